This is an optimization exercise on Yosys and OpenROAD, whose aim is small area and a short achievable clock period, not a production implementation.
Where RTL was checked, it was by simulation tests only, not by an equivalence proof against the original.
The runs stand in the order in which they began. Some may have run side by side, so a run need not build on the results above it, and the first need not be the original design.
The series may have gaps, and a smaller design here may also do less where the tests do not look.
The RTL of runs 3 to 10 was laid out without a check of its function.

### flow/design.v
module uart_fifo #(
    parameter WIDTH = 32,            
    parameter DEPTH = 4,             
    parameter AWIDTH = $clog2(DEPTH)
) (
    input                       rst,
    input                       clk,
    input                       push,
    input                       pop,
    input [WIDTH-1:0]           din,
    output logic [WIDTH-1:0]    dout,
    output                      full,
    output                      empty,
    output [AWIDTH:0]           entry
);
    reg [WIDTH-1:0]     mem[2**AWIDTH-1:0];      
    reg [AWIDTH:0]      rdptr;
    reg [AWIDTH:0]      wtptr;
    logic               ren;
    logic               wen;
    logic [AWIDTH:0]    wrptr_minus_rdptr;
    always @(posedge clk) begin
        if (rst) begin
            rdptr <= 'b0;
            wtptr <= 'b0;
        end
        else begin
            if (ren) begin
                rdptr <= rdptr + 1'b1;
            end
            if (wen) begin
                wtptr <= wtptr + 1'b1;
            end
        end
    end
    assign wen = ~full & push;
    assign ren = ~empty & pop;
    assign wrptr_minus_rdptr = wtptr - rdptr;
    assign full  = wrptr_minus_rdptr == DEPTH;
    assign empty = wrptr_minus_rdptr == 0;
    assign entry = wrptr_minus_rdptr;
    always @(posedge clk) begin
        if (wen)
        begin
            mem[wtptr[AWIDTH-1:0]] <= din;
        end
    end
    always @* begin
        dout = mem[rdptr[AWIDTH-1:0]];
    end
endmodule
module uart_baud #(
    parameter SAMPLE = 1
) (
    input           clk,
    input           rst,
    input [15:0]    cfg_div,
    input           baud_clear,
    output reg      baud_tick,
    output reg      baud_sample
);
    reg [15:0]      baud_cnt;
    logic           baud_cnt_fire;
    logic [15:0]    div;
    assign baud_cnt_fire = baud_cnt == 0;
    assign div = cfg_div + 1'b1;
    always @(posedge clk) begin
        if (rst) baud_cnt <= 0;
        else begin
            if (baud_cnt_fire || baud_clear) baud_cnt <= div;
            else baud_cnt <= baud_cnt - 1'b1;
        end
    end
    always @(posedge clk) begin
        if (rst) baud_tick <= 0;
        else baud_tick <= baud_cnt_fire;
    end
    generate
        if (SAMPLE) begin: sample_logic
            reg [11:0]  sample_cnt;
            logic       sample_cnt_fire;
            assign sample_cnt_fire = sample_cnt == 0;
            always @(posedge clk) begin
                if (rst) sample_cnt <= 0;
                else begin
                    if (sample_cnt_fire || baud_clear) sample_cnt <= div[15:4];
                    else sample_cnt <= sample_cnt - 1'b1;
                end
            end
            always @(posedge clk) begin
                if (rst) baud_sample <= 0;
                else baud_sample <= sample_cnt_fire;
            end
        end
        else begin: no_sample_logic
            always baud_sample = 0;
        end
    endgenerate
endmodule
module uart_rx (
    input           clk,
    input           rst,
    input [15:0]    cfg_div,
    input           cfg_rxen,
    input           cfg_nstop,
    output reg       rx_valid,
    output reg [7:0] rx_data,
    input           uart_rxd
);
    logic           baud_tick;
    logic           baud_sample;
    logic           cycle_cnt_fire;
    logic           cycle_cnt_cmpl;
    logic           sample_cnt_fire;
    logic           uart_rxd_synced;
    reg [1:0]       uart_rxd_sync;
    reg             baud_clear;
    reg [2:0]       cycle_cnt;
    reg [3:0]       sample_cnt;
    localparam IDLE  = 0;
    localparam START = 1;
    localparam DATA  = 2;
    localparam STOP  = 3;
    reg [1:0]       state;
    logic [1:0]     state_next;
    assign cycle_cnt_fire = (cycle_cnt == 0);
    assign cycle_cnt_cmpl = cycle_cnt_fire & baud_tick;
    assign sample_cnt_fire = (sample_cnt == 0);
    always @(posedge clk) begin
        if (rst) uart_rxd_sync <= 2'b11;
        else begin
            uart_rxd_sync[0] <= uart_rxd;
            uart_rxd_sync[1] <= uart_rxd_sync[0];
        end
    end
    assign uart_rxd_synced = uart_rxd_sync[1];
    always @(*) begin
        state_next = state;
        case(state)
            IDLE:  if (!uart_rxd_synced & cfg_rxen) state_next = START;
            START: if (sample_cnt_fire) state_next = DATA;  
            DATA:  if (cycle_cnt_cmpl) state_next = STOP;
            STOP:  if (cycle_cnt_cmpl) state_next = IDLE;
        endcase
    end
    always @(posedge clk) begin
        if (rst) state <= IDLE;
        else state <= state_next;
    end
    always @(posedge clk) begin
        baud_clear <= 1'b0;
        rx_valid <= 1'b0;
        if (baud_sample) sample_cnt <= sample_cnt - 1'b1;
        if (baud_tick) cycle_cnt <= cycle_cnt - 1'b1;
        case(state)
            IDLE: begin
                baud_clear <= 1'b1;
                sample_cnt <= 7;
            end
            START: begin
                if (sample_cnt_fire) baud_clear <= 1'b1;
                cycle_cnt <= 7;
            end
            DATA: begin
                if (baud_tick) rx_data <= {uart_rxd_synced, rx_data[7:1]};
                if (cycle_cnt_cmpl) cycle_cnt <= {2'b0, cfg_nstop};
            end
            STOP: begin
                rx_valid <= cycle_cnt_cmpl;
            end
        endcase
    end
    uart_baud u_uart_baud(
        .clk            (clk),
        .rst            (rst),
        .cfg_div        (cfg_div),
        .baud_clear     (baud_clear),
        .baud_tick      (baud_tick),
        .baud_sample    (baud_sample)
    );
endmodule
module uart_tx (
    input           clk,
    input           rst,
    input [15:0]    cfg_div,
    input           cfg_txen,
    input           cfg_nstop,
    input           tx_valid,
    input [7:0]     tx_data,
    output reg      tx_ready,
    output reg      uart_txd
);
    logic           req;
    logic           baud_tick;
    logic           cycle_cnt_cmpl;
    logic           cycle_cnt_fire;
    reg             baud_clear;
    reg [7:0]       buffer;
    reg [2:0]       cycle_cnt;
    localparam IDLE  = 0;
    localparam START = 1;
    localparam DATA  = 2;
    localparam STOP  = 3;
    reg [1:0]       state;
    logic [1:0]     state_next;
    assign          req = tx_valid & tx_ready & cfg_txen;
    assign          cycle_cnt_fire = (cycle_cnt == 0);
    assign          cycle_cnt_cmpl = cycle_cnt_fire & baud_tick;
    always @(*) begin
        state_next = state;
        case(state)
            IDLE:  if (req) state_next = START;
            START: if (baud_tick) state_next = DATA;
            DATA:  if (cycle_cnt_cmpl) state_next = STOP;
            STOP:  if (cycle_cnt_cmpl) state_next = IDLE;
        endcase
    end
    always @(posedge clk) begin
        if (rst) state <= IDLE;
        else state <= state_next;
    end
    always @(posedge clk) begin
        baud_clear <= 1'b0;
        tx_ready <= 1'b0;
        if (baud_tick) cycle_cnt <= cycle_cnt - 1'b1;
        case(state)
            IDLE: begin
                buffer <= tx_data;
                tx_ready <= ~req;
                uart_txd <= 1'b1;
                baud_clear <= 1'b1;
            end
            START: begin
                uart_txd <= 1'b0;
                cycle_cnt <= 7;
            end
            DATA: begin
                uart_txd <= buffer[0];
                if (baud_tick) buffer <= (buffer >> 1);
                if (cycle_cnt_cmpl) cycle_cnt <= {2'b0, cfg_nstop};
            end
            STOP: begin
                uart_txd <= 1'b1;
            end
        endcase
    end
    uart_baud u_uart_baud(
        .clk            (clk),
        .rst            (rst),
        .cfg_div        (cfg_div),
        .baud_clear     (baud_clear),
        .baud_tick      (baud_tick),
        .baud_sample    ()
    );
endmodule
module avalon_uart (
    input               clk,
    input               rst,
    input               avn_read,
    input               avn_write,
    input [4:0]         avn_address,
    input [31:0]        avn_writedata,
    output reg [31:0]   avn_readdata,
    output              avn_waitrequest,
    output              int_txwm,
    output              int_rxwm,
    output              uart_txd,
    input               uart_rxd
);
    logic [15:0]    cfg_div;
    logic           cfg_txen;
    logic           cfg_rxen;
    logic           cfg_nstop;
    logic           tx_valid;
    logic [7:0]     tx_data;
    logic           tx_ready;
    logic           rx_valid;
    logic [7:0]     rx_data;
    logic           txfifo_push;
    logic           txfifo_pop;
    logic [7:0]     txfifo_din;
    logic [7:0]     txfifo_dout;
    logic           txfifo_full;
    logic           txfifo_empty;
    logic [3:0]     txfifo_entry;
    logic           rxfifo_push;
    logic           rxfifo_pop;
    logic [7:0]     rxfifo_din;
    logic [7:0]     rxfifo_dout;
    logic           rxfifo_full;
    logic           rxfifo_empty;
    logic [3:0]     rxfifo_entry;
    logic           txwm;
    logic           rxwm;
    reg             txdata_valid;
    logic [31:0]    txdata;
    reg             txdata_full;
    reg [7:0]       txdata_data;
    logic           txdata_write;
    assign txdata = {txdata_full, 23'b0, txdata_data};
    logic [31:0]    rxdata;
    logic           rxdata_empty;
    logic [7:0]     rxdata_data;
    logic           rxdata_read;
    assign rxdata = {rxdata_empty, 23'b0, rxdata_data};
    logic [31:0]    txctrl;
    reg [2:0]       txctrl_txcnt;
    reg             txctrl_nstop;    
    reg             txctrl_txen;
    logic           txctrl_write;
    assign txctrl = {13'b0, txctrl_txcnt, 14'b0, txctrl_nstop, txctrl_txen};
    logic [31:0]    rxctrl;
    reg [2:0]       rxctrl_rxcnt;
    reg             rxctrl_rxen;
    logic           rxctrl_write;
    assign rxctrl = {13'b0, rxctrl_rxcnt, 15'b0, rxctrl_rxen};
    logic [31:0]    ie;
    reg             ie_rxwm;
    reg             ie_txwm;
    logic           ie_write;
    assign ie = {30'b0, ie_rxwm, ie_txwm};
    logic [31:0]    ip;
    reg             ip_rxwm;
    reg             ip_txwm;
    assign ip = {30'b0, ip_rxwm, ip_txwm};
    logic [31:0]    div;
    reg [15:0]      div_div;     
    logic           div_write;
    assign div = {16'b0, div_div};
    always @(posedge clk) begin
        case(avn_address)
        5'h00: avn_readdata <= txdata;
        5'h04: avn_readdata <= rxdata;
        5'h08: avn_readdata <= txctrl;
        5'h0C: avn_readdata <= rxctrl;
        5'h10: avn_readdata <= ie;
        5'h14: avn_readdata <= ip;
        5'h18: avn_readdata <= div;
        default: avn_readdata <= txdata;
        endcase
    end
    always @* begin
        txdata_write = 1'b0;
        txctrl_write = 1'b0;
        rxctrl_write = 1'b0;
        ie_write = 1'b0;
        div_write = 1'b0;
        /*verilator lint_off CASEINCOMPLETE*/
        case(avn_address)
        /*verilator lint_on CASEINCOMPLETE*/
        5'h00: txdata_write = avn_write;
        5'h08: txctrl_write = avn_write;
        5'h0C: rxctrl_write = avn_write;
        5'h10: ie_write = avn_write;
        5'h18: div_write = avn_write;
        endcase
    end
    always @(posedge clk) begin
        if (rst) begin
            txdata_data <= 8'b0;
            txctrl_txcnt <= 3'b0;
            txctrl_nstop <= 1'b0;
            txctrl_txen <= 1'b0;
            rxctrl_rxcnt <= 3'b0;
            rxctrl_rxen <= 1'b0;
            ie_rxwm <= 1'b0;
            ie_txwm <= 1'b0;
            div_div <= 16'b0;
        end
        else begin
        if (txdata_write) begin
            txdata_data <= avn_writedata[7:0];
        end
        if (txctrl_write) begin
            txctrl_txcnt <= avn_writedata[18:16];
            txctrl_nstop <= avn_writedata[1];
            txctrl_txen <= avn_writedata[0];
        end
        if (rxctrl_write) begin
            rxctrl_rxcnt <= avn_writedata[18:16];
            rxctrl_rxen <= avn_writedata[0];
        end
        if (ie_write) begin
            ie_rxwm <= avn_writedata[1];
            ie_txwm <= avn_writedata[0];
        end
        if (div_write) begin
            div_div <= avn_writedata[15:0];
        end
        end
    end
    always @(posedge clk) begin
        txdata_full <= txfifo_full;
        ip_rxwm <= rxwm;
        ip_txwm <= txwm;
    end
    assign avn_waitrequest = 1'b0;
    assign rxdata_empty = rxfifo_empty;
    assign rxdata_data = rxfifo_dout;
    assign int_txwm = ip_txwm;
    assign int_rxwm = ip_rxwm;
    assign rxdata_read = (avn_address == 5'h04) & avn_read;
    assign cfg_div   = div_div;
    assign cfg_txen  = txctrl_txen;
    assign cfg_rxen  = rxctrl_rxen;
    assign cfg_nstop = txctrl_nstop;
    always @(posedge clk) begin
        if (rst) txdata_valid <= 1'b0;
        else txdata_valid <= txdata_write;
    end
    assign txfifo_push  = txdata_valid & ~txfifo_full;
    assign txfifo_pop   = ~txfifo_empty & tx_ready;
    assign txfifo_din   = txdata_data;
    assign tx_valid     = txfifo_pop;
    assign tx_data      = txfifo_dout;
    assign txwm         = (txfifo_entry < {1'b0, txctrl_txcnt}) & ie_txwm;
    assign rxfifo_push  = rx_valid & ~rxfifo_full;
    assign rxfifo_pop   = rxdata_read;
    assign rxfifo_din   = rx_data;
    assign rxwm         = (rxfifo_entry > {1'b0, rxctrl_rxcnt}) & ie_rxwm;
    uart_tx u_uart_tx(.*);
    uart_rx u_uart_rx(.*);
    uart_fifo #( .WIDTH (8), .DEPTH (8))
    u_tx_fifo (
        .rst    (rst),
        .clk    (clk),
        .push   (txfifo_push),
        .pop    (txfifo_pop),
        .din    (txfifo_din),
        .dout   (txfifo_dout),
        .full   (txfifo_full),
        .empty  (txfifo_empty),
        .entry  (txfifo_entry)
    );
    uart_fifo #( .WIDTH (8), .DEPTH (8))
    u_rx_fifo (
        .rst    (rst),
        .clk    (clk),
        .push   (rxfifo_push),
        .pop    (rxfifo_pop),
        .din    (rxfifo_din),
        .dout   (rxfifo_dout),
        .full   (rxfifo_full),
        .empty  (rxfifo_empty),
        .entry  (rxfifo_entry)
    );
endmodule
### flow/run.sh
#!/bin/bash
# synth_recipe.tcl (not shown) runs the flow's synth.tcl, then flattens the netlist and writes it again
# the make line also repeats each setting of config.mk as NAME=value (left out here)
make -C /OpenROAD-flow-scripts/flow DESIGN_CONFIG=/design/flow/config.mk WORK_HOME=/design/flow/orfs CLKGATE_MAP_FILE= SYNTH_SCRIPT=/design/flow/synth_recipe.tcl finish
### flow/config.mk
export PLATFORM = sky130hd
export DESIGN_NAME = avalon_uart
export DESIGN_NICKNAME = avalon_uart
export VERILOG_FILES = /design/flow/design.v
export SDC_FILE = /design/flow/constraint.sdc
export NUM_CORES = 4
export LEC_CHECK = 0
export CAP_MARGIN = 20
export CORE_MARGIN = 2
export CORE_UTILIZATION = 40
export SLEW_MARGIN = 20
### flow/constraint.sdc
create_clock -name core_clock -period 3.5 [get_ports {clk}]
set_input_delay 0.7000 -clock core_clock [delete_from_list [all_inputs] [get_ports {clk}]]
set_output_delay 0.7000 -clock core_clock [all_outputs]
set_load 0.01 [all_outputs]
==> results by group, run 1 <==
Placement
  – Area after DPL: 13700 sq um
  – PortBufs: 51
  – Dpl ws: 0.479 ns
  – Placed cell count: 1487
  – Gp weighted congestion: 0.776
  – Detail Placement HPWL: 18.2 mm

Global route
  – GRT overflow: 0
  – First-pass GRT wire length: 42.6 mm
  – Total GRT Usage: 16.0%
  – Pin count of the biggest net entering global routing: 83
  – Vias in the first global route: 7865
  – Antenna violations before repair: 0

Final layout
  – Antenna diodes: 0
  – Fin area: 14700 sq um
  – Area grow syn2layout: 15.6%
  – Non-Filler Instances: 1545
  – Layout cell share with drive strength beyond 1: 12.1%
  – Total Nets Final: 1197

Logic synthesis
  – Sequential area share after synthesis: 57.4%
  – Ys Warns: 5
  – Number of flops mapped to enable cells by yosys: 144
  – Synth cell types: 70
  – Synth Register Bits: 293
  – Syn_area_per_cell: 12.1 sq um
  – Asr flop ratio synth: 0%
  – Mapped cell area: 12700 sq um
  – Post-Syn Instances: 1056
  – Main synth FF type: dfxtp_1

Timing
  – Fin. max-slew vios: 0
  – Peak Freq: 335 MHz
  – Fin. Hold Viols: 0
  – Worst slew pin tran: 1.04 ns
  – Slew headroom: 30.8%
  – Final setup violation count: 0
  – Period utilization: 85.2%
  – Min cycle time layout: 2.98 ns
  – Total Neg Setup Slack: 0 ns
  – Worst setup margin: 0.516 ns
  – Clock skew: 0.0174 ns
  – RSZ-0062 raised after global routing: no

Critical path
  – CP Data Arrival Time: 3.24 ns
  – Slowest stage delay, CP: 0.53 ns
  – CP cell instances: inv_1 > ha_1 > inv_1 > fa_1 > xor2_1 > or3b_1 > o311a_1 > and3_1
  – Crit path max-delay family: simple AND/OR/NAND/NOR gates
  – Worst Path Buf+Inv: 2
  – Critical Path RT: 3.75 ns
  – Slowest cell on the critical path: or3b_1
  – Cell mode on critical path: inv_1
  – Worst-path fanout max: 8
  – Crit. End Element: flip-flop
  – Critical path type: reg -> reg
  – Startpoint type of the worst setup path: flip-flop
  – Critical Path Stages: 8
  – Worst reg2reg path depth: 8

Floorplanning
  – Row cnt: 65
  – Die Area: 33300 sq um
  – Die width: 182 um
  – Die height: 182 um
  – Core ar.: 31500 sq um
  – IO Count: 78
  – Starting Density: 40.5%

Clocking
  – CTS tree: done
  – Root Buffer: clkbuf_16
  – Reg clk slew, reported paths: 0.06 ns
  – Post-CTS Setup Inserts: 0
  – Worst-Skew Late Latency: 0.55 ns
  – Hold Buf Count CTS: 0
  – Clock Path Buffers: 3
  – Num CTS Buffers: 31
  – Num Clock Sinks: 293
  – Cts repair resizes: 0
  – H-tree levels: 1

Route
  – First-pass DRT Iterations: 5
  – Vias per cell: 5.21
  – Via count: 8053
  – WL per Instance: 17.1 um
  – Routed Antenna Nets: 0
  – WL final: 26.5 mm
  – DRC: 0
  – Iteration-0 DRC Markers: 447

Run
  – Max cap viols: 0

Min path
  – Min-Delay Path Depth: 1
  – Min-delay worst type: reg -> reg

Run status
  – Status: timing/DRC/antenna clean
[cell usage in the layout (no fill, tap or decap), drive strengths merged, types with 7 or more instances in the layout]
cell type and instances:
a211oi 40, a21oi 39, a311oi 7, and2 13, buf 28, clkbuf 38
clkdlybuf4s50 50, clkinv 11, conb 13, dfxtp 149, edfxtp 144, ha 35
inv 42, mux2i 40, mux4 32, nand2 69, nand2b 7, nand3 36
nor2 101, nor2b 8, nor3 24, nor3b 7, nor4 17, o21ai 34
o31ai 8, or2 7, xnor2 37, xor2 26
[worst paths after layout]
| path | startpoint | end | slack [ns] |
|---|---|---|---|
| min reg2reg | u_uart_rx.uart_rxd_sync[0]$_SDFF_PP1_ | u_uart_rx.uart_rxd_sync[1]$_SDFF_PP1_ | 0.42 |
| max reg2reg | u_tx_fifo.wtptr[0]$_SDFFE_PP0P_ | u_tx_fifo.mem[6][5]$_DFFE_PP_ | 0.52 |
| max | u_tx_fifo.wtptr[0]$_SDFFE_PP0P_ | u_tx_fifo.mem[6][5]$_DFFE_PP_ | 0.52 |
| min | u_uart_rx.uart_rxd_sync[0]$_SDFF_PP1_ | u_uart_rx.uart_rxd_sync[1]$_SDFF_PP1_ | 0.42 |
[cells by family (layout without fill, tap and decap cells)]
kind of cell | after synthesis | count (layout) | synth area share [%]
buf+inv | 101 | 176 | 3.64
flops | 293 | 293 | 57.4
xor+xnor | 63 | 63 | 4.33
other cells | 1 | 13 | 0.0294
fa+ha+maj | 37 | 37 | 3.75
simple gates | 325 | 325 | 12.6
compound gates | 161 | 161 | 9.21
mux | 75 | 75 | 9.07
[metal layers]
| layer | vias up | wire length, um | GRT usage (%) |
|---|---|---|---|
| li1 | 3948 | - | - |
| met1 | 3920 | 12500 | 22.0 |
| met2 | 154 | 12400 | 26.6 |
| met3 | 31 | 1120 | 2.69 |
| met4 | 0 | 490 | 3.94 |
| met5 | - | 0 | 0 |
[Yosys cell counts (16+ instances only)]
cell	n	area, sq um
dfxtp_1	149	2980
edfxtp_1	144	4320
nor2_1	101	379
nand2_1	69	259
inv_1	40	150
mux2i_1	40	400
a21oi_1	39	195
xnor2_1	37	324
nand3_1	36	180
ha_1	35	438
o21ai_0	34	170
mux4_2	32	721
clkbuf_1	31	116
a211oi_1	30	225
xor2_1	26	228
nor3_1	22	110
nor4_1	16	100
[cell type report]
type / count / area, sq um
Sequential cell: 293 / 7310
Fill cell: 2791 / 16800
Clock inverter: 20 / 208
Multi-Input combinational cell: 674 / 5020
Clock buffer: 38 / 802
Timing Repair Buffer: 78 / 723
Tap cell: 402 / 503
Inverter: 40 / 150
[registers in the layout, summed over array words and instances, names as in the netlist, 8 cells and up, named ones only]
name / cells
avn_readdata: 20
div_div: 16
txdata_data: 8
u_rx_fifo.mem: 64
u_tx_fifo.mem: 64
u_uart_rx.rx_data: 8
u_uart_rx.u_uart_baud.baud_cnt: 16
u_uart_rx.u_uart_baud.sample_logic.sample_cnt: 12
u_uart_tx.buffer: 8
u_uart_tx.u_uart_baud.baud_cnt: 16
[metrics by stage]
stage,util [%],hold WS (ns)
after floorplan,-,0.389
after global placement,43.5,0.409
after detailed placement,43.5,0.402
after CTS,46.8,0.420
after global routing,46.8,0.430
final,46.8,0.417
Power of run 1 is not shown: the default activity estimate is doubtful for this run.
==> inputs of run 2 (changes only) <==
==> flow/design.v (replaced) <==
module avalon_uart (
    input               clk,
    input               rst,
    input               avn_read,
    input               avn_write,
    input [4:0]         avn_address,
    input [31:0]        avn_writedata,
    output reg [31:0]   avn_readdata,
    output              avn_waitrequest,
    output              int_txwm,
    output              int_rxwm,
    output              uart_txd,
    input               uart_rxd
);
    localparam IDLE  = 2'd0;
    localparam START = 2'd1;
    localparam DATA  = 2'd2;
    localparam STOP  = 2'd3;
    reg [7:0]   txdata_data;
    reg [2:0]   txctrl_txcnt;
    reg         txctrl_nstop;
    reg         txctrl_txen;
    reg [2:0]   rxctrl_rxcnt;
    reg         rxctrl_rxen;
    reg         ie_rxwm;
    reg         ie_txwm;
    reg [15:0]  div_div;
    reg         txdata_full;
    reg         ip_rxwm;
    reg         ip_txwm;
    reg         txdata_valid;
    wire a_txdata = avn_address == 5'h00;
    wire a_rxdata = avn_address == 5'h04;
    wire a_txctrl = avn_address == 5'h08;
    wire a_rxctrl = avn_address == 5'h0C;
    wire a_ie     = avn_address == 5'h10;
    wire a_ip     = avn_address == 5'h14;
    wire a_div    = avn_address == 5'h18;
    wire txdata_write = avn_write & a_txdata;
    wire rxdata_read  = avn_read  & a_rxdata;
    always @(posedge clk) begin
        if (rst) begin
            txdata_data  <= 8'b0;
            txctrl_txcnt <= 3'b0;
            txctrl_nstop <= 1'b0;
            txctrl_txen  <= 1'b0;
            rxctrl_rxcnt <= 3'b0;
            rxctrl_rxen  <= 1'b0;
            ie_rxwm      <= 1'b0;
            ie_txwm      <= 1'b0;
            div_div      <= 16'b0;
        end
        else begin
            if (txdata_write) txdata_data <= avn_writedata[7:0];
            if (avn_write & a_txctrl) begin
                txctrl_txcnt <= avn_writedata[18:16];
                txctrl_nstop <= avn_writedata[1];
                txctrl_txen  <= avn_writedata[0];
            end
            if (avn_write & a_rxctrl) begin
                rxctrl_rxcnt <= avn_writedata[18:16];
                rxctrl_rxen  <= avn_writedata[0];
            end
            if (avn_write & a_ie) begin
                ie_rxwm <= avn_writedata[1];
                ie_txwm <= avn_writedata[0];
            end
            if (avn_write & a_div) div_div <= avn_writedata[15:0];
        end
    end
    always @(posedge clk) begin
        if (rst) txdata_valid <= 1'b0;
        else txdata_valid <= txdata_write;
    end
    reg [7:0]   txmem [0:7];
    reg [3:0]   tx_wp;
    reg [3:0]   tx_rp;
    reg [7:0]   rxmem [0:7];
    reg [3:0]   rx_wp;
    reg [3:0]   rx_rp;
    wire [3:0]  tx_entry = tx_wp - tx_rp;
    wire        tx_full  = (tx_wp ^ tx_rp) == 4'b1000;
    wire        tx_empty = tx_wp == tx_rp;
    wire [7:0]  tx_head  = txmem[tx_rp[2:0]];
    wire [3:0]  rx_entry = rx_wp - rx_rp;
    wire        rx_full  = (rx_wp ^ rx_rp) == 4'b1000;
    wire        rx_empty = rx_wp == rx_rp;
    wire [7:0]  rx_head  = rxmem[rx_rp[2:0]];
    wire        tx_ready;
    wire        rx_valid;
    reg [7:0]   rx_data;
    wire        tx_push = txdata_valid & ~tx_full;
    wire        tx_pop  = ~tx_empty & tx_ready;
    wire        rx_push = rx_valid & ~rx_full;
    wire        rx_pop  = rxdata_read & ~rx_empty;
    always @(posedge clk) begin
        if (rst) begin
            tx_wp <= 4'b0;
            tx_rp <= 4'b0;
            rx_wp <= 4'b0;
            rx_rp <= 4'b0;
        end
        else begin
            if (tx_push) tx_wp <= tx_wp + 1'b1;
            if (tx_pop)  tx_rp <= tx_rp + 1'b1;
            if (rx_push) rx_wp <= rx_wp + 1'b1;
            if (rx_pop)  rx_rp <= rx_rp + 1'b1;
        end
    end
    always @(posedge clk) begin
        if (tx_push) txmem[tx_wp[2:0]] <= txdata_data;
        if (rx_push) rxmem[rx_wp[2:0]] <= rx_data;
    end
    always @(posedge clk) begin
        txdata_full <= tx_full;
        ip_txwm <= (tx_entry < {1'b0, txctrl_txcnt}) & ie_txwm;
        ip_rxwm <= (rx_entry > {1'b0, rxctrl_rxcnt}) & ie_rxwm;
    end
    always @(posedge clk) begin
        avn_readdata <= 32'b0;
        if (a_rxdata) begin
            avn_readdata[31]  <= rx_empty;
            avn_readdata[7:0] <= rx_head;
        end
        else if (a_txctrl) begin
            avn_readdata[18:16] <= txctrl_txcnt;
            avn_readdata[1:0]   <= {txctrl_nstop, txctrl_txen};
        end
        else if (a_rxctrl) begin
            avn_readdata[18:16] <= rxctrl_rxcnt;
            avn_readdata[0]     <= rxctrl_rxen;
        end
        else if (a_ie) begin
            avn_readdata[1:0] <= {ie_rxwm, ie_txwm};
        end
        else if (a_ip) begin
            avn_readdata[1:0] <= {ip_rxwm, ip_txwm};
        end
        else if (a_div) begin
            avn_readdata[15:0] <= div_div;
        end
        else begin
            avn_readdata[31]  <= txdata_full;
            avn_readdata[7:0] <= txdata_data;
        end
    end
    assign avn_waitrequest = 1'b0;
    assign int_txwm = ip_txwm;
    assign int_rxwm = ip_rxwm;
    reg [1:0]   tx_state;
    reg         tx_prev_idle;      
    reg [15:0]  tx_bcnt;
    reg         tx_tick;
    reg [2:0]   tx_ccnt;
    reg [7:0]   tx_buf;
    reg         txd;
    wire tx_idle   = tx_state == IDLE;
    assign tx_ready = tx_prev_idle & tx_idle;
    wire tx_req    = tx_ready & ~tx_empty & txctrl_txen;
    wire tx_cfire  = tx_ccnt == 3'd0;
    wire tx_cmpl   = tx_cfire & tx_tick;
    wire tx_bfire  = &tx_bcnt;
    always @(posedge clk) begin
        if (rst) tx_state <= IDLE;
        else begin
            case (tx_state)
            IDLE:  if (tx_req)  tx_state <= START;
            START: if (tx_tick) tx_state <= DATA;
            DATA:  if (tx_cmpl) tx_state <= STOP;
            STOP:  if (tx_cmpl) tx_state <= IDLE;
            endcase
        end
    end
    always @(posedge clk) begin
        if (rst) begin
            tx_bcnt <= 16'hFFFF;
            tx_tick <= 1'b0;
        end
        else begin
            if (tx_bfire || tx_prev_idle) tx_bcnt <= div_div;
            else tx_bcnt <= tx_bcnt - 1'b1;
            tx_tick <= tx_bfire;
        end
    end
    always @(posedge clk) begin
        tx_prev_idle <= tx_idle;
        if (tx_idle) tx_buf <= tx_head;
        case (tx_state)
        START: tx_ccnt <= 3'd7;
        DATA:  if (tx_cmpl) tx_ccnt <= {2'b0, txctrl_nstop};
               else if (tx_tick) tx_ccnt <= tx_ccnt - 1'b1;
        default: if (tx_tick) tx_ccnt <= tx_ccnt - 1'b1;
        endcase
        case (tx_state)
        START:   txd <= 1'b0;
        DATA:    txd <= tx_buf[~tx_ccnt];
        default: txd <= 1'b1;
        endcase
    end
    assign uart_txd = txd;
    reg [1:0]   rxd_sync;
    reg [1:0]   rx_state;
    reg         rx_bclear;
    reg [15:0]  rx_bcnt;
    reg         rx_tick;
    reg [11:0]  rx_scnt;
    reg         rx_sample;
    reg [2:0]   rx_ccnt;
    reg [2:0]   rx_smp;
    wire rxd_s     = rxd_sync[1];
    wire rx_idle   = rx_state == IDLE;
    wire rx_cfire  = rx_ccnt == 3'd0;
    wire rx_cmpl   = rx_cfire & rx_tick;
    wire rx_sfire  = rx_smp == 3'd0;
    wire rx_bfire  = &rx_bcnt;
    wire rx_scfire = rx_scnt == 12'd0;
    wire [11:0] div_hi_p1 = div_div[15:4] + (&div_div[3:0]);
    assign rx_valid = rx_idle & ~rx_bclear;
    always @(posedge clk) begin
        if (rst) rxd_sync <= 2'b11;
        else rxd_sync <= {rxd_sync[0], uart_rxd};
    end
    always @(posedge clk) begin
        if (rst) rx_state <= IDLE;
        else begin
            case (rx_state)
            IDLE:  if (!rxd_s & rxctrl_rxen) rx_state <= START;
            START: if (rx_sfire) rx_state <= DATA;
            DATA:  if (rx_cmpl) rx_state <= STOP;
            STOP:  if (rx_cmpl) rx_state <= IDLE;
            endcase
        end
    end
    always @(posedge clk) begin
        if (rst) begin
            rx_bcnt   <= 16'hFFFF;
            rx_tick   <= 1'b0;
            rx_scnt   <= 12'd0;
            rx_sample <= 1'b0;
        end
        else begin
            if (rx_bfire || rx_bclear) rx_bcnt <= div_div;
            else rx_bcnt <= rx_bcnt - 1'b1;
            rx_tick <= rx_bfire;
            if (rx_scfire || rx_bclear) rx_scnt <= div_hi_p1;
            else rx_scnt <= rx_scnt - 1'b1;
            rx_sample <= rx_scfire;
        end
    end
    always @(posedge clk) begin
        rx_bclear <= rx_idle | ((rx_state == START) & rx_sfire);
        case (rx_state)
        IDLE:  rx_smp <= 3'd7;
        START: if (rx_sample) rx_smp <= rx_smp - 1'b1;
        default: ;
        endcase
        case (rx_state)
        START: rx_ccnt <= 3'd7;
        DATA:  if (rx_cmpl) rx_ccnt <= {2'b0, txctrl_nstop};
               else if (rx_tick) rx_ccnt <= rx_ccnt - 1'b1;
        default: if (rx_tick) rx_ccnt <= rx_ccnt - 1'b1;
        endcase
        if ((rx_state == DATA) & rx_tick) rx_data <= {rxd_s, rx_data[7:1]};
    end
endmodule
==> results by group, run 2 <==
Global route
  – First-pass GRT wire length: 43.1 mm
  – Pin count of the biggest net entering global routing: 63
  – Vias in the first global route: 7724
  – Total GRT Usage: 16.7%
  – Antenna violations before repair: 1
  – GRT overflow: 0

Clocking
  – Cts repair resizes: 0
  – CTS tree: done
  – Root Buffer: clkbuf_16
  – Num CTS Buffers: 34
  – Post-CTS Setup Inserts: 0
  – H-tree levels: 2
  – Reg clk slew, reported paths: 0.06 ns
  – Num Clock Sinks: 287
  – Clock Path Buffers: 3
  – Worst-Skew Late Latency: 0.50 ns
  – Hold Buf Count CTS: 0

Timing
  – Fin. max-slew vios: 0
  – Total Neg Setup Slack: 0 ns
  – Worst slew pin tran: 0.739 ns
  – Fin. Hold Viols: 0
  – Min cycle time layout: 2.38 ns
  – Slew headroom: 50.7%
  – Peak Freq: 419 MHz
  – Final setup violation count: 0
  – RSZ-0062 raised after global routing: no
  – Clock skew: 0.0177 ns
  – Period utilization: 68.1%

Min path
  – Worst Hold Endpoint: rxd_sync[1]$_SDFF_PP1_
  – Min-Delay Path Depth: 1
  – Hold path start: rxd_sync[0]$_SDFF_PP1_
  – Min-delay worst type: reg -> reg

Route
  – First-pass DRT Iterations: 4
  – Vias per cell: 5.20
  – Via count: 7833
  – Routed Antenna Nets: 0
  – DRC: 0
  – WL final: 27.2 mm
  – WL per Instance: 18.0 um
  – Iteration-0 DRC Markers: 534

Floorplanning
  – Row cnt: 64
  – Core ar.: 30700 sq um
  – Die height: 181 um
  – Die width: 181 um
  – Die Area: 32600 sq um
  – Starting Density: 40.6%
  – IO Count: 78

Logic synthesis
  – Synth cell types: 72
  – Top post-synthesis cells by count: edfxtp_1, dfxtp_1, nor2_1
  – Largest cells by area after synthesis: edfxtp_1, dfxtp_1, mux4_2
  – Asr flop ratio synth: 0%
  – Synth top area share: 35.4%
  – Sequential area share after synthesis: 57.9%
  – Post-Syn Instances: 1016
  – Mapped cell area: 12500 sq um
  – Number of flops mapped to enable cells by yosys: 147
  – Cell taking the most area after synthesis: edfxtp_1
  – Count leader, synth: edfxtp_1
  – Ys Warns: 1
  – Synth Register Bits: 287
  – Main synth FF type: edfxtp_1
  – Syn_area_per_cell: 12.3 sq um

Final layout
  – Total Nets Final: 1166
  – Fillers: 2751
  – Commonest cells after routing, fill and taps aside: edfxtp_1, dfxtp_1, nor2_1, nand2_1, mux2i_1
  – Commonest non-fill, non-tap cell in the layout: edfxtp_1
  – Area grow syn2layout: 16.3%
  – Layout cell share with drive strength beyond 1: 12.8%
  – Non-Filler Instances: 1507

Critical path
  – Worst R2R Start: tx_rp[1]$_SDFFE_PP0N_
  – Crit path max-delay family: buffers and inverters
  – Crit. End Element: flip-flop
  – Cell mode on critical path: buf_4
  – Critical Path RT: 3.71 ns
  – CP cell instances: buf_4 > inv_1 > ha_1 > nand3_1 > o21a_1 > nand2_1 > nor2_1 > buf_4
  – Flop2flop setup slack: 1.12 ns
  – Worst-path fanout max: 19
  – Slowest stage delay, CP: 0.34 ns
  – Slowest cell on the critical path: nor2_1
  – FF-to-FF End: txmem[3][5]$_DFFE_PP_
  – CP Data Arrival Time: 2.59 ns
  – Critical path type: reg -> reg
  – Startpoint type of the worst setup path: flip-flop
  – Worst reg2reg path depth: 8
  – Worst Path Buf+Inv: 3

Run
  – Max cap viols: 0

Placement
  – Gp weighted congestion: 0.783
  – Detail Placement HPWL: 18.3 mm
  – PortBufs: 51
  – Placed cell count: 1444

Run status
  – Status: timing/DRC/antenna clean
==> run 2: cell count changes in the layout (fill, tap and decap cells not counted), sizes merged, moves of 9 or more <==
cell / before / now
a211o: 0 / 14
a211oi: 40 / 13
a21oi: 39 / 28
a22oi: 6 / 16
clkbuf: 38 / 50
dfxtp: 149 / 140
mux2i: 40 / 52
nand3: 36 / 21
nor2: 101 / 112
o21ai: 34 / 24
==> run 2: area by class of cell <==
type	count	area [sq um]	share of cell area, %
Clock inverter	12	88.8	0.613
Timing Repair Buffer	79	718	4.96
Tap cell	396	495	3.42
Clock buffer	50	995	6.87
Multi-Input combinational cell	644	4830	33.3
Antenna cell	1	2.50	0.0173
Inverter	38	143	0.985
Sequential cell	287	7220	49.8
==> run 2: worst max-delay path by stage <==
stage | from | end | slack, ns | depth (start not counted)
5_1_grt | tx_rp[1]$_SDFFE_PP0N_ | txmem[3][7]$_DFFE_PP_ | 0.94 | 8
3_5_place_dp | avn_address[3] | div_div[14]$_SDFFE_PP0P_ | 0.62 | 8
4_1_cts | tx_rp[1]$_SDFFE_PP0N_ | txmem[2][7]$_DFFE_PP_ | 1.08 | 8
6_report | tx_rp[1]$_SDFFE_PP0N_ | txmem[3][5]$_DFFE_PP_ | 1.12 | 8
2_1_floorplan | tx_rp[1]$_SDFFE_PP0N_ | txmem[1][0]$_DFFE_PP_ | 0.71 | 8
3_3_place_gp | avn_address[3] | div_div[11]$_SDFFE_PP0P_ | 0.67 | 8
==> run 2: logic make-up (layout without fill, tap and decap cells) <==
group	count (synthesis)	in the layout	share of synthesized area, %
flops	287	287	57.9
other cells	1	14	0.0301
fa+ha+maj	40	40	4.14
buf+inv	97	179	3.70
compound gates	136	136	7.84
simple gates	310	310	11.9
mux	88	88	10.5
xor+xnor	57	57	4.01
==> run 2: per-stage QoR <==
| step | area, sq um | utilization (%) | setup WS [ns] | hold slack, ns |
|---|---|---|---|---|
| after floorplan | 12500 | - | 0.713 | 0.389 |
| after global placement | 13400 | 43.7 | 0.672 | 0.417 |
| after detailed placement | 13400 | 43.7 | 0.623 | 0.412 |
| after CTS | 14500 | 47.2 | 1.08 | 0.426 |
| after global routing | 14500 | 47.2 | 0.944 | 0.439 |
| final | 14500 | 47.2 | 1.12 | 0.420 |
==> run 2: per-layer routing <==
metal | part of all wire (%) | up-vias | global-route usage [%]
met5 | 0 | - | 0
met4 | 1.5 | 0 | 3.58
met3 | 5.1 | 33 | 2.91
met2 | 46 | 185 | 27.1
met1 | 47 | 3810 | 23.6
li1 | - | 3805 | -
==> run 2: worst reg2reg max path, delay by kind of cell (launching register included) <==
family,cells,cell delay [ns]
buf+inv,3,0.66
simple gates,3,0.61
fa+ha+maj,1,0.33
flops,1,0.30
compound gates,1,0.19
Power of run 2 is not shown: the default activity estimate is doubtful for this run.
==> inputs of run 3 (changes only) <==
--- a/flow/design.v
+++ b/flow/design.v
@@ -69,22 +69,19 @@
         end
     end
-    always @(posedge clk) begin
-        if (rst) txdata_valid <= 1'b0;
-        else txdata_valid <= txdata_write;
-    end
+    always @(posedge clk) txdata_valid <= txdata_write;
     reg [7:0]   txmem [0:7];
-    reg [3:0]   tx_wp;
-    reg [3:0]   tx_rp;
+    reg [2:0]   tx_wp;
+    reg [2:0]   tx_rp;
+    reg [3:0]   tx_cnt;
     reg [7:0]   rxmem [0:7];
-    reg [3:0]   rx_wp;
-    reg [3:0]   rx_rp;
-    wire [3:0]  tx_entry = tx_wp - tx_rp;
-    wire        tx_full  = (tx_wp ^ tx_rp) == 4'b1000;
-    wire        tx_empty = tx_wp == tx_rp;
-    wire [7:0]  tx_head  = txmem[tx_rp[2:0]];
-    wire [3:0]  rx_entry = rx_wp - rx_rp;
-    wire        rx_full  = (rx_wp ^ rx_rp) == 4'b1000;
-    wire        rx_empty = rx_wp == rx_rp;
-    wire [7:0]  rx_head  = rxmem[rx_rp[2:0]];
+    reg [2:0]   rx_wp;
+    reg [2:0]   rx_rp;
+    reg [3:0]   rx_cnt;
+    wire        tx_full  = tx_cnt[3];
+    wire        tx_empty = tx_cnt == 4'd0;
+    wire [7:0]  tx_head  = txmem[tx_rp];
+    wire        rx_full  = rx_cnt[3];
+    wire        rx_empty = rx_cnt == 4'd0;
+    wire [7:0]  rx_head  = rxmem[rx_rp];
     wire        tx_ready;
     wire        rx_valid;
@@ -96,24 +93,30 @@
     always @(posedge clk) begin
         if (rst) begin
-            tx_wp <= 4'b0;
-            tx_rp <= 4'b0;
-            rx_wp <= 4'b0;
-            rx_rp <= 4'b0;
+            tx_wp  <= 3'b0;
+            tx_rp  <= 3'b0;
+            tx_cnt <= 4'b0;
+            rx_wp  <= 3'b0;
+            rx_rp  <= 3'b0;
+            rx_cnt <= 4'b0;
         end
         else begin
             if (tx_push) tx_wp <= tx_wp + 1'b1;
             if (tx_pop)  tx_rp <= tx_rp + 1'b1;
+            if (tx_push & ~tx_pop) tx_cnt <= tx_cnt + 1'b1;
+            else if (tx_pop & ~tx_push) tx_cnt <= tx_cnt - 1'b1;
             if (rx_push) rx_wp <= rx_wp + 1'b1;
             if (rx_pop)  rx_rp <= rx_rp + 1'b1;
-        end
-    end
-    always @(posedge clk) begin
-        if (tx_push) txmem[tx_wp[2:0]] <= txdata_data;
-        if (rx_push) rxmem[rx_wp[2:0]] <= rx_data;
+            if (rx_push & ~rx_pop) rx_cnt <= rx_cnt + 1'b1;
+            else if (rx_pop & ~rx_push) rx_cnt <= rx_cnt - 1'b1;
+        end
+    end
+    always @(posedge clk) begin
+        if (tx_push) txmem[tx_wp] <= txdata_data;
+        if (rx_push) rxmem[rx_wp] <= rx_data;
     end
     always @(posedge clk) begin
         txdata_full <= tx_full;
-        ip_txwm <= (tx_entry < {1'b0, txctrl_txcnt}) & ie_txwm;
-        ip_rxwm <= (rx_entry > {1'b0, rxctrl_rxcnt}) & ie_rxwm;
+        ip_txwm <= (tx_cnt < {1'b0, txctrl_txcnt}) & ie_txwm;
+        ip_rxwm <= (rx_cnt > {1'b0, rxctrl_rxcnt}) & ie_rxwm;
     end
     always @(posedge clk) begin
@@ -173,13 +176,7 @@
     end
     always @(posedge clk) begin
-        if (rst) begin
-            tx_bcnt <= 16'hFFFF;
-            tx_tick <= 1'b0;
-        end
-        else begin
-            if (tx_bfire || tx_prev_idle) tx_bcnt <= div_div;
-            else tx_bcnt <= tx_bcnt - 1'b1;
-            tx_tick <= tx_bfire;
-        end
+        if (tx_bfire || tx_prev_idle) tx_bcnt <= div_div;
+        else tx_bcnt <= tx_bcnt - 1'b1;
+        tx_tick <= tx_bfire;
     end
     always @(posedge clk) begin
@@ -233,18 +230,10 @@
     end
     always @(posedge clk) begin
-        if (rst) begin
-            rx_bcnt   <= 16'hFFFF;
-            rx_tick   <= 1'b0;
-            rx_scnt   <= 12'd0;
-            rx_sample <= 1'b0;
-        end
-        else begin
-            if (rx_bfire || rx_bclear) rx_bcnt <= div_div;
-            else rx_bcnt <= rx_bcnt - 1'b1;
-            rx_tick <= rx_bfire;
-            if (rx_scfire || rx_bclear) rx_scnt <= div_hi_p1;
-            else rx_scnt <= rx_scnt - 1'b1;
-            rx_sample <= rx_scfire;
-        end
+        if (rx_bfire || rx_bclear) rx_bcnt <= div_div;
+        else rx_bcnt <= rx_bcnt - 1'b1;
+        rx_tick <= rx_bfire;
+        if (rx_scfire || rx_bclear) rx_scnt <= div_hi_p1;
+        else rx_scnt <= rx_scnt - 1'b1;
+        rx_sample <= rx_scfire;
     end
     always @(posedge clk) begin
==> flow/flow/run.sh (new file) <==
#!/bin/bash
set -euo pipefail
bash standard.sh "BUFFER_PORTS_ARGS=-buffer_cell sky130_fd_sc_hd__buf_2" finish > flow_make.log 2>&1
==> flow/standard.sh (new file) <==
#!/bin/bash
# synth_recipe.tcl (not shown) runs the flow's synth.tcl, then flattens the netlist and writes it again
# the make line also repeats each setting of config.mk as NAME=value (left out here)
make -C /OpenROAD-flow-scripts/flow DESIGN_CONFIG=/design/flow/config.mk WORK_HOME=/design/flow/orfs CLKGATE_MAP_FILE= SYNTH_SCRIPT=/design/flow/synth_recipe.tcl "${@:-finish}"
removed: flow/run.sh
==> results by group, run 3 <==
Run status
  – Status: timing/DRC/antenna clean

Logic synthesis
  – Mapped cell area: 12500 sq um
  – Main synth FF type: edfxtp_1
  – Syn_area_per_cell: 12.4 sq um
  – Asr flop ratio synth: 0%
  – Count leader, synth: edfxtp_1
  – Ys Warns: 1
  – Sequential area share after synthesis: 58.5%
  – Largest cells by area after synthesis: edfxtp_1, dfxtp_1, mux4_2
  – Cell taking the most area after synthesis: edfxtp_1
  – Post-Syn Instances: 1008
  – Synth top area share: 35.4%
  – Synth Register Bits: 291
  – Number of flops mapped to enable cells by yosys: 147
  – Top post-synthesis cells by count: edfxtp_1, dfxtp_1, nor2_1
  – Synth cell types: 64

Critical path
  – Crit. End Element: flip-flop
  – CP Data Arrival Time: 3.26 ns
  – Worst-path fanout max: 5
  – Critical Path RT: 3.94 ns
  – Startpoint type of the worst setup path: flip-flop
  – Critical path type: reg -> reg

Clocking
  – Clock Path Buffers: 3
  – Root Buffer: clkbuf_16
  – Cts repair resizes: 0
  – Worst-Skew Late Latency: 0.55 ns
  – Post-CTS Setup Inserts: 0
  – Num CTS Buffers: 31
  – CTS tree: done
  – Hold Buf Count CTS: 0
  – H-tree levels: 1
  – Reg clk slew, reported paths: 0.06 ns
  – Num Clock Sinks: 291

Placement
  – PortBufs: 51
  – Placed cell count: 1443
  – Area after DPL: 13200 sq um
  – Gp weighted congestion: 0.821
  – Detail Placement HPWL: 17.7 mm

Floorplanning
  – Die height: 181 um
  – IO Count: 78
  – Row cnt: 64
  – Die Area: 32600 sq um
  – Die width: 181 um
  – Starting Density: 40.7%
  – Core ar.: 30700 sq um

Timing
  – Min cycle time layout: 2.82 ns
  – Clock skew: 0.0110 ns
  – Fin. max-slew vios: 0
  – Worst slew pin tran: 0.949 ns
  – RSZ-0062 raised after global routing: no
  – Fin. Hold Viols: 0
  – Slew headroom: 36.4%
  – Total Neg Setup Slack: 0 ns
  – Period utilization: 80.4%
  – Peak Freq: 355 MHz
  – Final setup violation count: 0

Global route
  – First-pass GRT wire length: 40.8 mm
  – GRT overflow: 0
  – Vias in the first global route: 7494
  – Total GRT Usage: 15.6%
  – Antenna violations before repair: 0
  – Pin count of the biggest net entering global routing: 39

Route
  – Iteration-0 DRC Markers: 463
  – Vias per cell: 5.09
  – WL final: 25.5 mm
  – WL per Instance: 17.0 um
  – First-pass DRT Iterations: 5
  – Via count: 7628
  – DRC: 0
  – Routed Antenna Nets: 0

Final layout
  – Antenna diodes: 0
  – Area grow syn2layout: 14.1%
  – Commonest non-fill, non-tap cell in the layout: edfxtp_1
  – Non-Filler Instances: 1500
  – Fin area: 14200 sq um
  – Commonest cells after routing, fill and taps aside: edfxtp_1, dfxtp_1, nor2_1, nand2_1, mux2i_1
  – Layout Utilization: 46.4%
  – Layout cell share with drive strength beyond 1: 17.0%
  – Total Nets Final: 1163

Min path
  – Min-delay worst type: in -> reg

Run
  – Max cap viols: 0
## run 3: cell types whose count changed after synthesis, moves of 10 or more
cell	delta
mux2_2	+10
a22oi_1	-15
mux2i_1	+12
a211o_1	-14
nor2_1	-15
o21ai_0	+26
## run 3: metal layers
metal | share of wire [%] | global-route usage [%]
met4 | 2.2 | 4.26
met1 | 45 | 20.1
met5 | 0 | 0
met2 | 49 | 27.7
met3 | 3.9 | 2.06
## run 3: final timing paths
path / startpoint / depth (start not counted) / slack [ns] / to
min reg2reg: rxd_sync[0]$_SDFF_PP1_ / 1 / 0.41 / rxd_sync[1]$_SDFF_PP1_
max: tx_cnt[0]$_SDFFE_PP0P_ / 10 / 0.68 / tx_cnt[3]$_SDFFE_PP0P_
max reg2reg: tx_cnt[0]$_SDFFE_PP0P_ / 10 / 0.68 / tx_cnt[3]$_SDFFE_PP0P_
min: uart_rxd / 2 / 0.33 / rxd_sync[0]$_SDFF_PP1_
## run 3: cell families after synthesis
group / Yosys count / share of synthesized area, %
AND/OR/NAND/NOR: 300 / 12.0
flip-flops: 291 / 58.5
AO/OA/AOI/OAI: 112 / 5.34
multiplexers: 110 / 12.3
buffers and inverters: 92 / 3.36
XOR/XNOR: 61 / 4.28
adder cells (fa/ha/maj): 41 / 4.23
other: 1 / 0.0300
## run 3: area by class of cell
cell class,instances,area (sq um)
Fill cell,2760,16400
Sequential cell,291,7300
Multi-Input combinational cell,637,4830
Clock buffer,35,811
Tap cell,396,495
Timing Repair Buffer,79,465
Clock inverter,22,198
Inverter,40,150
## run 3: metrics by stage
step | setup WS (ns) | hold WS, ns
final | 0.684 | 0.330
after global routing | 0.500 | 0.309
after CTS | 0.650 | 0.301
after detailed placement | 0.266 | 0.395
after global placement | 0.261 | 0.393
after floorplan | 0.233 | 0.380
## run 3: critical path, stage by stage (launching register included)
cell and delay, ns:
dfxtp_1 0.37, or4_1 0.59, and3_1 0.26, inv_1 0.07, ha_1 0.15, inv_1 0.09
ha_1 0.28, a21o_1 0.17, a21oi_1 0.16, mux2i_1 0.21, mux2_2 0.34
Power of run 3 is not shown: the default activity estimate is doubtful for this run.
==> inputs of run 4 (changes only) <==
==> flow/run.sh (new file) <==
#!/bin/bash
# synth_recipe.tcl (not shown) runs the flow's synth.tcl, then flattens the netlist and writes it again
# the make line also repeats each setting of config.mk as NAME=value (left out here)
make -C /OpenROAD-flow-scripts/flow DESIGN_CONFIG=/design/flow/config.mk WORK_HOME=/design/flow/orfs CLKGATE_MAP_FILE= SYNTH_SCRIPT=/design/flow/synth_recipe.tcl finish
removed: flow/flow/run.sh
removed: flow/standard.sh
==> results by group, run 4 <==
Run status
  – Status: timing/DRC/antenna clean

Timing
  – Worst slew pin tran: 0.928 ns
  – Peak Freq: 340 MHz
  – Fin. Hold Viols: 0
  – Clock skew: 0.00877 ns
  – RSZ-0062 raised after global routing: no
  – Total Neg Setup Slack: 0 ns
  – Slew headroom: 37.9%
  – Final setup violation count: 0
  – Fin. max-slew vios: 0
  – Period utilization: 84.1%
  – Min cycle time layout: 2.94 ns

Global route
  – Vias in the first global route: 7776
  – Total GRT Usage: 16.0%
  – Pin count of the biggest net entering global routing: 35
  – First-pass GRT wire length: 42.2 mm
  – GRT overflow: 0
  – Antenna violations before repair: 0

Placement
  – Area after DPL: 13500 sq um
  – Gp weighted congestion: 0.805
  – Placed cell count: 1447
  – Detail Placement HPWL: 17.9 mm
  – PortBufs: 51

Logic synthesis
  – Top post-synthesis cells by count: edfxtp_1, dfxtp_1, nor2_1
  – Mapped cell area: 12500 sq um
  – Largest cells by area after synthesis: edfxtp_1, dfxtp_1, mux4_2
  – Cell taking the most area after synthesis: edfxtp_1
  – Synth Register Bits: 291
  – Synth top area share: 35.4%
  – Sequential area share after synthesis: 58.5%
  – Synth cell types: 64
  – Asr flop ratio synth: 0%
  – Syn_area_per_cell: 12.4 sq um
  – Ys Warns: 1
  – Post-Syn Instances: 1008
  – Main synth FF type: edfxtp_1
  – Number of flops mapped to enable cells by yosys: 147
  – Count leader, synth: edfxtp_1

Floorplanning
  – Core ar.: 30700 sq um
  – Die width: 181 um
  – Starting Density: 40.7%
  – Row cnt: 64
  – Die height: 181 um
  – Die Area: 32600 sq um
  – IO Count: 78

Final layout
  – Layout cell share with drive strength beyond 1: 12.9%
  – Commonest non-fill, non-tap cell in the layout: edfxtp_1
  – Antenna diodes: 0
  – Total Nets Final: 1167
  – Area grow syn2layout: 16.2%
  – Commonest cells after routing, fill and taps aside: edfxtp_1, dfxtp_1, nor2_1, nand2_1, mux2i_1
  – Fillers: 2727
  – Fin area: 14500 sq um
  – Non-Filler Instances: 1505
  – Layout Utilization: 47.3%

Clocking
  – Num CTS Buffers: 31
  – Reg clk slew, reported paths: 0.06 ns
  – H-tree levels: 1
  – Hold Buf Count CTS: 0
  – CTS tree: done
  – Cts repair resizes: 0
  – Num Clock Sinks: 291
  – Clock Path Buffers: 3
  – Worst-Skew Late Latency: 0.55 ns
  – Root Buffer: clkbuf_16
  – Post-CTS Setup Inserts: 0

Route
  – Routed Antenna Nets: 0
  – Vias per cell: 5.13
  – DRC: 0
  – Via count: 7715
  – WL final: 26.0 mm
  – Iteration-0 DRC Markers: 416
  – First-pass DRT Iterations: 5
  – WL per Instance: 17.3 um

Critical path
  – Worst-path fanout max: 2
  – Startpoint type of the worst setup path: input pin
  – Worst R2R Start: tx_cnt[0]$_SDFFE_PP0P_
  – Critical Path RT: 3.94 ns
  – Critical path type: in -> reg
  – CP Data Arrival Time: 3.39 ns
  – Setup crit start: avn_address[2]
  – Crit. End Element: flip-flop

Min path
  – Min-delay worst type: reg -> reg
  – Hold path start: rxd_sync[0]$_SDFF_PP1_

Run
  – Max cap viols: 0
-- run 4: cell count changes in the layout (fill, tap and decap cells not counted), sizes merged --
| cell | previous run | this run |
|---|---|---|
| clkinv | 13 | 14 |
| bufinv | 3 | 1 |
| clkdlybuf4s50 | 0 | 50 |
| inv | 42 | 43 |
| clkbuf | 35 | 36 |
| buf | 79 | 33 |
-- run 4: per-stage QoR --
stage | hold slack, ns | setup WS [ns]
2_1_floorplan | 0.380 | 0.233
3_3_place_gp | 0.393 | -0.0111
3_5_place_dp | 0.398 | -0.00512
4_1_cts | 0.413 | 0.579
5_1_grt | 0.425 | 0.412
6_report | 0.410 | 0.556
-- run 4: layout make-up --
class / count / area (sq um) / area share (%)
Multi-Input combinational cell: 637 / 4830 / 33.3
Clock inverter: 22 / 155 / 1.07
Sequential cell: 291 / 7300 / 50.3
Tap cell: 396 / 495 / 3.41
Inverter: 40 / 150 / 1.03
Clock buffer: 36 / 826 / 5.69
Timing Repair Buffer: 83 / 758 / 5.23
-- run 4: path summary, 6_finish.rpt --
path,end,slack (ns),cells past startpoint
max,rx_cnt[3]$_SDFFE_PP0P_,0.56,11
min,rxd_sync[1]$_SDFF_PP1_,0.41,1
max reg2reg,tx_cnt[3]$_SDFFE_PP0P_,0.66,10
min reg2reg,rxd_sync[1]$_SDFF_PP1_,0.41,1
-- run 4: cells by family after synthesis --
logic type | Yosys count | share of synthesized area, %
flops | 291 | 58.5
fa+ha+maj | 41 | 4.23
buf+inv | 92 | 3.36
compound gates | 112 | 5.34
other cells | 1 | 0.0300
xor+xnor | 61 | 4.28
simple gates | 300 | 12.0
mux | 110 | 12.3
-- run 4: critical path, cell delays in order --
cell and delay (ns):
clkdlybuf4s50_1 0.47, or3b_2 0.47, nor3_1 0.27, inv_1 0.08
ha_1 0.20, inv_1 0.08, ha_1 0.22, a21o_1 0.18
a21oi_1 0.17, mux2i_1 0.21, mux2_2 0.34
-- run 4: per-layer routing --
layer / GRT usage [%] / routed length [um]
met4: 3.90 / 525
met5: 0 / 0
met2: 28.0 / 12800
met1: 21.0 / 11800
met3: 2.26 / 799
Power of run 4 is not shown: the default activity estimate is doubtful for this run.
==> inputs of run 5 (changes only) <==
--- a/flow/design.v
+++ b/flow/design.v
@@ -80,8 +80,19 @@
     wire        tx_full  = tx_cnt[3];
     wire        tx_empty = tx_cnt == 4'd0;
-    wire [7:0]  tx_head  = txmem[tx_rp];
+    reg  [7:0]  tx_head;
     wire        rx_full  = rx_cnt[3];
     wire        rx_empty = rx_cnt == 4'd0;
-    wire [7:0]  rx_head  = rxmem[rx_rp];
+    reg  [7:0]  rx_head;
+    wire [7:0]  tx_rsel = 8'd1 << tx_rp;
+    wire [7:0]  rx_rsel = 8'd1 << rx_rp;
+    integer     k;
+    always @* begin
+        tx_head = 8'd0;
+        rx_head = 8'd0;
+        for (k = 0; k < 8; k = k + 1) begin
+            tx_head = tx_head | (txmem[k] & {8{tx_rsel[k]}});
+            rx_head = rx_head | (rxmem[k] & {8{rx_rsel[k]}});
+        end
+    end
     wire        tx_ready;
     wire        rx_valid;
@@ -91,4 +102,8 @@
     wire        rx_push = rx_valid & ~rx_full;
     wire        rx_pop  = rxdata_read & ~rx_empty;
+    wire [3:0]  tx_cnt_pop   = tx_push ? tx_cnt : tx_cnt - 1'b1;
+    wire [3:0]  tx_cnt_nopop = tx_push ? tx_cnt + 1'b1 : tx_cnt;
+    wire [3:0]  rx_cnt_pop   = rx_push ? rx_cnt : rx_cnt - 1'b1;
+    wire [3:0]  rx_cnt_nopop = rx_push ? rx_cnt + 1'b1 : rx_cnt;
     always @(posedge clk) begin
         if (rst) begin
@@ -103,10 +118,8 @@
             if (tx_push) tx_wp <= tx_wp + 1'b1;
             if (tx_pop)  tx_rp <= tx_rp + 1'b1;
-            if (tx_push & ~tx_pop) tx_cnt <= tx_cnt + 1'b1;
-            else if (tx_pop & ~tx_push) tx_cnt <= tx_cnt - 1'b1;
+            tx_cnt <= tx_pop ? tx_cnt_pop : tx_cnt_nopop;
             if (rx_push) rx_wp <= rx_wp + 1'b1;
             if (rx_pop)  rx_rp <= rx_rp + 1'b1;
-            if (rx_push & ~rx_pop) rx_cnt <= rx_cnt + 1'b1;
-            else if (rx_pop & ~rx_push) rx_cnt <= rx_cnt - 1'b1;
+            rx_cnt <= rx_pop ? rx_cnt_pop : rx_cnt_nopop;
         end
     end
@@ -120,31 +133,17 @@
         ip_rxwm <= (rx_cnt > {1'b0, rxctrl_rxcnt}) & ie_rxwm;
     end
-    always @(posedge clk) begin
-        avn_readdata <= 32'b0;
-        if (a_rxdata) begin
-            avn_readdata[31]  <= rx_empty;
-            avn_readdata[7:0] <= rx_head;
-        end
-        else if (a_txctrl) begin
-            avn_readdata[18:16] <= txctrl_txcnt;
-            avn_readdata[1:0]   <= {txctrl_nstop, txctrl_txen};
-        end
-        else if (a_rxctrl) begin
-            avn_readdata[18:16] <= rxctrl_rxcnt;
-            avn_readdata[0]     <= rxctrl_rxen;
-        end
-        else if (a_ie) begin
-            avn_readdata[1:0] <= {ie_rxwm, ie_txwm};
-        end
-        else if (a_ip) begin
-            avn_readdata[1:0] <= {ip_rxwm, ip_txwm};
-        end
-        else if (a_div) begin
-            avn_readdata[15:0] <= div_div;
-        end
-        else begin
-            avn_readdata[31]  <= txdata_full;
-            avn_readdata[7:0] <= txdata_data;
-        end
+    wire a_other = ~(a_rxdata | a_txctrl | a_rxctrl | a_ie | a_ip | a_div);
+    always @(posedge clk) begin
+        avn_readdata[31]    <= (a_rxdata & rx_empty) | (a_other & txdata_full);
+        avn_readdata[30:19] <= 12'b0;
+        avn_readdata[18:16] <= ({3{a_txctrl}} & txctrl_txcnt) | ({3{a_rxctrl}} & rxctrl_rxcnt);
+        avn_readdata[15:8]  <= {8{a_div}} & div_div[15:8];
+        avn_readdata[7:2]   <= ({6{a_other}} & txdata_data[7:2]) | ({6{a_rxdata}} & rx_head[7:2])
+                             | ({6{a_div}} & div_div[7:2]);
+        avn_readdata[1]     <= (a_other & txdata_data[1]) | (a_rxdata & rx_head[1]) | (a_div & div_div[1])
+                             | (a_txctrl & txctrl_nstop) | (a_ie & ie_rxwm) | (a_ip & ip_rxwm);
+        avn_readdata[0]     <= (a_other & txdata_data[0]) | (a_rxdata & rx_head[0]) | (a_div & div_div[0])
+                             | (a_txctrl & txctrl_txen) | (a_rxctrl & rxctrl_rxen) | (a_ie & ie_txwm)
+                             | (a_ip & ip_txwm);
     end
     assign avn_waitrequest = 1'b0;
==> flow/flow/run.sh (new file) <==
#!/bin/bash
set -euo pipefail
bash standard.sh "BUFFER_PORTS_ARGS=-buffer_cell sky130_fd_sc_hd__buf_2" finish > flow_make.log 2>&1
==> flow/standard.sh (new file) <==
#!/bin/bash
# synth_recipe.tcl (not shown) runs the flow's synth.tcl, then flattens the netlist and writes it again
# the make line also repeats each setting of config.mk as NAME=value (left out here)
make -C /OpenROAD-flow-scripts/flow DESIGN_CONFIG=/design/flow/config.mk WORK_HOME=/design/flow/orfs CLKGATE_MAP_FILE= SYNTH_SCRIPT=/design/flow/synth_recipe.tcl "${@:-finish}"
--- a/flow/config.mk
+++ b/flow/config.mk
@@ -9,3 +9,4 @@
 export CORE_MARGIN = 2
 export CORE_UTILIZATION = 40
+export SETUP_SLACK_MARGIN = 1.5
 export SLEW_MARGIN = 20
removed: flow/run.sh
==> results by group, run 5 <==
Clocking
  – Worst-Skew Late Latency: 0.56 ns
  – Hold Buf Count CTS: 0
  – Clock Path Buffers: 3
  – Reg clk slew, reported paths: 0.06 ns
  – Num CTS Buffers: 31
  – Num Clock Sinks: 288
  – H-tree levels: 1
  – CTS tree: done
  – Root Buffer: clkbuf_16

Timing
  – Fin. Hold Viols: 0
  – Clock skew: 0.0239 ns
  – RSZ-0062 raised after global routing: yes
  – Final setup violation count: 0
  – Peak Freq: 458 MHz
  – Period utilization: 62.4%
  – Worst slew pin tran: 0.825 ns
  – Fin. max-slew vios: 0
  – Slew headroom: 44.6%
  – Total Neg Setup Slack: 0 ns
  – Min cycle time layout: 2.18 ns

Logic synthesis
  – Syn_area_per_cell: 11.5 sq um
  – Number of flops mapped to enable cells by yosys: 147
  – Sequential area share after synthesis: 59.3%
  – Post-Syn Instances: 1062
  – Synth top area share: 36.2%
  – Ys Warns: 1
  – Synth cell types: 64
  – Synth Register Bits: 288
  – Count leader, synth: edfxtp_1
  – Top post-synthesis cells by count: edfxtp_1, dfxtp_1, nand2_1
  – Main synth FF type: edfxtp_1
  – Largest cells by area after synthesis: edfxtp_1, dfxtp_1, ha_1
  – Asr flop ratio synth: 0%
  – Mapped cell area: 12200 sq um
  – Cell taking the most area after synthesis: edfxtp_1

Final layout
  – Layout cell share with drive strength beyond 1: 18.7%
  – Multi-input gate area: 4860 sq um
  – Fillers: 2682
  – Commonest cells after routing, fill and taps aside: edfxtp_1, dfxtp_1, nand2_1, o21ai_0, buf_2
  – Total Nets Final: 1226
  – Commonest non-fill, non-tap cell in the layout: edfxtp_1
  – Sequential cell area: 7270 sq um
  – Area grow syn2layout: 18.8%

Critical path
  – Startpoint type of the worst setup path: flip-flop
  – Worst R2R Start: tx_cnt[0]$_SDFFE_PP0P_
  – Critical path type: reg -> reg
  – Worst-path fanout max: 3
  – Critical Path RT: 3.97 ns
  – Setup crit start: tx_cnt[0]$_SDFFE_PP0P_
  – Crit. End Element: flip-flop
  – CP Data Arrival Time: 2.66 ns

Global route
  – GRT overflow: 0
  – Antenna violations before repair: 3
  – Pin count of the biggest net entering global routing: 33
  – Vias in the first global route: 8073
  – First-pass GRT wire length: 42.9 mm
  – Total GRT Usage: 17.0%

Floorplanning
  – Core ar.: 29900 sq um
  – Row cnt: 63
  – IO Count: 78
  – Die height: 179 um
  – Die Area: 31900 sq um
  – Starting Density: 40.8%
  – Die width: 179 um

Route
  – DRC: 0
  – Vias per cell: 5.34
  – Routed Antenna Nets: 0
  – Iteration-0 DRC Markers: 628
  – Via count: 8298
  – First-pass DRT Iterations: 8
  – WL per Instance: 17.4 um
  – WL final: 27.0 mm

Placement
  – Detail Placement HPWL: 18.3 mm
  – Gp weighted congestion: 0.788
  – PortBufs: 51

Min path
  – Min-delay worst type: in -> reg
  – Hold path start: uart_rxd

Run status
  – Status: timing/DRC/antenna clean

Run
  – Max cap viols: 0
-- run 5: cell types whose count changed after synthesis, moves of 8 or more --
cell	change
a21oi_1	+20
a221o_1	+10
a222oi_1	+34
clkbuf_1	+16
mux2i_1	-34
mux4_2	-32
nand2_1	+57
nand3_1	+8
nor2_1	-52
nor3b_1	+8
o21ai_0	+19
-- run 5: stage by stage --
step / area [sq um] / worst slack (ns) / hold slack [ns] / instances / util [%]
after floorplan: 12300 / 1.23 / 0.350 / 1074 / -
after global placement: 13000 / 0.806 / 0.398 / 1475 / 43.4
after detailed placement: 13000 / 0.781 / 0.399 / 1476 / 43.5
after CTS: 14300 / 1.27 / 0.354 / 1542 / 47.9
after global routing: 14500 / 1.21 / 0.360 / 1554 / 48.5
final: 14500 / 1.32 / 0.384 / 1554 / 48.5
-- run 5: layout make-up --
type	count	area share, %
clock inverter	25	2.22
sequential	288	50.1
tap	390	3.37
timing repair buffer	92	4.20
inverter	41	1.13
multi-input combinational	683	33.5
antenna	3	0.0518
clock buffer	32	5.38
-- run 5: worst max-delay path, stage by stage, from the launching register on --
cell,delay [ns]
dfxtp_4,0.34
or4_4,0.55
nand3_4,0.12
inv_6,0.04
ha_4,0.19
a21o_1,0.15
a21o_1,0.18
or4_1,0.39
a31oi_1,0.13
-- run 5: cell families after synthesis --
logic type	Yosys count	synth area share, %
and+or+nand+nor	325	13.3
AOI/OAI and AO/OA	205	11.5
DFF	288	59.3
buffers and inverters	103	3.65
other	1	0.0307
muxes	37	3.29
adders and majority gates	47	4.94
xor gates and xnor gates	56	4.02
-- run 5: worst paths after layout --
| path | cells after the start | endpoint | slack (ns) |
|---|---|---|---|
| max | 8 | tx_cnt[3]$_SDFFE_PP0P_ | 1.32 |
| min | 2 | rxd_sync[0]$_SDFF_PP1_ | 0.38 |
| max reg2reg | 8 | tx_cnt[3]$_SDFFE_PP0P_ | 1.32 |
| min reg2reg | 1 | rxd_sync[1]$_SDFF_PP1_ | 0.41 |
-- run 5: what timing repair did --
item                                    4_1_cts  5_1_grt
setup buffers                                 9        9
pin swaps                                    10       13
gates cloned                                  0        0
gates resized for setup                      35       28
endpoints found under the setup margin       69       89
-- run 5: per-layer routing --
layer / part of all wire (%) / track usage (%) / up-vias
li1: - / - / 4065
met1: 44 / 22.6 / 3994
met5: 0 / 0 / -
met4: 2.1 / 4.98 / 0
met3: 5.0 / 2.29 / 46
met2: 49 / 29.0 / 193
Power of run 5 is not shown: the default activity estimate is doubtful for this run.
==> inputs of run 6 (changes only) <==
--- a/flow/config.mk
+++ b/flow/config.mk
@@ -9,4 +9,4 @@
 export CORE_MARGIN = 2
 export CORE_UTILIZATION = 40
-export SETUP_SLACK_MARGIN = 1.5
+export SETUP_SLACK_MARGIN = 2.0
 export SLEW_MARGIN = 20
==> results by group, run 6 <==
Run status
  – Status: timing/DRC/antenna clean

Logic synthesis
  – Count leader, synth: edfxtp_1
  – Largest cells by area after synthesis: edfxtp_1, dfxtp_1, ha_1
  – Number of flops mapped to enable cells by yosys: 147
  – Mapped cell area: 12200 sq um
  – Main synth FF type: edfxtp_1
  – Top post-synthesis cells by count: edfxtp_1, dfxtp_1, nand2_1
  – Synth Register Bits: 288
  – Cell taking the most area after synthesis: edfxtp_1
  – Sequential area share after synthesis: 59.3%
  – Synth top area share: 36.2%
  – Synth cell types: 64
  – Post-Syn Instances: 1062
  – Syn_area_per_cell: 11.5 sq um
  – Ys Warns: 1
  – Asr flop ratio synth: 0%

Critical path
  – Slowest stage delay, CP: 0.49 ns
  – Slowest cell on the critical path: o41a_1
  – Cell mode on critical path: a21o_1
  – CP Data Arrival Time: 2.80 ns
  – Critical path type: reg -> reg
  – FF-to-FF End: rx_cnt[3]$_SDFFE_PP0P_
  – Worst reg2reg path depth: 8
  – Worst R2R Start: rx_cnt[3]$_SDFFE_PP0P_
  – Critical Path RT: 3.98 ns
  – Worst-path fanout max: 3
  – Startpoint type of the worst setup path: flip-flop
  – Crit. End Element: flip-flop
  – Setup crit start: rx_cnt[3]$_SDFFE_PP0P_
  – CP cell instances: o41a_1 > nand3_4 > inv_6 > ha_4 > a21o_1 > a21o_1 > or4_1 > a31oi_2
  – Flop2flop setup slack: 1.19 ns

Global route
  – First-pass GRT wire length: 47.3 mm
  – Total GRT Usage: 19.1%
  – Pin count of the biggest net entering global routing: 42
  – GRT overflow: 0
  – Vias in the first global route: 8465
  – Antenna violations before repair: 1

Final layout
  – Area grow syn2layout: 36.9%
  – Total Nets Final: 1316
  – Layout cell share with drive strength beyond 1: 39.1%
  – Layout Utilization: 55.9%
  – Fillers: 2339
  – Commonest non-fill, non-tap cell in the layout: edfxtp_1
  – Fin area: 16700 sq um
  – Commonest cells after routing, fill and taps aside: edfxtp_1, nand2_1, buf_4, dfxtp_1, buf_6

Timing
  – Period utilization: 66.1%
  – Fin. max-slew vios: 0
  – Total Neg Setup Slack: 0 ns
  – Worst slew pin tran: 0.887 ns
  – Fin. Hold Viols: 0
  – WHS: 0.323 ns
  – Clock skew: 0.0243 ns
  – Final setup violation count: 0
  – Min cycle time layout: 2.31 ns
  – RSZ-0062 raised after global routing: yes
  – Peak Freq: 432 MHz
  – Slew headroom: 40.9%

Placement
  – PortBufs: 51
  – Gp weighted congestion: 0.811
  – Area after DPL: 13200 sq um
  – Detail Placement HPWL: 18.3 mm

Min path
  – Worst Hold Endpoint: rxd_sync[0]$_SDFF_PP1_
  – Hold path start: uart_rxd
  – Min-delay worst type: in -> reg
  – Min-Delay Path Depth: 2

Route
  – First-pass DRT Iterations: 5
  – WL per Instance: 19.3 um
  – WL final: 31.6 mm
  – Vias per cell: 5.44
  – DRC: 0
  – Via count: 8916
  – Iteration-0 DRC Markers: 616
  – Routed Antenna Nets: 0

Clocking
  – Root Buffer: clkbuf_16
  – CTS tree: done
  – Hold Buf Count CTS: 0
  – Clock Path Buffers: 3
  – Worst-Skew Late Latency: 0.58 ns
  – Reg clk slew, reported paths: 0.06 ns
  – Num Clock Sinks: 288
  – Num CTS Buffers: 30
  – H-tree levels: 1

Floorplanning
  – Die width: 179 um
  – Core ar.: 29900 sq um
  – Die Area: 31900 sq um
  – Starting Density: 40.8%
  – IO Count: 78
  – Die height: 179 um
  – Row cnt: 63

Run
  – Max cap viols: 0
==> run 6: cell types whose count changed in the layout (fill, tap and decap cells not counted), sizes merged <==
cell	change
clkinv	-4
clkbuf	+14
or4	+1
diode	-2
inv	-3
bufinv	-4
buf	+89
clkinvlp	-5
==> run 6: cells by family after synthesis <==
logic type	Yosys count	share of synthesized area (%)
buf+inv	103	3.65
flops	288	59.3
xor+xnor	56	4.02
fa+ha+maj	47	4.94
simple gates	325	13.3
compound gates	205	11.5
other cells	1	0.0307
mux	37	3.29
==> run 6: repair_timing <==
item / 4_1_cts / 5_1_grt
setup buffers: 81 / 35
resized for setup: 229 / 163
pin swaps: 77 / 75
endpoints found under the setup margin: 249 / 184
hold endpoints to repair: 0 / 0
gates cloned: 5 / 1
==> run 6: through the flow <==
| stage | worst slack (ns) | std cells |
|---|---|---|
| 2_1_floorplan | 1.25 | 1074 |
| 3_3_place_gp | 0.854 | 1463 |
| 3_5_place_dp | 0.840 | 1463 |
| 4_1_cts | 1.31 | 1603 |
| 5_1_grt | 1.15 | 1640 |
| 6_report | 1.19 | 1640 |
==> run 6: worst max-delay path by stage <==
| stage | to | slack, ns |
|---|---|---|
| 6_report | rx_cnt[3]$_SDFFE_PP0P_ | 1.19 |
| 5_1_grt | rx_cnt[3]$_SDFFE_PP0P_ | 1.15 |
| 4_1_cts | tx_cnt[3]$_SDFFE_PP0P_ | 1.31 |
| 3_5_place_dp | rx_cnt[3]$_SDFFE_PP0P_ | 0.84 |
| 3_3_place_gp | rx_cnt[3]$_SDFFE_PP0P_ | 0.85 |
| 2_1_floorplan | rx_cnt[3]$_SDFFE_PP0P_ | 1.25 |
==> run 6: routing by layer <==
metal,vias up,share of wire (%),GRT usage (%)
met3,54,5.2,2.21
li1,4244,-,-
met4,0,2.8,5.32
met2,248,50,32.5
met5,-,0,0
met1,4370,42,25.7
==> run 6: final cells by class <==
class / count / area, sq um / area share [%]
clock inverter: 9 / 151 / 0.906
inverter: 41 / 176 / 1.06
multi-input combinational: 684 / 5830 / 34.9
sequential: 288 / 7410 / 44.3
timing repair buffer: 182 / 1750 / 10.5
antenna: 1 / 2.50 / 0.0150
clock buffer: 45 / 898 / 5.38
tap: 390 / 488 / 2.92
==> run 6: worst max-delay path: cells and delay by family, from the launching register on <==
| family | cells | cell delay [ns] |
|---|---|---|
| compound gates | 4 | 1.03 |
| simple gates | 2 | 0.60 |
| flops | 1 | 0.34 |
| fa+ha+maj | 1 | 0.20 |
| buf+inv | 1 | 0.05 |
Power of run 6 is not shown: the default activity estimate is doubtful for this run.
==> inputs of run 7 (changes only) <==
--- a/flow/design.v
+++ b/flow/design.v
@@ -154,4 +154,5 @@
     reg [15:0]  tx_bcnt;
     reg         tx_tick;
+    reg         tx_bfire;
     reg [2:0]   tx_ccnt;
     reg [7:0]   tx_buf;
@@ -162,5 +163,6 @@
     wire tx_cfire  = tx_ccnt == 3'd0;
     wire tx_cmpl   = tx_cfire & tx_tick;
-    wire tx_bfire  = &tx_bcnt;
+    wire div_ones  = &div_div;
+    wire tx_reload = tx_bfire | tx_prev_idle;
     always @(posedge clk) begin
         if (rst) tx_state <= IDLE;
@@ -175,6 +177,7 @@
     end
     always @(posedge clk) begin
-        if (tx_bfire || tx_prev_idle) tx_bcnt <= div_div;
+        if (tx_reload) tx_bcnt <= div_div;
         else tx_bcnt <= tx_bcnt - 1'b1;
+        tx_bfire <= tx_reload ? div_ones : (tx_bcnt == 16'd0);
         tx_tick <= tx_bfire;
     end
@@ -200,5 +203,7 @@
     reg [15:0]  rx_bcnt;
     reg         rx_tick;
+    reg         rx_bfire;      
     reg [11:0]  rx_scnt;
+    reg         rx_scfire;     
     reg         rx_sample;
     reg [2:0]   rx_ccnt;
@@ -209,7 +214,7 @@
     wire rx_cmpl   = rx_cfire & rx_tick;
     wire rx_sfire  = rx_smp == 3'd0;
-    wire rx_bfire  = &rx_bcnt;
-    wire rx_scfire = rx_scnt == 12'd0;
     wire [11:0] div_hi_p1 = div_div[15:4] + (&div_div[3:0]);
+    wire rx_breload = rx_bfire | rx_bclear;
+    wire rx_sreload = rx_scfire | rx_bclear;
     assign rx_valid = rx_idle & ~rx_bclear;
     always @(posedge clk) begin
@@ -229,9 +234,11 @@
     end
     always @(posedge clk) begin
-        if (rx_bfire || rx_bclear) rx_bcnt <= div_div;
+        if (rx_breload) rx_bcnt <= div_div;
         else rx_bcnt <= rx_bcnt - 1'b1;
+        rx_bfire <= rx_breload ? div_ones : (rx_bcnt == 16'd0);
         rx_tick <= rx_bfire;
-        if (rx_scfire || rx_bclear) rx_scnt <= div_hi_p1;
+        if (rx_sreload) rx_scnt <= div_hi_p1;
         else rx_scnt <= rx_scnt - 1'b1;
+        rx_scfire <= rx_sreload ? (div_hi_p1 == 12'd0) : (rx_scnt == 12'd1);
         rx_sample <= rx_scfire;
     end
--- a/flow/config.mk
+++ b/flow/config.mk
@@ -9,4 +9,6 @@
 export CORE_MARGIN = 2
 export CORE_UTILIZATION = 40
-export SETUP_SLACK_MARGIN = 2.0
+export CTS_BUF_LIST = sky130_fd_sc_hd__clkbuf_8
+export CTS_CLUSTER_SIZE = 20
+export SETUP_SLACK_MARGIN = 1.5
 export SLEW_MARGIN = 20
==> results by group, run 7 <==
Run status
  – Status: timing/DRC/antenna clean

Timing
  – RSZ-0062 raised after global routing: yes
  – Fin. max-slew vios: 0
  – Slew headroom: 35.0%
  – Period utilization: 58.4%
  – Fin. Hold Viols: 0
  – Worst slew pin tran: 0.975 ns
  – Peak Freq: 489 MHz
  – Final setup violation count: 0
  – Clock skew: 0.0615 ns
  – Min cycle time layout: 2.04 ns
  – Total Neg Setup Slack: 0 ns

Critical path
  – Slowest stage delay, CP: 0.51 ns
  – Startpoint type of the worst setup path: flip-flop
  – Worst R2R Start: rx_cnt[3]$_SDFFE_PP0P_
  – Worst reg2reg path depth: 8
  – Flop2flop setup slack: 1.46 ns
  – FF-to-FF End: rx_cnt[3]$_SDFFE_PP0P_
  – CP cell instances: or4_4 > and4_4 > ha_4 > a21o_1 > a21oi_2 > and3_1 > nor3_1 > a211oi_1
  – Worst Path Buf+Inv: 0
  – Crit. End Element: flip-flop
  – Worst-path fanout max: 4
  – Slowest cell on the critical path: or4_4
  – CP Data Arrival Time: 2.54 ns
  – Crit path max-delay family: simple AND/OR/NAND/NOR gates
  – Critical path type: reg -> reg
  – Critical Path RT: 4.00 ns

Floorplanning
  – Die Area: 31900 sq um
  – Starting Density: 40.9%
  – IO Count: 78
  – Die height: 179 um
  – Die width: 179 um
  – Row cnt: 63
  – Core ar.: 29900 sq um

Global route
  – Vias in the first global route: 7884
  – Total GRT Usage: 17.0%
  – First-pass GRT wire length: 42.5 mm
  – Antenna violations before repair: 0
  – Pin count of the biggest net entering global routing: 38
  – GRT overflow: 0

Min path
  – Min-Delay Path Depth: 2
  – Worst Hold Endpoint: rxd_sync[0]$_SDFF_PP1_
  – Hold path start: uart_rxd
  – Min-delay worst type: in -> reg

Logic synthesis
  – Cell taking the most area after synthesis: edfxtp_1
  – Post-Syn Instances: 1062
  – Top post-synthesis cells by count: edfxtp_1, dfxtp_1, nand2_1
  – Largest cells by area after synthesis: edfxtp_1, dfxtp_1, ha_1
  – Mapped cell area: 12200 sq um
  – Count leader, synth: edfxtp_1
  – Syn_area_per_cell: 11.5 sq um
  – Synth Register Bits: 291
  – Number of flops mapped to enable cells by yosys: 147
  – Asr flop ratio synth: 0%
  – Main synth FF type: edfxtp_1
  – Synth cell types: 65
  – Sequential area share after synthesis: 59.7%
  – Ys Warns: 1
  – Synth top area share: 36.1%

Clocking
  – Reg clk slew, reported paths: 0.06 ns
  – Hold Buf Count CTS: 0
  – Clock Path Buffers: 3
  – Num CTS Buffers: 49
  – H-tree levels: 2
  – Num Clock Sinks: 291
  – CTS tree: done
  – Worst-Skew Late Latency: 0.61 ns
  – Root Buffer: clkbuf_8

Placement
  – PortBufs: 51
  – Gp weighted congestion: 0.797
  – Area after DPL: 12900 sq um
  – Detail Placement HPWL: 17.6 mm

Final layout
  – Commonest non-fill, non-tap cell in the layout: edfxtp_1
  – Commonest cells after routing, fill and taps aside: edfxtp_1, dfxtp_1, nand2_1, nor2_1, inv_1
  – Layout cell share with drive strength beyond 1: 18.0%
  – Area grow syn2layout: 15.9%
  – Fin area: 14200 sq um
  – Antenna diodes: 0
  – Total Nets Final: 1228

Route
  – Routed Antenna Nets: 0
  – WL final: 26.9 mm
  – Via count: 8166
  – First-pass DRT Iterations: 5
  – DRC: 0
  – WL per Instance: 17.1 um
  – Vias per cell: 5.20
  – Iteration-0 DRC Markers: 653

Run
  – Max cap viols: 0
[run 7: timing repair]
action | CTS | global route
pin swaps | 11 | 17
buffers inserted | 8 | 9
endpoints found under the setup margin | 54 | 84
gates resized for setup | 33 | 25
hold endpoints to repair | 0 | 0
[run 7: how the worst max path moves through the flow]
stage / from / endpoint / slack [ns] / cells after the start
after floorplan: avn_address[4] / rx_cnt[3]$_SDFFE_PP0P_ / 1.31 / 9
after global placement: avn_address[2] / div_div[13]$_SDFFE_PP0P_ / 0.73 / 6
after detailed placement: avn_address[2] / div_div[14]$_SDFFE_PP0P_ / 0.73 / 6
after CTS: div_div[2]$_SDFFE_PP0P_ / rx_scfire$_DFF_P_ / 1.38 / 8
after global routing: tx_cnt[2]$_SDFFE_PP0P_ / tx_cnt[3]$_SDFFE_PP0P_ / 1.40 / 9
final: rx_cnt[3]$_SDFFE_PP0P_ / rx_cnt[3]$_SDFFE_PP0P_ / 1.46 / 8
[run 7: cells by family after synthesis]
| group | count (synthesis) | synth area share, % |
|---|---|---|
| XOR/XNOR | 65 | 4.82 |
| multiplexers | 41 | 3.61 |
| adder cells (fa/ha/maj) | 45 | 4.73 |
| AO/OA/AOI/OAI | 180 | 10.2 |
| AND/OR/NAND/NOR | 333 | 13.1 |
| other | 1 | 0.0307 |
| buffers and inverters | 106 | 3.76 |
| flip-flops | 291 | 59.7 |
[run 7: through the flow]
stage / std cells / utilization, % / hold WS (ns) / worst slack (ns)
detailed placement: 1463 / 43.1 / 0.338 / 0.730
finish: 1570 / 47.4 / 0.278 / 1.46
global route: 1570 / 47.4 / 0.259 / 1.40
floorplan: 1074 / - / 0.323 / 1.31
CTS: 1561 / 46.8 / 0.242 / 1.38
global placement: 1463 / 43.1 / 0.339 / 0.728
[run 7: final cells by class]
| type | count | area [sq um] |
|---|---|---|
| clock inverter | 37 | 174 |
| fill | 2700 | 15700 |
| sequential | 291 | 7330 |
| multi-input combinational | 677 | 4760 |
| timing repair buffer | 83 | 524 |
| clock buffer | 53 | 729 |
| inverter | 39 | 151 |
| tap | 390 | 488 |
[run 7: worst reg2reg max path, stage by stage, from the launching register on]
cell and delay [ns]:
dfxtp_4 0.35, or4_4 0.51, and4_4 0.22, ha_4 0.20
a21o_1 0.15, a21oi_2 0.13, and3_1 0.18, nor3_1 0.05
a211oi_1 0.15
[run 7: routing by layer]
layer	routed length (um)	share of wire, %	vias up	global-route usage (%)
met4	459	1.7	0	4.95
li1	-	-	3995	-
met5	0	0	-	0
met2	13200	49	191	28.9
met1	11900	44	3941	22.2
met3	1360	5.1	39	2.86
Power of run 7 is not shown: the default activity estimate is doubtful for this run.
==> inputs of run 8 (changes only) <==
--- a/flow/config.mk
+++ b/flow/config.mk
@@ -9,6 +9,4 @@
 export CORE_MARGIN = 2
 export CORE_UTILIZATION = 40
-export CTS_BUF_LIST = sky130_fd_sc_hd__clkbuf_8
-export CTS_CLUSTER_SIZE = 20
 export SETUP_SLACK_MARGIN = 1.5
 export SLEW_MARGIN = 20
==> results by group, run 8 <==
Final layout
  – Layout cell share with drive strength beyond 1: 17.2%
  – Antenna diodes: 0
  – Fillers: 2669
  – Commonest non-fill, non-tap cell in the layout: edfxtp_1
  – Commonest cells after routing, fill and taps aside: edfxtp_1, dfxtp_1, nand2_1, nor2_1, buf_2
  – Multi-input gate area: 4760 sq um
  – Total Nets Final: 1209
  – Layout Utilization: 47.7%
  – Sequential cell area: 7330 sq um
  – Area grow syn2layout: 16.8%
  – Fin area: 14300 sq um

Logic synthesis
  – Synth Register Bits: 291
  – Asr flop ratio synth: 0%
  – Main synth FF type: edfxtp_1
  – Top post-synthesis cells by count: edfxtp_1, dfxtp_1, nand2_1
  – Ys Warns: 1
  – Mapped cell area: 12200 sq um
  – Post-Syn Instances: 1062
  – Cell taking the most area after synthesis: edfxtp_1
  – Synth top area share: 36.1%
  – Count leader, synth: edfxtp_1
  – Syn_area_per_cell: 11.5 sq um
  – Number of flops mapped to enable cells by yosys: 147
  – Synth cell types: 65
  – Largest cells by area after synthesis: edfxtp_1, dfxtp_1, ha_1
  – Sequential area share after synthesis: 59.7%

Clocking
  – Worst-Skew Late Latency: 0.58 ns
  – CTS tree: done
  – Hold Buf Count CTS: 0
  – Num CTS Buffers: 30
  – Clock Path Buffers: 3
  – H-tree levels: 1
  – Root Buffer: clkbuf_16
  – Num Clock Sinks: 291
  – Reg clk slew, reported paths: 0.06 ns

Timing
  – Period utilization: 58.7%
  – Fin. max-slew vios: 0
  – Worst slew pin tran: 0.973 ns
  – Final setup violation count: 0
  – Slew headroom: 35.1%
  – Peak Freq: 486 MHz
  – RSZ-0062 raised after global routing: yes
  – Total Neg Setup Slack: 0 ns
  – Clock skew: 0.0336 ns
  – Min cycle time layout: 2.06 ns
  – Fin. Hold Viols: 0

Placement
  – Area after DPL: 12900 sq um
  – Gp weighted congestion: 0.797
  – PortBufs: 51
  – Detail Placement HPWL: 17.6 mm

Critical path
  – Worst-path fanout max: 5
  – CP Data Arrival Time: 2.54 ns
  – Critical path type: reg -> reg
  – Critical Path RT: 3.98 ns
  – Worst R2R Start: rx_cnt[0]$_SDFFE_PP0P_
  – Setup crit start: rx_cnt[0]$_SDFFE_PP0P_
  – Crit. End Element: flip-flop
  – Startpoint type of the worst setup path: flip-flop

Floorplanning
  – Core ar.: 29900 sq um
  – IO Count: 78
  – Starting Density: 40.9%
  – Die height: 179 um
  – Row cnt: 63
  – Die width: 179 um
  – Die Area: 31900 sq um

Route
  – WL per Instance: 17.2 um
  – DRC: 0
  – Via count: 8060
  – First-pass DRT Iterations: 6
  – Iteration-0 DRC Markers: 613
  – Vias per cell: 5.25
  – WL final: 26.4 mm
  – Routed Antenna Nets: 0

Global route
  – Pin count of the biggest net entering global routing: 38
  – Antenna violations before repair: 0
  – First-pass GRT wire length: 41.9 mm
  – Total GRT Usage: 16.7%
  – GRT overflow: 0
  – Vias in the first global route: 7730

Min path
  – Hold path start: uart_rxd
  – Min-delay worst type: in -> reg

Run
  – Max cap viols: 0

Run status
  – Status: timing/DRC/antenna clean
[run 8: logic make-up (layout without fill, tap and decap cells)]
kind of cell,Yosys count,in the layout,share of synthesized area (%)
adders and majority gates,45,45,4.73
other,1,13,0.0307
buffers and inverters,106,178,3.76
xor gates and xnor gates,65,65,4.82
AOI/OAI and AO/OA,180,180,10.2
DFF,291,291,59.7
and+or+nand+nor,333,333,13.1
muxes,41,41,3.61
[run 8: timing repair]
item                       4_1_cts  5_1_grt
setup endpoints to repair       54       84
pin swaps                       13       23
buffers inserted                 9        8
resized for setup               35       25
[run 8: path summary, 6_finish.rpt]
check,end,slack [ns],cells after the start
setup / recovery,rx_cnt[3]$_SDFFE_PP0P_,1.44,8
hold / removal,rxd_sync[0]$_SDFF_PP1_,0.31,2
setup reg to reg,rx_cnt[3]$_SDFFE_PP0P_,1.44,8
hold reg to reg,rx_sample$_DFF_P_,0.35,0
[run 8: final cells by class]
type | count | area share (%)
clock buffers | 36 | 5.42
clock inverters | 20 | 1.68
inverters | 39 | 1.06
multi-input cells | 677 | 33.4
flip-flops and latches | 291 | 51.4
well taps | 390 | 3.42
repair buffers | 83 | 3.64
[run 8: metal layers]
layer / wire, um / part of all wire [%] / GRT usage, %
met5: 0 / 0 / 0
met4: 478 / 1.8 / 4.40
met3: 1110 / 4.2 / 2.08
met2: 12900 / 49 / 28.8
met1: 11900 / 45 / 22.1
[run 8: per-stage QoR]
step / hold slack [ns] / instances / worst slack [ns]
2_1_floorplan: 0.323 / 1074 / 1.31
3_3_place_gp: 0.339 / 1463 / 0.728
3_5_place_dp: 0.338 / 1463 / 0.730
4_1_cts: 0.289 / 1528 / 1.34
5_1_grt: 0.303 / 1536 / 1.39
6_report: 0.308 / 1536 / 1.44
[run 8: critical path: stages, from the launching register on]
cell      delay (ns)
dfxtp_2         0.32
or4_4           0.53
and4_4          0.23
ha_4            0.21
a21o_1          0.15
a21oi_2         0.14
and3_1          0.18
nor3_1          0.05
a211oi_1        0.15
Power of run 8 is not shown: the default activity estimate is doubtful for this run.
==> inputs of run 9 (changes only) <==
--- a/flow/design.v
+++ b/flow/design.v
@@ -78,9 +78,9 @@
     reg [2:0]   rx_rp;
     reg [3:0]   rx_cnt;
+    reg         tx_empty;      
+    reg         rx_empty;      
     wire        tx_full  = tx_cnt[3];
-    wire        tx_empty = tx_cnt == 4'd0;
     reg  [7:0]  tx_head;
     wire        rx_full  = rx_cnt[3];
-    wire        rx_empty = rx_cnt == 4'd0;
     reg  [7:0]  rx_head;
     wire [7:0]  tx_rsel = 8'd1 << tx_rp;
@@ -96,5 +96,5 @@
     end
     wire        tx_ready;
-    wire        rx_valid;
+    reg         rx_valid;
     reg [7:0]   rx_data;
     wire        tx_push = txdata_valid & ~tx_full;
@@ -111,4 +111,6 @@
             tx_rp  <= 3'b0;
             tx_cnt <= 4'b0;
+            tx_empty <= 1'b1;
+            rx_empty <= 1'b1;
             rx_wp  <= 3'b0;
             rx_rp  <= 3'b0;
@@ -119,7 +121,9 @@
             if (tx_pop)  tx_rp <= tx_rp + 1'b1;
             tx_cnt <= tx_pop ? tx_cnt_pop : tx_cnt_nopop;
+            tx_empty <= ~tx_push & (tx_pop ? (tx_cnt == 4'd1) : tx_empty);
             if (rx_push) rx_wp <= rx_wp + 1'b1;
             if (rx_pop)  rx_rp <= rx_rp + 1'b1;
             rx_cnt <= rx_pop ? rx_cnt_pop : rx_cnt_nopop;
+            rx_empty <= ~rx_push & (rx_pop ? (rx_cnt == 4'd1) : rx_empty);
         end
     end
@@ -217,5 +221,4 @@
     wire rx_breload = rx_bfire | rx_bclear;
     wire rx_sreload = rx_scfire | rx_bclear;
-    assign rx_valid = rx_idle & ~rx_bclear;
     always @(posedge clk) begin
         if (rst) rxd_sync <= 2'b11;
@@ -240,9 +243,11 @@
         if (rx_sreload) rx_scnt <= div_hi_p1;
         else rx_scnt <= rx_scnt - 1'b1;
-        rx_scfire <= rx_sreload ? (div_hi_p1 == 12'd0) : (rx_scnt == 12'd1);
+        rx_scfire <= rx_sreload ? (((div_div[15:4] == 12'd0) & ~(&div_div[3:0])) | div_ones)
+                                : (rx_scnt == 12'd1);
         rx_sample <= rx_scfire;
     end
     always @(posedge clk) begin
         rx_bclear <= rx_idle | ((rx_state == START) & rx_sfire);
+        rx_valid  <= (rx_state == STOP) & rx_cmpl;
         case (rx_state)
         IDLE:  rx_smp <= 3'd7;
==> flow/flow/run.sh (replaced) <==
#!/bin/bash
set -euo pipefail
bash standard.sh "BUFFER_PORTS_ARGS=-buffer_cell sky130_fd_sc_hd__buf_2" \
  "CTS_ARGS=-sink_clustering_enable -repair_clock_nets -sink_clustering_size 16 -sink_clustering_max_diameter 60 -buf_list sky130_fd_sc_hd__clkbuf_8 -dont_use_dummy_load" \
  finish > flow_make.log 2>&1
--- a/flow/config.mk
+++ b/flow/config.mk
@@ -8,5 +8,6 @@
 export CAP_MARGIN = 20
 export CORE_MARGIN = 2
-export CORE_UTILIZATION = 40
+export CORE_UTILIZATION = 65
+export PLACE_DENSITY = 0.75
 export SETUP_SLACK_MARGIN = 1.5
 export SLEW_MARGIN = 20
==> results by group, run 9 <==
Run status
  – Status: timing/DRC/antenna clean

Critical path
  – Worst-path fanout max: 15
  – FF-to-FF End: rx_state[0]$_SDFFE_PP0P_
  – Critical Path RT: 3.94 ns
  – Flop2flop setup slack: 1.56 ns
  – Worst reg2reg path depth: 7
  – Startpoint type of the worst setup path: input pin
  – Worst R2R Start: rx_state[0]$_SDFFE_PP0P_
  – Critical path type: in -> reg
  – Crit. End Element: flip-flop
  – CP Data Arrival Time: 2.41 ns

Timing
  – RSZ-0062 raised after global routing: no
  – Peak Freq: 507 MHz
  – Total Neg Setup Slack: 0 ns
  – Clock skew: 0.0382 ns
  – Final setup violation count: 0
  – Worst slew pin tran: 0.819 ns
  – Period utilization: 56.3%
  – Min cycle time layout: 1.97 ns
  – Fin. Hold Viols: 0
  – Fin. max-slew vios: 0
  – Slew headroom: 45.2%

Clocking
  – Root Buffer: clkbuf_8
  – Clock Path Buffers: 3
  – Num Clock Sinks: 294
  – H-tree levels: 1
  – Num CTS Buffers: 22
  – CTS tree: done
  – Reg clk slew, reported paths: 0.10 ns
  – Worst-Skew Late Latency: 0.54 ns

Floorplanning
  – Core ar.: 18700 sq um
  – Die Area: 20200 sq um
  – IO Count: 78
  – Starting Density: 66.2%
  – Die width: 142 um
  – Row cnt: 50
  – Die height: 142 um

Logic synthesis
  – Sequential area share after synthesis: 59.4%
  – Synth top area share: 35.6%
  – Post-Syn Instances: 1088
  – Largest cells by area after synthesis: edfxtp_1, dfxtp_1, ha_1
  – Syn_area_per_cell: 11.4 sq um
  – Mapped cell area: 12400 sq um
  – Asr flop ratio synth: 0%
  – Main synth FF type: edfxtp_1
  – Synth cell types: 69
  – Synth Register Bits: 294
  – Number of flops mapped to enable cells by yosys: 147
  – Ys Warns: 1
  – Top post-synthesis cells by count: dfxtp_1, edfxtp_1, nor2_1
  – Cell taking the most area after synthesis: edfxtp_1

Global route
  – Total GRT Usage: 25.1%
  – GRT overflow: 0
  – First-pass GRT wire length: 40.0 mm
  – Pin count of the biggest net entering global routing: 48
  – Antenna violations before repair: 1
  – Vias in the first global route: 7633

Final layout
  – Commonest non-fill, non-tap cell in the layout: edfxtp_1
  – Multi-input gate area: 4710 sq um
  – Total Nets Final: 1206
  – Sequential cell area: 7370 sq um
  – Fillers: 1371
  – Area grow syn2layout: 6.70%
  – Commonest cells after routing, fill and taps aside: edfxtp_1, dfxtp_1, nor2_1, nand2_1, a21oi_1
  – Layout cell share with drive strength beyond 1: 12.1%

Route
  – DRC: 0
  – Via count: 8243
  – WL final: 25.3 mm
  – Routed Antenna Nets: 0
  – WL per Instance: 18.7 um
  – Iteration-0 DRC Markers: 822
  – Vias per cell: 6.10
  – First-pass DRT Iterations: 9

Min path
  – Worst Hold Endpoint: rxd_sync[0]$_SDFF_PP1_
  – Min-Delay Path Depth: 2
  – Min-delay worst type: in -> reg
  – Hold path start: uart_rxd

Placement
  – PortBufs: 51
  – Gp weighted congestion: 0.861
  – Detail Placement HPWL: 17.2 mm

Run
  – Max cap viols: 0
[run 9: what timing repair did]
item	CTS	global route
pin swaps	0	3
gates resized for setup	8	19
setup buffers	0	1
hold buffers	0	0
setup endpoints to repair	16	27
[run 9: critical path, cell delays in order]
cell	delay, ns
buf_2	0.19
or4_4	0.60
or2_0	0.35
o22ai_1	0.24
mux2_1	0.33
[run 9: worst max-delay path by stage]
stage                        startpoint                          end  slack (ns)  cells after the start
3_5_place_dp                  avn_write  txdata_data[0]$_SDFFE_PP0P_        0.97                      5
5_1_grt        rx_state[0]$_SDFFE_PP0P_     rx_state[1]$_SDFFE_PP0P_        1.43                      7
6_report                 avn_address[4]       rx_cnt[2]$_SDFFE_PP0P_        1.53                      5
3_3_place_gp                  avn_write  txdata_data[7]$_SDFFE_PP0P_        0.95                      5
2_1_floorplan            avn_address[3]       rx_cnt[2]$_SDFFE_PP0P_        1.28                      6
4_1_cts           rx_rp[0]$_SDFFE_PP0P_      avn_readdata[5]$_DFF_P_        1.53                      6
[run 9: routing by layer]
layer  up-vias  share of wire, %  GRT usage, %
li1       3996                 -             -
met3        35               5.9          3.43
met4         0               2.0          5.42
met5         -                 0             0
met2       247                46          41.0
met1      3965                46          36.3
[run 9: layout make-up]
type                    count  area share [%]
well taps                 234            2.22
multi-input cells         693            35.7
flip-flops and latches    294            55.7
diodes                      1          0.0189
inverters                  39            1.11
clock buffers              22            2.29
repair buffers             69            2.95
[run 9: cells by family after synthesis]
kind of cell | synth area share (%)
fa+ha+maj | 4.55
compound gates | 10.9
flops | 59.4
simple gates | 14.0
xor+xnor | 3.89
other cells | 0.0303
mux | 3.38
buf+inv | 3.84
[run 9: per-stage QoR]
step                util [%]  instances  instance area, sq um  setup WS (ns)  hold slack, ns
floorplan                  -       1100                 12400           1.28           0.332
global placement        68.3       1328                 12800          0.945           0.357
detailed placement      68.3       1328                 12800          0.969           0.360
CTS                     70.1       1350                 13100           1.53           0.319
global route            70.6       1351                 13200           1.43           0.321
finish                  70.6       1352                 13200           1.53           0.336
Power of run 9 is not shown: the default activity estimate is doubtful for this run.
==> inputs of run 10 (changes only) <==
==> flow/flow/run.sh (replaced) <==
#!/bin/bash
set -euo pipefail
bash standard.sh "BUFFER_PORTS_ARGS=-buffer_cell sky130_fd_sc_hd__buf_2" \
  "CTS_ARGS=-sink_clustering_enable -repair_clock_nets -sink_clustering_size 30 -sink_clustering_max_diameter 100 -buf_list sky130_fd_sc_hd__clkbuf_16 -dont_use_dummy_load" \
  finish > flow_make.log 2>&1
==> results by group, run 10 <==
Final layout
  – Sequential cell area: 7370 sq um
  – Commonest cells after routing, fill and taps aside: edfxtp_1, dfxtp_1, nor2_1, nand2_1, a21oi_1
  – Fillers: 1386
  – Area grow syn2layout: 7.01%
  – Commonest non-fill, non-tap cell in the layout: edfxtp_1
  – Total Nets Final: 1197
  – Multi-input gate area: 4720 sq um
  – Layout cell share with drive strength beyond 1: 11.7%

Critical path
  – Slowest stage delay, CP: 0.60 ns
  – Critical path type: in -> reg
  – Crit. End Element: flip-flop
  – Critical Path RT: 3.88 ns
  – Slowest cell on the critical path: or4_4
  – CP cell instances: buf_2 > or4_4 > or2_1 > o22ai_1 > mux2_1
  – Startpoint type of the worst setup path: input pin
  – CP Data Arrival Time: 2.37 ns
  – Flop2flop setup slack: 1.53 ns
  – Worst-path fanout max: 15

Logic synthesis
  – Main combinational cell family by area after synthesis: simple AND/OR/NAND/NOR gates
  – Ys Warns: 1
  – Post-synthesis simple-gate area fraction: 14.0%
  – Mux share of post-synthesis cell area: 3.38%
  – Cell taking the most area after synthesis: edfxtp_1
  – Synth Register Bits: 294
  – Synth cell types: 69
  – Largest cells by area after synthesis: edfxtp_1, dfxtp_1, ha_1
  – Top post-synthesis cells by count: dfxtp_1, edfxtp_1, nor2_1
  – Mapped cell area: 12400 sq um
  – Compound-cell area share of the yosys netlist: 10.9%
  – Post-Synth Adder-Cell Area: 4.55%
  – Sequential area share after synthesis: 59.4%
  – Main synth FF type: edfxtp_1
  – Post-synthesis xor/xnor area fraction: 3.89%
  – Number of flops mapped to enable cells by yosys: 147
  – Syn_area_per_cell: 11.4 sq um
  – Synth top area share: 35.6%
  – Asr flop ratio synth: 0%
  – Post-Syn Instances: 1088

Global route
  – Vias in the first global route: 7655
  – First-pass GRT wire length: 39.9 mm
  – GRT overflow: 0
  – Global route hottest layer: met2
  – Pin count of the biggest net entering global routing: 48
  – GR Util met1: 36.3%
  – Met2 GRT Util: 41.3%
  – Total GRT Usage: 25.2%
  – Antenna violations before repair: 1
  – GR Layer Usage met3: 2.96%

Timing
  – Total Neg Setup Slack: 0 ns
  – RSZ-0062 raised after global routing: yes
  – Fin. max-slew vios: 0
  – Period utilization: 56.7%
  – Slew headroom: 46.0%
  – Worst slew pin tran: 0.804 ns
  – Peak Freq: 504 MHz
  – Fin. Hold Viols: 0
  – Clock skew: 0.0181 ns
  – Min cycle time layout: 1.98 ns
  – Final setup violation count: 0

Run status
  – Status: timing/DRC/antenna clean

Floorplanning
  – IO Count: 78
  – Die width: 142 um
  – Starting Density: 66.2%
  – Die Area: 20200 sq um
  – Row cnt: 50
  – Core ar.: 18700 sq um
  – Die height: 142 um

Clocking
  – Worst-Skew Late Latency: 0.48 ns
  – Num CTS Buffers: 13
  – Num Clock Sinks: 294
  – CTS tree: done
  – H-tree levels: 1
  – Reg clk slew, reported paths: 0.11 ns
  – Root Buffer: clkbuf_16
  – Clock Path Buffers: 3
  – Hold Buf Count CTS: 0

Placement
  – Detail Placement HPWL: 17.2 mm
  – Gp weighted congestion: 0.861
  – PortBufs: 51

Route
  – Routed Antenna Nets: 0
  – Iteration-0 DRC Markers: 835
  – DRC: 0
  – WL final: 25.3 mm
  – First-pass DRT Iterations: 7
  – Vias per cell: 6.14
  – Via count: 8240
  – WL per Instance: 18.8 um

Min path
  – Min-delay worst type: reg -> reg

Run
  – Max cap viols: 0
[run 10: metrics by stage]
step                      hold slack [ns]  cell area (sq um)  util [%]  worst slack [ns]  instances
final                               0.377              13300      70.9              1.52       1343
after CTS                           0.377              13100      70.2              1.49       1341
after global placement              0.357              12800      68.3             0.945       1328
after floorplan                     0.332              12400         -              1.28       1100
after global routing                0.379              13300      70.8              1.35       1342
after detailed placement            0.360              12800      68.3             0.969       1328
[run 10: critical path, delay by kind of cell]
kind	cells	cell delay, ns
buffers and inverters	1	0.19
multiplexers	1	0.33
AO/OA/AOI/OAI	1	0.22
AND/OR/NAND/NOR	2	0.93
[run 10: cell families (layout without fill, tap and decap cells)]
group	count (synthesis)	count (layout)
buf+inv	113	121
mux	39	39
fa+ha+maj	45	45
compound gates	198	198
xor+xnor	55	55
flops	294	294
other cells	1	14
simple gates	343	343
[run 10: routing by layer]
metal	vias to the layer above	wire length, um
li1	3995	-
met2	266	11900
met4	0	512
met1	3943	11500
met3	36	1420
met5	-	0
[run 10: worst paths after layout]
| check | endpoint | cells past startpoint | startpoint |
|---|---|---|---|
| worst min register to register | rx_tick$_DFF_P_ | 0 | rx_bfire$_DFF_P_ |
| worst min-delay path | rx_tick$_DFF_P_ | 0 | rx_bfire$_DFF_P_ |
| worst max register to register | avn_readdata[3]$_DFF_P_ | 6 | rx_rp[0]$_SDFFE_PP0P_ |
| worst max-delay path | rx_cnt[2]$_SDFFE_PP0P_ | 5 | avn_address[4] |
[run 10: final cells by class]
| class | instances | share of cell area, % |
|---|---|---|
| flip-flops and latches | 294 | 55.6 |
| inverters | 39 | 1.10 |
| clock buffers | 13 | 2.45 |
| diodes | 1 | 0.0189 |
| multi-input cells | 693 | 35.6 |
| well taps | 234 | 2.21 |
| repair buffers | 69 | 2.95 |
[run 10: timing repair]
item                                   in CTS  in global routing
endpoints found under the hold margin       0                  0
gates resized for setup                     8                 26
pin swaps                                   0                  4
buffers inserted                            0                  1
setup endpoints to repair                  23                 52
Power of run 10 is not shown: the default activity estimate is doubtful for this run.
==> inputs of run 11 (changes only) <==
--- a/flow/design.v
+++ b/flow/design.v
@@ -209,4 +209,5 @@
     reg         rx_bfire;      
     reg [11:0]  rx_scnt;
+    reg         rx_sext;
     reg         rx_scfire;     
     reg         rx_sample;
@@ -218,5 +219,5 @@
     wire rx_cmpl   = rx_cfire & rx_tick;
     wire rx_sfire  = rx_smp == 3'd0;
-    wire [11:0] div_hi_p1 = div_div[15:4] + (&div_div[3:0]);
+    wire        div_lo_ones = &div_div[3:0];
     wire rx_breload = rx_bfire | rx_bclear;
     wire rx_sreload = rx_scfire | rx_bclear;
@@ -241,8 +242,14 @@
         rx_bfire <= rx_breload ? div_ones : (rx_bcnt == 16'd0);
         rx_tick <= rx_bfire;
-        if (rx_sreload) rx_scnt <= div_hi_p1;
-        else rx_scnt <= rx_scnt - 1'b1;
+        if (rx_sreload) begin
+            rx_scnt <= div_div[15:4] & {12{~div_ones}};
+            rx_sext <= div_lo_ones & ~div_ones;
+        end
+        else begin
+            rx_scnt <= rx_scnt - {11'd0, ~rx_sext};
+            rx_sext <= 1'b0;
+        end
         rx_scfire <= rx_sreload ? (((div_div[15:4] == 12'd0) & ~(&div_div[3:0])) | div_ones)
-                                : (rx_scnt == 12'd1);
+                                : (rx_sext ? (rx_scnt == 12'd0) : (rx_scnt == 12'd1));
         rx_sample <= rx_scfire;
     end
==> flow/flow/run.sh (replaced) <==
#!/bin/bash
set -euo pipefail
bash standard.sh "BUFFER_PORTS_ARGS=-buffer_cell sky130_fd_sc_hd__buf_2" \
  "CTS_ARGS=-sink_clustering_enable -repair_clock_nets -sink_clustering_size 16 -sink_clustering_max_diameter 60 -buf_list sky130_fd_sc_hd__clkbuf_8 -dont_use_dummy_load" \
  finish > flow_make.log 2>&1
==> results by group, run 11 <==
Run status
  – Status: timing/DRC/antenna clean

Route
  – Met1 Wirelength: 11.4 mm
  – First-pass DRT Iterations: 6
  – Vias per cell: 6.13
  – WL per Instance: 18.8 um
  – Top Layer Used: met4
  – Met2 WL post-DR: 12.0 mm
  – Iteration-0 DRC Markers: 796
  – DRC: 0
  – Routed wl met3: 1.30 mm
  – WL final: 25.3 mm
  – Routed Antenna Nets: 0
  – Via count: 8226

Logic synthesis
  – Count leader, synth: dfxtp_1
  – Mapped cell area: 12200 sq um
  – Sequential area share after synthesis: 60.3%
  – Synth top area share: 36.1%
  – Post-Syn Instances: 1062
  – Largest cells by area after synthesis: edfxtp_1, dfxtp_1, ha_1
  – Cell taking the most area after synthesis: edfxtp_1
  – Syn_area_per_cell: 11.5 sq um
  – Asr flop ratio synth: 0%
  – Top post-synthesis cells by count: dfxtp_1, edfxtp_1, nand2_1
  – Number of flops mapped to enable cells by yosys: 147
  – Synth Register Bits: 295
  – Main synth FF type: dfxtp_1
  – Ys Warns: 1
  – Synth cell types: 70

Min path
  – Hold path start: uart_rxd
  – Min-delay worst type: in -> reg
  – Min-Delay Path Depth: 2
  – Worst Hold Endpoint: rxd_sync[0]$_SDFF_PP1_

Timing
  – Slew headroom: 28.7%
  – Final setup violation count: 0
  – Worst slew pin tran: 1.04 ns
  – Period utilization: 56.5%
  – Peak Freq: 506 MHz
  – Worst setup margin: 1.52 ns
  – Clock skew: 0.0369 ns
  – Min cycle time layout: 1.98 ns
  – Fin. max-slew vios: 0
  – Fin. Hold Viols: 0
  – Total Neg Setup Slack: 0 ns
  – RSZ-0062 raised after global routing: yes

Final layout
  – Total Nets Final: 1194
  – Antenna diodes: 0
  – Commonest non-fill, non-tap cell in the layout: edfxtp_1
  – Layout cell share with drive strength beyond 1: 13.7%
  – Fillers: 1355
  – Area grow syn2layout: 7.64%
  – Fin area: 13200 sq um
  – Commonest cells after routing, fill and taps aside: edfxtp_1, dfxtp_1, nand2_1, nor2_1, a21oi_1

Floorplanning
  – Core ar.: 18600 sq um
  – Starting Density: 65.9%
  – Die width: 141 um
  – Die Area: 19900 sq um
  – IO Count: 78
  – Row cnt: 50
  – Die height: 141 um

Clocking
  – Num Clock Sinks: 295
  – Worst-Skew Late Latency: 0.55 ns
  – Hold Buf Count CTS: 0
  – Clock Path Buffers: 3
  – Root Buffer: clkbuf_8
  – CTS tree: done
  – H-tree levels: 1
  – Num CTS Buffers: 23
  – Reg clk slew, reported paths: 0.10 ns

Critical path
  – Startpoint type of the worst setup path: flip-flop
  – FF-to-FF End: avn_readdata[3]$_DFF_P_
  – Crit. End Element: flip-flop
  – Worst-path fanout max: 13
  – Critical Path RT: 3.93 ns
  – Setup crit start: rx_rp[1]$_SDFFE_PP0P_
  – Critical path type: reg -> reg
  – Worst reg2reg path depth: 6
  – Worst R2R Start: rx_rp[1]$_SDFFE_PP0P_
  – Flop2flop setup slack: 1.52 ns
  – CP Data Arrival Time: 2.40 ns

Placement
  – PortBufs: 51
  – Gp weighted congestion: 0.816
  – Dpl ws: 0.846 ns
  – Detail Placement HPWL: 17.1 mm
  – Area after DPL: 12700 sq um

Global route
  – Antenna violations before repair: 0
  – GRT overflow: 0
  – Pin count of the biggest net entering global routing: 34
  – Total GRT Usage: 25.5%
  – First-pass GRT wire length: 40.0 mm
  – Vias in the first global route: 7673

Run
  – Max cap viols: 0
run 11: stage by stage:
step	hold slack [ns]	utilization (%)	cells
floorplan	0.344	-	1074
global placement	0.363	68.3	1311
detailed placement	0.369	68.3	1311
CTS	0.305	70.4	1334
global route	0.303	70.9	1341
finish	0.322	70.9	1341
run 11: worst max path at each step:
stage	to
floorplan	rx_cnt[2]$_SDFFE_PP0P_
global placement	div_div[15]$_SDFFE_PP0P_
detailed placement	div_div[11]$_SDFFE_PP0P_
CTS	avn_readdata[3]$_DFF_P_
global route	avn_readdata[3]$_DFF_P_
finish	avn_readdata[3]$_DFF_P_
run 11: area by class of cell:
type / instances / area [sq um] / share of cell area [%]
Clock buffer: 23 / 317 / 2.40
Inverter: 36 / 136 / 1.04
Multi-Input combinational cell: 674 / 4570 / 34.7
Sequential cell: 295 / 7380 / 56.1
Tap cell: 234 / 293 / 2.22
Timing Repair Buffer: 79 / 465 / 3.53
run 11: kinds of logic after synthesis:
logic type      after synthesis  share of synthesized area (%)
other cells                   1                         0.0306
simple gates                337                           14.1
flops                       295                           60.3
mux                          25                           2.29
buf+inv                     105                           3.69
fa+ha+maj                    43                           4.40
compound gates              208                           11.7
xor+xnor                     48                           3.44
run 11: metal layers:
layer,track usage (%),vias up
li1,-,3965
met1,36.7,3980
met2,40.9,242
met3,3.40,39
met4,7.47,0
met5,0,-
run 11: timing repair:
item / in CTS / in global routing
setup buffers: 0 / 7
pin swaps: 2 / 10
resized for setup: 19 / 10
endpoints found under the setup margin: 49 / 54
endpoints found under the hold margin: 0 / 0
run 11: worst max-delay path, stage by stage, from the launching register on:
cell	delay, ns
dfxtp_4	0.39
inv_1	0.10
ha_4	0.24
a222oi_1	0.42
nand2_1	0.12
a222oi_1	0.45
o21ai_0	0.12
Power of run 11 is not shown: the default activity estimate is doubtful for this run.
==> inputs of run 12 (changes only) <==
--- a/flow/config.mk
+++ b/flow/config.mk
@@ -10,4 +10,4 @@
 export CORE_UTILIZATION = 65
 export PLACE_DENSITY = 0.75
-export SETUP_SLACK_MARGIN = 1.5
+export SETUP_SLACK_MARGIN = 1.7
 export SLEW_MARGIN = 20
==> results by group, run 12 <==
Run status
  – Status: timing/DRC/antenna clean

Critical path
  – CP Data Arrival Time: 2.32 ns
  – Crit. End Element: flip-flop
  – Worst-path fanout max: 7
  – Critical Path RT: 3.93 ns
  – Startpoint type of the worst setup path: flip-flop
  – Critical path type: reg -> reg

Placement
  – Placed cell count: 1305
  – Detail Placement HPWL: 16.8 mm
  – PortBufs: 51
  – Gp weighted congestion: 0.837

Floorplanning
  – Core ar.: 18600 sq um
  – Die Area: 19900 sq um
  – Die width: 141 um
  – IO Count: 78
  – Die height: 141 um
  – Starting Density: 65.9%
  – Row cnt: 50

Logic synthesis
  – Cell taking the most area after synthesis: edfxtp_1
  – Main synth FF type: dfxtp_1
  – Post-Syn Instances: 1062
  – Largest cells by area after synthesis: edfxtp_1, dfxtp_1, ha_1
  – Mux share of post-synthesis cell area: 2.29%
  – Synth top area share: 36.1%
  – Top post-synthesis cells by count: dfxtp_1, edfxtp_1, nand2_1
  – Compound-cell area share of the yosys netlist: 11.7%
  – Synth Register Bits: 295
  – Ys Warns: 1
  – Post-synthesis xor/xnor area fraction: 3.44%
  – Sequential area share after synthesis: 60.3%
  – Mapped cell area: 12200 sq um
  – Syn_area_per_cell: 11.5 sq um
  – Asr flop ratio synth: 0%
  – Count leader, synth: dfxtp_1
  – Number of flops mapped to enable cells by yosys: 147
  – Main combinational cell family by area after synthesis: simple AND/OR/NAND/NOR gates
  – Post-Synth Adder-Cell Area: 4.40%
  – Post-synthesis simple-gate area fraction: 14.1%
  – Synth cell types: 70

Final layout
  – Commonest non-fill, non-tap cell in the layout: edfxtp_1
  – Layout cell share with drive strength beyond 1: 17.9%
  – Fillers: 1266
  – Area grow syn2layout: 11.3%
  – Total Nets Final: 1207
  – Non-Filler Instances: 1355
  – Commonest cells after routing, fill and taps aside: edfxtp_1, dfxtp_1, nand2_1, nor2_1, a21oi_1

Timing
  – Clock skew: 0.0359 ns
  – RSZ-0062 raised after global routing: yes
  – Fin. max-slew vios: 0
  – Total Neg Setup Slack: 0 ns
  – Final setup violation count: 0
  – Worst slew pin tran: 0.818 ns
  – Fin. Hold Viols: 0
  – Peak Freq: 530 MHz
  – Min cycle time layout: 1.89 ns
  – Period utilization: 53.9%
  – Slew headroom: 44.1%

Global route
  – Total GRT Usage: 25.7%
  – Antenna violations before repair: 1
  – GRT overflow: 0
  – First-pass GRT wire length: 40.6 mm
  – Vias in the first global route: 7776
  – Pin count of the biggest net entering global routing: 35

Clocking
  – Num Clock Sinks: 295
  – Worst-Skew Late Latency: 0.55 ns
  – H-tree levels: 1
  – Root Buffer: clkbuf_8
  – Num CTS Buffers: 23
  – CTS tree: done
  – Clock Path Buffers: 3
  – Reg clk slew, reported paths: 0.10 ns

Route
  – Iteration-0 DRC Markers: 789
  – WL per Instance: 19.3 um
  – Routed Antenna Nets: 0
  – DRC: 0
  – Via count: 8315
  – First-pass DRT Iterations: 5
  – Vias per cell: 6.14
  – WL final: 26.1 mm

Run
  – Max cap viols: 0

Min path
  – Min-delay worst type: in -> reg
-- run 12: layout make-up --
type                       count  area [sq um]  share of cell area (%)
inverter                      36           143                    1.05
antenna                        1          2.50                  0.0184
sequential                   295          7400                    54.4
multi-input combinational    674          4820                    35.4
tap                          234           293                    2.15
timing repair buffer          92           641                    4.71
clock buffer                  23           317                    2.33
-- run 12: worst max-delay path: stages, from the launching register on --
cell      delay (ns)
dfxtp_4         0.40
inv_4           0.06
ha_4            0.20
buf_4           0.14
a222oi_1        0.33
nand2_1         0.10
a222oi_1        0.43
o21ai_1         0.11
-- run 12: cells by family (layout without fill, tap and decap cells) --
family	Yosys count	in the layout
muxes	25	25
and+or+nand+nor	337	337
AOI/OAI and AO/OA	208	208
DFF	295	295
xor gates and xnor gates	48	48
adders and majority gates	43	43
other	1	14
buffers and inverters	105	151
-- run 12: repair_timing --
item | CTS | global route
endpoints found under the setup margin | 128 | 123
resized for setup | 49 | 41
hold buffers | 0 | 0
pin swaps | 21 | 28
setup buffers | 14 | 12
-- run 12: worst paths after layout --
| check | from | to | slack (ns) | cells past startpoint |
|---|---|---|---|---|
| worst max-delay path | rx_rp[1]$_SDFFE_PP0P_ | avn_readdata[2]$_DFF_P_ | 1.61 | 7 |
| worst min-delay path | uart_rxd | rxd_sync[0]$_SDFF_PP1_ | 0.33 | 2 |
| worst max register to register | rx_rp[1]$_SDFFE_PP0P_ | avn_readdata[2]$_DFF_P_ | 1.61 | 7 |
| worst min register to register | rx_bfire$_DFF_P_ | rx_tick$_DFF_P_ | 0.37 | 0 |
-- run 12: per-layer routing --
metal | GRT usage, % | vias to the layer above | wire length [um]
li1 | - | 4001 | -
met1 | 38.2 | 4010 | 11700
met2 | 41.0 | 253 | 12300
met3 | 2.96 | 51 | 1530
met4 | 6.42 | 0 | 574
met5 | 0 | - | 0
-- run 12: per-stage QoR --
step	hold WS (ns)	setup WS [ns]	util, %	area (sq um)
floorplan	0.344	1.35	-	12400
global placement	0.358	1.03	68.3	12700
detailed placement	0.357	1.03	68.3	12700
CTS	0.311	1.60	71.7	13300
global route	0.311	1.49	73.3	13600
finish	0.331	1.61	73.3	13600
Power of run 12 is not shown: the default activity estimate is doubtful for this run.
==> inputs of run 13 (changes only) <==
--- a/flow/design.v
+++ b/flow/design.v
@@ -71,10 +71,10 @@
     always @(posedge clk) txdata_valid <= txdata_write;
     reg [7:0]   txmem [0:7];
-    reg [2:0]   tx_wp;
-    reg [2:0]   tx_rp;
+    reg [3:0]   tx_wp;
+    reg [3:0]   tx_rp;
     reg [3:0]   tx_cnt;
     reg [7:0]   rxmem [0:7];
-    reg [2:0]   rx_wp;
-    reg [2:0]   rx_rp;
+    reg [3:0]   rx_wp;
+    reg [3:0]   rx_rp;
     reg [3:0]   rx_cnt;
     reg         tx_empty;      
@@ -84,6 +84,12 @@
     wire        rx_full  = rx_cnt[3];
     reg  [7:0]  rx_head;
-    wire [7:0]  tx_rsel = 8'd1 << tx_rp;
-    wire [7:0]  rx_rsel = 8'd1 << rx_rp;
+    function automatic [7:0] jdec(input [3:0] j);
+        jdec = {j[3] & ~j[2], j[2] & ~j[1], j[1] & ~j[0], j[3] & j[0],
+                ~j[3] & j[2], ~j[2] & j[1], ~j[1] & j[0], ~j[3] & ~j[0]};
+    endfunction
+    wire [7:0]  tx_rsel = jdec(tx_rp);
+    wire [7:0]  rx_rsel = jdec(rx_rp);
+    wire [7:0]  tx_wsel = jdec(tx_wp);
+    wire [7:0]  rx_wsel = jdec(rx_wp);
     integer     k;
     always @* begin
@@ -108,20 +114,20 @@
     always @(posedge clk) begin
         if (rst) begin
-            tx_wp  <= 3'b0;
-            tx_rp  <= 3'b0;
+            tx_wp  <= 4'b0;
+            tx_rp  <= 4'b0;
             tx_cnt <= 4'b0;
             tx_empty <= 1'b1;
             rx_empty <= 1'b1;
-            rx_wp  <= 3'b0;
-            rx_rp  <= 3'b0;
+            rx_wp  <= 4'b0;
+            rx_rp  <= 4'b0;
             rx_cnt <= 4'b0;
         end
         else begin
-            if (tx_push) tx_wp <= tx_wp + 1'b1;
-            if (tx_pop)  tx_rp <= tx_rp + 1'b1;
+            if (tx_push) tx_wp <= {tx_wp[2:0], ~tx_wp[3]};
+            if (tx_pop)  tx_rp <= {tx_rp[2:0], ~tx_rp[3]};
             tx_cnt <= tx_pop ? tx_cnt_pop : tx_cnt_nopop;
             tx_empty <= ~tx_push & (tx_pop ? (tx_cnt == 4'd1) : tx_empty);
-            if (rx_push) rx_wp <= rx_wp + 1'b1;
-            if (rx_pop)  rx_rp <= rx_rp + 1'b1;
+            if (rx_push) rx_wp <= {rx_wp[2:0], ~rx_wp[3]};
+            if (rx_pop)  rx_rp <= {rx_rp[2:0], ~rx_rp[3]};
             rx_cnt <= rx_pop ? rx_cnt_pop : rx_cnt_nopop;
             rx_empty <= ~rx_push & (rx_pop ? (rx_cnt == 4'd1) : rx_empty);
@@ -129,6 +135,8 @@
     end
     always @(posedge clk) begin
-        if (tx_push) txmem[tx_wp] <= txdata_data;
-        if (rx_push) rxmem[rx_wp] <= rx_data;
+        for (k = 0; k < 8; k = k + 1) begin
+            if (tx_push & tx_wsel[k]) txmem[k] <= txdata_data;
+            if (rx_push & rx_wsel[k]) rxmem[k] <= rx_data;
+        end
     end
     always @(posedge clk) begin
@@ -159,4 +167,5 @@
     reg         tx_tick;
     reg         tx_bfire;
+    reg         tx_blz;        
     reg [2:0]   tx_ccnt;
     reg [7:0]   tx_buf;
@@ -168,4 +177,5 @@
     wire tx_cmpl   = tx_cfire & tx_tick;
     wire div_ones  = &div_div;
+    wire div_lo8_zero = div_div[7:0] == 8'd0;
     wire tx_reload = tx_bfire | tx_prev_idle;
     always @(posedge clk) begin
@@ -182,6 +192,10 @@
     always @(posedge clk) begin
         if (tx_reload) tx_bcnt <= div_div;
-        else tx_bcnt <= tx_bcnt - 1'b1;
-        tx_bfire <= tx_reload ? div_ones : (tx_bcnt == 16'd0);
+        else begin
+            tx_bcnt[7:0]  <= tx_bcnt[7:0] - 1'b1;
+            tx_bcnt[15:8] <= tx_bcnt[15:8] - tx_blz;
+        end
+        tx_blz   <= tx_reload ? div_lo8_zero : (tx_bcnt[7:0] == 8'd1);
+        tx_bfire <= tx_reload ? div_ones : ((tx_bcnt[15:8] == 8'd0) & tx_blz);
         tx_tick <= tx_bfire;
     end
@@ -208,4 +222,6 @@
     reg         rx_tick;
     reg         rx_bfire;      
+    reg         rx_blz;        
+    reg         rx_slz;        
     reg [11:0]  rx_scnt;
     reg         rx_sext;
@@ -239,17 +255,24 @@
     always @(posedge clk) begin
         if (rx_breload) rx_bcnt <= div_div;
-        else rx_bcnt <= rx_bcnt - 1'b1;
-        rx_bfire <= rx_breload ? div_ones : (rx_bcnt == 16'd0);
+        else begin
+            rx_bcnt[7:0]  <= rx_bcnt[7:0] - 1'b1;
+            rx_bcnt[15:8] <= rx_bcnt[15:8] - rx_blz;
+        end
+        rx_blz   <= rx_breload ? div_lo8_zero : (rx_bcnt[7:0] == 8'd1);
+        rx_bfire <= rx_breload ? div_ones : ((rx_bcnt[15:8] == 8'd0) & rx_blz);
         rx_tick <= rx_bfire;
         if (rx_sreload) begin
             rx_scnt <= div_div[15:4] & {12{~div_ones}};
             rx_sext <= div_lo_ones & ~div_ones;
-        end
-        else begin
-            rx_scnt <= rx_scnt - {11'd0, ~rx_sext};
+            rx_slz  <= (div_div[9:4] == 6'd0) | div_ones;
+        end
+        else begin
+            rx_scnt[5:0]  <= rx_scnt[5:0] - {5'd0, ~rx_sext};
+            rx_scnt[11:6] <= rx_scnt[11:6] - {5'd0, ~rx_sext & rx_slz};
             rx_sext <= 1'b0;
+            rx_slz  <= rx_sext ? rx_slz : (rx_scnt[5:0] == 6'd1);
         end
         rx_scfire <= rx_sreload ? (((div_div[15:4] == 12'd0) & ~(&div_div[3:0])) | div_ones)
-                                : (rx_sext ? (rx_scnt == 12'd0) : (rx_scnt == 12'd1));
+                                : ((rx_scnt[11:6] == 6'd0) & (rx_sext ? rx_slz : (rx_scnt[5:0] == 6'd1)));
         rx_sample <= rx_scfire;
     end
==> results by group, run 13 <==
Run status
  – Status: timing/DRC/antenna clean

Global route
  – Total GRT Usage: 26.5%
  – Vias in the first global route: 7918
  – First-pass GRT wire length: 42.0 mm
  – GRT overflow: 0
  – Antenna violations before repair: 1
  – Pin count of the biggest net entering global routing: 40

Critical path
  – Critical path type: in -> reg
  – Crit. End Element: flip-flop
  – CP Data Arrival Time: 2.20 ns
  – Worst-path fanout max: 9
  – Critical Path RT: 3.95 ns
  – Startpoint type of the worst setup path: input pin

Floorplanning
  – Die Area: 20100 sq um
  – Starting Density: 66.1%
  – IO Count: 78
  – Die width: 142 um
  – Core ar.: 18700 sq um
  – Row cnt: 50
  – Die height: 142 um

Route
  – Iteration-0 DRC Markers: 744
  – DRC: 0
  – First-pass DRT Iterations: 5
  – Vias per cell: 6.15
  – WL per Instance: 19.1 um
  – Via count: 8481
  – WL final: 26.3 mm
  – Routed Antenna Nets: 0

Clocking
  – Num Clock Sinks: 302
  – Clock Path Buffers: 3
  – H-tree levels: 1
  – Hold Buf Count CTS: 0
  – CTS tree: done
  – Worst-Skew Late Latency: 0.55 ns
  – Reg clk slew, reported paths: 0.10 ns
  – Num CTS Buffers: 23
  – Root Buffer: clkbuf_8

Logic synthesis
  – Count leader, synth: dfxtp_1
  – Syn_area_per_cell: 11.3 sq um
  – Synth Register Bits: 302
  – Top post-synthesis cells by count: dfxtp_1, edfxtp_1, nand2_1
  – Asr flop ratio synth: 0%
  – Synth cell types: 69
  – Cell taking the most area after synthesis: edfxtp_1
  – Mapped cell area: 12400 sq um
  – Number of flops mapped to enable cells by yosys: 147
  – Synth top area share: 35.7%
  – Sequential area share after synthesis: 60.8%
  – Ys Warns: 3
  – Post-Syn Instances: 1093
  – Main synth FF type: dfxtp_1
  – Largest cells by area after synthesis: edfxtp_1, dfxtp_1, ha_1

Timing
  – Worst slew pin tran: 0.783 ns
  – Min cycle time layout: 1.75 ns
  – Peak Freq: 573 MHz
  – Slew headroom: 47.7%
  – Total Neg Setup Slack: 0 ns
  – Final setup violation count: 0
  – RSZ-0062 raised after global routing: yes
  – Period utilization: 49.9%
  – Clock skew: 0.0586 ns
  – Fin. Hold Viols: 0
  – Fin. max-slew vios: 0

Placement
  – Detail Placement HPWL: 17.9 mm
  – PortBufs: 51
  – Gp weighted congestion: 0.878

Final layout
  – Antenna diodes: 0
  – Total Nets Final: 1226
  – Area grow syn2layout: 7.11%
  – Commonest cells after routing, fill and taps aside: dfxtp_1, edfxtp_1, nand2_1, nor2_1, a21oi_1
  – Layout cell share with drive strength beyond 1: 12.1%
  – Layout Utilization: 70.8%

Min path
  – Min-delay worst type: in -> reg

Run
  – Max cap viols: 0
[run 13: changes by cell type after synthesis, moves of 7 or more]
cell,change
nor3b_1,+7
a22o_1,+7
inv_1,+9
nand3_1,-7
dfxtp_1,+7
nor2_1,+11
a222oi_1,-34
a22oi_1,+9
a221o_1,-8
and2_1,+11
a221oi_1,+33
a21oi_1,+11
[run 13: stage by stage]
| stage | cells | hold WS [ns] | worst slack, ns | cell area (sq um) |
|---|---|---|---|---|
| final | 1379 | 0.333 | 1.75 | 13200 |
| after global routing | 1379 | 0.314 | 1.64 | 13200 |
| after CTS | 1376 | 0.314 | 1.70 | 13200 |
| after detailed placement | 1349 | 0.341 | 1.07 | 12800 |
| after global placement | 1349 | 0.341 | 1.07 | 12800 |
| after floorplan | 1105 | 0.324 | 1.28 | 12400 |
[run 13: timing repair]
item / CTS / global route
gates cloned: 0 / 0
resized for setup: 13 / 11
endpoints found under the setup margin: 66 / 46
pin swaps: 3 / 2
setup buffers: 4 / 3
[run 13: critical path, stage by stage]
cell     delay, ns
buf_2         0.16
or4_4         0.61
or2_4         0.30
o22ai_2       0.10
mux2_1        0.32
[run 13: layout make-up]
class / instances / area (sq um)
tap: 234 / 293
timing repair buffer: 77 / 450
fill: 1362 / 5460
sequential: 302 / 7530
inverter: 47 / 183
clock buffer: 23 / 317
multi-input combinational: 696 / 4480
[run 13: metal layers]
layer / GRT usage (%) / vias to the layer above / share of wire [%] / wire length [um]
met2: 43.6 / 276 / 48 / 12500
met4: 7.16 / 2 / 2.6 / 680
li1: - / 4051 / - / -
met5: 0 / - / 0.049 / 13
met1: 37.9 / 4103 / 44 / 11600
met3: 3.36 / 49 / 5.6 / 1470
[run 13: cell families after synthesis]
| kind of cell | after synthesis | share of synthesized area (%) |
|---|---|---|
| AOI/OAI and AO/OA | 240 | 13.1 |
| xor gates and xnor gates | 42 | 2.97 |
| adders and majority gates | 37 | 3.74 |
| buffers and inverters | 107 | 3.78 |
| DFF | 302 | 60.8 |
| muxes | 22 | 2.00 |
| other | 1 | 0.0303 |
| and+or+nand+nor | 342 | 13.6 |
[run 13: path summary, 6_finish.rpt]
kind / startpoint / to / slack [ns] / cells after the start
setup reg to reg: div_div[9]$_SDFFE_PP0P_ / rx_scnt[9]$_DFF_P_ / 1.78 / 4
hold / removal: uart_rxd / rxd_sync[0]$_SDFF_PP1_ / 0.33 / 2
hold reg to reg: tx_bfire$_DFF_P_ / tx_tick$_DFF_P_ / 0.36 / 0
setup / recovery: avn_address[0] / rx_cnt[2]$_SDFFE_PP0P_ / 1.75 / 5
Power of run 13 is not shown: the default activity estimate is doubtful for this run.
==> inputs of run 14 (changes only) <==
--- a/flow/design.v
+++ b/flow/design.v
@@ -229,10 +229,9 @@
     reg         rx_sample;
     reg [2:0]   rx_ccnt;
-    reg [2:0]   rx_smp;
     wire rxd_s     = rxd_sync[1];
     wire rx_idle   = rx_state == IDLE;
     wire rx_cfire  = rx_ccnt == 3'd0;
     wire rx_cmpl   = rx_cfire & rx_tick;
-    wire rx_sfire  = rx_smp == 3'd0;
+    wire rx_sfire  = rx_cfire;
     wire        div_lo_ones = &div_div[3:0];
     wire rx_breload = rx_bfire | rx_bclear;
@@ -281,10 +280,7 @@
         rx_valid  <= (rx_state == STOP) & rx_cmpl;
         case (rx_state)
-        IDLE:  rx_smp <= 3'd7;
-        START: if (rx_sample) rx_smp <= rx_smp - 1'b1;
-        default: ;
-        endcase
-        case (rx_state)
-        START: rx_ccnt <= 3'd7;
+        IDLE:  rx_ccnt <= 3'd7;
+        START: if (rx_sfire) rx_ccnt <= 3'd7;
+               else if (rx_sample) rx_ccnt <= rx_ccnt - 1'b1;
         DATA:  if (rx_cmpl) rx_ccnt <= {2'b0, txctrl_nstop};
                else if (rx_tick) rx_ccnt <= rx_ccnt - 1'b1;
==> flow/flow/run.sh (replaced) <==
#!/bin/bash
set -euo pipefail
bash standard.sh "BUFFER_PORTS_ARGS=-buffer_cell sky130_fd_sc_hd__buf_2" \
  "CTS_ARGS=-sink_clustering_enable -repair_clock_nets -sink_clustering_size 24 -sink_clustering_max_diameter 100 -buf_list sky130_fd_sc_hd__clkbuf_16 -dont_use_dummy_load" \
  finish > flow_make.log 2>&1
--- a/flow/config.mk
+++ b/flow/config.mk
@@ -10,4 +10,4 @@
 export CORE_UTILIZATION = 65
 export PLACE_DENSITY = 0.75
-export SETUP_SLACK_MARGIN = 1.7
+export SETUP_SLACK_MARGIN = 1.9
 export SLEW_MARGIN = 20
==> results by group, run 14 <==
Timing
  – Worst slew pin tran: 0.659 ns
  – Clock skew: 0.0375 ns
  – Fin. max-slew vios: 0
  – Final setup violation count: 0
  – RSZ-0062 raised after global routing: yes
  – Period utilization: 50.7%
  – Peak Freq: 564 MHz
  – Total Neg Setup Slack: 0 ns
  – Fin. Hold Viols: 0
  – Min cycle time layout: 1.77 ns
  – Slew headroom: 56.1%

Clocking
  – Num Clock Sinks: 299
  – Reg clk slew, reported paths: 0.09 ns
  – H-tree levels: 1
  – Num CTS Buffers: 16
  – Hold Buf Count CTS: 0
  – Clock Path Buffers: 3
  – Root Buffer: clkbuf_16
  – CTS tree: done
  – Worst-Skew Late Latency: 0.50 ns

Floorplanning
  – Die height: 142 um
  – IO Count: 78
  – Core ar.: 18700 sq um
  – Starting Density: 66.0%
  – Row cnt: 50
  – Die Area: 20100 sq um
  – Die width: 142 um

Final layout
  – Layout cell share with drive strength beyond 1: 23.3%
  – Commonest non-fill, non-tap cell in the layout: edfxtp_1
  – Antenna diodes: 0
  – Area grow syn2layout: 16.4%
  – Total Nets Final: 1261
  – Layout Utilization: 76.9%
  – Fillers: 1191
  – Commonest cells after routing, fill and taps aside: edfxtp_1, nand2_1, dfxtp_1, buf_4, o21ai_0

Route
  – Iteration-0 DRC Markers: 906
  – Top Layer Used: met4
  – Met2 WL post-DR: 14.5 mm
  – Met1 Wirelength: 12.3 mm
  – Routed Antenna Nets: 0
  – First-pass DRT Iterations: 5
  – WL per Instance: 20.5 um
  – Via count: 8748
  – Vias per cell: 6.18
  – Routed wl met3: 1.85 mm
  – DRC: 0
  – WL final: 29.0 mm

Logic synthesis
  – Syn_area_per_cell: 11.2 sq um
  – Sequential area share after synthesis: 60.4%
  – Synth cell types: 65
  – Largest cells by area after synthesis: edfxtp_1, dfxtp_1, nand2_1
  – Ys Warns: 3
  – Cell taking the most area after synthesis: edfxtp_1
  – Asr flop ratio synth: 0%
  – Mapped cell area: 12400 sq um
  – Post-Syn Instances: 1100
  – Synth top area share: 35.7%
  – Top post-synthesis cells by count: dfxtp_1, edfxtp_1, nand2_1
  – Main synth FF type: dfxtp_1
  – Synth Register Bits: 299
  – Number of flops mapped to enable cells by yosys: 147
  – Count leader, synth: dfxtp_1

Global route
  – Pin count of the biggest net entering global routing: 44
  – Antenna violations before repair: 1
  – Vias in the first global route: 8244
  – Total GRT Usage: 28.3%
  – GRT overflow: 0
  – First-pass GRT wire length: 44.2 mm

Critical path
  – CP Data Arrival Time: 2.17 ns
  – Startpoint type of the worst setup path: input pin
  – Slowest stage delay, CP: 0.57 ns
  – Slowest cell on the critical path: or4b_4
  – Worst-path fanout max: 4
  – CP cell instances: buf_12 > or4b_4 > or2_4 > o22ai_4 > mux2_4
  – Crit. End Element: flip-flop
  – Critical Path RT: 3.89 ns
  – Critical path type: in -> reg

Placement
  – PortBufs: 51
  – Gp weighted congestion: 0.837
  – Detail Placement HPWL: 17.9 mm

Min path
  – Min-delay worst type: reg -> reg

Run status
  – Status: timing/DRC/antenna clean

Run
  – Max cap viols: 0
==> run 14: cell count changes in the layout (fill, tap and decap cells not counted), moves of 9 or more <==
| cell | delta |
|---|---|
| a21oi_1 | -17 |
| nor2_4 | +9 |
| nand2_1 | +14 |
| clkbuf_8 | -23 |
| buf_2 | -18 |
| dfxtp_4 | +10 |
| buf_6 | +16 |
| nor2_1 | -22 |
| buf_4 | +35 |
| dfxtp_2 | +25 |
| clkbuf_16 | +16 |
| dfxtp_1 | -38 |
==> run 14: path summary, 6_finish.rpt <==
kind,endpoint,slack (ns),start,depth (start not counted)
min reg2reg,tx_tick$_DFF_P_,0.35,tx_bfire$_DFF_P_,0
max reg2reg,rx_cnt[2]$_SDFFE_PP0P_,1.75,rx_empty$_SDFF_PP1_,4
max,rx_cnt[2]$_SDFFE_PP0P_,1.73,avn_address[1],5
min,tx_tick$_DFF_P_,0.35,tx_bfire$_DFF_P_,0
==> run 14: cell type report <==
type | count | area [sq um] | area share, %
well taps | 234 | 293 | 2.04
repair buffers | 122 | 993 | 6.91
clock buffers | 16 | 400 | 2.79
flip-flops and latches | 299 | 7540 | 52.4
multi-input cells | 700 | 4970 | 34.5
inverters | 45 | 185 | 1.29
==> run 14: cell families (layout without fill, tap and decap cells) <==
family                     Yosys count  in the layout  share of synthesized area, %
DFF                                299            299                          60.4
muxes                               23             23                          2.09
buffers and inverters              113            183                          4.00
and+or+nand+nor                    346            346                          13.9
xor gates and xnor gates            41             41                          2.91
AOI/OAI and AO/OA                  242            242                          13.2
adders and majority gates           35             35                          3.55
other                                1             13                        0.0304
==> run 14: what timing repair did <==
action                                  CTS  global route
pin swaps                                14            21
setup buffers                            42            21
endpoints found under the setup margin  239           131
resized for setup                       109            76
==> run 14: per-layer routing <==
metal | GRT usage (%) | up-vias
li1 | - | 4155
met1 | 39.8 | 4273
met2 | 47.5 | 290
met3 | 3.31 | 30
met4 | 7.11 | 0
met5 | 0 | -
==> run 14: critical path, delay by kind of cell <==
family | cells | cell delay (ns)
and+or+nand+nor | 2 | 0.86
muxes | 1 | 0.31
AOI/OAI and AO/OA | 1 | 0.19
buffers and inverters | 1 | 0.10
==> run 14: through the flow <==
step           hold slack (ns)  instances  setup WS [ns]  area [sq um]
2_1_floorplan            0.323       1112           1.22         12600
3_3_place_gp             0.330       1337          0.928         12800
3_5_place_dp             0.339       1337          0.911         12800
4_1_cts                  0.357       1395           1.74         13900
5_1_grt                  0.359       1416           1.71         14400
6_report                 0.352       1416           1.73         14400
Power of run 14 is not shown: the default activity estimate is doubtful for this run.
==> inputs of run 15 (changes only) <==
==> flow/flow/run.sh (replaced) <==
#!/bin/bash
set -euo pipefail
bash standard.sh "BUFFER_PORTS_ARGS=-buffer_cell sky130_fd_sc_hd__buf_2" \
  "CTS_ARGS=-sink_clustering_enable -repair_clock_nets -sink_clustering_size 16 -sink_clustering_max_diameter 60 -buf_list sky130_fd_sc_hd__clkbuf_8 -dont_use_dummy_load" \
  finish > flow_make.log 2>&1
--- a/flow/config.mk
+++ b/flow/config.mk
@@ -10,4 +10,4 @@
 export CORE_UTILIZATION = 65
 export PLACE_DENSITY = 0.75
-export SETUP_SLACK_MARGIN = 1.9
+export SETUP_SLACK_MARGIN = 1.85
 export SLEW_MARGIN = 20
==> results by group, run 15 <==
Run status
  – Status: timing/DRC/antenna clean

Route
  – WL final: 26.8 mm
  – First-pass DRT Iterations: 6
  – Met2 WL post-DR: 12.9 mm
  – WL per Instance: 19.0 um
  – Iteration-0 DRC Markers: 778
  – Met1 Wirelength: 11.9 mm
  – Routed Antenna Nets: 0
  – DRC: 0
  – Routed wl met3: 1.41 mm
  – Via count: 8531
  – Vias per cell: 6.06
  – Top Layer Used: met4

Logic synthesis
  – Synth cell types: 65
  – Mapped cell area: 12400 sq um
  – Cell taking the most area after synthesis: edfxtp_1
  – Ys Warns: 3
  – Asr flop ratio synth: 0%
  – Synth Register Bits: 299
  – Syn_area_per_cell: 11.2 sq um
  – Top post-synthesis cells by count: dfxtp_1, edfxtp_1, nand2_1
  – Sequential area share after synthesis: 60.4%
  – Synth top area share: 35.7%
  – Count leader, synth: dfxtp_1
  – Number of flops mapped to enable cells by yosys: 147
  – Post-Syn Instances: 1100
  – Largest cells by area after synthesis: edfxtp_1, dfxtp_1, nand2_1
  – Main synth FF type: dfxtp_1

Final layout
  – Layout cell share with drive strength beyond 1: 20.9%
  – Total Nets Final: 1251
  – Commonest non-fill, non-tap cell in the layout: edfxtp_1
  – Fin area: 13900 sq um
  – Non-Filler Instances: 1407
  – Area grow syn2layout: 12.9%
  – Commonest cells after routing, fill and taps aside: edfxtp_1, nand2_1, dfxtp_1, o21ai_0

Timing
  – Worst slew pin tran: 0.869 ns
  – RSZ-0062 raised after global routing: yes
  – Fin. Hold Viols: 0
  – Worst setup margin: 1.69 ns
  – Total Neg Setup Slack: 0 ns
  – Clock skew: 0.0480 ns
  – Slew headroom: 42.1%
  – Fin. max-slew vios: 0
  – Peak Freq: 554 MHz
  – Min cycle time layout: 1.81 ns
  – Final setup violation count: 0
  – Period utilization: 51.6%

Critical path
  – Slowest stage delay, CP: 0.47 ns
  – Critical path type: reg -> reg
  – Crit. End Element: flip-flop
  – Slowest cell on the critical path: a2111oi_2
  – Worst-path fanout max: 10
  – CP Data Arrival Time: 2.22 ns
  – Startpoint type of the worst setup path: flip-flop
  – Flop2flop setup slack: 1.69 ns
  – Worst reg2reg path depth: 4
  – Critical Path RT: 3.91 ns
  – CP cell instances: and3b_1 > a2111oi_2 > a41oi_2 > a221o_1

Global route
  – Pin count of the biggest net entering global routing: 51
  – Vias in the first global route: 7835
  – Total GRT Usage: 26.4%
  – GRT overflow: 0
  – First-pass GRT wire length: 42.0 mm
  – Antenna violations before repair: 1

Min path
  – Min-delay worst type: in -> reg
  – Min-Delay Path Depth: 2

Placement
  – Dpl ws: 0.890 ns
  – Area after DPL: 12800 sq um
  – Gp weighted congestion: 0.854
  – PortBufs: 51
  – Detail Placement HPWL: 17.0 mm
  – Placed cell count: 1338

Floorplanning
  – Die height: 142 um
  – IO Count: 78
  – Core ar.: 18700 sq um
  – Die Area: 20100 sq um
  – Die width: 142 um
  – Starting Density: 66.0%
  – Row cnt: 50

Run
  – Max cap viols: 0

Clocking
  – Hold Buf Count CTS: 0
  – Root Buffer: clkbuf_8
  – Clock Path Buffers: 3
  – Reg clk slew, reported paths: 0.10 ns
  – CTS tree: done
  – Worst-Skew Late Latency: 0.57 ns
  – Num CTS Buffers: 23
  – Num Clock Sinks: 299
  – H-tree levels: 1
## run 15: cell types whose count changed in the layout (fill, tap and decap cells not counted), moves of 3 or more
cell / before / now
a22oi_1: 13 / 16
dfxtp_2: 32 / 29
dfxtp_1: 109 / 115
buf_2: 33 / 37
dfxtp_4: 11 / 8
clkbuf_4: 4 / 0
buf_12: 8 / 3
clkbuf_8: 0 / 23
a22oi_2: 3 / 0
buf_4: 61 / 48
clkbuf_16: 16 / 0
## run 15: what timing repair did
action / CTS / global route
gates resized for setup: 88 / 57
endpoints found under the hold margin: 0 / 0
cloned: 0 / 1
setup endpoints to repair: 217 / 136
buffers inserted: 19 / 25
pin swaps: 10 / 15
## run 15: final cells by class
type / instances / area (sq um)
tap: 234 / 293
fill: 1250 / 4760
sequential: 299 / 7520
antenna: 1 / 2.50
clock buffer: 23 / 317
timing repair buffer: 104 / 786
timing repair inverter: 1 / 7.51
inverter: 45 / 186
multi-input combinational: 700 / 4830
## run 15: final timing paths
kind	end	start
hold / removal	rxd_sync[0]$_SDFF_PP1_	uart_rxd
hold reg to reg	tx_tick$_DFF_P_	tx_bfire$_DFF_P_
setup / recovery	avn_readdata[6]$_DFF_P_	rx_rp[3]$_SDFFE_PP0P_
setup reg to reg	avn_readdata[6]$_DFF_P_	rx_rp[3]$_SDFFE_PP0P_
## run 15: cell families (layout without fill, tap and decap cells)
family                     count (synthesis)  after routing  share of synthesized area (%)
xor gates and xnor gates                  41             41                           2.91
muxes                                     23             23                           2.09
DFF                                      299            299                           60.4
buffers and inverters                    113            173                           4.00
other                                      1             14                         0.0304
adders and majority gates                 35             35                           3.55
AOI/OAI and AO/OA                        242            242                           13.2
and+or+nand+nor                          346            346                           13.9
## run 15: stage by stage
step | hold slack (ns) | utilization (%)
finish | 0.316 | 74.5
CTS | 0.304 | 72.3
floorplan | 0.323 | -
global placement | 0.340 | 68.2
detailed placement | 0.338 | 68.2
global route | 0.303 | 74.5
## run 15: critical path: cells and delay by family, from the launching register on
| family | cells | cell delay (ns) |
|---|---|---|
| compound gates | 3 | 1.01 |
| flops | 1 | 0.43 |
| simple gates | 1 | 0.20 |
## run 15: routing by layer
layer,vias up,global-route usage (%)
met1,4109,39.0
met4,0,6.84
li1,4121,-
met2,267,41.7
met5,-,0
met3,34,3.51
Power of run 15 is not shown: the default activity estimate is doubtful for this run.
==> inputs of run 16 (changes only) <==
--- a/flow/config.mk
+++ b/flow/config.mk
@@ -8,6 +8,6 @@
 export CAP_MARGIN = 20
 export CORE_MARGIN = 2
-export CORE_UTILIZATION = 65
-export PLACE_DENSITY = 0.75
-export SETUP_SLACK_MARGIN = 1.85
+export CORE_UTILIZATION = 75
+export PLACE_DENSITY = 0.85
+export SETUP_SLACK_MARGIN = 1.7
 export SLEW_MARGIN = 20
==> results by group, run 16 <==
Global route
  – Antenna violations before repair: 2
  – GRT overflow: 0
  – Total GRT Usage: 29.0%
  – First-pass GRT wire length: 40.7 mm
  – Vias in the first global route: 8029
  – Pin count of the biggest net entering global routing: 41

Route
  – Vias per cell: 6.36
  – WL per Instance: 19.5 um
  – Via count: 8635
  – Iteration-0 DRC Markers: 758
  – WL final: 26.4 mm
  – DRC: 0
  – First-pass DRT Iterations: 5
  – Routed Antenna Nets: 0

Critical path
  – Crit. End Element: flip-flop
  – Startpoint type of the worst setup path: flip-flop
  – Critical Path RT: 3.94 ns
  – Worst-path fanout max: 6
  – Worst reg2reg path depth: 4
  – Critical path type: reg -> reg
  – CP Data Arrival Time: 2.21 ns

Timing
  – Min cycle time layout: 1.78 ns
  – Peak Freq: 563 MHz
  – Final setup violation count: 0
  – Period utilization: 50.8%
  – Fin. max-slew vios: 0
  – RSZ-0062 raised after global routing: yes
  – Worst slew pin tran: 0.728 ns
  – Total Neg Setup Slack: 0 ns
  – Clock skew: 0.0207 ns
  – Fin. Hold Viols: 0
  – Slew headroom: 51.3%

Floorplanning
  – Die Area: 17500 sq um
  – Die width: 132 um
  – Core ar.: 16000 sq um
  – IO Count: 78
  – Row cnt: 46
  – Starting Density: 77.2%
  – Die height: 132 um

Logic synthesis
  – Synth Register Bits: 299
  – Count leader, synth: dfxtp_1
  – Asr flop ratio synth: 0%
  – Cell taking the most area after synthesis: edfxtp_1
  – Main synth FF type: dfxtp_1
  – Synth cell types: 65
  – Synth top area share: 35.7%
  – Largest cells by area after synthesis: edfxtp_1, dfxtp_1, nand2_1
  – Sequential area share after synthesis: 60.4%
  – Post-Syn Instances: 1100
  – Mapped cell area: 12400 sq um
  – Top post-synthesis cells by count: dfxtp_1, edfxtp_1, nand2_1
  – Number of flops mapped to enable cells by yosys: 147
  – Syn_area_per_cell: 11.2 sq um
  – Ys Warns: 3

Clocking
  – Worst-Skew Late Latency: 0.54 ns
  – Root Buffer: clkbuf_8
  – Num Clock Sinks: 299
  – Num CTS Buffers: 22
  – Reg clk slew, reported paths: 0.11 ns
  – Clock Path Buffers: 3
  – Hold Buf Count CTS: 0
  – H-tree levels: 1
  – CTS tree: done

Final layout
  – Layout cell share with drive strength beyond 1: 13.3%
  – Area grow syn2layout: 7.43%
  – Total Nets Final: 1219
  – Commonest cells after routing, fill and taps aside: edfxtp_1, dfxtp_1, nand2_1, o21ai_0, nor2_1
  – Commonest non-fill, non-tap cell in the layout: edfxtp_1
  – Fin area: 13300 sq um

Placement
  – PortBufs: 51
  – Gp weighted congestion: 0.824
  – Detail Placement HPWL: 17.3 mm
  – Area after DPL: 12700 sq um

Run
  – Max cap viols: 0

Min path
  – Min-Delay Path Depth: 2
  – Min-delay worst type: in -> reg

Run status
  – Status: timing/DRC/antenna clean
run 16: cell counts after synthesis:
No cell type changed its count.
run 16: path summary, 6_finish.rpt:
kind,from,endpoint,slack (ns)
worst min-delay path,uart_rxd,rxd_sync[0]$_SDFF_PP1_,0.34
worst max-delay path,rx_empty$_SDFF_PP1_,rx_cnt[2]$_SDFFE_PP0P_,1.72
worst max register to register,rx_empty$_SDFF_PP1_,rx_cnt[2]$_SDFFE_PP0P_,1.72
worst min register to register,tx_bfire$_DFF_P_,tx_tick$_DFF_P_,0.35
run 16: cell type report:
cell class / count / area [sq um]
flip-flops and latches: 299 / 7480
multi-input cells: 700 / 4600
fillers: 927 / 2730
repair buffers: 74 / 437
clock buffers: 22 / 303
well taps: 216 / 270
inverters: 45 / 174
diodes: 2 / 5.00
run 16: cell families after synthesis:
group / after synthesis / share of synthesized area (%)
xor+xnor: 41 / 2.91
other cells: 1 / 0.0304
flops: 299 / 60.4
fa+ha+maj: 35 / 3.55
simple gates: 346 / 13.9
buf+inv: 113 / 4.00
compound gates: 242 / 13.2
mux: 23 / 2.09
run 16: metrics by stage:
| step | worst slack (ns) | hold slack [ns] | utilization (%) | instances |
|---|---|---|---|---|
| 2_1_floorplan | 1.22 | 0.323 | - | 1112 |
| 3_3_place_gp | 0.913 | 0.335 | 79.6 | 1324 |
| 3_5_place_dp | 0.881 | 0.338 | 79.6 | 1324 |
| 4_1_cts | 1.71 | 0.337 | 81.9 | 1348 |
| 5_1_grt | 1.65 | 0.337 | 82.9 | 1358 |
| 6_report | 1.72 | 0.340 | 82.9 | 1358 |
run 16: what timing repair did:
item | in CTS | in global routing
pin swaps | 1 | 3
setup buffers | 2 | 8
gates resized for setup | 28 | 23
endpoints found under the hold margin | 0 | 0
endpoints found under the setup margin | 104 | 105
run 16: worst max-delay path, stage by stage, from the launching register on:
cell and delay, ns:
dfxtp_2 0.34, or4b_4 0.56, or2_4 0.31, o22ai_4 0.16
mux2_4 0.31
run 16: per-layer routing:
layer / GRT usage, % / vias to the layer above / part of all wire (%)
li1: - / 4067 / -
met1: 40.5 / 4158 / 42
met2: 47.8 / 359 / 48
met3: 3.38 / 51 / 7.0
met4: 10.2 / 0 / 2.8
met5: 0 / - / 0
Power of run 16 is not shown: the default activity estimate is doubtful for this run.
==> inputs of run 17 (changes only) <==
--- a/flow/config.mk
+++ b/flow/config.mk
@@ -8,6 +8,6 @@
 export CAP_MARGIN = 20
 export CORE_MARGIN = 2
-export CORE_UTILIZATION = 75
-export PLACE_DENSITY = 0.85
+export CORE_UTILIZATION = 65
+export PLACE_DENSITY = 0.75
 export SETUP_SLACK_MARGIN = 1.7
 export SLEW_MARGIN = 20
==> results by group, run 17 <==
Global route
  – Antenna violations before repair: 1
  – Total GRT Usage: 26.0%
  – Pin count of the biggest net entering global routing: 45
  – GRT overflow: 0
  – First-pass GRT wire length: 41.3 mm
  – Vias in the first global route: 7934

Logic synthesis
  – Count leader, synth: dfxtp_1
  – Asr flop ratio synth: 0%
  – Sequential area share after synthesis: 60.4%
  – Number of flops mapped to enable cells by yosys: 147
  – Largest cells by area after synthesis: edfxtp_1, dfxtp_1, nand2_1
  – Mapped cell area: 12400 sq um
  – Synth cell types: 65
  – Synth Register Bits: 299
  – Main synth FF type: dfxtp_1
  – Ys Warns: 3
  – Cell taking the most area after synthesis: edfxtp_1
  – Syn_area_per_cell: 11.2 sq um
  – Synth top area share: 35.7%
  – Post-Syn Instances: 1100
  – Top post-synthesis cells by count: dfxtp_1, edfxtp_1, nand2_1

Clocking
  – Root Buffer: clkbuf_8
  – Hold Buf Count CTS: 0
  – Num CTS Buffers: 23
  – Clock Path Buffers: 3
  – H-tree levels: 1
  – Num Clock Sinks: 299
  – CTS tree: done
  – Worst-Skew Late Latency: 0.55 ns
  – Reg clk slew, reported paths: 0.10 ns

Final layout
  – Commonest non-fill, non-tap cell in the layout: edfxtp_1
  – Fillers: 1352
  – Layout cell share with drive strength beyond 1: 14.1%
  – Total Nets Final: 1218
  – Area grow syn2layout: 8.04%
  – Commonest cells after routing, fill and taps aside: edfxtp_1, dfxtp_1, nand2_1, o21ai_0, nor2_1
  – Antenna diodes: 0
  – Multi-input gate area: 4660 sq um
  – Sequential cell area: 7480 sq um

Floorplanning
  – Die Area: 20100 sq um
  – Die width: 142 um
  – IO Count: 78
  – Row cnt: 50
  – Starting Density: 66.0%
  – Die height: 142 um
  – Core ar.: 18700 sq um

Run
  – Max cap viols: 0

Route
  – DRC: 0
  – Via count: 8397
  – WL final: 25.9 mm
  – Vias per cell: 6.12
  – WL per Instance: 18.9 um
  – Iteration-0 DRC Markers: 686
  – Routed Antenna Nets: 0
  – First-pass DRT Iterations: 7

Critical path
  – CP cell instances: nand2b_1 > nor3b_2 > buf_4
  – Startpoint type of the worst setup path: flip-flop
  – Critical Path RT: 3.76 ns
  – Worst Path Buf+Inv: 1
  – Crit path max-delay family: simple AND/OR/NAND/NOR gates
  – Slowest stage delay, CP: 0.51 ns
  – Crit. End Element: flip-flop
  – Worst-path fanout max: 10
  – CP Data Arrival Time: 2.06 ns
  – Critical path type: reg -> reg
  – Slowest cell on the critical path: nor3b_2

Placement
  – Detail Placement HPWL: 17.3 mm
  – Gp weighted congestion: 0.862
  – Dpl ws: 0.917 ns
  – PortBufs: 51

Timing
  – Period utilization: 51.3%
  – Worst slew pin tran: 0.790 ns
  – Final setup violation count: 0
  – Peak Freq: 557 MHz
  – Worst setup margin: 1.70 ns
  – RSZ-0062 raised after global routing: yes
  – Total Neg Setup Slack: 0 ns
  – Fin. Hold Viols: 0
  – Min cycle time layout: 1.80 ns
  – Fin. max-slew vios: 0
  – Slew headroom: 47.3%
  – Clock skew: 0.0327 ns

Run status
  – Status: timing/DRC/antenna clean

Min path
  – Min-delay worst type: in -> reg
[run 17: cell count changes in the layout (fill, tap and decap cells not counted), moves of 2 or more]
cell / before / now
diode_2: 2 / 0
dfxtp_1: 143 / 138
nor2_4: 4 / 7
dfxtp_4: 4 / 2
nor3b_1: 4 / 2
dfxtp_2: 5 / 12
nor2_2: 8 / 4
buf_4: 23 / 21
[run 17: layer usage]
| metal | vias to the layer above | global-route usage [%] | share of wire, % |
|---|---|---|---|
| li1 | 4049 | - | - |
| met1 | 4035 | 36.5 | 44 |
| met2 | 261 | 43.3 | 48 |
| met3 | 50 | 3.34 | 5.3 |
| met4 | 2 | 7.16 | 2.3 |
| met5 | - | 0 | 0.050 |
[run 17: final cells by class]
| cell class | instances | area share (%) |
|---|---|---|
| flip-flops and latches | 299 | 56.0 |
| multi-input cells | 700 | 34.9 |
| repair buffers | 72 | 3.16 |
| clock buffers | 23 | 2.37 |
| well taps | 234 | 2.19 |
| inverters | 45 | 1.31 |
[run 17: path summary, 6_finish.rpt]
check                                         endpoint  slack (ns)  cells past startpoint                   start
worst min register to register         tx_tick$_DFF_P_        0.35                      0        tx_bfire$_DFF_P_
worst max register to register   txmem[7][2]$_DFFE_PP_        1.70                      3  tx_cnt[3]$_SDFFE_PP0P_
worst max-delay path             txmem[7][2]$_DFFE_PP_        1.70                      3  tx_cnt[3]$_SDFFE_PP0P_
worst min-delay path            rxd_sync[0]$_SDFF_PP1_        0.32                      2                uart_rxd
[run 17: what timing repair did]
item | in CTS | in global routing
pin swaps | 1 | 3
endpoints found under the setup margin | 139 | 100
buffers inserted | 1 | 5
gates cloned | 0 | 0
gates resized for setup | 34 | 30
[run 17: cells by family (layout without fill, tap and decap cells)]
logic type               after synthesis  after routing  share of synthesized area, %
multiplexers                          23             23                          2.09
flip-flops                           299            299                          60.4
AO/OA/AOI/OAI                        242            242                          13.2
other                                  1             13                        0.0304
AND/OR/NAND/NOR                      346            346                          13.9
buffers and inverters                113            140                          4.00
adder cells (fa/ha/maj)               35             35                          3.55
XOR/XNOR                              41             41                          2.91
[run 17: metrics by stage]
step / hold slack [ns] / cell area, sq um / utilization [%] / instances
final: 0.324 / 13300 / 71.3 / 1373
after global routing: 0.302 / 13300 / 71.3 / 1373
after CTS: 0.297 / 13200 / 70.6 / 1368
after detailed placement: 0.347 / 12800 / 68.3 / 1344
after global placement: 0.337 / 12800 / 68.3 / 1344
after floorplan: 0.323 / 12500 / - / 1112
Power of run 17 is not shown: the default activity estimate is doubtful for this run.
==> inputs of run 18 (changes only) <==
--- a/flow/design.v
+++ b/flow/design.v
@@ -229,9 +229,10 @@
     reg         rx_sample;
     reg [2:0]   rx_ccnt;
+    reg [2:0]   rx_smp;
     wire rxd_s     = rxd_sync[1];
     wire rx_idle   = rx_state == IDLE;
     wire rx_cfire  = rx_ccnt == 3'd0;
     wire rx_cmpl   = rx_cfire & rx_tick;
-    wire rx_sfire  = rx_cfire;
+    wire rx_sfire  = rx_smp == 3'd0;
     wire        div_lo_ones = &div_div[3:0];
     wire rx_breload = rx_bfire | rx_bclear;
@@ -280,7 +281,10 @@
         rx_valid  <= (rx_state == STOP) & rx_cmpl;
         case (rx_state)
-        IDLE:  rx_ccnt <= 3'd7;
-        START: if (rx_sfire) rx_ccnt <= 3'd7;
-               else if (rx_sample) rx_ccnt <= rx_ccnt - 1'b1;
+        IDLE:  rx_smp <= 3'd7;
+        START: if (rx_sample) rx_smp <= rx_smp - 1'b1;
+        default: ;
+        endcase
+        case (rx_state)
+        START: rx_ccnt <= 3'd7;
         DATA:  if (rx_cmpl) rx_ccnt <= {2'b0, txctrl_nstop};
                else if (rx_tick) rx_ccnt <= rx_ccnt - 1'b1;
==> flow/flow/run.sh (replaced) <==
#!/bin/bash
set -euo pipefail
bash standard.sh "BUFFER_PORTS_ARGS=-buffer_cell sky130_fd_sc_hd__buf_2" \
  "CTS_ARGS=-sink_clustering_enable -repair_clock_nets -sink_clustering_size 16 -sink_clustering_max_diameter 60 -buf_list sky130_fd_sc_hd__clkbuf_8 -root_buf sky130_fd_sc_hd__clkbuf_16 -dont_use_dummy_load" \
  finish > flow_make.log 2>&1
--- a/flow/config.mk
+++ b/flow/config.mk
@@ -8,6 +8,6 @@
 export CAP_MARGIN = 20
 export CORE_MARGIN = 2
-export CORE_UTILIZATION = 65
-export PLACE_DENSITY = 0.75
-export SETUP_SLACK_MARGIN = 1.7
+export CORE_UTILIZATION = 75
+export PLACE_DENSITY = 0.85
+export SETUP_SLACK_MARGIN = 1.75
 export SLEW_MARGIN = 20
==> results by group, run 18 <==
Floorplanning
  – Die Area: 17500 sq um
  – Core ar.: 16000 sq um
  – Die width: 132 um
  – Row cnt: 46
  – IO Count: 78
  – Die height: 132 um
  – Starting Density: 77.3%

Logic synthesis
  – Sequential area share after synthesis: 60.8%
  – Mapped cell area: 12400 sq um
  – Largest cells by area after synthesis: edfxtp_1, dfxtp_1, ha_1
  – Main synth FF type: dfxtp_1
  – Number of flops mapped to enable cells by yosys: 147
  – Post-Syn Instances: 1093
  – Synth Register Bits: 302
  – Count leader, synth: dfxtp_1
  – Synth cell types: 69
  – Top post-synthesis cells by count: dfxtp_1, edfxtp_1, nand2_1
  – Ys Warns: 3
  – Synth top area share: 35.7%
  – Asr flop ratio synth: 0%
  – Cell taking the most area after synthesis: edfxtp_1
  – Syn_area_per_cell: 11.3 sq um

Timing
  – Fin. max-slew vios: 0
  – RSZ-0062 raised after global routing: yes
  – Fin. Hold Viols: 0
  – Worst slew pin tran: 0.589 ns
  – Clock skew: 0.0228 ns
  – Slew headroom: 60.6%
  – Min cycle time layout: 1.75 ns
  – Final setup violation count: 0
  – Period utilization: 50.1%
  – Total Neg Setup Slack: 0 ns
  – Worst setup margin: 1.75 ns
  – Peak Freq: 570 MHz

Route
  – Via count: 8806
  – First-pass DRT Iterations: 6
  – Routed Antenna Nets: 0
  – DRC: 0
  – Vias per cell: 6.44
  – WL per Instance: 20.0 um
  – WL final: 27.3 mm
  – Iteration-0 DRC Markers: 1029

Clocking
  – Root Buffer: clkbuf_16
  – Num Clock Sinks: 302
  – Worst-Skew Late Latency: 0.49 ns
  – Reg clk slew, reported paths: 0.09 ns
  – CTS tree: done
  – Hold Buf Count CTS: 0
  – Clock Path Buffers: 3
  – Num CTS Buffers: 22
  – H-tree levels: 1

Min path
  – Worst Hold Endpoint: tx_tick$_DFF_P_
  – Hold path start: tx_bfire$_DFF_P_
  – Min-Delay Path Depth: 0
  – Min-delay worst type: reg -> reg

Final layout
  – Area grow syn2layout: 9.21%
  – Layout Utilization: 84.4%
  – Fillers: 908
  – Commonest cells after routing, fill and taps aside: edfxtp_1, dfxtp_1, nand2_1, nor2_1, a21oi_1
  – Total Nets Final: 1231
  – Commonest non-fill, non-tap cell in the layout: edfxtp_1
  – Layout cell share with drive strength beyond 1: 15.2%

Placement
  – Dpl ws: 1.07 ns
  – Gp weighted congestion: 0.855
  – Detail Placement HPWL: 17.6 mm
  – PortBufs: 51

Critical path
  – Flop2flop setup slack: 1.75 ns
  – Worst reg2reg path depth: 3
  – Crit path max-delay family: simple AND/OR/NAND/NOR gates
  – Critical Path RT: 3.70 ns
  – CP Data Arrival Time: 1.96 ns
  – Critical path type: reg -> reg
  – Slowest stage delay, CP: 0.43 ns
  – Startpoint type of the worst setup path: flip-flop
  – Crit. End Element: flip-flop
  – Worst Path Buf+Inv: 1
  – CP cell instances: nand2b_2 > nor3b_2 > buf_4
  – Worst R2R Start: tx_cnt[3]$_SDFFE_PP0P_
  – Worst-path fanout max: 10
  – Slowest cell on the critical path: dfxtp_1
  – FF-to-FF End: txmem[6][7]$_DFFE_PP_

Global route
  – Pin count of the biggest net entering global routing: 52
  – First-pass GRT wire length: 42.3 mm
  – Total GRT Usage: 30.0%
  – GRT overflow: 0
  – Antenna violations before repair: 0
  – Vias in the first global route: 8238

Run
  – Max cap viols: 0

Run status
  – Status: timing/DRC/antenna clean
[run 18: cell families (layout without fill, tap and decap cells)]
family / after synthesis / count (layout) / share of synthesized area, %
AO/OA/AOI/OAI: 240 / 240 / 13.1
XOR/XNOR: 42 / 42 / 2.97
adder cells (fa/ha/maj): 37 / 37 / 3.74
buffers and inverters: 107 / 152 / 3.78
flip-flops: 302 / 302 / 60.8
multiplexers: 22 / 22 / 2.00
other: 1 / 14 / 0.0303
AND/OR/NAND/NOR: 342 / 342 / 13.6
[run 18: metrics by stage]
stage,cell area (sq um),hold WS [ns],std cells
after floorplan,12500,0.324,1105
after global placement,12800,0.328,1322
after detailed placement,12800,0.335,1322
after CTS,13300,0.354,1355
after global routing,13500,0.368,1366
final,13500,0.352,1367
[run 18: worst max path at each step]
stage	start	end	slack (ns)	cells past startpoint
final	tx_cnt[3]$_SDFFE_PP0P_	txmem[6][7]$_DFFE_PP_	1.75	3
after detailed placement	avn_address[4]	rx_cnt[2]$_SDFFE_PP0P_	1.07	5
after global placement	avn_address[4]	rx_cnt[2]$_SDFFE_PP0P_	1.08	5
after CTS	rx_cnt[3]$_SDFFE_PP0P_	rxmem[7][4]$_DFFE_PP_	1.48	2
after floorplan	avn_address[4]	rx_cnt[2]$_SDFFE_PP0P_	1.28	6
after global routing	rx_rp[2]$_SDFFE_PP0P_	avn_readdata[1]$_DFF_P_	1.71	4
[run 18: repair_timing]
action                                  CTS  global route
setup buffers                            11            11
gates resized for setup                  23            43
pin swaps                                 6            10
endpoints found under the setup margin  133           115
[run 18: routing by layer]
metal / up-vias / share of wire [%] / global-route usage, % / wire [um]
li1: 4075 / - / - / -
met2: 423 / 48 / 48.9 / 13200
met3: 71 / 7.6 / 3.83 / 2080
met1: 4237 / 41 / 42.6 / 11300
met4: 0 / 2.7 / 9.62 / 736
met5: - / 0 / 0 / 0
[run 18: cell type report]
cell class,instances,area [sq um],share of cell area [%]
Sequential cell,302,7550,55.9
Multi-Input combinational cell,696,4620,34.2
Timing Repair Buffer,83,528,3.91
Clock buffer,22,337,2.49
Tap cell,216,270,2.00
Inverter,47,198,1.46
Antenna cell,1,2.50,0.0185
Power of run 18 is not shown: the default activity estimate is doubtful for this run.
==> inputs of run 19 (changes only) <==
--- a/flow/design.v
+++ b/flow/design.v
@@ -15,6 +15,6 @@
     localparam IDLE  = 2'd0;
     localparam START = 2'd1;
-    localparam DATA  = 2'd2;
-    localparam STOP  = 2'd3;
+    localparam DATA  = 2'd3;
+    localparam STOP  = 2'd2;
     reg [7:0]   txdata_data;
     reg [2:0]   txctrl_txcnt;
==> flow/flow/run.sh (replaced) <==
#!/bin/bash
set -euo pipefail
bash standard.sh "BUFFER_PORTS_ARGS=-buffer_cell sky130_fd_sc_hd__buf_2" \
  "CTS_ARGS=-sink_clustering_enable -repair_clock_nets -sink_clustering_size 16 -sink_clustering_max_diameter 60 -buf_list sky130_fd_sc_hd__clkbuf_8 -dont_use_dummy_load" \
  finish > flow_make.log 2>&1
--- a/flow/config.mk
+++ b/flow/config.mk
@@ -8,6 +8,6 @@
 export CAP_MARGIN = 20
 export CORE_MARGIN = 2
-export CORE_UTILIZATION = 75
-export PLACE_DENSITY = 0.85
-export SETUP_SLACK_MARGIN = 1.75
+export CORE_UTILIZATION = 65
+export PLACE_DENSITY = 0.75
+export SETUP_SLACK_MARGIN = 1.7
 export SLEW_MARGIN = 20
==> results by group, run 19 <==
Run status
  – Status: timing/DRC/antenna clean

Min path
  – Min-Delay Path Depth: 2
  – Min-delay worst type: in -> reg

Logic synthesis
  – Asr flop ratio synth: 0%
  – Count leader, synth: dfxtp_1
  – Ys Warns: 3
  – Cell taking the most area after synthesis: edfxtp_1
  – Number of flops mapped to enable cells by yosys: 147
  – Synth top area share: 36.0%
  – Syn_area_per_cell: 11.4 sq um
  – Top post-synthesis cells by count: dfxtp_1, edfxtp_1, nand2_1, nor2_1, a21oi_1
  – Sequential area share after synthesis: 61.3%
  – Mapped cell area: 12300 sq um
  – Main synth FF type: dfxtp_1
  – Largest cells by area after synthesis: edfxtp_1, dfxtp_1, ha_1
  – Post-Syn Instances: 1075
  – Synth Register Bits: 302
  – Synth cell types: 77

Route
  – Met1 Wirelength: 11.5 mm
  – Met2 WL post-DR: 12.8 mm
  – WL per Instance: 19.4 um
  – WL final: 26.4 mm
  – Via count: 8281
  – Routed wl met3: 1.70 mm
  – Top Layer Used: met4
  – Routed Antenna Nets: 0
  – Iteration-0 DRC Markers: 701
  – First-pass DRT Iterations: 5
  – Vias per cell: 6.08
  – DRC: 0

Placement
  – Gp weighted congestion: 0.842
  – PortBufs: 51
  – Detail Placement HPWL: 17.2 mm

Floorplanning
  – Die height: 141 um
  – Starting Density: 66.0%
  – Row cnt: 50
  – Core ar.: 18600 sq um
  – IO Count: 78
  – Die width: 141 um
  – Die Area: 20000 sq um

Critical path
  – Crit path max-delay family: flip-flops
  – Worst reg2reg path depth: 5
  – Worst Path Buf+Inv: 1
  – CP Data Arrival Time: 1.06 ns
  – Startpoint type of the worst setup path: flip-flop
  – Critical path type: reg -> out
  – Crit. End Element: output pin
  – Slowest stage delay, CP: 0.37 ns
  – Worst-path fanout max: 1
  – CP cell instances: buf_2
  – Slowest cell on the critical path: dfxtp_1
  – Critical Path Stages: 1
  – Critical Path RT: 2.80 ns

Clocking
  – Worst-Skew Late Latency: 0.57 ns
  – Root Buffer: clkbuf_8
  – Num Clock Sinks: 302
  – H-tree levels: 1
  – Clock Path Buffers: 3
  – Num CTS Buffers: 23
  – CTS tree: done
  – Hold Buf Count CTS: 0
  – Reg clk slew, reported paths: 0.09 ns

Timing
  – Slew headroom: 49.3%
  – RSZ-0062 raised after global routing: no
  – Fin. max-slew vios: 0
  – Final setup violation count: 0
  – Total Neg Setup Slack: 0 ns
  – Peak Freq: 569 MHz
  – Fin. Hold Viols: 0
  – Worst slew pin tran: 0.756 ns
  – Min cycle time layout: 1.76 ns
  – Period utilization: 50.2%
  – Clock skew: 0.0401 ns

Global route
  – Pin count of the biggest net entering global routing: 39
  – Antenna violations before repair: 0
  – GRT overflow: 0
  – Vias in the first global route: 7873
  – Total GRT Usage: 26.7%
  – First-pass GRT wire length: 41.8 mm

Final layout
  – Antenna diodes: 0
  – Area grow syn2layout: 7.63%
  – Total Nets Final: 1204
  – Layout cell share with drive strength beyond 1: 13.7%
  – Commonest cells after routing, fill and taps aside: edfxtp_1, dfxtp_1, nand2_1, nor2_1, a21oi_1
  – Commonest non-fill, non-tap cell in the layout: edfxtp_1
  – Fillers: 1362
  – Layout Utilization: 71.0%

Run
  – Max cap viols: 0
## run 19: cell type report
cell class / instances / area (sq um) / area share, %
flip-flops and latches: 302 / 7530 / 57.1
clock buffers: 23 / 317 / 2.40
repair buffers: 80 / 510 / 3.87
inverters: 42 / 171 / 1.30
multi-input cells: 680 / 4370 / 33.1
well taps: 234 / 293 / 2.22
## run 19: through the flow
stage / cells / area, sq um / setup slack, ns / hold slack [ns]
finish: 1361 / 13200 / 1.74 / 0.325
global route: 1361 / 13200 / 1.70 / 0.298
CTS: 1353 / 13100 / 1.51 / 0.303
detailed placement: 1324 / 12700 / 0.893 / 0.354
global placement: 1324 / 12700 / 0.934 / 0.353
floorplan: 1087 / 12300 / 1.71 / 0.331
## run 19: final timing paths
kind / startpoint / endpoint / slack (ns)
setup / recovery: avn_readdata[3]$_DFF_P_ / avn_readdata[3] / 1.74
hold / removal: uart_rxd / rxd_sync[0]$_SDFF_PP1_ / 0.32
setup reg to reg: rx_rp[3]$_SDFFE_PP0P_ / avn_readdata[2]$_DFF_P_ / 1.77
hold reg to reg: tx_bfire$_DFF_P_ / tx_tick$_DFF_P_ / 0.37
## run 19: kinds of logic (layout without fill, tap and decap cells)
family | count (synthesis) | count (layout) | synth area share, %
other | 1 | 13 | 0.0306
adder cells (fa/ha/maj) | 34 | 34 | 3.46
AO/OA/AOI/OAI | 235 | 235 | 13.0
buffers and inverters | 105 | 145 | 4.02
XOR/XNOR | 39 | 39 | 2.79
flip-flops | 302 | 302 | 61.3
AND/OR/NAND/NOR | 338 | 338 | 13.5
multiplexers | 21 | 21 | 1.92
## run 19: per-layer routing
metal  GRT usage [%]  vias to the layer above
met5               0                        -
met4            6.32                        0
met3            3.58                       39
met2            44.2                      231
met1            38.0                     4015
li1                -                     3996
## run 19: what timing repair did
item	CTS	global route
pin swaps	3	3
setup buffers	6	8
endpoints found under the setup margin	88	72
resized for setup	13	17
hold endpoints to repair	0	0
Power of run 19 is not shown: the default activity estimate is doubtful for this run.
==> inputs of run 20 (changes only) <==
==> flow/flow/run.sh (replaced) <==
#!/bin/bash
set -euo pipefail
bash standard.sh "BUFFER_PORTS_ARGS=-buffer_cell sky130_fd_sc_hd__buf_2" \
  "CTS_ARGS=-sink_clustering_enable -repair_clock_nets -sink_clustering_size 16 -sink_clustering_max_diameter 60 -buf_list sky130_fd_sc_hd__clkbuf_8 -dont_use_dummy_load -root_buf sky130_fd_sc_hd__clkbuf_16" \
  finish > flow_make.log 2>&1
--- a/flow/config.mk
+++ b/flow/config.mk
@@ -8,6 +8,6 @@
 export CAP_MARGIN = 20
 export CORE_MARGIN = 2
-export CORE_UTILIZATION = 65
-export PLACE_DENSITY = 0.75
+export CORE_UTILIZATION = 75
+export PLACE_DENSITY = 0.85
 export SETUP_SLACK_MARGIN = 1.7
 export SLEW_MARGIN = 20
==> results by group, run 20 <==
Placement
  – Area after DPL: 12600 sq um
  – Detail Placement HPWL: 17.4 mm
  – Gp weighted congestion: 0.847
  – Dpl ws: 1.24 ns
  – PortBufs: 51

Timing
  – Worst setup margin: 1.74 ns
  – Fin. Hold Viols: 0
  – Min cycle time layout: 1.76 ns
  – RSZ-0062 raised after global routing: no
  – Clock skew: 0.0466 ns
  – Peak Freq: 567 MHz
  – Period utilization: 50.4%
  – Worst slew pin tran: 0.863 ns
  – Fin. max-slew vios: 0
  – Total Neg Setup Slack: 0 ns
  – Final setup violation count: 0
  – Slew headroom: 42.5%

Floorplanning
  – Core ar.: 15900 sq um
  – Row cnt: 46
  – Starting Density: 76.9%
  – IO Count: 78
  – Die height: 132 um
  – Die width: 132 um
  – Die Area: 17400 sq um

Global route
  – GRT overflow: 0
  – Pin count of the biggest net entering global routing: 45
  – Vias in the first global route: 8128
  – First-pass GRT wire length: 41.8 mm
  – Antenna violations before repair: 0
  – Total GRT Usage: 30.1%

Clocking
  – Hold Buf Count CTS: 0
  – CTS tree: done
  – Num Clock Sinks: 302
  – Root Buffer: clkbuf_16
  – Worst-Skew Late Latency: 0.50 ns
  – Clock Path Buffers: 3
  – Num CTS Buffers: 22
  – Reg clk slew, reported paths: 0.09 ns
  – H-tree levels: 1

Route
  – Vias per cell: 6.38
  – WL per Instance: 20.0 um
  – Routed Antenna Nets: 0
  – Iteration-0 DRC Markers: 841
  – First-pass DRT Iterations: 8
  – Via count: 8583
  – WL final: 26.9 mm
  – DRC: 0

Min path
  – Min-delay worst type: in -> reg

Final layout
  – Multi-input gate area: 4360 sq um
  – Sequential cell area: 7530 sq um
  – Total Nets Final: 1207
  – Layout cell share with drive strength beyond 1: 13.3%
  – Layout Utilization: 82.7%
  – Area grow syn2layout: 7.59%
  – Commonest cells after routing, fill and taps aside: dfxtp_1, edfxtp_1, nand2_1, nor2_1, a21oi_1
  – Fin area: 13200 sq um
  – Commonest non-fill, non-tap cell in the layout: dfxtp_1
  – Fillers: 917
  – Antenna diodes: 0

Logic synthesis
  – Count leader, synth: dfxtp_1
  – Cell taking the most area after synthesis: edfxtp_1
  – Synth Register Bits: 302
  – Sequential area share after synthesis: 61.3%
  – Synth cell types: 77
  – Main combinational cell family by area after synthesis: simple AND/OR/NAND/NOR gates
  – Compound-cell area share of the yosys netlist: 13.0%
  – Mapped cell area: 12300 sq um
  – Largest cells by area after synthesis: edfxtp_1, dfxtp_1, ha_1
  – Main synth FF type: dfxtp_1
  – Asr flop ratio synth: 0%
  – Ys Warns: 3
  – Syn_area_per_cell: 11.4 sq um
  – Synth top area share: 36.0%
  – Post-Syn Instances: 1075
  – Post-Synth Adder-Cell Area: 3.46%
  – Post-synthesis simple-gate area fraction: 13.5%
  – Number of flops mapped to enable cells by yosys: 147
  – Top post-synthesis cells by count: dfxtp_1, edfxtp_1, nand2_1, nor2_1, a21oi_1
  – Post-synthesis xor/xnor area fraction: 2.79%
  – Mux share of post-synthesis cell area: 1.92%

Critical path
  – Critical path type: reg -> reg
  – CP cell instances: buf_8 > clkinvlp_4 > buf_4 > nor2_1 > a222oi_1 > o221ai_1
  – CP Data Arrival Time: 1.93 ns
  – Critical Path RT: 3.67 ns
  – Worst Path Buf+Inv: 3
  – Slowest cell on the critical path: a222oi_1
  – Startpoint type of the worst setup path: flip-flop
  – Slowest stage delay, CP: 0.41 ns
  – Crit. End Element: flip-flop
  – Worst-path fanout max: 10
  – Crit path max-delay family: compound AO/OA/AOI/OAI gates

Run status
  – Status: timing/DRC/antenna clean

Run
  – Max cap viols: 0
[run 20: cell counts after synthesis]
No cell type changed its count.
[run 20: routing by layer]
layer / global-route usage (%) / routed length, um
met1: 41.7 / 10900
met2: 51.2 / 13300
met3: 3.73 / 2140
met4: 8.03 / 639
met5: 0 / 0
[run 20: kinds of logic (layout without fill, tap and decap cells)]
group / Yosys count / in the layout
other cells: 1 / 13
compound gates: 235 / 235
xor+xnor: 39 / 39
simple gates: 338 / 338
fa+ha+maj: 34 / 34
mux: 21 / 21
flops: 302 / 302
buf+inv: 105 / 148
[run 20: layout make-up]
cell class | count | area share, %
Clock buffer | 22 | 2.55
Inverter | 42 | 1.32
Multi-Input combinational cell | 680 | 33.0
Sequential cell | 302 | 57.1
Tap cell | 216 | 2.05
Timing Repair Buffer | 84 | 3.97
[run 20: worst reg2reg max path, cell delays in order (launching register included)]
cell and delay [ns]:
dfxtp_1 0.32, buf_8 0.13, clkinvlp_4 0.10, buf_4 0.20, nor2_1 0.07, a222oi_1 0.41
o221ai_1 0.24
[run 20: path summary, 6_finish.rpt]
kind,depth (start not counted),slack [ns],to,from
setup / recovery,6,1.74,tx_buf[1]$_DFFE_PP_,tx_rp[1]$_SDFFE_PP0P_
hold reg to reg,0,0.38,rx_tick$_DFF_P_,rx_bfire$_DFF_P_
hold / removal,2,0.38,rxd_sync[0]$_SDFF_PP1_,uart_rxd
setup reg to reg,6,1.74,tx_buf[1]$_DFFE_PP_,tx_rp[1]$_SDFFE_PP0P_
[run 20: per-stage QoR]
| step | cells | hold WS, ns |
|---|---|---|
| floorplan | 1087 | 0.331 |
| global placement | 1306 | 0.353 |
| detailed placement | 1306 | 0.354 |
| CTS | 1338 | 0.368 |
| global route | 1346 | 0.366 |
| finish | 1346 | 0.379 |
[run 20: what timing repair did]
action                     in CTS  in global routing
pin swaps                       2                  4
resized for setup              17                 14
setup buffers                  10                  8
setup endpoints to repair      73                 51
Power of run 20 is not shown: the default activity estimate is doubtful for this run.
==> inputs of run 21 (changes only) <==
==> flow/flow/run.sh (replaced) <==
#!/bin/bash
set -euo pipefail
bash standard.sh "BUFFER_PORTS_ARGS=-buffer_cell sky130_fd_sc_hd__buf_2" \
  "CTS_ARGS=-sink_clustering_enable -repair_clock_nets -sink_clustering_size 16 -sink_clustering_max_diameter 60 -buf_list sky130_fd_sc_hd__clkbuf_8 -dont_use_dummy_load" \
  finish > flow_make.log 2>&1
--- a/flow/config.mk
+++ b/flow/config.mk
@@ -8,6 +8,6 @@
 export CAP_MARGIN = 20
 export CORE_MARGIN = 2
-export CORE_UTILIZATION = 75
-export PLACE_DENSITY = 0.85
-export SETUP_SLACK_MARGIN = 1.7
+export CORE_UTILIZATION = 65
+export PLACE_DENSITY = 0.75
+export SETUP_SLACK_MARGIN = 1.75
 export SLEW_MARGIN = 20
==> results by group, run 21 <==
Run status
  – Status: timing/DRC/antenna clean

Timing
  – Peak Freq: 581 MHz
  – Fin. max-slew vios: 0
  – Slew headroom: 52.8%
  – Fin. Hold Viols: 0
  – Total Neg Setup Slack: 0 ns
  – Min cycle time layout: 1.72 ns
  – Period utilization: 49.2%
  – Clock skew: 0.0488 ns
  – Worst slew pin tran: 0.708 ns
  – WHS: 0.368 ns
  – RSZ-0062 raised after global routing: no
  – Final setup violation count: 0

Clocking
  – Reg clk slew, reported paths: 0.10 ns
  – Num CTS Buffers: 23
  – CTS tree: done
  – Hold Buf Count CTS: 0
  – H-tree levels: 1
  – Root Buffer: clkbuf_8
  – Num Clock Sinks: 302
  – Worst-Skew Late Latency: 0.56 ns
  – Clock Path Buffers: 3

Placement
  – Gp weighted congestion: 0.823
  – PortBufs: 51
  – Detail Placement HPWL: 17.1 mm

Final layout
  – Multi-input gate area: 4400 sq um
  – Layout Utilization: 71.6%
  – Fillers: 1361
  – Commonest cells after routing, fill and taps aside: edfxtp_1, dfxtp_1, nand2_1, nor2_1, a21oi_1
  – Layout cell share with drive strength beyond 1: 14.5%
  – Sequential cell area: 7540 sq um
  – Commonest non-fill, non-tap cell in the layout: edfxtp_1
  – Area grow syn2layout: 8.51%
  – Antenna diodes: 0
  – Total Nets Final: 1211

Logic synthesis
  – Main synth FF type: dfxtp_1
  – Top post-synthesis cells by count: dfxtp_1, edfxtp_1, nand2_1, nor2_1, a21oi_1
  – Number of flops mapped to enable cells by yosys: 147
  – Synth top area share: 36.0%
  – Sequential area share after synthesis: 61.3%
  – Synth cell types: 77
  – Asr flop ratio synth: 0%
  – Mapped cell area: 12300 sq um
  – Syn_area_per_cell: 11.4 sq um
  – Cell taking the most area after synthesis: edfxtp_1
  – Post-Syn Instances: 1075
  – Count leader, synth: dfxtp_1
  – Synth Register Bits: 302
  – Largest cells by area after synthesis: edfxtp_1, dfxtp_1, ha_1
  – Ys Warns: 3

Floorplanning
  – Starting Density: 66.0%
  – Die width: 141 um
  – Die Area: 20000 sq um
  – Row cnt: 50
  – Die height: 141 um
  – Core ar.: 18600 sq um
  – IO Count: 78

Global route
  – Vias in the first global route: 7772
  – Total GRT Usage: 26.0%
  – Pin count of the biggest net entering global routing: 39
  – First-pass GRT wire length: 40.9 mm
  – GRT overflow: 0
  – Antenna violations before repair: 1

Route
  – Routed Antenna Nets: 0
  – DRC: 0
  – Vias per cell: 6.05
  – First-pass DRT Iterations: 7
  – Via count: 8283
  – WL per Instance: 19.1 um
  – Iteration-0 DRC Markers: 736
  – WL final: 26.2 mm

Min path
  – Min-delay worst type: in -> reg

Critical path
  – Crit. End Element: output pin
  – Crit path max-delay family: flip-flops
  – Startpoint type of the worst setup path: flip-flop
  – Critical path type: reg -> out
  – CP Data Arrival Time: 1.02 ns
  – CP cell instances: buf_2
  – Critical Path RT: 2.80 ns
  – Slowest stage delay, CP: 0.33 ns
  – Worst-path fanout max: 1
  – Worst Path Buf+Inv: 1
  – Slowest cell on the critical path: dfxtp_2

Run
  – Max cap viols: 0
-- run 21: cell counts after synthesis --
No cell type changed its count.
-- run 21: area by class of cell --
cell class | instances | area share (%)
repair buffers | 87 | 4.35
multi-input cells | 680 | 33.1
flip-flops and latches | 302 | 56.7
well taps | 234 | 2.20
clock buffers | 23 | 2.38
inverters | 42 | 1.33
-- run 21: logic make-up after synthesis --
logic type | after synthesis | synth area share, %
and+or+nand+nor | 338 | 13.5
DFF | 302 | 61.3
AOI/OAI and AO/OA | 235 | 13.0
buffers and inverters | 105 | 4.02
xor gates and xnor gates | 39 | 2.79
adders and majority gates | 34 | 3.46
muxes | 21 | 1.92
other | 1 | 0.0306
-- run 21: worst paths after layout --
kind / from / to / slack (ns) / cells past startpoint
max reg2reg: rx_rp[1]$_SDFFE_PP0P_ / avn_readdata[4]$_DFF_P_ / 1.80 / 5
min: uart_rxd / rxd_sync[0]$_SDFF_PP1_ / 0.37 / 2
min reg2reg: tx_bfire$_DFF_P_ / tx_tick$_DFF_P_ / 0.39 / 0
max: avn_readdata[1]$_DFF_P_ / avn_readdata[1] / 1.78 / 1
-- run 21: metal layers --
metal / track usage, % / part of all wire (%) / vias up
met2: 42.1 / 48 / 255
met5: 0 / 0.050 / -
li1: - / - / 3987
met3: 3.31 / 6.1 / 38
met1: 38.0 / 44 / 4001
met4: 6.21 / 1.8 / 2
-- run 21: through the flow --
step / worst slack (ns) / instances / instance area [sq um]
5_1_grt: 1.72 / 1368 / 13300
6_report: 1.78 / 1368 / 13300
4_1_cts: 1.67 / 1355 / 13100
3_3_place_gp: 1.28 / 1326 / 12700
2_1_floorplan: 1.72 / 1087 / 12300
3_5_place_dp: 1.21 / 1326 / 12700
-- run 21: what timing repair did --
action	4_1_cts	5_1_grt
endpoints found under the setup margin	81	84
resized for setup	20	22
setup buffers	6	13
pin swaps	1	5
Power of run 21 is not shown: the default activity estimate is doubtful for this run.
==> inputs of run 22 (changes only) <==
--- a/flow/config.mk
+++ b/flow/config.mk
@@ -10,4 +10,4 @@
 export CORE_UTILIZATION = 65
 export PLACE_DENSITY = 0.75
-export SETUP_SLACK_MARGIN = 1.75
+export SETUP_SLACK_MARGIN = 1.6
 export SLEW_MARGIN = 20
==> results by group, run 22 <==
Final layout
  – Fin area: 13100 sq um
  – Area grow syn2layout: 6.79%
  – Commonest non-fill, non-tap cell in the layout: dfxtp_1
  – Non-Filler Instances: 1355
  – Antenna diodes: 0
  – Total Nets Final: 1198
  – Fillers: 1334
  – Multi-input gate area: 4350 sq um
  – Commonest cells after routing, fill and taps aside: dfxtp_1, edfxtp_1, nand2_1, nor2_1, a21oi_1
  – Sequential cell area: 7520 sq um
  – Layout cell share with drive strength beyond 1: 12.6%

Timing
  – Peak Freq: 506 MHz
  – Worst slew pin tran: 0.916 ns
  – Slew headroom: 38.9%
  – Clock skew: 0.0321 ns
  – Min cycle time layout: 1.98 ns
  – Total Neg Setup Slack: 0 ns
  – Period utilization: 56.5%
  – Final setup violation count: 0
  – Fin. Hold Viols: 0
  – RSZ-0062 raised after global routing: yes
  – Fin. max-slew vios: 0

Route
  – WL final: 25.7 mm
  – Vias per cell: 6.10
  – First-pass DRT Iterations: 5
  – DRC: 0
  – WL per Instance: 19.0 um
  – Iteration-0 DRC Markers: 687
  – Via count: 8266
  – Routed Antenna Nets: 0

Min path
  – Worst Hold Endpoint: rxd_sync[0]$_SDFF_PP1_
  – Hold path start: uart_rxd
  – Min-Delay Path Depth: 2
  – Min-delay worst type: in -> reg

Logic synthesis
  – Number of flops mapped to enable cells by yosys: 147
  – Synth cell types: 77
  – Top post-synthesis cells by count: dfxtp_1, edfxtp_1, nand2_1, nor2_1, a21oi_1
  – Largest cells by area after synthesis: edfxtp_1, dfxtp_1, ha_1
  – Count leader, synth: dfxtp_1
  – Post-Syn Instances: 1075
  – Mapped cell area: 12300 sq um
  – Main synth FF type: dfxtp_1
  – Synth Register Bits: 302
  – Ys Warns: 3
  – Cell taking the most area after synthesis: edfxtp_1
  – Syn_area_per_cell: 11.4 sq um
  – Sequential area share after synthesis: 61.3%
  – Synth top area share: 36.0%
  – Asr flop ratio synth: 0%

Critical path
  – Setup crit start: rx_cnt[3]$_SDFFE_PP0P_
  – Worst-path fanout max: 12
  – Critical path type: reg -> reg
  – Startpoint type of the worst setup path: flip-flop
  – FF-to-FF End: rxmem[5][3]$_DFFE_PP_
  – Crit. End Element: flip-flop
  – CP Data Arrival Time: 2.11 ns
  – Worst reg2reg path depth: 2
  – Flop2flop setup slack: 1.52 ns
  – Worst R2R Start: rx_cnt[3]$_SDFFE_PP0P_
  – Critical Path RT: 3.64 ns

Placement
  – Area after DPL: 12600 sq um
  – Gp weighted congestion: 0.830
  – Placed cell count: 1323
  – Detail Placement HPWL: 17.0 mm
  – PortBufs: 51

Global route
  – Antenna violations before repair: 1
  – Pin count of the biggest net entering global routing: 37
  – GRT overflow: 0
  – Total GRT Usage: 25.9%
  – Vias in the first global route: 7618
  – First-pass GRT wire length: 40.7 mm

Clocking
  – Clock Path Buffers: 3
  – Num CTS Buffers: 24
  – Root Buffer: clkbuf_8
  – CTS tree: done
  – Worst-Skew Late Latency: 0.54 ns
  – H-tree levels: 1
  – Num Clock Sinks: 302
  – Reg clk slew, reported paths: 0.09 ns

Floorplanning
  – Core ar.: 18600 sq um
  – IO Count: 78
  – Starting Density: 66.0%
  – Die Area: 20000 sq um
  – Die height: 141 um
  – Row cnt: 50
  – Die width: 141 um

Run
  – Max cap viols: 0

Run status
  – Status: timing/DRC/antenna clean
==> run 22: cell counts after synthesis <==
Identical to the previous run, type by type.
==> run 22: worst max path at each step <==
stage | slack [ns] | end | cells after the start
3_5_place_dp | 1.02 | div_div[15]$_SDFFE_PP0P_ | 6
2_1_floorplan | 1.68 | txdata_data[7]$_SDFFE_PP0P_ | 6
4_1_cts | 1.51 | rxmem[2][2]$_DFFE_PP_ | 2
3_3_place_gp | 1.04 | div_div[10]$_SDFFE_PP0P_ | 6
5_1_grt | 1.44 | rxmem[2][2]$_DFFE_PP_ | 2
6_report | 1.52 | rxmem[5][3]$_DFFE_PP_ | 2
==> run 22: metal layers <==
layer / track usage (%) / vias to the layer above / part of all wire, %
met5: 0 / - / 0.051
met4: 7.74 / 2 / 2.7
met3: 4.05 / 52 / 6.2
met2: 41.5 / 252 / 47
met1: 37.2 / 3988 / 44
li1: - / 3972 / -
==> run 22: what timing repair did <==
item | in CTS | in global routing
pin swaps | 0 | 2
hold buffers | 0 | 0
resized for setup | 12 | 7
endpoints found under the hold margin | 0 | 0
buffers inserted | 2 | 6
setup endpoints to repair | 62 | 60
==> run 22: cell families after synthesis <==
family	after synthesis	share of synthesized area, %
adders and majority gates	34	3.46
buffers and inverters	105	4.02
AOI/OAI and AO/OA	235	13.0
xor gates and xnor gates	39	2.79
and+or+nand+nor	338	13.5
muxes	21	1.92
DFF	302	61.3
other	1	0.0306
==> run 22: per-stage QoR <==
step | utilization (%) | worst slack (ns) | hold slack, ns
2_1_floorplan | - | 1.68 | 0.331
3_3_place_gp | 68.1 | 1.04 | 0.353
3_5_place_dp | 68.1 | 1.02 | 0.354
4_1_cts | 70.1 | 1.51 | 0.312
5_1_grt | 70.5 | 1.44 | 0.326
6_report | 70.5 | 1.52 | 0.343
==> run 22: final cells by class <==
| cell class | count | area share (%) |
|---|---|---|
| timing repair buffer | 73 | 3.31 |
| sequential | 302 | 57.5 |
| multi-input combinational | 680 | 33.2 |
| tap | 234 | 2.24 |
| inverter | 42 | 1.26 |
| clock buffer | 24 | 2.52 |
==> run 22: worst max-delay path, stage by stage (launching register included) <==
cell      delay (ns)
dfxtp_1         0.37
nand2b_1        0.37
nor3b_2         0.84
Power of run 22 is not shown: the default activity estimate is doubtful for this run.
==> inputs of run 23 (changes only) <==
==> flow/flow/run.sh (replaced) <==
#!/bin/bash
set -euo pipefail
bash standard.sh "BUFFER_PORTS_ARGS=-buffer_cell sky130_fd_sc_hd__buf_2" \
  "CTS_ARGS=-sink_clustering_enable -repair_clock_nets -sink_clustering_size 16 -sink_clustering_max_diameter 60 -buf_list sky130_fd_sc_hd__clkbuf_8 -root_buf sky130_fd_sc_hd__clkbuf_16 -dont_use_dummy_load" \
  finish > flow_make.log 2>&1
--- a/flow/config.mk
+++ b/flow/config.mk
@@ -10,4 +10,4 @@
 export CORE_UTILIZATION = 65
 export PLACE_DENSITY = 0.75
-export SETUP_SLACK_MARGIN = 1.6
+export SETUP_SLACK_MARGIN = 1.7
 export SLEW_MARGIN = 20
==> results by group, run 23 <==
Logic synthesis
  – Syn_area_per_cell: 11.4 sq um
  – Number of flops mapped to enable cells by yosys: 147
  – Cell taking the most area after synthesis: edfxtp_1
  – Asr flop ratio synth: 0%
  – Synth top area share: 36.0%
  – Top post-synthesis cells by count: dfxtp_1, edfxtp_1, nand2_1, nor2_1, a21oi_1
  – Sequential area share after synthesis: 61.3%
  – Mapped cell area: 12300 sq um
  – Main synth FF type: dfxtp_1
  – Synth Register Bits: 302
  – Post-Syn Instances: 1075
  – Synth cell types: 77
  – Count leader, synth: dfxtp_1
  – Ys Warns: 3
  – Largest cells by area after synthesis: edfxtp_1, dfxtp_1, ha_1

Min path
  – Min-delay worst type: reg -> reg
  – Worst Hold Endpoint: tx_tick$_DFF_P_
  – Min-Delay Path Depth: 0
  – Hold path start: tx_bfire$_DFF_P_

Timing
  – Clock skew: 0.0314 ns
  – Min cycle time layout: 1.74 ns
  – Final setup violation count: 0
  – Worst slew pin tran: 0.729 ns
  – Fin. Hold Viols: 0
  – Slew headroom: 51.1%
  – Period utilization: 49.6%
  – Peak Freq: 576 MHz
  – Fin. max-slew vios: 0
  – Total Neg Setup Slack: 0 ns
  – RSZ-0062 raised after global routing: no

Final layout
  – Area grow syn2layout: 7.88%
  – Layout cell share with drive strength beyond 1: 13.4%
  – Total Nets Final: 1204
  – Antenna diodes: 0
  – Multi-input gate area: 4370 sq um
  – Fillers: 1367
  – Commonest cells after routing, fill and taps aside: dfxtp_1, edfxtp_1, nand2_1, nor2_1, a21oi_1
  – Commonest non-fill, non-tap cell in the layout: dfxtp_1
  – Sequential cell area: 7530 sq um
  – Layout Utilization: 71.2%

Critical path
  – Worst R2R Start: rx_rp[3]$_SDFFE_PP0P_
  – CP cell instances: buf_2
  – CP Data Arrival Time: 1.04 ns
  – FF-to-FF End: avn_readdata[2]$_DFF_P_
  – Worst reg2reg path depth: 5
  – Critical path type: reg -> out
  – Slowest cell on the critical path: dfxtp_1
  – Slowest stage delay, CP: 0.38 ns
  – Startpoint type of the worst setup path: flip-flop
  – Crit path max-delay family: flip-flops
  – Worst Path Buf+Inv: 1
  – Flop2flop setup slack: 1.78 ns
  – Critical Path RT: 2.80 ns
  – Crit. End Element: output pin
  – Worst-path fanout max: 2

Placement
  – Gp weighted congestion: 0.842
  – Detail Placement HPWL: 17.2 mm
  – PortBufs: 51

Floorplanning
  – Core ar.: 18600 sq um
  – Row cnt: 50
  – IO Count: 78
  – Die Area: 20000 sq um
  – Die height: 141 um
  – Die width: 141 um
  – Starting Density: 66.0%

Global route
  – Antenna violations before repair: 0
  – GR Layer Usage met3: 4.08%
  – First-pass GRT wire length: 41.8 mm
  – Global route hottest layer: met2
  – Vias in the first global route: 7855
  – GR Util met1: 38.4%
  – Total GRT Usage: 26.7%
  – GRT overflow: 0
  – Met2 GRT Util: 43.5%
  – Pin count of the biggest net entering global routing: 39

Route
  – WL final: 26.5 mm
  – DRC: 0
  – First-pass DRT Iterations: 6
  – Iteration-0 DRC Markers: 637
  – Routed Antenna Nets: 0
  – Via count: 8315
  – Vias per cell: 6.11
  – WL per Instance: 19.5 um

Clocking
  – Clock Path Buffers: 3
  – CTS tree: done
  – Worst-Skew Late Latency: 0.50 ns
  – Num CTS Buffers: 23
  – Root Buffer: clkbuf_16
  – H-tree levels: 1
  – Reg clk slew, reported paths: 0.09 ns
  – Num Clock Sinks: 302

Run
  – Max cap viols: 0

Run status
  – Status: timing/DRC/antenna clean
-- run 23: cell counts after synthesis --
No cell type changed its count.
-- run 23: repair_timing --
item	4_1_cts	5_1_grt
endpoints found under the setup margin	89	70
hold buffers	0	0
pin swaps	2	4
gates resized for setup	13	14
buffers inserted	5	9
-- run 23: how the worst max path moves through the flow --
stage,start,endpoint,cells past startpoint
floorplan,avn_address[1],div_div[6]$_SDFFE_PP0P_,7
global placement,avn_address[1],div_div[8]$_SDFFE_PP0P_,6
detailed placement,avn_address[1],div_div[13]$_SDFFE_PP0P_,6
CTS,rx_cnt[3]$_SDFFE_PP0P_,rxmem[5][3]$_DFFE_PP_,2
global route,rx_rp[3]$_SDFFE_PP0P_,avn_readdata[2]$_DFF_P_,5
finish,ip_txwm$_DFF_P_,int_txwm,1
-- run 23: layer usage --
metal | vias to the layer above | part of all wire [%]
met2 | 252 | 48
met5 | - | 0
met1 | 4038 | 44
met4 | 0 | 1.8
met3 | 34 | 6.1
li1 | 3991 | -
-- run 23: kinds of logic after synthesis --
kind of cell | count (synthesis) | share of synthesized area (%)
AND/OR/NAND/NOR | 338 | 13.5
adder cells (fa/ha/maj) | 34 | 3.46
AO/OA/AOI/OAI | 235 | 13.0
buffers and inverters | 105 | 4.02
other | 1 | 0.0306
multiplexers | 21 | 1.92
flip-flops | 302 | 61.3
XOR/XNOR | 39 | 2.79
-- run 23: per-stage QoR --
step / worst slack, ns / hold WS, ns / cells / area, sq um
2_1_floorplan: 1.71 / 0.331 / 1087 / 12300
3_3_place_gp: 0.934 / 0.353 / 1324 / 12700
3_5_place_dp: 0.893 / 0.354 / 1324 / 12700
4_1_cts: 1.51 / 0.369 / 1352 / 13100
5_1_grt: 1.71 / 0.369 / 1361 / 13200
6_report: 1.76 / 0.367 / 1361 / 13200
-- run 23: layout make-up --
class                      count  share of cell area (%)
multi-input combinational    680                    33.1
timing repair buffer          80                    3.86
tap                          234                    2.21
inverter                      42                    1.30
clock buffer                  23                    2.65
sequential                   302                    56.9
Power of run 23 is not shown: the default activity estimate is doubtful for this run.
==> inputs of run 24 (changes only) <==
--- a/flow/config.mk
+++ b/flow/config.mk
@@ -10,4 +10,4 @@
 export CORE_UTILIZATION = 65
 export PLACE_DENSITY = 0.75
-export SETUP_SLACK_MARGIN = 1.7
+export SETUP_SLACK_MARGIN = 1.78
 export SLEW_MARGIN = 20
==> results by group, run 24 <==
Route
  – First-pass DRT Iterations: 5
  – DRC: 0
  – Iteration-0 DRC Markers: 608
  – Vias per cell: 6.04
  – Via count: 8227
  – WL final: 25.9 mm
  – Routed Antenna Nets: 0
  – WL per Instance: 19.0 um

Clocking
  – Num Clock Sinks: 302
  – CTS tree: done
  – Worst-Skew Late Latency: 0.50 ns
  – Root Buffer: clkbuf_16
  – Hold Buf Count CTS: 0
  – Clock Path Buffers: 3
  – Reg clk slew, reported paths: 0.09 ns
  – H-tree levels: 1
  – Num CTS Buffers: 23

Critical path
  – Setup crit start: rx_valid$_DFF_P_
  – Startpoint type of the worst setup path: flip-flop
  – Crit. End Element: flip-flop
  – Critical Path Stages: 4
  – Worst Path Buf+Inv: 1
  – Flop2flop setup slack: 1.79 ns
  – Slowest stage delay, CP: 0.50 ns
  – Worst R2R Start: rx_valid$_DFF_P_
  – Critical path type: reg -> reg
  – CP cell instances: nor2b_1 > buf_4 > nand2_1 > nor2_2
  – Crit path max-delay family: simple AND/OR/NAND/NOR gates
  – Slowest cell on the critical path: nor2_2
  – FF-to-FF End: rxmem[6][3]$_DFFE_PP_
  – Critical Path RT: 3.64 ns
  – Worst reg2reg path depth: 4
  – Worst-path fanout max: 8
  – CP endpoint: rxmem[6][3]$_DFFE_PP_
  – CP Data Arrival Time: 1.85 ns

Final layout
  – Total Nets Final: 1204
  – Fillers: 1326
  – Area grow syn2layout: 8.53%
  – Layout cell share with drive strength beyond 1: 14.8%
  – Non-Filler Instances: 1361
  – Commonest non-fill, non-tap cell in the layout: edfxtp_1
  – Sequential cell area: 7550 sq um
  – Commonest cells after routing, fill and taps aside: edfxtp_1, dfxtp_1, nand2_1, nor2_1, a21oi_1
  – Multi-input gate area: 4420 sq um
  – Antenna diodes: 0

Timing
  – WHS: 0.391 ns
  – Fin. Hold Viols: 0
  – Fin. max-slew vios: 0
  – Slew headroom: 42.7%
  – Peak Freq: 585 MHz
  – Clock skew: 0.0346 ns
  – Total Neg Setup Slack: 0 ns
  – RSZ-0062 raised after global routing: yes
  – Worst setup margin: 1.79 ns
  – Worst slew pin tran: 0.860 ns
  – Period utilization: 48.8%
  – Final setup violation count: 0
  – Min cycle time layout: 1.71 ns

Logic synthesis
  – Number of flops mapped to enable cells by yosys: 147
  – Largest cells by area after synthesis: edfxtp_1, dfxtp_1, ha_1
  – Top post-synthesis cells by count: dfxtp_1, edfxtp_1, nand2_1, nor2_1, a21oi_1
  – Post-synthesis xor/xnor area fraction: 2.79%
  – Syn_area_per_cell: 11.4 sq um
  – Synth Register Bits: 302
  – Asr flop ratio synth: 0%
  – Cell taking the most area after synthesis: edfxtp_1
  – Ys Warns: 3
  – Mux share of post-synthesis cell area: 1.92%
  – Compound-cell area share of the yosys netlist: 13.0%
  – Post-Syn Instances: 1075
  – Sequential area share after synthesis: 61.3%
  – Post-Synth Adder-Cell Area: 3.46%
  – Synth top area share: 36.0%
  – Main synth FF type: dfxtp_1
  – Count leader, synth: dfxtp_1
  – Mapped cell area: 12300 sq um
  – Synth cell types: 77
  – Main combinational cell family by area after synthesis: simple AND/OR/NAND/NOR gates
  – Post-synthesis simple-gate area fraction: 13.5%

Placement
  – Detail Placement HPWL: 17.0 mm
  – PortBufs: 51
  – Gp weighted congestion: 0.825
  – Placed cell count: 1323
  – Dpl ws: 0.983 ns

Floorplanning
  – Core ar.: 18600 sq um
  – Starting Density: 66.0%
  – Row cnt: 50
  – Die Area: 20000 sq um
  – Die height: 141 um
  – Die width: 141 um
  – IO Count: 78

Global route
  – Vias in the first global route: 7860
  – Pin count of the biggest net entering global routing: 47
  – Antenna violations before repair: 1
  – Total GRT Usage: 26.0%
  – GRT overflow: 0
  – First-pass GRT wire length: 40.9 mm

Min path
  – Min-delay worst type: reg -> reg

Run
  – Max cap viols: 0

Run status
  – Status: timing/DRC/antenna clean
==> run 24: cell count changes in the layout (fill, tap and decap cells not counted), sizes merged <==
cell / previous run / this run
buf: 80 / 79
clkbuf: 23 / 24
clkinv: 1 / 2
inv: 38 / 37
==> run 24: layer usage <==
metal  track usage, %  share of wire (%)
met1             36.5                 44
met2             43.5                 48
met3             3.37                5.8
met4             6.68                2.0
met5                0              0.050
==> run 24: kinds of logic (layout without fill, tap and decap cells) <==
logic type / after synthesis / count (layout)
fa+ha+maj: 34 / 34
buf+inv: 105 / 145
mux: 21 / 21
flops: 302 / 302
compound gates: 235 / 235
simple gates: 338 / 338
xor+xnor: 39 / 39
other cells: 1 / 13
==> run 24: worst reg2reg max path, delay by kind of cell, from the launching register on <==
family | cells | cell delay [ns]
AND/OR/NAND/NOR | 3 | 0.78
flip-flops | 1 | 0.41
buffers and inverters | 1 | 0.17
==> run 24: repair_timing <==
| item | 4_1_cts | 5_1_grt |
|---|---|---|
| pin swaps | 5 | 1 |
| gates resized for setup | 23 | 28 |
| setup buffers | 11 | 4 |
| setup endpoints to repair | 110 | 57 |
==> run 24: final cells by class <==
cell class	instances	share of cell area, %
clock buffer	23	2.63
multi-input combinational	680	33.2
inverter	42	1.34
timing repair buffer	80	3.88
sequential	302	56.7
tap	234	2.20
==> run 24: metrics by stage <==
step	utilization (%)	cell area, sq um
5_1_grt	71.6	13300
6_report	71.6	13300
2_1_floorplan	-	12400
3_3_place_gp	68.2	12700
4_1_cts	71.0	13200
3_5_place_dp	68.2	12700
==> run 24: how the worst min path moves through the flow <==
stage	from	to	slack, ns	cells past startpoint
after floorplan	tx_bfire$_DFF_P_	tx_tick$_DFF_P_	0.33	0
after global placement	tx_bfire$_DFF_P_	tx_tick$_DFF_P_	0.35	0
after detailed placement	tx_bfire$_DFF_P_	tx_tick$_DFF_P_	0.36	0
after CTS	tx_bfire$_DFF_P_	tx_tick$_DFF_P_	0.37	0
after global routing	uart_rxd	rxd_sync[0]$_SDFF_PP1_	0.38	2
final	tx_bfire$_DFF_P_	tx_tick$_DFF_P_	0.39	0
Power of run 24 is not shown: the default activity estimate is doubtful for this run.
==> inputs of run 25 (changes only) <==
--- a/flow/config.mk
+++ b/flow/config.mk
@@ -10,4 +10,4 @@
 export CORE_UTILIZATION = 65
 export PLACE_DENSITY = 0.75
-export SETUP_SLACK_MARGIN = 1.78
+export SETUP_SLACK_MARGIN = 1.82
 export SLEW_MARGIN = 20
==> results by group, run 25 <==
Route
  – First-pass DRT Iterations: 5
  – DRC: 0
  – Via count: 8378
  – Iteration-0 DRC Markers: 743
  – WL per Instance: 19.3 um
  – Vias per cell: 6.12
  – WL final: 26.4 mm
  – Routed Antenna Nets: 0

Critical path
  – Startpoint type of the worst setup path: flip-flop
  – Crit path max-delay family: flip-flops
  – Slowest cell on the critical path: dfxtp_2
  – Critical Path RT: 2.80 ns
  – CP cell instances: buf_6
  – CP Data Arrival Time: 0.95 ns
  – Worst-path fanout max: 1
  – Slowest stage delay, CP: 0.36 ns
  – Crit. End Element: output pin
  – Worst Path Buf+Inv: 1
  – Critical path type: reg -> out

Logic synthesis
  – Number of flops mapped to enable cells by yosys: 147
  – Main synth FF type: dfxtp_1
  – Post-Syn Instances: 1075
  – Ys Warns: 3
  – Syn_area_per_cell: 11.4 sq um
  – Count leader, synth: dfxtp_1
  – Mapped cell area: 12300 sq um
  – Sequential area share after synthesis: 61.3%
  – Asr flop ratio synth: 0%
  – Top post-synthesis cells by count: dfxtp_1, edfxtp_1, nand2_1, nor2_1, a21oi_1
  – Synth Register Bits: 302
  – Cell taking the most area after synthesis: edfxtp_1
  – Synth top area share: 36.0%
  – Largest cells by area after synthesis: edfxtp_1, dfxtp_1, ha_1
  – Synth cell types: 77

Run status
  – Status: timing/DRC/antenna clean

Floorplanning
  – Die width: 141 um
  – Die Area: 20000 sq um
  – Starting Density: 66.0%
  – Die height: 141 um
  – Core ar.: 18600 sq um
  – Row cnt: 50
  – IO Count: 78

Timing
  – Peak Freq: 605 MHz
  – Total Neg Setup Slack: 0 ns
  – Worst slew pin tran: 0.730 ns
  – Period utilization: 47.2%
  – Slew headroom: 51.3%
  – RSZ-0062 raised after global routing: yes
  – Clock skew: 0.0275 ns
  – Fin. max-slew vios: 0
  – Final setup violation count: 0
  – Fin. Hold Viols: 0
  – Min cycle time layout: 1.65 ns

Final layout
  – Antenna diodes: 0
  – Area grow syn2layout: 9.64%
  – Commonest non-fill, non-tap cell in the layout: edfxtp_1
  – Commonest cells after routing, fill and taps aside: edfxtp_1, dfxtp_1, nand2_1, nor2_1, a21oi_1
  – Sequential cell area: 7560 sq um
  – Multi-input gate area: 4460 sq um
  – Fillers: 1294
  – Layout cell share with drive strength beyond 1: 16.4%
  – Total Nets Final: 1211

Placement
  – Detail Placement HPWL: 16.9 mm
  – PortBufs: 51
  – Gp weighted congestion: 0.843

Global route
  – Vias in the first global route: 7934
  – Antenna violations before repair: 2
  – First-pass GRT wire length: 41.6 mm
  – GRT overflow: 0
  – Total GRT Usage: 26.3%
  – Pin count of the biggest net entering global routing: 68

Clocking
  – H-tree levels: 1
  – Root Buffer: clkbuf_16
  – Clock Path Buffers: 3
  – Num CTS Buffers: 23
  – CTS tree: done
  – Reg clk slew, reported paths: 0.10 ns
  – Worst-Skew Late Latency: 0.49 ns
  – Num Clock Sinks: 302

Min path
  – Min-delay worst type: reg -> reg

Run
  – Max cap viols: 0
==> run 25: worst paths after layout <==
check / startpoint / to / slack (ns) / cells after the start
setup / recovery: avn_readdata[3]$_DFF_P_ / avn_readdata[3] / 1.85 / 1
hold / removal: tx_bfire$_DFF_P_ / tx_tick$_DFF_P_ / 0.37 / 0
setup reg to reg: tx_cnt[3]$_SDFFE_PP0P_ / txmem[6][2]$_DFFE_PP_ / 1.88 / 3
hold reg to reg: tx_bfire$_DFF_P_ / tx_tick$_DFF_P_ / 0.37 / 0
==> run 25: through the flow <==
stage / setup slack [ns] / cell area (sq um) / hold slack (ns) / cells / utilization (%)
finish: 1.85 / 13400 / 0.371 / 1368 / 72.3
global route: 1.77 / 13400 / 0.380 / 1368 / 72.3
CTS: 1.60 / 13300 / 0.371 / 1361 / 71.5
detailed placement: 1.21 / 12700 / 0.354 / 1323 / 68.3
global placement: 1.25 / 12700 / 0.353 / 1323 / 68.3
floorplan: 1.72 / 12400 / 0.331 / 1087 / -
==> run 25: routing by layer <==
metal  global-route usage, %  vias to the layer above  wire [um]
met4                    7.53                        4        499
met5                       0                        -         26
li1                        -                     3998          -
met3                    3.61                       44       1380
met2                    43.4                      233      12700
met1                    37.2                     4099      11800
==> run 25: cells by family (layout without fill, tap and decap cells) <==
group / count (synthesis) / count (layout) / share of synthesized area, %
AOI/OAI and AO/OA: 235 / 235 / 13.0
xor gates and xnor gates: 39 / 39 / 2.79
adders and majority gates: 34 / 34 / 3.46
buffers and inverters: 105 / 152 / 4.02
DFF: 302 / 302 / 61.3
muxes: 21 / 21 / 1.92
other: 1 / 13 / 0.0306
and+or+nand+nor: 338 / 338 / 13.5
==> run 25: layout make-up <==
type	count	area share, %
clock buffers	23	2.61
inverters	42	1.37
multi-input cells	680	33.2
flip-flops and latches	302	56.2
well taps	234	2.18
repair buffers	87	4.46
==> run 25: timing repair <==
item,CTS,global route
resized for setup,30,41
pin swaps,6,4
hold buffers,0,0
setup endpoints to repair,127,78
setup buffers,15,7
Power of run 25 is not shown: the default activity estimate is doubtful for this run.
==> inputs of run 26 (changes only) <==
==> flow/flow/run.sh (replaced) <==
#!/bin/bash
set -euo pipefail
bash standard.sh "BUFFER_PORTS_ARGS=-buffer_cell sky130_fd_sc_hd__buf_2" \
  "CTS_ARGS=-sink_clustering_enable -repair_clock_nets -sink_clustering_size 24 -sink_clustering_max_diameter 100 -buf_list sky130_fd_sc_hd__clkbuf_16 -dont_use_dummy_load" \
  finish > flow_make.log 2>&1
--- a/flow/config.mk
+++ b/flow/config.mk
@@ -10,4 +10,4 @@
 export CORE_UTILIZATION = 65
 export PLACE_DENSITY = 0.75
-export SETUP_SLACK_MARGIN = 1.82
+export SETUP_SLACK_MARGIN = 1.8
 export SLEW_MARGIN = 20
==> results by group, run 26 <==
Global route
  – Pin count of the biggest net entering global routing: 51
  – Vias in the first global route: 7834
  – Antenna violations before repair: 1
  – Total GRT Usage: 26.5%
  – First-pass GRT wire length: 41.7 mm
  – GRT overflow: 0

Critical path
  – CP Data Arrival Time: 0.99 ns
  – Slowest stage delay, CP: 0.37 ns
  – Crit. End Element: output pin
  – Slowest cell on the critical path: dfxtp_2
  – Crit path max-delay family: flip-flops
  – Worst reg2reg path depth: 3
  – Critical Path RT: 2.80 ns
  – Worst-path fanout max: 1
  – Startpoint type of the worst setup path: flip-flop
  – CP cell instances: buf_6
  – Critical Path Stages: 1
  – Critical path type: reg -> out
  – Worst Path Buf+Inv: 1

Floorplanning
  – Die height: 141 um
  – Row cnt: 50
  – Die width: 141 um
  – IO Count: 78
  – Die Area: 20000 sq um
  – Starting Density: 66.0%
  – Core ar.: 18600 sq um

Final layout
  – Antenna diodes: 0
  – Area grow syn2layout: 9.11%
  – Layout cell share with drive strength beyond 1: 14.9%
  – Commonest cells after routing, fill and taps aside: edfxtp_1, dfxtp_1, nand2_1, nor2_1, a21oi_1
  – Commonest non-fill, non-tap cell in the layout: edfxtp_1
  – Fin area: 13400 sq um
  – Total Nets Final: 1196
  – Fillers: 1296

Logic synthesis
  – Mux share of post-synthesis cell area: 1.92%
  – Synth top area share: 36.0%
  – Syn_area_per_cell: 11.4 sq um
  – Mapped cell area: 12300 sq um
  – Main combinational cell family by area after synthesis: simple AND/OR/NAND/NOR gates
  – Post-Syn Instances: 1075
  – Main synth FF type: dfxtp_1
  – Cell taking the most area after synthesis: edfxtp_1
  – Post-Synth Adder-Cell Area: 3.46%
  – Top post-synthesis cells by count: dfxtp_1, edfxtp_1, nand2_1, nor2_1, a21oi_1
  – Count leader, synth: dfxtp_1
  – Ys Warns: 3
  – Number of flops mapped to enable cells by yosys: 147
  – Compound-cell area share of the yosys netlist: 13.0%
  – Synth Register Bits: 302
  – Largest cells by area after synthesis: edfxtp_1, dfxtp_1, ha_1
  – Sequential area share after synthesis: 61.3%
  – Post-synthesis simple-gate area fraction: 13.5%
  – Post-synthesis xor/xnor area fraction: 2.79%
  – Synth cell types: 77
  – Asr flop ratio synth: 0%

Timing
  – Peak Freq: 590 MHz
  – RSZ-0062 raised after global routing: yes
  – Min cycle time layout: 1.69 ns
  – Final setup violation count: 0
  – Slew headroom: 35.0%
  – Period utilization: 48.4%
  – Total Neg Setup Slack: 0 ns
  – Worst slew pin tran: 0.976 ns
  – Worst setup margin: 1.81 ns
  – Clock skew: 0.0438 ns
  – Fin. max-slew vios: 0
  – Fin. Hold Viols: 0

Route
  – Iteration-0 DRC Markers: 653
  – Via count: 8316
  – Vias per cell: 6.15
  – WL per Instance: 19.7 um
  – Routed Antenna Nets: 0
  – WL final: 26.6 mm
  – First-pass DRT Iterations: 5
  – DRC: 0

Clocking
  – CTS tree: done
  – Worst-Skew Late Latency: 0.51 ns
  – H-tree levels: 1
  – Num CTS Buffers: 16
  – Root Buffer: clkbuf_16
  – Reg clk slew, reported paths: 0.10 ns
  – Clock Path Buffers: 3
  – Num Clock Sinks: 302

Placement
  – Dpl ws: 1.19 ns
  – PortBufs: 51
  – Detail Placement HPWL: 17.2 mm
  – Area after DPL: 12700 sq um
  – Gp weighted congestion: 0.834

Min path
  – Min-delay worst type: in -> reg
  – Min-Delay Path Depth: 2

Run
  – Max cap viols: 0

Run status
  – Status: timing/DRC/antenna clean
==> run 26: cell counts after synthesis <==
Identical to the previous run, type by type.
==> run 26: path summary, 6_finish.rpt <==
path / start / slack [ns] / endpoint
setup reg to reg: rx_cnt[3]$_SDFFE_PP0P_ / 1.81 / rxmem[7][0]$_DFFE_PP_
setup / recovery: avn_readdata[3]$_DFF_P_ / 1.81 / avn_readdata[3]
hold / removal: uart_rxd / 0.40 / rxd_sync[0]$_SDFF_PP1_
hold reg to reg: tx_bfire$_DFF_P_ / 0.40 / tx_tick$_DFF_P_
==> run 26: per-stage QoR <==
stage	hold WS, ns	util (%)	std cells
6_report	0.397	72.0	1353
2_1_floorplan	0.331	-	1087
4_1_cts	0.376	71.3	1350
5_1_grt	0.388	72.0	1353
3_5_place_dp	0.362	68.2	1324
3_3_place_gp	0.353	68.2	1324
==> run 26: timing repair <==
item,in CTS,in global routing
gates resized for setup,26,42
pin swaps,5,1
buffers inserted,10,3
hold buffers,0,0
setup endpoints to repair,110,67
cloned,0,0
==> run 26: logic make-up (layout without fill, tap and decap cells) <==
| group | Yosys count | after routing |
|---|---|---|
| other | 1 | 13 |
| adders and majority gates | 34 | 34 |
| muxes | 21 | 21 |
| AOI/OAI and AO/OA | 235 | 235 |
| and+or+nand+nor | 338 | 338 |
| buffers and inverters | 105 | 137 |
| DFF | 302 | 302 |
| xor gates and xnor gates | 39 | 39 |
==> run 26: cell type report <==
cell class	instances	area, sq um	area share [%]
inverters	42	180	1.35
clock buffers	16	400	2.99
well taps	234	293	2.19
repair buffers	79	515	3.85
multi-input cells	680	4430	33.1
flip-flops and latches	302	7560	56.5
==> run 26: metal layers <==
layer	vias to the layer above	share of wire [%]	global-route usage (%)
li1	3978	-	-
met4	2	1.5	5.89
met3	36	5.8	3.75
met1	4038	44	37.9
met2	262	49	43.7
met5	-	0.049	0
Power of run 26 is not shown: the default activity estimate is doubtful for this run.
==> inputs of run 27 (changes only) <==
==> flow/flow/run.sh (replaced) <==
#!/bin/bash
set -euo pipefail
bash standard.sh "BUFFER_PORTS_ARGS=-buffer_cell sky130_fd_sc_hd__buf_2" \
  "CTS_ARGS=-sink_clustering_enable -repair_clock_nets -sink_clustering_size 16 -sink_clustering_max_diameter 60 -buf_list sky130_fd_sc_hd__clkbuf_8 -root_buf sky130_fd_sc_hd__clkbuf_16 -dont_use_dummy_load" \
  finish > flow_make.log 2>&1
--- a/flow/config.mk
+++ b/flow/config.mk
@@ -10,4 +10,4 @@
 export CORE_UTILIZATION = 65
 export PLACE_DENSITY = 0.75
-export SETUP_SLACK_MARGIN = 1.8
+export SETUP_SLACK_MARGIN = 1.88
 export SLEW_MARGIN = 20
==> results by group, run 27 <==
Run
  – Max cap viols: 0

Min path
  – Hold path start: uart_rxd
  – Worst Hold Endpoint: rxd_sync[0]$_SDFF_PP1_
  – Min-Delay Path Depth: 2
  – Min-delay worst type: in -> reg

Logic synthesis
  – Number of flops mapped to enable cells by yosys: 147
  – Cell taking the most area after synthesis: edfxtp_1
  – Largest cells by area after synthesis: edfxtp_1, dfxtp_1, ha_1
  – Mapped cell area: 12300 sq um
  – Synth cell types: 77
  – Asr flop ratio synth: 0%
  – Sequential area share after synthesis: 61.3%
  – Count leader, synth: dfxtp_1
  – Synth Register Bits: 302
  – Main synth FF type: dfxtp_1
  – Post-Syn Instances: 1075
  – Top post-synthesis cells by count: dfxtp_1, edfxtp_1, nand2_1, nor2_1, a21oi_1
  – Syn_area_per_cell: 11.4 sq um
  – Ys Warns: 3
  – Synth top area share: 36.0%

Clocking
  – Reg clk slew, reported paths: 0.09 ns
  – Num CTS Buffers: 24
  – Clock Path Buffers: 3
  – Root Buffer: clkbuf_16
  – CTS tree: done
  – Hold Buf Count CTS: 0
  – Worst-Skew Late Latency: 0.49 ns
  – Num Clock Sinks: 302
  – H-tree levels: 1

Timing
  – Peak Freq: 601 MHz
  – Min cycle time layout: 1.66 ns
  – Fin. max-slew vios: 0
  – Worst slew pin tran: 0.716 ns
  – Slew headroom: 52.3%
  – WHS: 0.381 ns
  – Final setup violation count: 0
  – RSZ-0062 raised after global routing: yes
  – Period utilization: 47.5%
  – Fin. Hold Viols: 0
  – Total Neg Setup Slack: 0 ns
  – Clock skew: 0.0364 ns

Route
  – Iteration-0 DRC Markers: 766
  – Via count: 8288
  – Vias per cell: 6.06
  – First-pass DRT Iterations: 7
  – DRC: 0
  – WL per Instance: 19.4 um
  – WL final: 26.5 mm
  – Routed Antenna Nets: 0

Global route
  – GR Util met1: 37.9%
  – Global route hottest layer: met2
  – First-pass GRT wire length: 41.5 mm
  – Met2 GRT Util: 43.1%
  – Total GRT Usage: 26.4%
  – Pin count of the biggest net entering global routing: 39
  – Vias in the first global route: 7933
  – Antenna violations before repair: 0
  – GRT overflow: 0
  – GR Layer Usage met3: 3.61%

Critical path
  – Crit path max-delay family: flip-flops
  – Setup crit start: avn_readdata[2]$_DFF_P_
  – Critical path type: reg -> out
  – FF-to-FF End: tx_buf[5]$_DFFE_PP_
  – Slowest stage delay, CP: 0.36 ns
  – Startpoint type of the worst setup path: flip-flop
  – CP Data Arrival Time: 0.96 ns
  – Worst-path fanout max: 1
  – Slowest cell on the critical path: dfxtp_2
  – CP cell instances: buf_6
  – Crit. End Element: output pin
  – Worst reg2reg path depth: 4
  – Flop2flop setup slack: 1.89 ns
  – Worst R2R Start: tx_rp[1]$_SDFFE_PP0P_
  – Worst Path Buf+Inv: 1
  – Critical Path RT: 2.80 ns

Placement
  – Gp weighted congestion: 0.835
  – PortBufs: 51
  – Detail Placement HPWL: 17.1 mm
  – Placed cell count: 1323

Final layout
  – Total Nets Final: 1211
  – Area grow syn2layout: 11.2%
  – Sequential cell area: 7590 sq um
  – Commonest cells after routing, fill and taps aside: edfxtp_1, dfxtp_1, nand2_1, nor2_1, a21oi_1
  – Layout cell share with drive strength beyond 1: 18.4%
  – Multi-input gate area: 4490 sq um
  – Commonest non-fill, non-tap cell in the layout: edfxtp_1
  – Non-Filler Instances: 1368
  – Antenna diodes: 0
  – Fillers: 1276

Floorplanning
  – Die width: 141 um
  – Die Area: 20000 sq um
  – Row cnt: 50
  – Starting Density: 66.0%
  – Die height: 141 um
  – IO Count: 78
  – Core ar.: 18600 sq um

Run status
  – Status: timing/DRC/antenna clean
-- run 27: cell counts after synthesis --
Identical to the previous run, type by type.
-- run 27: repair_timing --
action	CTS	global route
setup buffers	12	9
pin swaps	6	11
setup endpoints to repair	152	176
resized for setup	66	46
-- run 27: cells by family after synthesis --
logic type / Yosys count / share of synthesized area [%]
and+or+nand+nor: 338 / 13.5
DFF: 302 / 61.3
other: 1 / 0.0306
AOI/OAI and AO/OA: 235 / 13.0
buffers and inverters: 105 / 4.02
adders and majority gates: 34 / 3.46
muxes: 21 / 1.92
xor gates and xnor gates: 39 / 2.79
-- run 27: area by class of cell --
cell class                 count  share of cell area, %
inverter                      42                   1.34
multi-input combinational    680                   33.0
sequential                   302                   55.7
clock buffer                  24                   2.67
tap                          234                   2.15
timing repair buffer          86                   5.20
-- run 27: per-stage QoR --
stage | worst slack, ns | area (sq um) | util (%)
2_1_floorplan | 1.72 | 12400 | -
3_3_place_gp | 1.17 | 12700 | 68.4
3_5_place_dp | 1.12 | 12700 | 68.4
4_1_cts | 1.79 | 13400 | 72.2
5_1_grt | 1.80 | 13600 | 73.4
6_report | 1.84 | 13600 | 73.4
-- run 27: routing by layer --
layer / vias to the layer above / share of wire (%)
met5: - / 0
met4: 0 / 2.2
met3: 44 / 5.6
met2: 232 / 48
met1: 4013 / 44
li1: 3999 / -
-- run 27: how the worst max path moves through the flow --
stage | cells past startpoint | to
2_1_floorplan | 3 | rxmem[2][0]$_DFFE_PP_
3_3_place_gp | 7 | div_div[14]$_SDFFE_PP0P_
3_5_place_dp | 7 | div_div[14]$_SDFFE_PP0P_
4_1_cts | 3 | rxmem[6][3]$_DFFE_PP_
5_1_grt | 1 | avn_readdata[2]
6_report | 1 | avn_readdata[2]
Power of run 27 is not shown: the default activity estimate is doubtful for this run.
==> inputs of run 28 (changes only) <==
--- a/flow/config.mk
+++ b/flow/config.mk
@@ -10,4 +10,4 @@
 export CORE_UTILIZATION = 65
 export PLACE_DENSITY = 0.75
-export SETUP_SLACK_MARGIN = 1.88
+export SETUP_SLACK_MARGIN = 1.95
 export SLEW_MARGIN = 20
==> results by group, run 28 <==
Run status
  – Status: timing/DRC/antenna clean

Logic synthesis
  – Post-Syn Instances: 1075
  – Cell taking the most area after synthesis: edfxtp_1
  – Count leader, synth: dfxtp_1
  – Ys Warns: 3
  – Asr flop ratio synth: 0%
  – Main synth FF type: dfxtp_1
  – Number of flops mapped to enable cells by yosys: 147
  – Largest cells by area after synthesis: edfxtp_1, dfxtp_1, ha_1
  – Synth top area share: 36.0%
  – Syn_area_per_cell: 11.4 sq um
  – Synth Register Bits: 302
  – Top post-synthesis cells by count: dfxtp_1, edfxtp_1, nand2_1, nor2_1, a21oi_1
  – Mapped cell area: 12300 sq um
  – Sequential area share after synthesis: 61.3%
  – Synth cell types: 77

Run
  – Max cap viols: 0

Final layout
  – Layout cell share with drive strength beyond 1: 21.5%
  – Total Nets Final: 1232
  – Commonest cells after routing, fill and taps aside: edfxtp_1, dfxtp_1, nand2_1, nor2_1, a21oi_1
  – Commonest non-fill, non-tap cell in the layout: edfxtp_1
  – Non-Filler Instances: 1392
  – Area grow syn2layout: 13.6%

Min path
  – Worst Hold Endpoint: rxd_sync[0]$_SDFF_PP1_
  – Min-Delay Path Depth: 2
  – Hold path start: uart_rxd
  – Min-delay worst type: in -> reg

Critical path
  – Critical path type: reg -> out
  – Slowest cell on the critical path: dfxtp_2
  – CP cell instances: buf_6
  – Slowest stage delay, CP: 0.36 ns
  – Crit. End Element: output pin
  – Worst R2R Start: tx_rp[1]$_SDFFE_PP0P_
  – Flop2flop setup slack: 1.88 ns
  – FF-to-FF End: tx_buf[5]$_DFFE_PP_
  – Crit path max-delay family: flip-flops
  – CP Data Arrival Time: 0.97 ns
  – Worst Path Buf+Inv: 1
  – Startpoint type of the worst setup path: flip-flop
  – Worst reg2reg path depth: 4
  – Critical Path RT: 2.80 ns
  – Worst-path fanout max: 1

Global route
  – Total GRT Usage: 26.7%
  – Antenna violations before repair: 3
  – Vias in the first global route: 8025
  – First-pass GRT wire length: 42.0 mm
  – Pin count of the biggest net entering global routing: 68
  – GRT overflow: 0

Route
  – First-pass DRT Iterations: 5
  – Vias per cell: 6.06
  – Routed Antenna Nets: 0
  – WL per Instance: 19.5 um
  – DRC: 0
  – Via count: 8439
  – Iteration-0 DRC Markers: 731
  – WL final: 27.1 mm

Timing
  – WHS: 0.386 ns
  – Min cycle time layout: 1.67 ns
  – Clock skew: 0.0373 ns
  – Worst setup margin: 1.83 ns
  – Total Neg Setup Slack: 0 ns
  – Period utilization: 47.6%
  – Peak Freq: 600 MHz
  – Fin. max-slew vios: 0
  – Final setup violation count: 0
  – Fin. Hold Viols: 0
  – Worst slew pin tran: 0.748 ns
  – Slew headroom: 50.1%
  – RSZ-0062 raised after global routing: yes

Placement
  – Dpl ws: 1.01 ns
  – Placed cell count: 1323
  – PortBufs: 51
  – Gp weighted congestion: 0.824
  – Detail Placement HPWL: 17.1 mm

Floorplanning
  – IO Count: 78
  – Die width: 141 um
  – Core ar.: 18600 sq um
  – Row cnt: 50
  – Die height: 141 um
  – Starting Density: 66.0%
  – Die Area: 20000 sq um

Clocking
  – Worst-Skew Late Latency: 0.50 ns
  – Num Clock Sinks: 302
  – CTS tree: done
  – H-tree levels: 1
  – Root Buffer: clkbuf_16
  – Reg clk slew, reported paths: 0.09 ns
  – Num CTS Buffers: 24
  – Clock Path Buffers: 3
-- run 28: area by class of cell --
cell class                 instances  area (sq um)
fill                            1217          4650
clock buffer                      24           364
antenna                            3          7.51
inverter                          42           195
tap                              234           293
sequential                       302          7590
timing repair buffer             107           857
multi-input combinational        680          4620
-- run 28: logic make-up (layout without fill, tap and decap cells) --
| group | after synthesis | after routing | synth area share (%) |
|---|---|---|---|
| buffers and inverters | 105 | 173 | 4.02 |
| AOI/OAI and AO/OA | 235 | 235 | 13.0 |
| adders and majority gates | 34 | 34 | 3.46 |
| DFF | 302 | 302 | 61.3 |
| other | 1 | 16 | 0.0306 |
| xor gates and xnor gates | 39 | 39 | 2.79 |
| muxes | 21 | 21 | 1.92 |
| and+or+nand+nor | 338 | 338 | 13.5 |
-- run 28: worst register-to-register path, cell delays in order (launching register included) --
cell        delay, ns
dfxtp_2          0.36
clkinvlp_4       0.14
a22o_1           0.23
a222oi_1         0.34
o221ai_1         0.24
-- run 28: how the worst max path moves through the flow --
stage | start | to | depth (start not counted)
2_1_floorplan | rx_cnt[3]$_SDFFE_PP0P_ | rxmem[2][0]$_DFFE_PP_ | 3
3_3_place_gp | avn_address[1] | div_div[14]$_SDFFE_PP0P_ | 7
3_5_place_dp | avn_address[1] | div_div[2]$_SDFFE_PP0P_ | 7
4_1_cts | ip_txwm$_DFF_P_ | int_txwm | 1
5_1_grt | tx_rp[1]$_SDFFE_PP0P_ | tx_buf[1]$_DFFE_PP_ | 5
6_report | avn_readdata[3]$_DFF_P_ | avn_readdata[3] | 1
-- run 28: routing by layer --
layer | vias to the layer above | part of all wire [%] | global-route usage, %
met5 | - | 0 | 0
met4 | 0 | 2.8 | 9.37
met3 | 57 | 5.9 | 3.85
met2 | 267 | 48 | 43.2
met1 | 4065 | 43 | 37.3
li1 | 4050 | - | -
-- run 28: per-stage QoR --
step	area [sq um]	utilization, %
after floorplan	12500	-
after global placement	12700	68.6
after detailed placement	12700	68.6
after CTS	13600	73.3
after global routing	13900	75.0
final	13900	75.0
-- run 28: repair_timing --
item | in CTS | in global routing
cloned | 1 | 1
hold buffers | 0 | 0
setup endpoints to repair | 160 | 160
buffers inserted | 25 | 15
pin swaps | 8 | 20
resized for setup | 84 | 51
Power of run 28 is not shown: the default activity estimate is doubtful for this run.
==> inputs of run 29 (changes only) <==
==> flow/flow/run.sh (replaced) <==
#!/bin/bash
set -euo pipefail
bash standard.sh "BUFFER_PORTS_ARGS=-buffer_cell sky130_fd_sc_hd__buf_2" \
  "CTS_ARGS=-sink_clustering_enable -repair_clock_nets -sink_clustering_size 14 -sink_clustering_max_diameter 50 -buf_list sky130_fd_sc_hd__clkbuf_8 -root_buf sky130_fd_sc_hd__clkbuf_16 -dont_use_dummy_load" \
  finish > flow_make.log 2>&1
--- a/flow/config.mk
+++ b/flow/config.mk
@@ -10,4 +10,4 @@
 export CORE_UTILIZATION = 65
 export PLACE_DENSITY = 0.75
-export SETUP_SLACK_MARGIN = 1.95
+export SETUP_SLACK_MARGIN = 1.82
 export SLEW_MARGIN = 20
==> results by group, run 29 <==
Route
  – Routed wl met3: 1.63 mm
  – Top Layer Used: met5
  – Iteration-0 DRC Markers: 674
  – DRC: 0
  – First-pass DRT Iterations: 7
  – Via count: 8501
  – Met2 WL post-DR: 13.0 mm
  – Routed Antenna Nets: 0
  – WL per Instance: 19.4 um
  – Vias per cell: 6.15
  – WL final: 26.8 mm
  – Met1 Wirelength: 11.7 mm

Clocking
  – Num CTS Buffers: 29
  – H-tree levels: 1
  – Worst-Skew Late Latency: 0.50 ns
  – CTS tree: done
  – Num Clock Sinks: 302
  – Hold Buf Count CTS: 0
  – Clock Path Buffers: 3
  – Reg clk slew, reported paths: 0.09 ns
  – Root Buffer: clkbuf_16

Logic synthesis
  – Asr flop ratio synth: 0%
  – Main synth FF type: dfxtp_1
  – Sequential area share after synthesis: 61.3%
  – Post-Syn Instances: 1075
  – Ys Warns: 3
  – Largest cells by area after synthesis: edfxtp_1, dfxtp_1, ha_1
  – Top post-synthesis cells by count: dfxtp_1, edfxtp_1, nand2_1, nor2_1, a21oi_1
  – Number of flops mapped to enable cells by yosys: 147
  – Synth cell types: 77
  – Synth Register Bits: 302
  – Cell taking the most area after synthesis: edfxtp_1
  – Synth top area share: 36.0%
  – Count leader, synth: dfxtp_1
  – Mapped cell area: 12300 sq um
  – Syn_area_per_cell: 11.4 sq um

Floorplanning
  – Starting Density: 66.0%
  – IO Count: 78
  – Die width: 141 um
  – Die height: 141 um
  – Core ar.: 18600 sq um
  – Row cnt: 50
  – Die Area: 20000 sq um

Final layout
  – Non-Filler Instances: 1382
  – Multi-input gate area: 4450 sq um
  – Sequential cell area: 7560 sq um
  – Antenna diodes: 0
  – Commonest non-fill, non-tap cell in the layout: edfxtp_1
  – Commonest cells after routing, fill and taps aside: edfxtp_1, dfxtp_1, nand2_1, nor2_1, a21oi_1
  – Total Nets Final: 1225
  – Fin area: 13600 sq um
  – Layout Utilization: 73.2%
  – Fillers: 1270
  – Layout cell share with drive strength beyond 1: 17.8%
  – Area grow syn2layout: 10.9%

Global route
  – Total GRT Usage: 26.2%
  – Pin count of the biggest net entering global routing: 68
  – Antenna violations before repair: 2
  – First-pass GRT wire length: 41.3 mm
  – Vias in the first global route: 7968
  – GRT overflow: 0

Critical path
  – Flop2flop setup slack: 1.83 ns
  – Worst reg2reg path depth: 3
  – Critical Path RT: 3.68 ns
  – Critical path type: reg -> reg
  – Worst-path fanout max: 11
  – Startpoint type of the worst setup path: flip-flop
  – FF-to-FF End: txmem[6][7]$_DFFE_PP_
  – CP endpoint: txmem[6][7]$_DFFE_PP_
  – Crit. End Element: flip-flop
  – Setup crit start: tx_cnt[3]$_SDFFE_PP0P_
  – CP Data Arrival Time: 1.86 ns
  – Worst R2R Start: tx_cnt[3]$_SDFFE_PP0P_

Timing
  – Peak Freq: 597 MHz
  – Slew headroom: 51.8%
  – Total Neg Setup Slack: 0 ns
  – Fin. max-slew vios: 0
  – Fin. Hold Viols: 0
  – Min cycle time layout: 1.67 ns
  – Worst slew pin tran: 0.723 ns
  – RSZ-0062 raised after global routing: yes
  – Final setup violation count: 0
  – Period utilization: 47.8%
  – Clock skew: 0.0317 ns

Run status
  – Status: timing/DRC/antenna clean

Min path
  – Min-delay worst type: in -> reg

Placement
  – Placed cell count: 1323
  – Gp weighted congestion: 0.843
  – Detail Placement HPWL: 16.9 mm
  – PortBufs: 51
  – Area after DPL: 12700 sq um

Run
  – Max cap viols: 0
run 29: cell counts after synthesis:
No cell type changed its count.
run 29: critical path, stage by stage (launching register included):
cell and delay (ns):
dfxtp_1 0.39, nand2b_2 0.38, nor3b_1 0.35, buf_4 0.25
run 29: logic make-up (layout without fill, tap and decap cells):
kind of cell | count (synthesis) | count (layout) | synth area share, %
AO/OA/AOI/OAI | 235 | 235 | 13.0
multiplexers | 21 | 21 | 1.92
AND/OR/NAND/NOR | 338 | 338 | 13.5
other | 1 | 13 | 0.0306
flip-flops | 302 | 302 | 61.3
adder cells (fa/ha/maj) | 34 | 34 | 3.46
buffers and inverters | 105 | 166 | 4.02
XOR/XNOR | 39 | 39 | 2.79
run 29: how the worst min path moves through the flow:
stage,start,to,slack [ns],cells after the start
6_report,uart_rxd,rxd_sync[0]$_SDFF_PP1_,0.37,2
5_1_grt,uart_rxd,rxd_sync[0]$_SDFF_PP1_,0.37,2
4_1_cts,uart_rxd,rxd_sync[0]$_SDFF_PP1_,0.35,2
3_5_place_dp,tx_bfire$_DFF_P_,tx_tick$_DFF_P_,0.35,0
3_3_place_gp,tx_bfire$_DFF_P_,tx_tick$_DFF_P_,0.35,0
2_1_floorplan,tx_bfire$_DFF_P_,tx_tick$_DFF_P_,0.33,0
run 29: cell type report:
class / instances / area share (%)
flip-flops and latches: 302 / 55.6
multi-input cells: 680 / 32.8
repair buffers: 95 / 4.91
clock buffers: 29 / 3.18
well taps: 234 / 2.15
inverters: 42 / 1.33
run 29: layer usage:
metal | GRT usage [%] | vias to the layer above
li1 | - | 4035
met1 | 36.4 | 4132
met2 | 43.8 | 283
met3 | 4.29 | 47
met4 | 6.53 | 4
met5 | 0 | -
run 29: through the flow:
stage / worst slack, ns / hold slack [ns]
2_1_floorplan: 1.72 / 0.331
3_3_place_gp: 1.25 / 0.353
3_5_place_dp: 1.21 / 0.354
4_1_cts: 1.59 / 0.351
5_1_grt: 1.79 / 0.366
6_report: 1.83 / 0.371
run 29: timing repair:
action                                 CTS  global route
buffers inserted                        17            13
pin swaps                                6             4
setup endpoints to repair              126            86
resized for setup                       29            46
endpoints found under the hold margin    0             0
Power of run 29 is not shown: the default activity estimate is doubtful for this run.
==> inputs of run 30 (changes only) <==
==> flow/flow/run.sh (replaced) <==
#!/bin/bash
set -euo pipefail
bash standard.sh "BUFFER_PORTS_ARGS=-buffer_cell sky130_fd_sc_hd__buf_2" \
  "CTS_ARGS=-sink_clustering_enable -repair_clock_nets -sink_clustering_size 24 -sink_clustering_max_diameter 100 -buf_list sky130_fd_sc_hd__clkbuf_16 -dont_use_dummy_load" \
  finish > flow_make.log 2>&1
--- a/flow/config.mk
+++ b/flow/config.mk
@@ -10,4 +10,4 @@
 export CORE_UTILIZATION = 65
 export PLACE_DENSITY = 0.75
-export SETUP_SLACK_MARGIN = 1.82
+export SETUP_SLACK_MARGIN = 1.86
 export SLEW_MARGIN = 20
==> results by group, run 30 <==
Route
  – WL final: 27.0 mm
  – Top Layer Used: met4
  – WL per Instance: 19.5 um
  – DRC: 0
  – Met2 WL post-DR: 13.1 mm
  – First-pass DRT Iterations: 5
  – Via count: 8483
  – Vias per cell: 6.14
  – Met1 Wirelength: 11.8 mm
  – Routed Antenna Nets: 0
  – Iteration-0 DRC Markers: 611
  – Routed wl met3: 1.52 mm

Logic synthesis
  – Syn_area_per_cell: 11.4 sq um
  – Post-synthesis simple-gate area fraction: 13.5%
  – Synth cell types: 77
  – Sequential area share after synthesis: 61.3%
  – Mux share of post-synthesis cell area: 1.92%
  – Compound-cell area share of the yosys netlist: 13.0%
  – Post-synthesis xor/xnor area fraction: 2.79%
  – Synth Register Bits: 302
  – Number of flops mapped to enable cells by yosys: 147
  – Cell taking the most area after synthesis: edfxtp_1
  – Mapped cell area: 12300 sq um
  – Asr flop ratio synth: 0%
  – Ys Warns: 3
  – Main synth FF type: dfxtp_1
  – Main combinational cell family by area after synthesis: simple AND/OR/NAND/NOR gates
  – Post-Synth Adder-Cell Area: 3.46%
  – Post-Syn Instances: 1075
  – Top post-synthesis cells by count: dfxtp_1, edfxtp_1, nand2_1, nor2_1, a21oi_1
  – Synth top area share: 36.0%
  – Count leader, synth: dfxtp_1
  – Largest cells by area after synthesis: edfxtp_1, dfxtp_1, ha_1

Final layout
  – Total Nets Final: 1224
  – Commonest non-fill, non-tap cell in the layout: edfxtp_1
  – Area grow syn2layout: 11.5%
  – Layout cell share with drive strength beyond 1: 18.2%
  – Commonest cells after routing, fill and taps aside: edfxtp_1, dfxtp_1, nand2_1, nor2_1, a21oi_1
  – Fillers: 1295
  – Sequential cell area: 7560 sq um
  – Multi-input gate area: 4470 sq um

Floorplanning
  – Core ar.: 18600 sq um
  – Die width: 141 um
  – Row cnt: 50
  – IO Count: 78
  – Die Area: 20000 sq um
  – Die height: 141 um
  – Starting Density: 66.0%

Global route
  – Vias in the first global route: 7989
  – Total GRT Usage: 27.0%
  – First-pass GRT wire length: 42.6 mm
  – Antenna violations before repair: 1
  – Pin count of the biggest net entering global routing: 44
  – GRT overflow: 0

Critical path
  – Startpoint type of the worst setup path: flip-flop
  – CP cell instances: buf_6
  – Crit. End Element: output pin
  – Critical Path RT: 2.80 ns
  – CP Data Arrival Time: 0.99 ns
  – Critical path type: reg -> out
  – Worst Path Buf+Inv: 1
  – Worst-path fanout max: 1
  – Slowest cell on the critical path: dfxtp_2
  – Slowest stage delay, CP: 0.37 ns
  – Crit path max-delay family: flip-flops

Timing
  – Min cycle time layout: 1.69 ns
  – Total Neg Setup Slack: 0 ns
  – Worst slew pin tran: 0.861 ns
  – Fin. max-slew vios: 0
  – Final setup violation count: 0
  – Fin. Hold Viols: 0
  – Slew headroom: 42.6%
  – RSZ-0062 raised after global routing: yes
  – Period utilization: 48.4%
  – Peak Freq: 591 MHz
  – Clock skew: 0.0487 ns

Clocking
  – Root Buffer: clkbuf_16
  – H-tree levels: 1
  – Worst-Skew Late Latency: 0.51 ns
  – Num Clock Sinks: 302
  – Reg clk slew, reported paths: 0.09 ns
  – Num CTS Buffers: 16
  – CTS tree: done
  – Clock Path Buffers: 3

Placement
  – PortBufs: 51
  – Gp weighted congestion: 0.837
  – Detail Placement HPWL: 17.4 mm

Run
  – Max cap viols: 0

Run status
  – Status: timing/DRC/antenna clean

Min path
  – Min-delay worst type: reg -> reg
run 30: cell types whose count changed in the layout (fill, tap and decap cells not counted), moves of 4 or more:
| cell | previous run | this run |
|---|---|---|
| buf_12 | 5 | 1 |
| buf_2 | 49 | 42 |
| buf_6 | 4 | 11 |
| clkbuf_16 | 3 | 16 |
| buf_4 | 37 | 49 |
| clkbuf_8 | 26 | 0 |
run 30: through the flow:
step | worst slack, ns | util (%) | cells | hold WS (ns) | instance area, sq um
after CTS | 1.81 | 72.1 | 1361 | 0.381 | 13400
after global routing | 1.74 | 73.6 | 1381 | 0.409 | 13700
final | 1.81 | 73.6 | 1382 | 0.400 | 13700
after global placement | 1.23 | 68.4 | 1325 | 0.358 | 12700
after detailed placement | 1.18 | 68.4 | 1325 | 0.368 | 12700
after floorplan | 1.72 | - | 1087 | 0.331 | 12400
run 30: kinds of logic after synthesis:
| kind of cell | count (synthesis) |
|---|---|
| fa+ha+maj | 34 |
| other cells | 1 |
| flops | 302 |
| compound gates | 235 |
| xor+xnor | 39 |
| simple gates | 338 |
| mux | 21 |
| buf+inv | 105 |
run 30: cell type report:
cell class / instances / share of cell area (%)
flip-flops and latches: 302 / 55.3
multi-input cells: 680 / 32.7
repair buffers: 107 / 5.53
clock buffers: 16 / 2.93
well taps: 234 / 2.14
inverters: 42 / 1.36
diodes: 1 / 0.0183
run 30: timing repair:
| item | in CTS | in global routing |
|---|---|---|
| gates resized for setup | 42 | 44 |
| endpoints found under the setup margin | 133 | 120 |
| gates cloned | 0 | 1 |
| hold endpoints to repair | 0 | 0 |
| hold buffers | 0 | 0 |
| pin swaps | 6 | 9 |
| setup buffers | 20 | 19 |
run 30: routing by layer:
metal	global-route usage, %	vias up
met2	44.6	237
met5	0	-
li1	-	4036
met4	6.58	0
met1	38.8	4164
met3	3.41	46
run 30: path summary, 6_finish.rpt:
kind,startpoint,end,slack (ns),cells past startpoint
min,tx_bfire$_DFF_P_,tx_tick$_DFF_P_,0.40,0
max,avn_readdata[3]$_DFF_P_,avn_readdata[3],1.81,1
min reg2reg,tx_bfire$_DFF_P_,tx_tick$_DFF_P_,0.40,0
max reg2reg,rx_rp[3]$_SDFFE_PP0P_,avn_readdata[5]$_DFF_P_,1.89,5
Power of run 30 is not shown: the default activity estimate is doubtful for this run.
==> inputs of run 31 (changes only) <==
==> flow/flow/run.sh (replaced) <==
#!/bin/bash
set -euo pipefail
bash standard.sh "BUFFER_PORTS_ARGS=-buffer_cell sky130_fd_sc_hd__buf_2" \
  "CTS_ARGS=-sink_clustering_enable -repair_clock_nets -sink_clustering_size 16 -sink_clustering_max_diameter 60 -buf_list sky130_fd_sc_hd__clkbuf_8 -root_buf sky130_fd_sc_hd__clkbuf_16 -dont_use_dummy_load" \
  finish > flow_make.log 2>&1
--- a/flow/config.mk
+++ b/flow/config.mk
@@ -10,4 +10,4 @@
 export CORE_UTILIZATION = 65
 export PLACE_DENSITY = 0.75
-export SETUP_SLACK_MARGIN = 1.86
+export SETUP_SLACK_MARGIN = 1.85
 export SLEW_MARGIN = 20
==> results by group, run 31 <==
Global route
  – First-pass GRT wire length: 42.1 mm
  – Total GRT Usage: 26.6%
  – Pin count of the biggest net entering global routing: 49
  – Vias in the first global route: 7982
  – Antenna violations before repair: 2
  – GRT overflow: 0

Logic synthesis
  – Asr flop ratio synth: 0%
  – Sequential area share after synthesis: 61.3%
  – Top post-synthesis cells by count: dfxtp_1, edfxtp_1, nand2_1, nor2_1, a21oi_1
  – Syn_area_per_cell: 11.4 sq um
  – Synth cell types: 77
  – Cell taking the most area after synthesis: edfxtp_1
  – Mapped cell area: 12300 sq um
  – Synth top area share: 36.0%
  – Main synth FF type: dfxtp_1
  – Ys Warns: 3
  – Count leader, synth: dfxtp_1
  – Post-Syn Instances: 1075
  – Number of flops mapped to enable cells by yosys: 147
  – Largest cells by area after synthesis: edfxtp_1, dfxtp_1, ha_1
  – Synth Register Bits: 302

Critical path
  – Worst Path Buf+Inv: 1
  – Slowest cell on the critical path: dfxtp_2
  – Crit path max-delay family: flip-flops
  – Crit. End Element: output pin
  – Flop2flop setup slack: 1.87 ns
  – Worst-path fanout max: 1
  – CP cell instances: buf_6
  – Slowest stage delay, CP: 0.37 ns
  – Startpoint type of the worst setup path: flip-flop
  – Critical Path RT: 2.80 ns
  – CP Data Arrival Time: 0.98 ns
  – Critical path type: reg -> out

Final layout
  – Total Nets Final: 1207
  – Area grow syn2layout: 9.38%
  – Fillers: 1326
  – Multi-input gate area: 4420 sq um
  – Layout Utilization: 72.2%
  – Commonest non-fill, non-tap cell in the layout: edfxtp_1
  – Sequential cell area: 7570 sq um
  – Non-Filler Instances: 1365
  – Commonest cells after routing, fill and taps aside: edfxtp_1, dfxtp_1, nand2_1, nor2_1, a21oi_1
  – Layout cell share with drive strength beyond 1: 16.5%

Clocking
  – CTS tree: done
  – H-tree levels: 1
  – Num Clock Sinks: 302
  – Num CTS Buffers: 23
  – Clock Path Buffers: 3
  – Root Buffer: clkbuf_16
  – Reg clk slew, reported paths: 0.10 ns
  – Worst-Skew Late Latency: 0.50 ns

Timing
  – Fin. Hold Viols: 0
  – Period utilization: 47.9%
  – Fin. max-slew vios: 0
  – Slew headroom: 40.8%
  – Final setup violation count: 0
  – Min cycle time layout: 1.68 ns
  – WHS: 0.370 ns
  – Clock skew: 0.0346 ns
  – Total Neg Setup Slack: 0 ns
  – RSZ-0062 raised after global routing: yes
  – Peak Freq: 597 MHz
  – Worst slew pin tran: 0.888 ns

Route
  – Via count: 8359
  – First-pass DRT Iterations: 5
  – DRC: 0
  – WL final: 26.3 mm
  – WL per Instance: 19.3 um
  – Vias per cell: 6.12
  – Iteration-0 DRC Markers: 748
  – Routed Antenna Nets: 0

Placement
  – Detail Placement HPWL: 17.2 mm
  – Placed cell count: 1325
  – PortBufs: 51
  – Gp weighted congestion: 0.824

Run status
  – Status: timing/DRC/antenna clean

Floorplanning
  – IO Count: 78
  – Core ar.: 18600 sq um
  – Starting Density: 66.0%
  – Die height: 141 um
  – Die Area: 20000 sq um
  – Row cnt: 50
  – Die width: 141 um

Min path
  – Min-delay worst type: reg -> reg

Run
  – Max cap viols: 0
## run 31: cell count changes in the layout (fill, tap and decap cells not counted), sizes merged
| cell | previous run | this run |
|---|---|---|
| buf | 103 | 80 |
| inv | 36 | 37 |
| clkdlybuf4s15 | 1 | 0 |
| clkinvlp | 4 | 2 |
| clkbuf | 19 | 26 |
| clkinv | 2 | 3 |
## run 31: path summary, 6_finish.rpt
check                          start               endpoint  cells past startpoint
max          avn_readdata[2]$_DFF_P_        avn_readdata[2]                      1
min reg2reg         tx_bfire$_DFF_P_        tx_tick$_DFF_P_                      0
min                 tx_bfire$_DFF_P_        tx_tick$_DFF_P_                      0
max reg2reg         rx_valid$_DFF_P_  rxmem[6][0]$_DFFE_PP_                      4
## run 31: what timing repair did
action | in CTS | in global routing
setup endpoints to repair | 122 | 90
hold buffers | 0 | 0
pin swaps | 3 | 4
resized for setup | 50 | 36
endpoints found under the hold margin | 0 | 0
buffers inserted | 10 | 6
## run 31: cell families after synthesis
group,Yosys count,synth area share (%)
AOI/OAI and AO/OA,235,13.0
muxes,21,1.92
adders and majority gates,34,3.46
DFF,302,61.3
and+or+nand+nor,338,13.5
xor gates and xnor gates,39,2.79
buffers and inverters,105,4.02
other,1,0.0306
## run 31: area by class of cell
class                   count  area share [%]
inverters                  42            1.34
well taps                 234            2.18
flip-flops and latches    302            56.5
clock buffers              23            2.61
diodes                      1          0.0187
multi-input cells         680            32.9
repair buffers             83            4.43
## run 31: through the flow
stage / instance area, sq um / setup WS [ns]
3_5_place_dp: 12700 / 1.11
5_1_grt: 13400 / 1.73
6_report: 13400 / 1.82
3_3_place_gp: 12700 / 1.14
2_1_floorplan: 12400 / 1.72
4_1_cts: 13300 / 1.83
## run 31: worst reg2reg max path, delay by kind of cell (launching register included)
family	cells	cell delay, ns
and+or+nand+nor	3	0.71
DFF	1	0.39
buffers and inverters	1	0.17
## run 31: routing by layer
layer | up-vias | global-route usage (%) | wire length (um)
met5 | - | 0 | 13
met4 | 2 | 6.05 | 471
met3 | 42 | 3.37 | 1450
met2 | 250 | 43.6 | 12800
met1 | 4066 | 38.5 | 11600
li1 | 3999 | - | -
Power of run 31 is not shown: the default activity estimate is doubtful for this run.
==> inputs of run 32 (changes only) <==
--- a/flow/config.mk
+++ b/flow/config.mk
@@ -8,6 +8,6 @@
 export CAP_MARGIN = 20
 export CORE_MARGIN = 2
-export CORE_UTILIZATION = 65
-export PLACE_DENSITY = 0.75
-export SETUP_SLACK_MARGIN = 1.85
+export CORE_UTILIZATION = 55
+export PLACE_DENSITY = 0.65
+export SETUP_SLACK_MARGIN = 1.82
 export SLEW_MARGIN = 20
==> results by group, run 32 <==
Logic synthesis
  – Synth Register Bits: 302
  – Top post-synthesis cells by count: dfxtp_1, edfxtp_1, nand2_1, nor2_1, a21oi_1
  – Synth cell types: 77
  – Sequential area share after synthesis: 61.3%
  – Largest cells by area after synthesis: edfxtp_1, dfxtp_1, ha_1
  – Asr flop ratio synth: 0%
  – Ys Warns: 3
  – Post-Syn Instances: 1075
  – Syn_area_per_cell: 11.4 sq um
  – Number of flops mapped to enable cells by yosys: 147
  – Cell taking the most area after synthesis: edfxtp_1
  – Synth top area share: 36.0%
  – Mapped cell area: 12300 sq um
  – Count leader, synth: dfxtp_1
  – Main synth FF type: dfxtp_1

Route
  – Via count: 8207
  – DRC: 0
  – Vias per cell: 5.76
  – First-pass DRT Iterations: 6
  – WL per Instance: 19.0 um
  – WL final: 27.0 mm
  – Routed Antenna Nets: 0
  – Iteration-0 DRC Markers: 529

Final layout
  – Layout cell share with drive strength beyond 1: 17.3%
  – Commonest non-fill, non-tap cell in the layout: edfxtp_1
  – Total Nets Final: 1220
  – Area grow syn2layout: 11.1%
  – Commonest cells after routing, fill and taps aside: edfxtp_1, dfxtp_1, nand2_1, nor2_1, a21oi_1

Floorplanning
  – Die Area: 23500 sq um
  – Die width: 153 um
  – Row cnt: 54
  – Die height: 153 um
  – Starting Density: 56.2%
  – IO Count: 78
  – Core ar.: 21800 sq um

Critical path
  – Setup crit start: div_div[13]$_SDFFE_PP0P_
  – Crit path max-delay family: simple AND/OR/NAND/NOR gates
  – Critical Path RT: 3.90 ns
  – Critical Path Stages: 3
  – Worst Path Buf+Inv: 0
  – Critical path type: reg -> reg
  – Slowest cell on the critical path: or4_4
  – Worst-path fanout max: 7
  – Slowest stage delay, CP: 0.60 ns
  – Worst reg2reg path depth: 3
  – CP Data Arrival Time: 2.06 ns
  – Worst R2R Start: div_div[13]$_SDFFE_PP0P_
  – Startpoint type of the worst setup path: flip-flop
  – CP cell instances: nand4_1 > or4_4 > o21ai_1
  – Crit. End Element: flip-flop

Clocking
  – Root Buffer: clkbuf_16
  – Num Clock Sinks: 302
  – CTS tree: done
  – H-tree levels: 1
  – Num CTS Buffers: 24
  – Worst-Skew Late Latency: 0.49 ns
  – Clock Path Buffers: 3
  – Reg clk slew, reported paths: 0.08 ns

Placement
  – Gp weighted congestion: 0.829
  – PortBufs: 51
  – Detail Placement HPWL: 17.4 mm

Timing
  – Min cycle time layout: 1.66 ns
  – RSZ-0062 raised after global routing: yes
  – Final setup violation count: 0
  – Total Neg Setup Slack: 0 ns
  – Fin. max-slew vios: 0
  – Fin. Hold Viols: 0
  – Clock skew: 0.0418 ns
  – Worst slew pin tran: 0.752 ns
  – Peak Freq: 603 MHz
  – Period utilization: 47.4%
  – Slew headroom: 49.9%

Global route
  – GRT overflow: 0
  – Total GRT Usage: 23.1%
  – Pin count of the biggest net entering global routing: 68
  – First-pass GRT wire length: 43.3 mm
  – Vias in the first global route: 7912
  – Antenna violations before repair: 3

Min path
  – Min-delay worst type: reg -> reg
  – Hold path start: rx_bfire$_DFF_P_
  – Min-Delay Path Depth: 0

Run status
  – Status: timing/DRC/antenna clean

Run
  – Max cap viols: 0
==> run 32: final cells by class <==
class / count / area (sq um)
diodes: 3 / 7.51
inverters: 42 / 183
multi-input cells: 680 / 4480
well taps: 280 / 350
clock buffers: 24 / 364
flip-flops and latches: 302 / 7570
fillers: 1735 / 8200
repair buffers: 95 / 676
==> run 32: cell families after synthesis <==
kind of cell	after synthesis	share of synthesized area [%]
simple gates	338	13.5
flops	302	61.3
compound gates	235	13.0
buf+inv	105	4.02
xor+xnor	39	2.79
fa+ha+maj	34	3.46
mux	21	1.92
other cells	1	0.0306
==> run 32: what timing repair did <==
item / in CTS / in global routing
endpoints found under the setup margin: 141 / 91
hold buffers: 0 / 0
pin swaps: 11 / 3
gates resized for setup: 45 / 39
gates cloned: 0 / 0
setup buffers: 23 / 8
==> run 32: final timing paths <==
kind	endpoint	slack, ns
max	rx_bfire$_DFF_P_	1.84
min	rx_tick$_DFF_P_	0.38
max reg2reg	rx_bfire$_DFF_P_	1.84
min reg2reg	rx_tick$_DFF_P_	0.38
==> run 32: layer usage <==
layer / global-route usage (%) / share of wire (%) / routed length (um)
met1: 33.2 / 46 / 12500
met2: 37.0 / 47 / 12600
met3: 3.60 / 5.2 / 1420
met4: 5.78 / 2.1 / 559
met5: 0 / 0 / 0
==> run 32: per-stage QoR <==
step | setup slack [ns] | instance area, sq um | instances | utilization, % | hold slack [ns]
detailed placement | 1.13 | 12700 | 1368 | 58.3 | 0.357
floorplan | 1.72 | 12400 | 1087 | - | 0.331
global placement | 1.16 | 12700 | 1368 | 58.3 | 0.354
global route | 1.75 | 13600 | 1423 | 62.4 | 0.367
finish | 1.84 | 13600 | 1426 | 62.4 | 0.376
CTS | 1.82 | 13400 | 1415 | 61.6 | 0.364
Power of run 32 is not shown: the default activity estimate is doubtful for this run.

==> re-timing with driven ports <==
In the flow no input, the clock included, has a driving cell. The finished layouts below were timed again as built, in two steps. Step 1 assumes that a clkbuf_16 drives the clock port and a buf_2 every other input. Step 2 adds t to the input delays and takes it off the output delays; t is the mean of the earliest and latest rising clock arrival at the registers after step 1. Input paths then give back, and output paths get back, about the clock's delay inside the block. Slacks: ideal / step 1 / step 2; pairs: ideal / step 1.
run	t, ns	setup WS [ns]	hold slack, ns	latest minus earliest clock arrival (ns)
run 1	0.591	0.516 / 0.516 / 0.474	0.417 / 0.417 / 0.417	0.017 / 0.017
run 2	0.538	1.115 / 1.115 / 0.626	0.420 / 0.420 / 0.420	0.019 / 0.019
run 3	0.593	0.684 / 0.684 / 0.268	0.330 / 0.305 / 0.410	0.012 / 0.011
run 4	0.599	0.556 / 0.580 / -0.019	0.410 / 0.410 / 0.410	0.010 / 0.010
run 5	0.595	1.316 / 1.316 / 0.831	0.384 / 0.357 / 0.407	0.027 / 0.026
run 6	0.615	1.186 / 1.186 / 0.681	0.323 / 0.294 / 0.412	0.026 / 0.026
run 7	0.619	1.455 / 1.455 / 1.002	0.278 / 0.255 / 0.352	0.062 / 0.063
run 8	0.607	1.444 / 1.444 / 0.992	0.308 / 0.280 / 0.350	0.035 / 0.034
run 9	0.566	1.529 / 1.556 / 0.990	0.336 / 0.310 / 0.372	0.041 / 0.041
run 10	0.518	1.516 / 1.532 / 1.025	0.377 / 0.366 / 0.377	0.020 / 0.020
run 11	0.571	1.522 / 1.522 / 1.065	0.322 / 0.303 / 0.389	0.037 / 0.037
run 12	0.571	1.614 / 1.614 / 1.164	0.331 / 0.314 / 0.365	0.036 / 0.036
run 13	0.565	1.754 / 1.719 / 1.210	0.333 / 0.312 / 0.358	0.059 / 0.059
run 14	0.529	1.727 / 1.718 / 1.189	0.352 / 0.350 / 0.352	0.038 / 0.038
run 15	0.590	1.695 / 1.695 / 1.234	0.316 / 0.291 / 0.353	0.050 / 0.050
run 16	0.572	1.723 / 1.690 / 1.177	0.340 / 0.317 / 0.351	0.023 / 0.023
run 17	0.573	1.703 / 1.703 / 1.202	0.324 / 0.301 / 0.353	0.033 / 0.034
run 18	0.526	1.747 / 1.747 / 1.263	0.352 / 0.352 / 0.352	0.026 / 0.025
run 19	0.588	1.744 / 1.701 / 1.305	0.325 / 0.309 / 0.366	0.040 / 0.040
run 20	0.527	1.736 / 1.709 / 1.303	0.379 / 0.355 / 0.385	0.049 / 0.050
run 21	0.572	1.779 / 1.740 / 1.248	0.368 / 0.349 / 0.393	0.052 / 0.052
run 22	0.566	1.524 / 1.524 / 1.283	0.343 / 0.330 / 0.368	0.037 / 0.037
run 23	0.534	1.763 / 1.716 / 1.345	0.367 / 0.367 / 0.367	0.032 / 0.031
run 24	0.526	1.791 / 1.778 / 1.335	0.391 / 0.373 / 0.391	0.036 / 0.037
run 25	0.521	1.848 / 1.807 / 1.390	0.371 / 0.371 / 0.371	0.028 / 0.028
run 26	0.533	1.807 / 1.764 / 1.389	0.397 / 0.380 / 0.399	0.048 / 0.048
run 27	0.522	1.837 / 1.791 / 1.474	0.381 / 0.358 / 0.388	0.039 / 0.039
run 28	0.524	1.834 / 1.787 / 1.464	0.386 / 0.366 / 0.394	0.038 / 0.037
run 29	0.526	1.826 / 1.796 / 1.390	0.371 / 0.363 / 0.376	0.034 / 0.033
run 30	0.532	1.808 / 1.762 / 1.415	0.400 / 0.389 / 0.400	0.053 / 0.054
run 31	0.524	1.824 / 1.783 / 1.456	0.370 / 0.370 / 0.370	0.035 / 0.035
run 32	0.526	1.841 / 1.792 / 1.388	0.376 / 0.359 / 0.376	0.048 / 0.048
Met with ideal ports but missed after step 2: setup timing in run 4. The setup slack of run 4, which loses most, moves by +0.024 ns with the drivers and by -0.575 ns with both steps.
